This design comes from an exercise in tuning for small area on the open sky130 flow, not from production work. At most, simulation tests tie the RTL to the original design; equivalence was not proved. The runs stand in the order in which they began. Some may have run side by side, so a run need not build on the results above it, and the first need not be the original design. Not every run is shown, and edits may drop behaviour that the tests do not exercise. Function not checked in runs 4, 5 and 9: the RTL went through the layout flow alone. Power figures rest on the tool's default switching activity, not on a simulated workload.

==> flow/config.mk <==
export PLATFORM = sky130hd
export DESIGN_NAME = Screen
export DESIGN_NICKNAME = Screen
export VERILOG_FILES = /design/flow/design.v
export SDC_FILE = /design/flow/constraint.sdc
export NUM_CORES = 4
export LEC_CHECK = 0
export CAP_MARGIN = 20
export CORE_MARGIN = 2
export CORE_UTILIZATION = 40
export SLEW_MARGIN = 20
==> flow/constraint.sdc <==
create_clock -name core_clock -period 16.0 [get_ports {clk}]
set_input_delay 3.2000 -clock core_clock [delete_from_list [all_inputs] [get_ports {clk}]]
set_output_delay 3.2000 -clock core_clock [all_outputs]
set_load 0.01 [all_outputs]
==> flow/design.v <==
`timescale 1ns / 1ps
module vga(clk,reset,hsync,vsync,hcnt,vcnt);
    input clk,reset;
    output reg hsync,vsync;
    output reg[10:0]hcnt,vcnt;
    always@(posedge clk)begin
        if(reset)begin
            hcnt<=0;vcnt<=0;
        end
        else begin
            if(hcnt>=11'd1679&&vcnt>=11'd827)begin
                hcnt<=0;vcnt<=0;
            end
            else if(hcnt>=11'd1679)begin
                hcnt<=0;vcnt<=vcnt+1'b1;
            end
            else
                hcnt<=hcnt+1'b1;
        end
    end
    always@*begin
        if(hcnt>=11'd1344&&hcnt<=11'd1479)hsync=0;
        else hsync=1'b1;
        if(vcnt>=11'd801&&vcnt<=11'd802)vsync=0;
        else vsync=1'b1;
    end
endmodule
`timescale 1ns / 1ps
module Screen(clk,reset,hsync,vsync,xball,yball,xpat,ypat,colors);
    input clk,reset;
    input [10:0]xball,yball,xpat,ypat;
    output hsync,vsync;
    output reg [11:0]colors;
    reg [2:0]color;
    wire [10:0]hcnt,vcnt;
    parameter rball = 20;
    parameter r = 60;
   vga VGA(clk,reset,hsync,vsync,hcnt,vcnt);
    always@(posedge clk)begin
        colors[8]=color[2]; 
        colors[4]=color[1]; 
        colors[0]=color[0]; 
        if((hcnt-xball)*(hcnt-xball)+(vcnt-yball)*(vcnt-yball)<=rball*rball)
            colors=12'b1111_1000_0000;
        else if((hcnt-xball)*(hcnt-xball)+(vcnt-yball)*(vcnt-yball)<=(rball+2)*(rball+2))
            colors=12'b1111_1111_1111;
        else if((hcnt-xpat)*(hcnt-xpat)+(vcnt-ypat)*(vcnt-ypat)<=r*r)
            colors=12'b1111_0000_0000;
        else if((hcnt-xpat<=11'd110&&hcnt-xpat>=11'd50)&&((vcnt-ypat)*(vcnt-ypat)<=20*20))
            colors=12'b0000_1111_0000;
        else if(
        ((hcnt-xpat)*(hcnt-xpat)+(vcnt-ypat)*(vcnt-ypat)>r*r&&(hcnt-xpat)*(hcnt-xpat)+(vcnt-ypat)*(vcnt-ypat)<=(r+5)*(r+5))||
        ((hcnt-xpat<=11'd115&&hcnt-xpat>=11'd50)&&((vcnt-ypat)*(vcnt-ypat)<=25*25))
        )
        colors=12'b1111_1111_1111;
        else if(vcnt>=11'd740||vcnt<=11'd50||(hcnt>=11'd0&&hcnt<=11'd50)||(hcnt>=11'd1230&&hcnt<=11'd1280))
            colors=12'b0000_0000_0000;
        else if(
        ((hcnt>=11'd58&&hcnt<=11'd118))&&((vcnt>=11'd345&&vcnt<=11'd445))
        )
            colors = 12'b1111_1111_0000;
        else if(
        ((hcnt>=11'd58&&hcnt<=11'd524)||(hcnt>=11'd644&&hcnt<=11'd1222))&&((vcnt>=11'd58&&vcnt<=11'd400)||(vcnt>=11'd401&&vcnt<=11'd732))
        )
            colors = 12'b0000_0000_1111;
        else if(
        (
        (hcnt>=11'd51&&hcnt<=11'd57)||
        (hcnt>=11'd525&&hcnt<=11'd531)||
        (hcnt>=11'd637&&hcnt<=11'd643)||
        (hcnt>=11'd562&&hcnt<=11'd569)||
        (hcnt>=11'd599&&hcnt<=11'd606)||
        (hcnt>=11'd1223&&hcnt<=11'd1229)
        )
        )
            colors = 12'b1111_1111_0000;
        else if(
        (
            (vcnt>=11'd51&&vcnt<=11'd57)||
            (vcnt>=11'd137&&vcnt<=11'd143)||
            (vcnt>=11'd223&&vcnt<=11'd229)||
            (vcnt>=11'd309&&vcnt<=11'd315)||
            (vcnt>=11'd395&&vcnt<=11'd401)||
            (vcnt>=11'd481&&vcnt<=11'd487)||
            (vcnt>=11'd567&&vcnt<=11'd573)||
            (vcnt>=11'd653&&vcnt<=11'd659)||
            (vcnt>=11'd733&&vcnt<=11'd739)
                )
        )
        colors = 12'b1111_1111_0000;
        else
            colors = 12'b0000_0000_1111;
    end
endmodule
==> flow/run.sh <==
#!/bin/bash
# synth_recipe.tcl (not shown) runs the flow's synth.tcl, then flattens the netlist and writes it again
# the make line also repeats each setting of config.mk as NAME=value (left out here)
make -C /OpenROAD-flow-scripts/flow DESIGN_CONFIG=/design/flow/config.mk WORK_HOME=/design/flow/orfs CLKGATE_MAP_FILE= SYNTH_SCRIPT=/design/flow/synth_recipe.tcl finish
==> impl_metrics.yaml, run 1 <==
outcome:
  status: "finished clean"
global_routing:
  overflow: 0
  antenna_found_initial: 3
  grt_pass1_vias: 20170
  grt.total_usage_pct: 20.05
  grt_pass1_wl_um: 102900
  grt_max_degree: 21
sta:
  finalSetupViolCount: 0
  rsz0062_at_grt: "no"
  setup_tns_ps: 0
  clock_skew_ps: 9.338
  hold_ws_ps: 591.9
  final_hold_viol_count: 0
  fmax_mhz: 70.90
  worst_pin_slew_ps: 1077
  slew_headroom_pct: 27.69
  post-route-min-period_ps: 14100
  slew_violations: 0
  post-route-period-util_pct: 88.15
clocking:
  cts_setup_buffers: 0
  clk_pin_slew_worst_paths_ps: 80
  cts_root_buf: "clkbuf_16"
  cts_inserted_buffers: 3
  htreeDepth: 1
  cts_resized: 0
  cts_max_path_buffers: 2
  tritoncts: "yes"
  numClockSinks: 26
  clk-insertion-delay-late_ps: 280
  ctsHoldBuffers: 0
min_path:
  hp-class: "flip-flop to flip-flop"
  hold-path-endpoint: "VGA.hcnt[0]"
  hold_start: "VGA.hcnt[0]"
  holdPathStages: 1
place:
  gp_congestion: 0.9305
  io_buffers: 59
  hpwl_um: 54030
route:
  drcViolationCount: 0
  wl_per_cell_um: 16.29
  num_vias: 19270
  routed_wl_um: 61800
  viasPerCell: 5.077
  drtIter0Drc: 1098
  ant_nets: 0
  firstDrtPassIters: 5
worst_setup_path:
  reg2reg_to: "colors[5]"
  r2r_cells: 43
  cp_data_arrival_time_ps: 14320
  cp_slowest_cell: "a2111oi_0"
  slowest_delay_ps: 640
  r2r_start: "VGA.vcnt[0]"
  end_kind: "flip-flop"
  cp-start-kind: "input pin"
  crit_path_start: "ypat[1]"
  worstPathRequired_ps: 16220
  path_max_fanout: 17
  r2r_slack_ps: 4500
  cp_common_cell: "inv_1"
  critPathKind: "input pin to flip-flop"
cells_and_area:
  antennaDiodeCount: 0
  nets: 3810
  drive_above_1_share_pct: 2.502
  area_growth_pct: 6.692
synthesis:
  synthTopCellsByArea: "fa_1 43%, ha_1 13%, inv_1 11%, nor2_1 4.1%, nand2_1 3.3%"
  avgSynthCellArea_um2: 8.534
  seq_area_frac_synth_pct: 2.076
  synth_most_common_cell: "inv_1"
  synthFlopType: "dfxtp_1"
  yosysTopAreaCell: "fa_1"
  synth_top_area_share_pct: 43.35
  ys_types: 79
  synthArstFlopShare_pct: 0
  yosys_warnings: 2
  synth_edf_count: 0
  ys_seq_elements: 26
  synth_nets: 3789
  ys_top_cells_by_count: "727 x inv_1, 543 x fa_1, 273 x nor2_1, 262 x ha_1, 219 x nand2_1"
  syn-cell-area_mm2: 0.02507
  postSynthCellCount: 2938
floorplan:
  die_h_um: 254.4
  pin_count: 60
  die-area_mm2: 0.06470
  row_count: 91
  start_util_pct: 40.56
  fp.coreArea_mm2: 0.06183
  chipWidth_um: 254.4
job:
  cap_violations: 0
-- metal layers --
layer	track usage, %	wire (um)	vias to the layer above
li1	-	-	9132
met5	0	41	-
met2	36.23	31160	432
met3	1.796	2664	97
met4	5.765	1891	6
met1	25.46	26040	9601
-- critical path, delay by kind of cell --
family | cells | cell delay (ps)
xor gates and xnor gates | 1 | 350
AOI/OAI and AO/OA | 19 | 4510
and+or+nand+nor | 10 | 1280
adders and majority gates | 8 | 3510
buffers and inverters | 8 | 1460
-- logic make-up (layout without fill, tap and decap cells) --
kind of cell	Yosys count	in the layout	synth area share [%]
compound gates	391	391	10.30
fa+ha+maj	805	805	56.43
mux	12	12	0.4890
buf+inv	826	846	12.50
xor+xnor	125	125	4.441
simple gates	753	753	13.76
flops	26	26	2.076
-- state kept, by name, indices dropped and copies added, names as in the netlist --
signal / flops
VGA.vcnt: 11
VGA.hcnt: 11
colors: 4
-- layout by cell type, fill, tap and decap left out, types with 21 or more instances in the layout --
cell	instances
a211oi_1	22
a21o_1	39
a21oi_1	90
buf_4	32
clkdlybuf4s50_1	59
dfxtp_1	26
fa_1	543
ha_1	262
inv_1	727
nand2_1	219
nand2b_1	41
nand3_1	31
nand4_1	21
nor2_1	273
nor2b_1	26
nor3_1	37
o21ai_0	84
xnor2_1	84
xor2_1	39
-- area by class of cell --
cell class | instances | area, um2
clock buffer | 3 | 75.07
clock inverter | 1 | 30.03
fill | 6200 | 35070
inverter | 751 | 2821
multi-input combinational | 2086 | 21430
sequential | 26 | 520.5
tap | 837 | 1047
timing repair buffer | 91 | 830.8
-- through the flow --
step / cells / worst slack (ps) / instance area (um2) / utilization [%]
floorplan: 2938 / 3494 / 25070 / -
global placement: 3791 / 1889 / 26650 / 43.10
detailed placement: 3791 / 1677 / 26650 / 43.10
CTS: 3795 / 1916 / 26750 / 43.27
global route: 3795 / 972.3 / 26750 / 43.27
finish: 3795 / 1896 / 26750 / 43.27
-- worst max-delay path by stage --
stage | end | slack [ps] | depth (start not counted)
2_1_floorplan | colors[3] | 3490 | 42
3_3_place_gp | colors[5] | 1890 | 46
3_5_place_dp | colors[5] | 1680 | 46
4_1_cts | colors[5] | 1920 | 46
5_1_grt | colors[5] | 970 | 43
6_report | colors[5] | 1900 | 46
Power of run 1 is not shown: default switching activity piles up to over one toggle a cycle in this logic, so the estimate is an artifact.
==> run 2, diff against run 1 <==
==> flow/design.v (replaced) <==
module vga(clk, reset, hsync, vsync, hcnt, vcnt);
    input clk, reset;
    output hsync, vsync;
    output reg [10:0] hcnt;
    output reg [9:0] vcnt;
    wire hend = hcnt[10] & hcnt[9] & hcnt[7] & (&hcnt[3:0]);
    wire vend = vcnt[9] & vcnt[8] & vcnt[5] & vcnt[4] & vcnt[3] & vcnt[1] & vcnt[0];
    always @(posedge clk) begin
        if (reset | hend) hcnt <= 11'd0;
        else hcnt <= hcnt + 11'd1;
        if (reset | (hend & vend)) vcnt <= 10'd0;
        else if (hend) vcnt <= vcnt + 10'd1;
    end
    assign hsync = ~(hcnt >= 11'd1344 && hcnt <= 11'd1479);
    assign vsync = ~(vcnt >= 10'd801 && vcnt <= 10'd802);
endmodule
module Screen(clk, reset, hsync, vsync, xball, yball, xpat, ypat, colors);
    input clk, reset;
    input [10:0] xball, yball, xpat, ypat;
    output hsync, vsync;
    output [11:0] colors;
    wire [10:0] hcnt;
    wire [9:0] vcnt;
    vga VGA(clk, reset, hsync, vsync, hcnt, vcnt);
    function [4:0] t20;
        input [4:0] a;
        case (a)
            5'd0: t20 = 5'd21;
            5'd1: t20 = 5'd20;
            5'd2: t20 = 5'd20;
            5'd3: t20 = 5'd20;
            5'd4: t20 = 5'd20;
            5'd5: t20 = 5'd20;
            5'd6: t20 = 5'd20;
            5'd7: t20 = 5'd19;
            5'd8: t20 = 5'd19;
            5'd9: t20 = 5'd18;
            5'd10: t20 = 5'd18;
            5'd11: t20 = 5'd17;
            5'd12: t20 = 5'd17;
            5'd13: t20 = 5'd16;
            5'd14: t20 = 5'd15;
            5'd15: t20 = 5'd14;
            5'd16: t20 = 5'd13;
            5'd17: t20 = 5'd11;
            5'd18: t20 = 5'd9;
            5'd19: t20 = 5'd7;
            5'd20: t20 = 5'd1;
            default: t20 = 5'd0;
        endcase
    endfunction
    function [4:0] t22;
        input [4:0] a;
        case (a)
            5'd0: t22 = 5'd23;
            5'd1: t22 = 5'd22;
            5'd2: t22 = 5'd22;
            5'd3: t22 = 5'd22;
            5'd4: t22 = 5'd22;
            5'd5: t22 = 5'd22;
            5'd6: t22 = 5'd22;
            5'd7: t22 = 5'd21;
            5'd8: t22 = 5'd21;
            5'd9: t22 = 5'd21;
            5'd10: t22 = 5'd20;
            5'd11: t22 = 5'd20;
            5'd12: t22 = 5'd19;
            5'd13: t22 = 5'd18;
            5'd14: t22 = 5'd17;
            5'd15: t22 = 5'd17;
            5'd16: t22 = 5'd16;
            5'd17: t22 = 5'd14;
            5'd18: t22 = 5'd13;
            5'd19: t22 = 5'd12;
            5'd20: t22 = 5'd10;
            5'd21: t22 = 5'd7;
            5'd22: t22 = 5'd1;
            default: t22 = 5'd0;
        endcase
    endfunction
    function [6:0] t60;
        input [6:0] a;
        case (a)
            7'd0: t60 = 7'd61;
            7'd1: t60 = 7'd60;
            7'd2: t60 = 7'd60;
            7'd3: t60 = 7'd60;
            7'd4: t60 = 7'd60;
            7'd5: t60 = 7'd60;
            7'd6: t60 = 7'd60;
            7'd7: t60 = 7'd60;
            7'd8: t60 = 7'd60;
            7'd9: t60 = 7'd60;
            7'd10: t60 = 7'd60;
            7'd11: t60 = 7'd59;
            7'd12: t60 = 7'd59;
            7'd13: t60 = 7'd59;
            7'd14: t60 = 7'd59;
            7'd15: t60 = 7'd59;
            7'd16: t60 = 7'd58;
            7'd17: t60 = 7'd58;
            7'd18: t60 = 7'd58;
            7'd19: t60 = 7'd57;
            7'd20: t60 = 7'd57;
            7'd21: t60 = 7'd57;
            7'd22: t60 = 7'd56;
            7'd23: t60 = 7'd56;
            7'd24: t60 = 7'd55;
            7'd25: t60 = 7'd55;
            7'd26: t60 = 7'd55;
            7'd27: t60 = 7'd54;
            7'd28: t60 = 7'd54;
            7'd29: t60 = 7'd53;
            7'd30: t60 = 7'd52;
            7'd31: t60 = 7'd52;
            7'd32: t60 = 7'd51;
            7'd33: t60 = 7'd51;
            7'd34: t60 = 7'd50;
            7'd35: t60 = 7'd49;
            7'd36: t60 = 7'd49;
            7'd37: t60 = 7'd48;
            7'd38: t60 = 7'd47;
            7'd39: t60 = 7'd46;
            7'd40: t60 = 7'd45;
            7'd41: t60 = 7'd44;
            7'd42: t60 = 7'd43;
            7'd43: t60 = 7'd42;
            7'd44: t60 = 7'd41;
            7'd45: t60 = 7'd40;
            7'd46: t60 = 7'd39;
            7'd47: t60 = 7'd38;
            7'd48: t60 = 7'd37;
            7'd49: t60 = 7'd35;
            7'd50: t60 = 7'd34;
            7'd51: t60 = 7'd32;
            7'd52: t60 = 7'd30;
            7'd53: t60 = 7'd29;
            7'd54: t60 = 7'd27;
            7'd55: t60 = 7'd24;
            7'd56: t60 = 7'd22;
            7'd57: t60 = 7'd19;
            7'd58: t60 = 7'd16;
            7'd59: t60 = 7'd11;
            7'd60: t60 = 7'd1;
            default: t60 = 7'd0;
        endcase
    endfunction
    function [6:0] t65;
        input [6:0] a;
        case (a)
            7'd0: t65 = 7'd66;
            7'd1: t65 = 7'd65;
            7'd2: t65 = 7'd65;
            7'd3: t65 = 7'd65;
            7'd4: t65 = 7'd65;
            7'd5: t65 = 7'd65;
            7'd6: t65 = 7'd65;
            7'd7: t65 = 7'd65;
            7'd8: t65 = 7'd65;
            7'd9: t65 = 7'd65;
            7'd10: t65 = 7'd65;
            7'd11: t65 = 7'd65;
            7'd12: t65 = 7'd64;
            7'd13: t65 = 7'd64;
            7'd14: t65 = 7'd64;
            7'd15: t65 = 7'd64;
            7'd16: t65 = 7'd64;
            7'd17: t65 = 7'd63;
            7'd18: t65 = 7'd63;
            7'd19: t65 = 7'd63;
            7'd20: t65 = 7'd62;
            7'd21: t65 = 7'd62;
            7'd22: t65 = 7'd62;
            7'd23: t65 = 7'd61;
            7'd24: t65 = 7'd61;
            7'd25: t65 = 7'd61;
            7'd26: t65 = 7'd60;
            7'd27: t65 = 7'd60;
            7'd28: t65 = 7'd59;
            7'd29: t65 = 7'd59;
            7'd30: t65 = 7'd58;
            7'd31: t65 = 7'd58;
            7'd32: t65 = 7'd57;
            7'd33: t65 = 7'd57;
            7'd34: t65 = 7'd56;
            7'd35: t65 = 7'd55;
            7'd36: t65 = 7'd55;
            7'd37: t65 = 7'd54;
            7'd38: t65 = 7'd53;
            7'd39: t65 = 7'd53;
            7'd40: t65 = 7'd52;
            7'd41: t65 = 7'd51;
            7'd42: t65 = 7'd50;
            7'd43: t65 = 7'd49;
            7'd44: t65 = 7'd48;
            7'd45: t65 = 7'd47;
            7'd46: t65 = 7'd46;
            7'd47: t65 = 7'd45;
            7'd48: t65 = 7'd44;
            7'd49: t65 = 7'd43;
            7'd50: t65 = 7'd42;
            7'd51: t65 = 7'd41;
            7'd52: t65 = 7'd40;
            7'd53: t65 = 7'd38;
            7'd54: t65 = 7'd37;
            7'd55: t65 = 7'd35;
            7'd56: t65 = 7'd34;
            7'd57: t65 = 7'd32;
            7'd58: t65 = 7'd30;
            7'd59: t65 = 7'd28;
            7'd60: t65 = 7'd26;
            7'd61: t65 = 7'd23;
            7'd62: t65 = 7'd20;
            7'd63: t65 = 7'd17;
            7'd64: t65 = 7'd12;
            7'd65: t65 = 7'd1;
            default: t65 = 7'd0;
        endcase
    endfunction
    wire [11:0] dxb = {1'b0, hcnt} - {1'b0, xball};
    wire [11:0] dyb = {2'b0, vcnt} - {1'b0, yball};
    wire [11:0] dxp = {1'b0, hcnt} - {1'b0, xpat};
    wire [11:0] dyp = {2'b0, vcnt} - {1'b0, ypat};
    wire bx = (dxb[10:0] <= 11'd22 & ~dxb[11]) | (dxb[10:0] >= 11'd2026);
    wire by = (dyb[10:0] <= 11'd22 & ~dyb[11]) | (dyb[10:0] >= 11'd2026);
    wire px = (dxp[10:0] <= 11'd65 & ~dxp[11]) | (dxp[10:0] >= 11'd1983);
    wire py = (dyp[10:0] <= 11'd65 & ~dyp[11]) | (dyp[10:0] >= 11'd1983);
    wire [4:0] axb = dxb[11] ? -dxb[4:0] : dxb[4:0];
    wire [4:0] ayb = dyb[11] ? -dyb[4:0] : dyb[4:0];
    wire [6:0] axp = dxp[11] ? -dxp[6:0] : dxp[6:0];
    wire [6:0] ayp = dyp[11] ? -dyp[6:0] : dyp[6:0];
    wire b20 = bx & by & (ayb < t20(axb));
    wire b22 = bx & by & (ayb < t22(axb));
    wire p60 = px & py & (ayp < t60(axp));
    wire p65 = px & py & (ayp < t65(axp));
    wire h1 = dxp[10:0] >= 11'd50 & dxp[10:0] <= 11'd110 & py & ayp <= 7'd20;
    wire h2 = dxp[10:0] >= 11'd50 & dxp[10:0] <= 11'd115 & py & ayp <= 7'd25;
    wire border = vcnt >= 10'd740 || vcnt <= 10'd50 || hcnt <= 11'd50 || (hcnt >= 11'd1230 && hcnt <= 11'd1280);
    wire serve = hcnt >= 11'd58 && hcnt <= 11'd118 && vcnt >= 10'd345 && vcnt <= 10'd445;
    wire table_ = (hcnt >= 11'd58 && hcnt <= 11'd524 || hcnt >= 11'd644 && hcnt <= 11'd1222) && vcnt >= 10'd58 && vcnt <= 10'd732;
    wire hline = (hcnt >= 11'd51 && hcnt <= 11'd57) || (hcnt >= 11'd525 && hcnt <= 11'd531) ||
                 (hcnt >= 11'd637 && hcnt <= 11'd643) || (hcnt >= 11'd562 && hcnt <= 11'd569) ||
                 (hcnt >= 11'd599 && hcnt <= 11'd606) || (hcnt >= 11'd1223 && hcnt <= 11'd1229);
    wire vline = (vcnt >= 10'd51 && vcnt <= 10'd57) || (vcnt >= 10'd137 && vcnt <= 10'd143) ||
                 (vcnt >= 10'd223 && vcnt <= 10'd229) || (vcnt >= 10'd309 && vcnt <= 10'd315) ||
                 (vcnt >= 10'd395 && vcnt <= 10'd401) || (vcnt >= 10'd481 && vcnt <= 10'd487) ||
                 (vcnt >= 10'd567 && vcnt <= 10'd573) || (vcnt >= 10'd653 && vcnt <= 10'd659) ||
                 (vcnt >= 10'd733 && vcnt <= 10'd739);
    wire yellow = serve | (~table_ & (hline | vline));
    reg cr, cg3, cgl, cb;
    always @(posedge clk) begin
        if (b20)         {cr, cg3, cgl, cb} <= 4'b1100;
        else if (b22)    {cr, cg3, cgl, cb} <= 4'b1111;
        else if (p60)    {cr, cg3, cgl, cb} <= 4'b1000;
        else if (h1)     {cr, cg3, cgl, cb} <= 4'b0110;
        else if (p65 | h2) {cr, cg3, cgl, cb} <= 4'b1111;
        else if (border) {cr, cg3, cgl, cb} <= 4'b0000;
        else if (yellow) {cr, cg3, cgl, cb} <= 4'b1110;
        else             {cr, cg3, cgl, cb} <= 4'b0001;
    end
    assign colors = {{4{cr}}, cg3, {3{cgl}}, {4{cb}}};
endmodule
==> run 2 against run 1 <==
Sequential share of layout area increased by 4.5 points. Still clean on timing, DRC and antenna. Non-clock buffer count fell by 30. Clock-buffer cell count grew 1.
==> impl_metrics.yaml, run 2 <==
outcome:
  status: "finished clean"
synthesis:
  synthArstFlopShare_pct: 0
  syn-cell-area_mm2: 0.007030
  postSynthCellCount: 1042
  synth_edf_count: 0
  ys_seq_elements: 25
  yosysTopAreaCell: "ha_1"
  seq_area_frac_synth_pct: 7.119
  yosys_warnings: 2
  synth_top_area_share_pct: 16.20
  synth_nets: 1183
  synthFlopType: "dfxtp_1"
  avgSynthCellArea_um2: 6.747
  synthTopCellsByArea: "ha_1 16%, dfxtp_1 7.1%, nor2_1 6.2%, a21oi_1 5.3%, o21ai_0 4.5%"
  ys_top_cells_by_count: "117 x nor2_1, 91 x ha_1, 83 x nand2_1, 74 x a21oi_1, 74 x inv_1"
  ys_types: 83
  synth_most_common_cell: "nor2_1"
cells_and_area:
  multi_input_area_mm2: 0.005958
  fillers: 1792
  regMostFlops: "VGA.hcnt"
  area_growth_pct: 9.610
  nets: 1187
  layout_common_cells: "117 x nor2_1, 91 x ha_1, 83 x nand2_1"
  regArea_um2: 500.5
  antennaDiodeCount: 0
  final_util_pct: 44.71
  final_common_cell: "nor2_1"
  drive_above_1_share_pct: 3.062
  largest_register_ffs: 11
worst_setup_path:
  crit_path_start: "xpat[0]"
  end_kind: "flip-flop"
  r2r_start: "VGA.hcnt[0]"
  cp_data_arrival_time_ps: 8600
  cp-start-kind: "input pin"
  critPathKind: "input pin to flip-flop"
  worstPathRequired_ps: 16140
  path_max_fanout: 16
global_routing:
  grt.total_usage_pct: 21.27
  grt_pass1_vias: 6665
  grt_max_degree: 26
  overflow: 0
  antenna_found_initial: 0
  grt_pass1_wl_um: 32840
place:
  hpwl_um: 15600
  place_ws_ps: 7296
  gp_congestion: 0.8696
  io_buffers: 59
sta:
  setup_ws_ps: 7536
  finalSetupViolCount: 0
  post-route-period-util_pct: 52.90
  slew_headroom_pct: 43.08
  clock_skew_ps: 5.144
  slew_violations: 0
  setup_tns_ps: 0
  fmax_mhz: 118.1
  post-route-min-period_ps: 8464
  worst_pin_slew_ps: 832.3
  final_hold_viol_count: 0
  rsz0062_at_grt: "no"
pwr:
  peakVddDrop_mv: 0.03255
  powerDensity_mw_per_mm2: 53.21
  p_leak_nw: 3.189
job:
  cap_violations: 0
clocking:
  cts_root_buf: "clkbuf_16"
  cts_resized: 0
  htreeDepth: 1
  ctsHoldBuffers: 0
  cts_max_path_buffers: 2
  clk-insertion-delay-late_ps: 260
  numClockSinks: 25
  tritoncts: "yes"
  cts_inserted_buffers: 3
  clk_pin_slew_worst_paths_ps: 70
  cts_setup_buffers: 0
floorplan:
  die-area_mm2: 0.01865
  pin_count: 60
  die_h_um: 136.6
  row_count: 48
  fp.coreArea_mm2: 0.01724
  chipWidth_um: 136.6
  start_util_pct: 40.79
min_path:
  hp-class: "flip-flop to flip-flop"
  hold_start: "VGA.hcnt[0]"
route:
  drcViolationCount: 0
  num_vias: 7564
  ant_nets: 0
  wl_per_cell_um: 15.74
  viasPerCell: 5.956
  firstDrtPassIters: 5
  drtIter0Drc: 589
  routed_wl_um: 19990
run 2: metal layers:
layer / share of wire (%) / wire length, um / vias up / GRT usage [%]
met5: 0 / 0 / - / 0
met4: 1.6 / 324 / 0 / 3.993
met3: 4.7 / 933 / 24 / 1.630
met2: 44 / 8845 / 230 / 34.06
met1: 49 / 9889 / 3477 / 31.27
li1: - / - / 3833 / -
run 2: path summary, 6_finish.rpt:
check	end	slack (ps)	depth (start not counted)
worst max register to register	cg3	10060	20
worst max-delay path	cg3	7540	20
worst min register to register	VGA.hcnt[0]	600	1
worst min-delay path	VGA.hcnt[0]	600	1
run 2: kinds of logic (layout without fill, tap and decap cells):
logic type	after synthesis	in the layout	share of synthesized area, %
AO/OA/AOI/OAI	309	309	29.74
flip-flops	25	25	7.119
AND/OR/NAND/NOR	405	405	28.37
buffers and inverters	137	140	8.133
XOR/XNOR	59	59	7.457
multiplexers	11	11	1.708
adder cells (fa/ha/maj)	96	96	17.48
run 2: where the power goes:
| group | internal, mW | switching [mW] | leakage, nW | total, mW |
|---|---|---|---|---|
| Combinational | 0.113 | 0.175 | 2.95 | 0.288 |
| Clock | 0.0341 | 0.0221 | 0.0382 | 0.0562 |
| Sequential | 0.0629 | 0.00263 | 0.202 | 0.0655 |
run 2: layout make-up:
class	count	share of cell area [%]
clock buffers	4	1.023
inverters	75	3.653
multi-input cells	880	77.32
flip-flops and latches	25	6.495
well taps	225	3.653
repair buffers	61	7.858
run 2: worst max-delay path: stages:
cell	delay, ps
clkdlybuf4s50_1	400
ha_1	240
fa_1	570
ha_1	340
or3_1	410
o21ai_1	220
and2_1	530
ha_1	330
o311ai_0	330
o211ai_1	150
ha_1	310
a21o_1	180
a21o_1	160
a21oi_1	180
nand2_1	70
nand2_1	110
nor3_1	50
a2111oi_0	420
o211a_1	280
o21ai_0	110
run 2: per-stage QoR:
step / std cells / hold WS [ps] / cell area (um2) / power [mW]
2_1_floorplan: 1042 / 578.2 / 7030 / 0.2884
3_3_place_gp: 1266 / 566.5 / 7627 / 0.3531
3_5_place_dp: 1266 / 574.4 / 7627 / 0.3510
4_1_cts: 1270 / 590.2 / 7706 / 0.4086
5_1_grt: 1270 / 632.8 / 7706 / 0.4513
6_report: 1270 / 600.0 / 7706 / 0.4101
==> run 3, diff against run 2 <==
==> flow/flow/run.sh (new file) <==
#!/bin/bash
# Standard layout, unchanged.
bash standard.sh > standard.log 2>&1
==> flow/standard.sh (new file) <==
#!/bin/bash
# synth_recipe.tcl (not shown) runs the flow's synth.tcl, then flattens the netlist and writes it again
# the make line also repeats each setting of config.mk as NAME=value (left out here)
make -C /OpenROAD-flow-scripts/flow DESIGN_CONFIG=/design/flow/config.mk WORK_HOME=/design/flow/orfs CLKGATE_MAP_FILE= SYNTH_SCRIPT=/design/flow/synth_recipe.tcl "${@:-finish}"
removed: flow/run.sh
==> run 3 against run 2 <==
Final area did not move. Sequential power is essentially flat. Combinational power is essentially flat. Sequential share of layout area unchanged. Utilization did not move. Area after synthesis did not move. Worst setup slack is the same. Register-to-register slack hardly changed. Cell count unchanged. Clock power barely moved. Clock-buffer cell count unchanged. Largest cell class unchanged.
==> impl_metrics.yaml, run 3 <==
worst_setup_path:
  path_max_fanout: 16
  worstPathRequired_ps: 16140
  cp-start-kind: "input pin"
  critPathKind: "input pin to flip-flop"
  cp_data_arrival_time_ps: 8600
  end_kind: "flip-flop"
  r2r_slack_ps: 10060
global_routing:
  grt_pass1_vias: 6665
  grt.total_usage_pct: 21.27
  antenna_found_initial: 0
  overflow: 0
  grt_max_degree: 26
  grt_pass1_wl_um: 32840
route:
  ant_nets: 0
  num_vias: 7564
  wl_per_cell_um: 15.74
  routed_wl_um: 19990
  drtIter0Drc: 589
  firstDrtPassIters: 5
  drcViolationCount: 0
  viasPerCell: 5.956
place:
  gp_congestion: 0.8696
  hpwl_um: 15600
  io_buffers: 59
clocking:
  clk_pin_slew_worst_paths_ps: 70
  tritoncts: "yes"
  htreeDepth: 1
  ctsHoldBuffers: 0
  cts_resized: 0
  cts_inserted_buffers: 3
  numClockSinks: 25
  cts_max_path_buffers: 2
  cts_root_buf: "clkbuf_16"
  cts_setup_buffers: 0
  clk-insertion-delay-late_ps: 260
cells_and_area:
  drive_above_1_share_pct: 3.062
  final_common_cell: "nor2_1"
  antennaDiodeCount: 0
  largest_register_ffs: 11
  layout_common_cells: "117 x nor2_1, 91 x ha_1, 83 x nand2_1"
  nets: 1187
  regMostFlops: "VGA.hcnt"
  area_growth_pct: 9.610
pwr:
  peakVddDrop_mv: 0.03255
  powerDensity_mw_per_mm2: 53.21
  p_total_mw: 0.4101
  p_leak_nw: 3.189
synthesis:
  yosys_warnings: 2
  synth_nets: 1183
  seq_area_frac_synth_pct: 7.119
  ys_types: 83
  avgSynthCellArea_um2: 6.747
  synth_top_area_share_pct: 16.20
  yosysTopAreaCell: "ha_1"
  synthTopCellsByArea: "ha_1 16%, dfxtp_1 7.1%, nor2_1 6.2%, a21oi_1 5.3%, o21ai_0 4.5%"
  syn-cell-area_mm2: 0.007030
  postSynthCellCount: 1042
  ys_top_cells_by_count: "117 x nor2_1, 91 x ha_1, 83 x nand2_1, 74 x a21oi_1, 74 x inv_1"
  synth_most_common_cell: "nor2_1"
  synthArstFlopShare_pct: 0
  ys_seq_elements: 25
  synth_edf_count: 0
  synthFlopType: "dfxtp_1"
floorplan:
  die-area_mm2: 0.01865
  start_util_pct: 40.79
  die_h_um: 136.6
  pin_count: 60
  fp.coreArea_mm2: 0.01724
  chipWidth_um: 136.6
  row_count: 48
sta:
  post-route-period-util_pct: 52.90
  setup_tns_ps: 0
  post-route-min-period_ps: 8464
  slew_headroom_pct: 43.08
  slew_violations: 0
  finalSetupViolCount: 0
  fmax_mhz: 118.1
  rsz0062_at_grt: "no"
  clock_skew_ps: 5.144
  worst_pin_slew_ps: 832.3
  final_hold_viol_count: 0
outcome:
  status: "finished clean"
job:
  cap_violations: 0
min_path:
  hp-class: "flip-flop to flip-flop"
## run 3: cells by family (layout without fill, tap and decap cells)
group,after synthesis,after routing,synth area share [%]
buf+inv,137,140,8.133
flops,25,25,7.119
mux,11,11,1.708
fa+ha+maj,96,96,17.48
compound gates,309,309,29.74
simple gates,405,405,28.37
xor+xnor,59,59,7.457
## run 3: layout make-up
class / instances / area, um2
multi-input cells: 880 / 5958
inverters: 75 / 281.5
well taps: 225 / 281.5
fillers: 1792 / 9530
repair buffers: 61 / 605.6
flip-flops and latches: 25 / 500.5
clock buffers: 4 / 78.83
## run 3: power breakdown
part	internal, mW	switching [mW]	total [mW]	leakage [nW]
combinational	0.113	0.175	0.288	2.95
clock	0.0341	0.0221	0.0562	0.0382
sequential	0.0629	0.00263	0.0655	0.202
## run 3: per-layer routing
| metal | vias up | wire [um] | share of wire (%) | track usage [%] |
|---|---|---|---|---|
| li1 | 3833 | - | - | - |
| met1 | 3477 | 9889 | 49 | 31.27 |
| met2 | 230 | 8845 | 44 | 34.06 |
| met3 | 24 | 933 | 4.7 | 1.630 |
| met4 | 0 | 324 | 1.6 | 3.993 |
| met5 | - | 0 | 0 | 0 |
## run 3: worst paths after layout
kind | from | endpoint | depth (start not counted)
worst max-delay path | xpat[0] | cg3 | 20
worst min-delay path | VGA.hcnt[0] | VGA.hcnt[0] | 1
worst max register to register | VGA.hcnt[0] | cg3 | 20
worst min register to register | VGA.hcnt[0] | VGA.hcnt[0] | 1
## run 3: worst max-delay path, cell delays in order
cell and delay [ps]:
clkdlybuf4s50_1 400, ha_1 240, fa_1 570, ha_1 340, or3_1 410, o21ai_1 220
and2_1 530, ha_1 330, o311ai_0 330, o211ai_1 150, ha_1 310, a21o_1 180
a21o_1 160, a21oi_1 180, nand2_1 70, nand2_1 110, nor3_1 50, a2111oi_0 420
o211a_1 280, o21ai_0 110
## run 3: through the flow
| step | setup slack (ps) | area, um2 | util (%) | std cells | hold WS [ps] |
|---|---|---|---|---|---|
| 2_1_floorplan | 7981 | 7030 | - | 1042 | 578.2 |
| 3_3_place_gp | 7416 | 7627 | 44.25 | 1266 | 566.5 |
| 3_5_place_dp | 7296 | 7627 | 44.25 | 1266 | 574.4 |
| 4_1_cts | 7542 | 7706 | 44.71 | 1270 | 590.2 |
| 5_1_grt | 7161 | 7706 | 44.71 | 1270 | 632.8 |
| 6_report | 7536 | 7706 | 44.71 | 1270 | 600.0 |
==> run 4, diff against run 3 <==
==> flow/design.v (replaced) <==
module vga(clk, reset, hsync, vsync, hcnt, vcnt);
    input clk, reset;
    output hsync, vsync;
    output reg [10:0] hcnt;
    output reg [9:0] vcnt;
    wire hend = hcnt[10] & hcnt[9] & hcnt[7] & (&hcnt[3:0]);
    wire vend = vcnt[9] & vcnt[8] & vcnt[5] & vcnt[4] & vcnt[3] & vcnt[1] & vcnt[0];
    wire hclr = reset | hend;
    wire vclr = reset | (hend & vend);
    wire [11:0] hc;
    wire [10:0] vc;
    assign hc[0] = 1'b1;
    assign vc[0] = hend;
    genvar i;
    generate
        for (i = 0; i < 11; i = i + 1) begin : hbit
            assign hc[i+1] = hc[i] & hcnt[i];
            always @(posedge clk) hcnt[i] <= ~hclr & (hcnt[i] ^ hc[i]);
        end
        for (i = 0; i < 10; i = i + 1) begin : vbit
            assign vc[i+1] = vc[i] & vcnt[i];
            always @(posedge clk) vcnt[i] <= ~vclr & (vcnt[i] ^ vc[i]);
        end
    endgenerate
    assign hsync = ~(hcnt >= 11'd1344 && hcnt <= 11'd1479);
    assign vsync = ~(vcnt >= 10'd801 && vcnt <= 10'd802);
endmodule
module Screen(clk, reset, hsync, vsync, xball, yball, xpat, ypat, colors);
    input clk, reset;
    input [10:0] xball, yball, xpat, ypat;
    output hsync, vsync;
    output [11:0] colors;
    wire [10:0] hcnt;
    wire [9:0] vcnt;
    vga VGA(clk, reset, hsync, vsync, hcnt, vcnt);
    function [11:0] sub11;
        input [10:0] a, b;
        reg c; integer i;
        begin
            c = 1'b1;
            for (i = 0; i < 11; i = i + 1) begin
                sub11[i] = a[i] ^ ~b[i] ^ c;
                c = (a[i] & ~b[i]) | (c & (a[i] ^ ~b[i]));
            end
            sub11[11] = ~c;
        end
    endfunction
    function [1:0] ball;
        input [4:0] a, b;
        reg [5:0] t [0:1];
        begin
            case (a)
                5'd0: begin t[0] = 21; t[1] = 23; end
                5'd1: begin t[0] = 20; t[1] = 22; end
                5'd2: begin t[0] = 20; t[1] = 22; end
                5'd3: begin t[0] = 20; t[1] = 22; end
                5'd4: begin t[0] = 20; t[1] = 22; end
                5'd5: begin t[0] = 20; t[1] = 22; end
                5'd6: begin t[0] = 20; t[1] = 22; end
                5'd7: begin t[0] = 19; t[1] = 21; end
                5'd8: begin t[0] = 19; t[1] = 21; end
                5'd9: begin t[0] = 18; t[1] = 21; end
                5'd10: begin t[0] = 18; t[1] = 20; end
                5'd11: begin t[0] = 17; t[1] = 20; end
                5'd12: begin t[0] = 17; t[1] = 19; end
                5'd13: begin t[0] = 16; t[1] = 18; end
                5'd14: begin t[0] = 15; t[1] = 17; end
                5'd15: begin t[0] = 14; t[1] = 17; end
                5'd16: begin t[0] = 13; t[1] = 16; end
                5'd17: begin t[0] = 11; t[1] = 14; end
                5'd18: begin t[0] = 9; t[1] = 13; end
                5'd19: begin t[0] = 7; t[1] = 12; end
                5'd20: begin t[0] = 1; t[1] = 10; end
                5'd21: begin t[0] = 0; t[1] = 7; end
                5'd22: begin t[0] = 0; t[1] = 1; end
                default: begin t[0] = 0; t[1] = 0; end
            endcase
            ball[0] = {1'b0, b} < t[0];
            ball[1] = {1'b0, b} < t[1];
        end
    endfunction
    function [1:0] pad;
        input [6:0] a, b;
        reg [7:0] t [0:1];
        begin
            case (a)
                7'd0: begin t[0] = 61; t[1] = 66; end
                7'd1: begin t[0] = 60; t[1] = 65; end
                7'd2: begin t[0] = 60; t[1] = 65; end
                7'd3: begin t[0] = 60; t[1] = 65; end
                7'd4: begin t[0] = 60; t[1] = 65; end
                7'd5: begin t[0] = 60; t[1] = 65; end
                7'd6: begin t[0] = 60; t[1] = 65; end
                7'd7: begin t[0] = 60; t[1] = 65; end
                7'd8: begin t[0] = 60; t[1] = 65; end
                7'd9: begin t[0] = 60; t[1] = 65; end
                7'd10: begin t[0] = 60; t[1] = 65; end
                7'd11: begin t[0] = 59; t[1] = 65; end
                7'd12: begin t[0] = 59; t[1] = 64; end
                7'd13: begin t[0] = 59; t[1] = 64; end
                7'd14: begin t[0] = 59; t[1] = 64; end
                7'd15: begin t[0] = 59; t[1] = 64; end
                7'd16: begin t[0] = 58; t[1] = 64; end
                7'd17: begin t[0] = 58; t[1] = 63; end
                7'd18: begin t[0] = 58; t[1] = 63; end
                7'd19: begin t[0] = 57; t[1] = 63; end
                7'd20: begin t[0] = 57; t[1] = 62; end
                7'd21: begin t[0] = 57; t[1] = 62; end
                7'd22: begin t[0] = 56; t[1] = 62; end
                7'd23: begin t[0] = 56; t[1] = 61; end
                7'd24: begin t[0] = 55; t[1] = 61; end
                7'd25: begin t[0] = 55; t[1] = 61; end
                7'd26: begin t[0] = 55; t[1] = 60; end
                7'd27: begin t[0] = 54; t[1] = 60; end
                7'd28: begin t[0] = 54; t[1] = 59; end
                7'd29: begin t[0] = 53; t[1] = 59; end
                7'd30: begin t[0] = 52; t[1] = 58; end
                7'd31: begin t[0] = 52; t[1] = 58; end
                7'd32: begin t[0] = 51; t[1] = 57; end
                7'd33: begin t[0] = 51; t[1] = 57; end
                7'd34: begin t[0] = 50; t[1] = 56; end
                7'd35: begin t[0] = 49; t[1] = 55; end
                7'd36: begin t[0] = 49; t[1] = 55; end
                7'd37: begin t[0] = 48; t[1] = 54; end
                7'd38: begin t[0] = 47; t[1] = 53; end
                7'd39: begin t[0] = 46; t[1] = 53; end
                7'd40: begin t[0] = 45; t[1] = 52; end
                7'd41: begin t[0] = 44; t[1] = 51; end
                7'd42: begin t[0] = 43; t[1] = 50; end
                7'd43: begin t[0] = 42; t[1] = 49; end
                7'd44: begin t[0] = 41; t[1] = 48; end
                7'd45: begin t[0] = 40; t[1] = 47; end
                7'd46: begin t[0] = 39; t[1] = 46; end
                7'd47: begin t[0] = 38; t[1] = 45; end
                7'd48: begin t[0] = 37; t[1] = 44; end
                7'd49: begin t[0] = 35; t[1] = 43; end
                7'd50: begin t[0] = 34; t[1] = 42; end
                7'd51: begin t[0] = 32; t[1] = 41; end
                7'd52: begin t[0] = 30; t[1] = 40; end
                7'd53: begin t[0] = 29; t[1] = 38; end
                7'd54: begin t[0] = 27; t[1] = 37; end
                7'd55: begin t[0] = 24; t[1] = 35; end
                7'd56: begin t[0] = 22; t[1] = 34; end
                7'd57: begin t[0] = 19; t[1] = 32; end
                7'd58: begin t[0] = 16; t[1] = 30; end
                7'd59: begin t[0] = 11; t[1] = 28; end
                7'd60: begin t[0] = 1; t[1] = 26; end
                7'd61: begin t[0] = 0; t[1] = 23; end
                7'd62: begin t[0] = 0; t[1] = 20; end
                7'd63: begin t[0] = 0; t[1] = 17; end
                7'd64: begin t[0] = 0; t[1] = 12; end
                7'd65: begin t[0] = 0; t[1] = 1; end
                default: begin t[0] = 0; t[1] = 0; end
            endcase
            pad[0] = {1'b0, b} < t[0];
            pad[1] = {1'b0, b} < t[1];
        end
    endfunction
    wire [11:0] dxb = sub11(hcnt, xball);
    wire [11:0] dyb = sub11({1'b0, vcnt}, yball);
    wire [11:0] dxp = sub11(hcnt, xpat);
    wire [11:0] dyp = sub11({1'b0, vcnt}, ypat);
    wire bx = (dxb[10:0] <= 11'd22 & ~dxb[11]) | (dxb[10:0] >= 11'd2026);
    wire by = (dyb[10:0] <= 11'd22 & ~dyb[11]) | (dyb[10:0] >= 11'd2026);
    wire px = (dxp[10:0] <= 11'd65 & ~dxp[11]) | (dxp[10:0] >= 11'd1983);
    wire py = (dyp[10:0] <= 11'd65 & ~dyp[11]) | (dyp[10:0] >= 11'd1983);
    wire [4:0] axb = dxb[11] ? -dxb[4:0] : dxb[4:0];
    wire [4:0] ayb = dyb[11] ? -dyb[4:0] : dyb[4:0];
    wire [6:0] axp = dxp[11] ? -dxp[6:0] : dxp[6:0];
    wire [6:0] ayp = dyp[11] ? -dyp[6:0] : dyp[6:0];
    wire [1:0] bc = ball(axb, ayb);
    wire [1:0] pc = pad(axp, ayp);
    wire b20 = bx & by & bc[0];
    wire b22 = bx & by & bc[1];
    wire p60 = px & py & pc[0];
    wire p65 = px & py & pc[1];
    wire h1 = dxp[10:0] >= 11'd50 & dxp[10:0] <= 11'd110 & py & ayp <= 7'd20;
    wire h2 = dxp[10:0] >= 11'd50 & dxp[10:0] <= 11'd115 & py & ayp <= 7'd25;
    wire border = vcnt >= 10'd740 || vcnt <= 10'd50 || hcnt <= 11'd50 || (hcnt >= 11'd1230 && hcnt <= 11'd1280);
    wire serve = hcnt >= 11'd58 && hcnt <= 11'd118 && vcnt >= 10'd345 && vcnt <= 10'd445;
    wire table_ = (hcnt >= 11'd58 && hcnt <= 11'd524 || hcnt >= 11'd644 && hcnt <= 11'd1222) && vcnt >= 10'd58 && vcnt <= 10'd732;
    wire hline = (hcnt >= 11'd51 && hcnt <= 11'd57) || (hcnt >= 11'd525 && hcnt <= 11'd531) ||
                 (hcnt >= 11'd637 && hcnt <= 11'd643) || (hcnt >= 11'd562 && hcnt <= 11'd569) ||
                 (hcnt >= 11'd599 && hcnt <= 11'd606) || (hcnt >= 11'd1223 && hcnt <= 11'd1229);
    wire vline = (vcnt >= 10'd51 && vcnt <= 10'd57) || (vcnt >= 10'd137 && vcnt <= 10'd143) ||
                 (vcnt >= 10'd223 && vcnt <= 10'd229) || (vcnt >= 10'd309 && vcnt <= 10'd315) ||
                 (vcnt >= 10'd395 && vcnt <= 10'd401) || (vcnt >= 10'd481 && vcnt <= 10'd487) ||
                 (vcnt >= 10'd567 && vcnt <= 10'd573) || (vcnt >= 10'd653 && vcnt <= 10'd659) ||
                 (vcnt >= 10'd733 && vcnt <= 10'd739);
    wire yellow = serve | (~table_ & (hline | vline));
    reg cr, cg3, cgl, cb;
    always @(posedge clk) begin
        if (b20)           {cr, cg3, cgl, cb} <= 4'b1100;
        else if (b22)      {cr, cg3, cgl, cb} <= 4'b1111;
        else if (p60)      {cr, cg3, cgl, cb} <= 4'b1000;
        else if (h1)       {cr, cg3, cgl, cb} <= 4'b0110;
        else if (p65 | h2) {cr, cg3, cgl, cb} <= 4'b1111;
        else if (border)   {cr, cg3, cgl, cb} <= 4'b0000;
        else if (yellow)   {cr, cg3, cgl, cb} <= 4'b1110;
        else               {cr, cg3, cgl, cb} <= 4'b0001;
    end
    assign colors = {{4{cr}}, cg3, {3{cgl}}, {4{cb}}};
endmodule
==> flow/flow/run.sh (replaced) <==
#!/bin/bash
# The standard layout (standard.sh), with two changes:
#  - synthesis runs flow/synth.tcl: the standard script with an
#    area-oriented ABC mapping (flow/area.abc) and no adder cells;
#  - port buffers are buf_1 cells instead of the default delay cells.
set -euo pipefail
F=$(cd "$(dirname "${BASH_SOURCE[0]}")" && pwd)
bash standard.sh SYNTH_SCRIPT=$F/synth.tcl \
  "BUFFER_PORTS_ARGS=-buffer_cell sky130_fd_sc_hd__buf_1" finish > standard.log 2>&1
==> flow/flow/area.abc (new file) <==
strash
dc2
balance
rewrite
refactor
balance
rewrite
rewrite -z
balance
refactor -z
rewrite -z
balance
&get -n
&deepsyn -T 60
&put
dch
amap
strash
dch
amap
topo
==> flow/flow/synth.tcl (new file) <==
# The standard synthesis (synth_recipe.tcl), with these changes: the
# combinational mapping runs an area-oriented ABC script (area.abc here)
# instead of ORFS's delay-oriented one. Registers are mapped as before.
set ::area_abc [file join [file dirname [file normalize [info script]]] area.abc]
proc synth {args} {
  set i [lsearch -exact $args -extra-map]
  if { $i >= 0 } { set args [lreplace $args $i [expr {$i + 1}]] }
  yosys synth -nofsm -noshare {*}$args
}
# no full/half adder cells: ABC maps the adders' gates with the rest
proc extract_fa {args} {}
proc abc {args} {
  set out {}
  set skip 0
  foreach a $args {
    if { $skip } { set skip 0; continue }
    if { $a eq "-script" || $a eq "-D" || $a eq "-constr" } { set skip 1; continue }
    lappend out $a
  }
  yosys abc -script $::area_abc {*}$out
}
source $::env(SCRIPTS_DIR)/synth.tcl
# left out here: clear keep_hierarchy, flatten, clean up, hide names made inside functions, write 1_2_yosys.v
==> run 4 against run 3 <==
Flip-flop and latch count unchanged. Via count is 28% lower. Power decreased by 38%. Clock power down 27%. Global-route usage grew 3.1 points. Largest power group unchanged. Clock-buffer cell count is the same. Sequential share of layout area up 4.9 points. Die area fell by 41%. Sequential power down 3.1%. Largest cell class unchanged. Utilization rose by 0.25 points. Highest routed layer unchanged. Register-to-register slack worse by 1400 ps.
==> impl_metrics.yaml, run 4 <==
synthesis:
  ys_seq_elements: 25
  ys_top_cells_by_count: "162 x nor2_1, 128 x o21ai_0, 111 x clkinv_1, 102 x nand2_1"
  synth_nets: 795
  yosysTopAreaCell: "o21ai_0"
  synthFlopType: "dfxtp_1"
  yosys_warnings: 4
  synthArstFlopShare_pct: 0
  synth_top_area_share_pct: 15.84
  seq_area_frac_synth_pct: 12.38
  synth_edf_count: 0
  avgSynthCellArea_um2: 5.399
  synth_most_common_cell: "nor2_1"
  syn-cell-area_mm2: 0.004044
  ys_types: 43
  postSynthCellCount: 749
  synthTopCellsByArea: "o21ai_0 16%, nor2_1 15%, dfxtp_1 12%, clkinv_1 10%, nand2_1 9.5%"
cells_and_area:
  final_common_cell: "nor2_1"
  fillers: 1083
  layout_common_cells: "162 x nor2_1, 128 x o21ai_0, 111 x clkinv_1"
  antennaDiodeCount: 0
  drive_above_1_share_pct: 0.4994
  largest_register_ffs: 11
  area_growth_pct: 8.663
  nets: 848
  regMostFlops: "VGA.hcnt"
global_routing:
  grt_pass1_vias: 4731
  grt_pass1_wl_um: 22140
  overflow: 0
  antenna_found_initial: 0
  grt_max_degree: 14
  grt.total_usage_pct: 24.36
worst_setup_path:
  crit_path_start: "xpat[2]"
  r2r_start: "VGA.hcnt[2]"
  worstPathRequired_ps: 16170
  end_kind: "flip-flop"
  cp_data_arrival_time_ps: 9910
  endpoint: "cgl"
  cp_slowest_cell: "o21ai_0"
  cp_common_cell: "o21ai_0"
  r2r_cells: 45
  reg2reg_to: "cgl"
  cp-start-kind: "input pin"
  slowest_delay_ps: 860
  critPathKind: "input pin to flip-flop"
  r2r_slack_ps: 8670
  path_max_fanout: 10
clocking:
  cts_resized: 0
  cts_root_buf: "clkbuf_8"
  ctsHoldBuffers: 0
  tritoncts: "yes"
  cts_setup_buffers: 0
  clk-insertion-delay-late_ps: 280
  numClockSinks: 25
  htreeDepth: 1
  clk_pin_slew_worst_paths_ps: 100
  cts_inserted_buffers: 3
  cts_max_path_buffers: 2
route:
  drcViolationCount: 0
  ant_nets: 0
  num_vias: 5458
  routed_wl_um: 13700
  drtIter0Drc: 332
  firstDrtPassIters: 5
  viasPerCell: 5.844
  wl_per_cell_um: 14.67
outcome:
  status: "finished clean"
pwr:
  peakVddDrop_mv: 0.03729
  powerDensity_mw_per_mm2: 58.03
  p_total_mw: 0.2550
  p_leak_nw: 1.408
min_path:
  holdPathStages: 1
  hp-class: "flip-flop to flip-flop"
floorplan:
  chipWidth_um: 104.5
  pin_count: 60
  die-area_mm2: 0.01093
  die_h_um: 104.5
  row_count: 36
  start_util_pct: 41.37
  fp.coreArea_mm2: 0.009774
job:
  cap_violations: 0
sta:
  post-route-min-period_ps: 9748
  post-route-period-util_pct: 60.92
  final_hold_viol_count: 0
  setup_tns_ps: 0
  clock_skew_ps: 3.364
  slew_violations: 0
  worst_pin_slew_ps: 1105
  rsz0062_at_grt: "no"
  slew_headroom_pct: 25.56
  fmax_mhz: 102.6
  finalSetupViolCount: 0
place:
  hpwl_um: 11250
  io_buffers: 59
  gp_congestion: 0.9820
[run 4: changes by cell type after synthesis, sizes merged, moves of 45 or more]
cell    delta
clkinv   +111
ha        -91
inv       -75
o21ai     +63
a21oi     -45
clkbuf    -45
nor2      +45
[run 4: cell type report]
| cell class | count | area [um2] | area share, % |
|---|---|---|---|
| Multi-Input combinational cell | 601 | 3037 | 69.11 |
| Sequential cell | 25 | 500.5 | 11.39 |
| Inverter | 111 | 416.7 | 9.482 |
| Timing Repair Buffer | 60 | 229.0 | 5.211 |
| Tap cell | 133 | 166.4 | 3.787 |
| Clock buffer | 4 | 45.04 | 1.025 |
[run 4: logic make-up after synthesis]
kind of cell	after synthesis	synth area share [%]
AOI/OAI and AO/OA	281	42.70
and+or+nand+nor	320	32.40
buffers and inverters	123	12.53
DFF	25	12.38
[run 4: through the flow]
| stage | std cells | hold slack [ps] | instance area (um2) | utilization, % | setup WS, ps |
|---|---|---|---|---|---|
| 2_1_floorplan | 749 | 426.9 | 4044 | - | 7303 |
| 3_3_place_gp | 930 | 447.0 | 4349 | 44.50 | 6489 |
| 3_5_place_dp | 930 | 451.4 | 4349 | 44.50 | 6152 |
| 4_1_cts | 934 | 475.9 | 4394 | 44.96 | 6455 |
| 5_1_grt | 934 | 542.0 | 4394 | 44.96 | 5375 |
| 6_report | 934 | 472.6 | 4394 | 44.96 | 6252 |
[run 4: critical path: cells and delay by family]
family          cells  cell delay (ps)
simple gates       22             2340
compound gates     18             3390
buf+inv             6              970
[run 4: worst min path at each step]
stage | start | to
final | VGA.hcnt[0] | VGA.hcnt[0]
after floorplan | VGA.hcnt[0] | VGA.hcnt[0]
after global placement | VGA.hcnt[0] | VGA.hcnt[0]
after CTS | VGA.hcnt[0] | VGA.hcnt[0]
after detailed placement | VGA.hcnt[0] | VGA.hcnt[0]
after global routing | VGA.hcnt[0] | VGA.hcnt[0]
[run 4: where the power goes]
group          internal, mW  leakage (nW)  switching, mW
registers            0.0628         0.202       0.000721
clock network        0.0179        0.0228         0.0233
logic                0.0495          1.18          0.101
total                 0.130          1.41          0.125
[run 4: metal layers]
metal	vias up	part of all wire (%)	track usage, %
li1	2778	-	-
met1	2419	45	32.99
met5	-	0	0
met4	0	2.2	6.081
met2	229	45	40.57
met3	32	7.8	3.431
==> run 5, diff against run 4 <==
--- a/flow/config.mk
+++ b/flow/config.mk
@@ -7,5 +7,5 @@
 export LEC_CHECK = 0
 export CAP_MARGIN = 20
 export CORE_MARGIN = 2
-export CORE_UTILIZATION = 40
+export CORE_UTILIZATION = 65
 export SLEW_MARGIN = 20
==> run 5 against run 4 <==
Worst setup slack improved by 280 ps. Flip-flop and latch count did not move. Non-clock buffer count rose by 1. Critical path type unchanged.
==> impl_metrics.yaml, run 5 <==
worst_setup_path:
  cp_data_arrival_time_ps: 9660
  end_kind: "flip-flop"
  slowest_delay_ps: 500
  path_max_fanout: 10
  cp_slowest_cell: "o41ai_1"
  worstPathRequired_ps: 16200
  critPathKind: "input pin to flip-flop"
  cp_num_buf_inv: 6
  r2r_cells: 46
  r2r_start: "VGA.hcnt[2]"
  cp-start-kind: "input pin"
  r2r_slack_ps: 9030
  reg2reg_to: "cg3"
  crit_family: "compound AO/OA/AOI/OAI gates"
synthesis:
  seq_area_frac_synth_pct: 12.38
  ys_types: 43
  synth_most_common_cell: "nor2_1"
  synthFlopType: "dfxtp_1"
  postSynthCellCount: 749
  synth_top_area_share_pct: 15.84
  synth_edf_count: 0
  yosysTopAreaCell: "o21ai_0"
  synth_nets: 795
  avgSynthCellArea_um2: 5.399
  syn-cell-area_mm2: 0.004044
  yosys_warnings: 4
  ys_seq_elements: 25
  synthTopCellsByArea: "o21ai_0 16%, nor2_1 15%, dfxtp_1 12%, clkinv_1 10%, nand2_1 9.5%"
  synthArstFlopShare_pct: 0
  ys_top_cells_by_count: "162 x nor2_1, 128 x o21ai_0, 111 x clkinv_1, 102 x nand2_1"
sta:
  hold_ws_ps: 499.4
  worst_pin_slew_ps: 894.7
  slew_violations: 0
  setup_ws_ps: 6536
  slew_headroom_pct: 39.72
  post-route-min-period_ps: 9464
  final_hold_viol_count: 0
  setup_tns_ps: 0
  post-route-period-util_pct: 59.15
  finalSetupViolCount: 0
  clock_skew_ps: 17.87
  rsz0062_at_grt: "no"
  fmax_mhz: 105.7
clocking:
  cts_root_buf: "clkbuf_8"
  htreeDepth: 1
  numClockSinks: 25
  cts_resized: 0
  ctsHoldBuffers: 0
  cts_max_path_buffers: 2
  cts_setup_buffers: 0
  clk-insertion-delay-late_ps: 290
  clk_pin_slew_worst_paths_ps: 110
  cts_inserted_buffers: 3
  tritoncts: "yes"
route:
  drtIter0Drc: 770
  drcViolationCount: 0
  viasPerCell: 6.689
  num_vias: 5866
  firstDrtPassIters: 9
  routed_wl_um: 13810
  ant_nets: 0
  wl_per_cell_um: 15.75
cells_and_area:
  nets: 849
  largest_register_ffs: 11
  layout_common_cells: "162 x nor2_1, 128 x o21ai_0, 111 x clkinv_1"
  drive_above_1_share_pct: 0.7481
  stdcell_area_mm2: 0.004334
  final_util_pct: 72.77
  stdcell_count: 877
  area_growth_pct: 7.178
  final_common_cell: "nor2_1"
  antennaDiodeCount: 0
  regMostFlops: "VGA.hcnt"
floorplan:
  die-area_mm2: 0.006868
  chipWidth_um: 82.88
  fp.coreArea_mm2: 0.005956
  start_util_pct: 67.90
  pin_count: 60
  row_count: 28
  die_h_um: 82.88
pwr:
  p_leak_nw: 1.417
  p_total_mw: 0.2612
  peakVddDrop_mv: 0.04491
  powerDensity_mw_per_mm2: 60.26
global_routing:
  grt_pass1_wl_um: 22560
  antenna_found_initial: 0
  overflow: 0
  grt_max_degree: 17
  grt.total_usage_pct: 38.10
  grt_pass1_vias: 5243
job:
  cap_violations: 0
min_path:
  holdPathStages: 1
  hp-class: "flip-flop to flip-flop"
  hold_start: "VGA.hcnt[0]"
  hold-path-endpoint: "VGA.hcnt[0]"
place:
  place_ws_ps: 6697
  dpl-instance-area_mm2: 0.004284
  gp_congestion: 1.010
  hpwl_um: 10910
  io_buffers: 59
  place_inst: 873
outcome:
  status: "finished clean"
-- run 5: cell counts after synthesis --
No cell type changed its count.
-- run 5: cell families (layout without fill, tap and decap cells) --
family / count (synthesis) / after routing / share of synthesized area [%]
AND/OR/NAND/NOR: 320 / 320 / 32.40
AO/OA/AOI/OAI: 281 / 281 / 42.70
buffers and inverters: 123 / 176 / 12.53
flip-flops: 25 / 25 / 12.38
-- run 5: final cells by class --
cell class,instances,area (um2)
clock buffers,3,41.29
clock inverters,1,8.758
fillers,540,1622
inverters,111,416.7
multi-input cells,601,3037
flip-flops and latches,25,500.5
well taps,75,93.84
repair buffers,61,236.5
-- run 5: power breakdown --
group	internal (mW)	switching, mW
clock	0.0184	0.0244
combinational	0.0501	0.105
sequential	0.0628	0.000763
total	0.131	0.130
-- run 5: worst max-delay path by stage --
| stage | start | slack [ps] | endpoint | cells after the start |
|---|---|---|---|---|
| floorplan | xpat[2] | 7300 | cg3 | 45 |
| global placement | xpat[0] | 6900 | cgl | 45 |
| detailed placement | xpat[0] | 6700 | cg3 | 47 |
| CTS | xpat[0] | 6870 | cg3 | 47 |
| global route | xpat[0] | 5820 | cg3 | 47 |
| finish | xpat[0] | 6540 | cg3 | 47 |
-- run 5: metal layers --
metal / track usage [%] / vias to the layer above / part of all wire (%)
met5: 0 / - / 0
met4: 19.82 / 0 / 5.7
met3: 9.543 / 135 / 12
met2: 61.88 / 453 / 44
met1: 46.32 / 2508 / 38
li1: - / 2770 / -
==> run 6, diff against run 5 <==
--- a/flow/design.v
+++ b/flow/design.v
@@ -1,10 +1,12 @@
-module vga(clk, reset, hsync, vsync, hcnt, vcnt);
+module vga(clk, reset, hsync, vsync, hn, vn);
     input clk, reset;
     output hsync, vsync;
-    output reg [10:0] hcnt;
-    output reg [9:0] vcnt;
-    wire hend = hcnt[10] & hcnt[9] & hcnt[7] & (&hcnt[3:0]);
-    wire vend = vcnt[9] & vcnt[8] & vcnt[5] & vcnt[4] & vcnt[3] & vcnt[1] & vcnt[0];
+    output reg [10:0] hn;
+    output reg [9:0] vn;
+    wire [10:0] h = ~hn;
+    wire [9:0] v = ~vn;
+    wire hend = h[10] & h[9] & h[7] & (&h[3:0]);
+    wire vend = v[9] & v[8] & v[5] & v[4] & v[3] & v[1] & v[0];
     wire hclr = reset | hend;
     wire vclr = reset | (hend & vend);
     wire [11:0] hc;
@@ -14,37 +16,27 @@
     genvar i;
     generate
         for (i = 0; i < 11; i = i + 1) begin : hbit
-            assign hc[i+1] = hc[i] & hcnt[i];
-            always @(posedge clk) hcnt[i] <= ~hclr & (hcnt[i] ^ hc[i]);
+            assign hc[i+1] = hc[i] & h[i];
+            always @(posedge clk) hn[i] <= hclr | ~(h[i] ^ hc[i]);
         end
         for (i = 0; i < 10; i = i + 1) begin : vbit
-            assign vc[i+1] = vc[i] & vcnt[i];
-            always @(posedge clk) vcnt[i] <= ~vclr & (vcnt[i] ^ vc[i]);
+            assign vc[i+1] = vc[i] & v[i];
+            always @(posedge clk) vn[i] <= vclr | ~(v[i] ^ vc[i]);
         end
     endgenerate
-    assign hsync = ~(hcnt >= 11'd1344 && hcnt <= 11'd1479);
-    assign vsync = ~(vcnt >= 10'd801 && vcnt <= 10'd802);
+    assign hsync = ~(h >= 11'd1344 && h <= 11'd1479);
+    assign vsync = ~(v >= 10'd801 && v <= 10'd802);
 endmodule
 module Screen(clk, reset, hsync, vsync, xball, yball, xpat, ypat, colors);
     input clk, reset;
     input [10:0] xball, yball, xpat, ypat;
     output hsync, vsync;
     output [11:0] colors;
-    wire [10:0] hcnt;
-    wire [9:0] vcnt;
-    vga VGA(clk, reset, hsync, vsync, hcnt, vcnt);
-    function [11:0] sub11;
-        input [10:0] a, b;
-        reg c; integer i;
-        begin
-            c = 1'b1;
-            for (i = 0; i < 11; i = i + 1) begin
-                sub11[i] = a[i] ^ ~b[i] ^ c;
-                c = (a[i] & ~b[i]) | (c & (a[i] ^ ~b[i]));
-            end
-            sub11[11] = ~c;
-        end
-    endfunction
+    wire [10:0] hn;
+    wire [9:0] vn;
+    wire [10:0] hcnt = ~hn;
+    wire [9:0] vcnt = ~vn;
+    vga VGA(clk, reset, hsync, vsync, hn, vn);
     function [1:0] ball;
         input [4:0] a, b;
         reg [5:0] t [0:1];
@@ -156,10 +148,18 @@
             pad[1] = {1'b0, b} < t[1];
         end
     endfunction
-    wire [11:0] dxb = sub11(hcnt, xball);
-    wire [11:0] dyb = sub11({1'b0, vcnt}, yball);
-    wire [11:0] dxp = sub11(hcnt, xpat);
-    wire [11:0] dyp = sub11({1'b0, vcnt}, ypat);
+    wire [11:0] exb, exp_;
+    wire [10:0] eybl, eypl;
+    nsub11 SXB(hn, xball, exb);
+    nsub11 SXP(hn, xpat, exp_);
+    nsub10 SYB(vn, yball[9:0], eybl);
+    nsub10 SYP(vn, ypat[9:0], eypl);
+    wire [11:0] eyb = {yball[10] | eybl[10], ~(yball[10] ^ eybl[10]), eybl[9:0]};
+    wire [11:0] eyp = {ypat[10] | eypl[10], ~(ypat[10] ^ eypl[10]), eypl[9:0]};
+    wire [11:0] dxb = {exb[11], ~exb[10:0]};
+    wire [11:0] dyb = {eyb[11], ~eyb[10:0]};
+    wire [11:0] dxp = {exp_[11], ~exp_[10:0]};
+    wire [11:0] dyp = {eyp[11], ~eyp[10:0]};
     wire bx = (dxb[10:0] <= 11'd22 & ~dxb[11]) | (dxb[10:0] >= 11'd2026);
     wire by = (dyb[10:0] <= 11'd22 & ~dyb[11]) | (dyb[10:0] >= 11'd2026);
     wire px = (dxp[10:0] <= 11'd65 & ~dxp[11]) | (dxp[10:0] >= 11'd1983);
@@ -201,3 +201,31 @@
     end
     assign colors = {{4{cr}}, cg3, {3{cgl}}, {4{cb}}};
 endmodule
+module nsub11(an, b, s);
+    input [10:0] an, b;
+    output [11:0] s;
+    wire [11:0] c;
+    assign c[0] = 1'b0;
+    genvar i;
+    generate
+        for (i = 0; i < 11; i = i + 1) begin : bit_
+            assign s[i] = an[i] ^ b[i] ^ c[i];
+            assign c[i+1] = (an[i] & b[i]) | (c[i] & (an[i] ^ b[i]));
+        end
+    endgenerate
+    assign s[11] = c[11];
+endmodule
+module nsub10(an, b, s);
+    input [9:0] an, b;
+    output [10:0] s;
+    wire [10:0] c;
+    assign c[0] = 1'b0;
+    genvar i;
+    generate
+        for (i = 0; i < 10; i = i + 1) begin : bit_
+            assign s[i] = an[i] ^ b[i] ^ c[i];
+            assign c[i+1] = (an[i] & b[i]) | (c[i] & (an[i] ^ b[i]));
+        end
+    endgenerate
+    assign s[10] = c[10];
+endmodule
==> flow/flow/run.sh (replaced) <==
#!/bin/bash
# The standard layout (standard.sh), with two changes:
#  - synthesis runs flow/synth.tcl (see there): the standard script with
#    an area-oriented ABC mapping and the ripple adders as full-adder cells;
#  - port buffers are buf_1 cells instead of the default delay cells.
# All tool output goes to the ORFS logs and to standard.log here.
set -euo pipefail
F=$(cd "$(dirname "${BASH_SOURCE[0]}")" && pwd)
bash standard.sh SYNTH_SCRIPT=$F/synth.tcl \
  "BUFFER_PORTS_ARGS=-buffer_cell sky130_fd_sc_hd__buf_1" finish > standard.log 2>&1
==> flow/flow/adders.v (new file) <==
// The ripple adders of Screen.v (nsub11, nsub10) as full-adder cells.
module nsub11(an, b, s);
    input [10:0] an, b;
    output [11:0] s;
    wire [11:0] c;
    sky130_fd_sc_hd__ha_1 B0(.A(an[0]), .B(b[0]), .SUM(s[0]), .COUT(c[1]));
    sky130_fd_sc_hd__fa_1 B1(.A(an[1]), .B(b[1]), .CIN(c[1]), .SUM(s[1]), .COUT(c[2]));
    sky130_fd_sc_hd__fa_1 B2(.A(an[2]), .B(b[2]), .CIN(c[2]), .SUM(s[2]), .COUT(c[3]));
    sky130_fd_sc_hd__fa_1 B3(.A(an[3]), .B(b[3]), .CIN(c[3]), .SUM(s[3]), .COUT(c[4]));
    sky130_fd_sc_hd__fa_1 B4(.A(an[4]), .B(b[4]), .CIN(c[4]), .SUM(s[4]), .COUT(c[5]));
    sky130_fd_sc_hd__fa_1 B5(.A(an[5]), .B(b[5]), .CIN(c[5]), .SUM(s[5]), .COUT(c[6]));
    sky130_fd_sc_hd__fa_1 B6(.A(an[6]), .B(b[6]), .CIN(c[6]), .SUM(s[6]), .COUT(c[7]));
    sky130_fd_sc_hd__fa_1 B7(.A(an[7]), .B(b[7]), .CIN(c[7]), .SUM(s[7]), .COUT(c[8]));
    sky130_fd_sc_hd__fa_1 B8(.A(an[8]), .B(b[8]), .CIN(c[8]), .SUM(s[8]), .COUT(c[9]));
    sky130_fd_sc_hd__fa_1 B9(.A(an[9]), .B(b[9]), .CIN(c[9]), .SUM(s[9]), .COUT(c[10]));
    sky130_fd_sc_hd__fa_1 B10(.A(an[10]), .B(b[10]), .CIN(c[10]), .SUM(s[10]), .COUT(c[11]));
    assign s[11] = c[11];
endmodule
module nsub10(an, b, s);
    input [9:0] an, b;
    output [10:0] s;
    wire [10:0] c;
    sky130_fd_sc_hd__ha_1 B0(.A(an[0]), .B(b[0]), .SUM(s[0]), .COUT(c[1]));
    sky130_fd_sc_hd__fa_1 B1(.A(an[1]), .B(b[1]), .CIN(c[1]), .SUM(s[1]), .COUT(c[2]));
    sky130_fd_sc_hd__fa_1 B2(.A(an[2]), .B(b[2]), .CIN(c[2]), .SUM(s[2]), .COUT(c[3]));
    sky130_fd_sc_hd__fa_1 B3(.A(an[3]), .B(b[3]), .CIN(c[3]), .SUM(s[3]), .COUT(c[4]));
    sky130_fd_sc_hd__fa_1 B4(.A(an[4]), .B(b[4]), .CIN(c[4]), .SUM(s[4]), .COUT(c[5]));
    sky130_fd_sc_hd__fa_1 B5(.A(an[5]), .B(b[5]), .CIN(c[5]), .SUM(s[5]), .COUT(c[6]));
    sky130_fd_sc_hd__fa_1 B6(.A(an[6]), .B(b[6]), .CIN(c[6]), .SUM(s[6]), .COUT(c[7]));
    sky130_fd_sc_hd__fa_1 B7(.A(an[7]), .B(b[7]), .CIN(c[7]), .SUM(s[7]), .COUT(c[8]));
    sky130_fd_sc_hd__fa_1 B8(.A(an[8]), .B(b[8]), .CIN(c[8]), .SUM(s[8]), .COUT(c[9]));
    sky130_fd_sc_hd__fa_1 B9(.A(an[9]), .B(b[9]), .CIN(c[9]), .SUM(s[9]), .COUT(c[10]));
    assign s[10] = c[10];
endmodule
--- a/flow/flow/area.abc
+++ b/flow/flow/area.abc
@@ -11,7 +11,7 @@
 rewrite -z
 balance
 &get -n
-&deepsyn -T 60
+&deepsyn -T 30
 &put
 dch
 amap
--- a/flow/flow/synth.tcl
+++ b/flow/flow/synth.tcl
@@ -1,8 +1,20 @@
-# The standard synthesis (synth_recipe.tcl), with these changes: the
-# combinational mapping runs an area-oriented ABC script (area.abc here)
-# instead of ORFS's delay-oriented one. Registers are mapped as before.
+# The standard synthesis (synth_recipe.tcl), with these changes:
+#  - the combinational mapping runs an area-oriented ABC script (area.abc)
+#    instead of ORFS's delay-oriented one, without the Kogge-Stone adder
+#    map and without extract_fa;
+#  - the ripple adder modules nsub11/nsub10 are mapped to full-adder
+#    cells (adders.v).
+# Registers are mapped as before.
 set ::area_abc [file join [file dirname [file normalize [info script]]] area.abc]
+set ::adders [file join [file dirname [file normalize [info script]]] adders.v]
+set ::adders_done 0
 proc synth {args} {
+  # the first call, before flattening: the ripple adders become
+  # full-adder cells
+  if { !$::adders_done } {
+    set ::adders_done 1
+    yosys read_verilog -overwrite $::adders
+  }
   set i [lsearch -exact $args -extra-map]
   if { $i >= 0 } { set args [lreplace $args $i [expr {$i + 1}]] }
   yosys synth -nofsm -noshare {*}$args
--- a/flow/config.mk
+++ b/flow/config.mk
@@ -7,5 +7,5 @@
 export LEC_CHECK = 0
 export CAP_MARGIN = 20
 export CORE_MARGIN = 2
-export CORE_UTILIZATION = 65
+export CORE_UTILIZATION = 40
 export SLEW_MARGIN = 20
==> run 6 against run 5 <==
Largest cell class unchanged. Sequential power hardly changed. Wire length is 18% lower. Clock skew is 14 ps lower. Highest routed layer unchanged. Flip-flop and latch count stayed put.
==> impl_metrics.yaml, run 6 <==
outcome:
  status: "finished clean"
floorplan:
  pin_count: 60
  fp.coreArea_mm2: 0.009284
  start_util_pct: 41.47
  die_h_um: 102.1
  die-area_mm2: 0.01043
  chipWidth_um: 102.1
  row_count: 35
cells_and_area:
  drive_above_1_share_pct: 0.9464
  regMostFlops: "VGA.hn"
  largest_register_ffs: 11
  final_common_cell: "nor2_1"
  stdcell_count: 763
  antennaDiodeCount: 0
  layout_common_cells: "143 x nor2_1, 80 x clkinv_1, 59 x o21ai_0, 59 x buf_1, 45 x nand2_1"
  nets: 723
  area_growth_pct: 9.197
clocking:
  clk-insertion-delay-late_ps: 280
  cts_resized: 0
  clk_pin_slew_worst_paths_ps: 100
  cts_root_buf: "clkbuf_8"
  ctsHoldBuffers: 0
  tritoncts: "yes"
  cts_max_path_buffers: 2
  cts_inserted_buffers: 3
  cts_setup_buffers: 0
  htreeDepth: 1
  numClockSinks: 25
global_routing:
  gr-usage-met2_pct: 38.77
  use_met1_pct: 29.95
  grt.total_usage_pct: 22.37
  antenna_found_initial: 0
  overflow: 0
  grt_pass1_wl_um: 18510
  grt_pass1_vias: 3906
  grt_max_degree: 15
  grt.busiest_layer: "met2"
  use_met3_pct: 1.847
route:
  ant_nets: 0
  viasPerCell: 5.502
  wl_per_cell_um: 14.81
  num_vias: 4198
  firstDrtPassIters: 5
  drtIter0Drc: 278
  drcViolationCount: 0
  routed_wl_um: 11300
pwr:
  powerDensity_mw_per_mm2: 62.19
  peakVddDrop_mv: 0.02933
  p_total_mw: 0.2615
  p_leak_nw: 1.305
place:
  place_inst: 759
  gp_congestion: 0.9443
  hpwl_um: 9503
  io_buffers: 59
sta:
  finalSetupViolCount: 0
  post-route-period-util_pct: 74.23
  slew_headroom_pct: 30.02
  slew_violations: 0
  hold_ws_ps: 581.6
  post-route-min-period_ps: 11880
  clock_skew_ps: 3.626
  fmax_mhz: 84.20
  setup_tns_ps: 0
  worst_pin_slew_ps: 1039
  final_hold_viol_count: 0
  rsz0062_at_grt: "no"
worst_setup_path:
  cp-start-kind: "input pin"
  r2r_start: "VGA.hn[0]"
  slowest_delay_ps: 830
  cp_slowest_cell: "o21ai_0"
  worstPathRequired_ps: 16170
  critPathKind: "input pin to flip-flop"
  crit_path_start: "xpat[0]"
  end_kind: "flip-flop"
  path_max_fanout: 10
  cp_common_cell: "fa_1"
  cp_data_arrival_time_ps: 12040
synthesis:
  synthFlopType: "dfxtp_1"
  syn-cell-area_mm2: 0.003850
  synthArstFlopShare_pct: 0
  synth_nets: 669
  synthTopCellsByArea: "fa_1 20%, nor2_1 14%, dfxtp_1 13%, clkinv_1 7.8%, o21ai_0 7.8%"
  postSynthCellCount: 581
  synth_top_area_share_pct: 19.76
  yosysTopAreaCell: "fa_1"
  ys_types: 43
  synth_most_common_cell: "nor2_1"
  seq_area_frac_synth_pct: 13.00
  yosys_warnings: 4
  avgSynthCellArea_um2: 6.626
  synth_edf_count: 0
  ys_top_cells_by_count: "143 x nor2_1, 80 x clkinv_1, 60 x o21ai_0, 45 x nand2_1, 38 x fa_1"
  ys_seq_elements: 25
min_path:
  hp-class: "flip-flop to flip-flop"
  hold_start: "VGA.hn[0]"
job:
  cap_violations: 0
[run 6: cell types whose count changed in the layout (fill, tap and decap cells not counted), sizes merged, moves of 4 or more]
cell,delta
nor2b,+4
o21ai,-68
nand2,-57
a22oi,-27
a211oi,-12
o22ai,-9
fa,+38
ha,+4
o221ai,+5
nor2,-19
o211ai,+5
o32ai,+5
clkinv,-30
nor3,-5
[run 6: cell families (layout without fill, tap and decap cells)]
group | count (synthesis) | count (layout) | share of synthesized area [%]
buffers and inverters | 92 | 145 | 10.14
DFF | 25 | 25 | 13.00
adders and majority gates | 42 | 42 | 21.06
and+or+nand+nor | 250 | 250 | 27.53
AOI/OAI and AO/OA | 172 | 172 | 28.27
[run 6: layout make-up]
| type | count | area (um2) |
|---|---|---|
| well taps | 129 | 161.4 |
| flip-flops and latches | 25 | 500.5 |
| multi-input cells | 464 | 2959 |
| fillers | 1017 | 5080 |
| repair buffers | 61 | 236.5 |
| clock buffers | 3 | 41.29 |
| clock inverters | 1 | 5.005 |
| inverters | 80 | 300.3 |
[run 6: worst max-delay path: cells and delay by family]
family	cells	cell delay, ps
buffers and inverters	3	710
adder cells (fa/ha/maj)	11	4060
AND/OR/NAND/NOR	8	1270
AO/OA/AOI/OAI	14	2770
[run 6: power by group]
group	leakage (nW)	internal [mW]	switching, mW
clock	0.0255	0.0175	0.0226
combinational	1.08	0.0546	0.103
sequential	0.203	0.0627	0.00121
[run 6: worst paths after layout]
kind	endpoint	slack, ps	cells past startpoint
max reg2reg	cr	6700	35
max	cr	4120	36
min reg2reg	VGA.hn[0]	580	2
min	VGA.hn[0]	580	2
[run 6: metrics by stage]
step / cell area, um2 / utilization [%] / setup WS (ps)
6_report: 4204 / 45.28 / 4123
5_1_grt: 4204 / 45.28 / 3527
4_1_cts: 4204 / 45.28 / 4280
3_5_place_dp: 4158 / 44.78 / 4009
3_3_place_gp: 4158 / 44.78 / 3878
2_1_floorplan: 3850 / - / 4888
[run 6: per-layer routing]
metal / share of wire, % / up-vias
met1: 45 / 1904
met5: 0 / -
li1: - / 2122
met3: 5.2 / 22
met2: 47 / 150
met4: 2.3 / 0
==> run 7, diff against run 6 <==
==> flow/design.v (replaced) <==
module vga(clk, reset, hn, vn);
    input clk, reset;
    output reg [10:0] hn;
    output reg [9:0] vn;
    wire [10:0] h = ~hn;
    wire [9:0] v = ~vn;
    wire hend = h[10] & h[9] & h[7] & (&h[3:0]);
    wire vend = v[9] & v[8] & v[5] & v[4] & v[3] & v[1] & v[0];
    wire hclr = reset | hend;
    wire vclr = reset | (hend & vend);
    wire [11:0] hc;
    wire [10:0] vc;
    assign hc[0] = 1'b1;
    assign vc[0] = hend;
    genvar i;
    generate
        for (i = 0; i < 11; i = i + 1) begin : hbit
            assign hc[i+1] = hc[i] & h[i];
            always @(posedge clk) hn[i] <= hclr | ~(h[i] ^ hc[i]);
        end
        for (i = 0; i < 10; i = i + 1) begin : vbit
            assign vc[i+1] = vc[i] & v[i];
            always @(posedge clk) vn[i] <= vclr | ~(v[i] ^ vc[i]);
        end
    endgenerate
endmodule
module bgh(input [10:0] hcnt, output bh, sh, th, hl, hs);
    wire n_new_n100;
    wire n_new_n17;
    wire n_new_n18;
    wire n_new_n19;
    wire n_new_n20;
    wire n_new_n21;
    wire n_new_n22;
    wire n_new_n23;
    wire n_new_n24;
    wire n_new_n25;
    wire n_new_n26;
    wire n_new_n27;
    wire n_new_n28;
    wire n_new_n29;
    wire n_new_n30;
    wire n_new_n31;
    wire n_new_n32;
    wire n_new_n33;
    wire n_new_n34;
    wire n_new_n35;
    wire n_new_n36;
    wire n_new_n37;
    wire n_new_n38;
    wire n_new_n39;
    wire n_new_n40;
    wire n_new_n41;
    wire n_new_n42;
    wire n_new_n43;
    wire n_new_n44;
    wire n_new_n45;
    wire n_new_n46;
    wire n_new_n47;
    wire n_new_n48;
    wire n_new_n49;
    wire n_new_n50;
    wire n_new_n51;
    wire n_new_n52;
    wire n_new_n53;
    wire n_new_n54;
    wire n_new_n55;
    wire n_new_n56;
    wire n_new_n57;
    wire n_new_n58;
    wire n_new_n59;
    wire n_new_n60;
    wire n_new_n61;
    wire n_new_n62;
    wire n_new_n63;
    wire n_new_n64;
    wire n_new_n65;
    wire n_new_n66;
    wire n_new_n67;
    wire n_new_n68;
    wire n_new_n69;
    wire n_new_n70;
    wire n_new_n71;
    wire n_new_n72;
    wire n_new_n73;
    wire n_new_n74;
    wire n_new_n75;
    wire n_new_n76;
    wire n_new_n77;
    wire n_new_n78;
    wire n_new_n79;
    wire n_new_n80;
    wire n_new_n81;
    wire n_new_n82;
    wire n_new_n83;
    wire n_new_n84;
    wire n_new_n85;
    wire n_new_n86;
    wire n_new_n88;
    wire n_new_n89;
    wire n_new_n91;
    wire n_new_n92;
    wire n_new_n93;
    wire n_new_n94;
    wire n_new_n95;
    wire n_new_n98;
    wire n_new_n99;
    assign n_new_n17 = (hcnt[2] & hcnt[3]);
    assign n_new_n18 = (~hcnt[0] & ~hcnt[1]);
    assign n_new_n19 = (n_new_n17 & ~n_new_n18);
    assign n_new_n20 = (hcnt[9] & n_new_n19);
    assign n_new_n21 = (hcnt[6] & ~n_new_n20);
    assign n_new_n22 = (~hcnt[7] & ~hcnt[10]);
    assign n_new_n23 = (hcnt[4] & n_new_n22);
    assign n_new_n24 = (hcnt[5] & n_new_n23);
    assign n_new_n25 = (~hcnt[1] & ~hcnt[2]);
    assign n_new_n26 = (hcnt[3] & ~n_new_n25);
    assign n_new_n27 = (~hcnt[6] & n_new_n26);
    assign n_new_n28 = (~hcnt[2] & ~hcnt[3]);
    assign n_new_n29 = (~hcnt[0] & ~hcnt[9]);
    assign n_new_n30 = (hcnt[1] & ~n_new_n29);
    assign n_new_n31 = (n_new_n28 & ~n_new_n30);
    assign n_new_n32 = (~n_new_n27 & ~n_new_n31);
    assign n_new_n33 = (n_new_n24 & n_new_n32);
    assign n_new_n34 = (~n_new_n21 & n_new_n33);
    assign n_new_n35 = (~hcnt[6] & ~hcnt[7]);
    assign n_new_n36 = (~hcnt[4] & ~hcnt[6]);
    assign n_new_n37 = (hcnt[9] & ~hcnt[10]);
    assign n_new_n38 = (n_new_n36 & n_new_n37);
    assign n_new_n39 = (n_new_n28 & n_new_n38);
    assign n_new_n40 = (~n_new_n35 & ~n_new_n39);
    assign n_new_n41 = (~n_new_n28 & ~n_new_n38);
    assign n_new_n42 = (~n_new_n40 & ~n_new_n41);
    assign n_new_n43 = (~hcnt[7] & ~n_new_n19);
    assign n_new_n44 = (n_new_n42 & ~n_new_n43);
    assign n_new_n45 = (hcnt[1] & n_new_n17);
    assign n_new_n46 = (~hcnt[9] & hcnt[10]);
    assign n_new_n47 = (~hcnt[4] & hcnt[7]);
    assign n_new_n48 = (n_new_n46 & n_new_n47);
    assign n_new_n49 = (~n_new_n45 & n_new_n48);
    assign n_new_n50 = (hcnt[0] & hcnt[1]);
    assign n_new_n51 = (hcnt[2] & n_new_n50);
    assign n_new_n52 = (hcnt[3] & n_new_n51);
    assign n_new_n53 = (hcnt[9] & n_new_n23);
    assign n_new_n54 = (~n_new_n52 & n_new_n53);
    assign n_new_n55 = (~n_new_n49 & ~n_new_n54);
    assign n_new_n56 = (~n_new_n44 & n_new_n55);
    assign n_new_n57 = (~hcnt[3] & ~n_new_n51);
    assign n_new_n58 = (hcnt[6] & ~n_new_n57);
    assign n_new_n59 = (~n_new_n42 & ~n_new_n58);
    assign n_new_n60 = (~hcnt[5] & ~n_new_n59);
    assign n_new_n61 = (~n_new_n56 & n_new_n60);
    assign n_new_n62 = (~n_new_n34 & ~n_new_n61);
    assign n_new_n63 = (~hcnt[8] & ~hcnt[9]);
    assign n_new_n64 = (hcnt[6] & hcnt[7]);
    assign n_new_n65 = (hcnt[10] & n_new_n64);
    assign n_new_n66 = (~hcnt[5] & ~n_new_n19);
    assign n_new_n67 = (n_new_n22 & n_new_n36);
    assign n_new_n68 = (~hcnt[8] & n_new_n67);
    assign n_new_n69 = (~n_new_n66 & n_new_n68);
    assign n_new_n70 = (~n_new_n65 & ~n_new_n69);
    assign n_new_n71 = (~hcnt[4] & ~hcnt[5]);
    assign n_new_n72 = (n_new_n57 & n_new_n71);
    assign n_new_n73 = (~n_new_n70 & ~n_new_n72);
    assign n_new_n74 = (hcnt[5] & n_new_n26);
    assign n_new_n75 = (n_new_n22 & n_new_n63);
    assign n_new_n76 = (~hcnt[6] & n_new_n75);
    assign n_new_n77 = (~n_new_n74 & n_new_n76);
    assign n_new_n78 = (~n_new_n73 & ~n_new_n77);
    assign n_new_n79 = (n_new_n63 & ~n_new_n78);
    assign n_new_n80 = (n_new_n62 & n_new_n79);
    assign n_new_n81 = (~hcnt[6] & n_new_n71);
    assign n_new_n82 = (n_new_n28 & n_new_n81);
    assign n_new_n83 = (hcnt[8] & n_new_n46);
    assign n_new_n84 = (~hcnt[7] & n_new_n18);
    assign n_new_n85 = (n_new_n83 & n_new_n84);
    assign n_new_n86 = (n_new_n82 & n_new_n85);
    assign bh = ~((~n_new_n80 & ~n_new_n86));
    assign n_new_n88 = (n_new_n24 & n_new_n58);
    assign n_new_n89 = (n_new_n75 & ~n_new_n88);
    assign sh = (n_new_n78 & n_new_n89);
    assign n_new_n91 = (hcnt[7] & ~n_new_n82);
    assign n_new_n92 = (~hcnt[8] & ~n_new_n91);
    assign n_new_n93 = (~hcnt[10] & ~n_new_n92);
    assign n_new_n94 = (~n_new_n63 & ~n_new_n67);
    assign n_new_n95 = (~n_new_n93 & n_new_n94);
    assign th = (n_new_n78 & ~n_new_n95);
    assign hl = (~hcnt[8] & ~n_new_n62);
    assign n_new_n98 = (~hcnt[3] & n_new_n71);
    assign n_new_n99 = (n_new_n64 & ~n_new_n98);
    assign n_new_n100 = (~n_new_n35 & n_new_n83);
    assign hs = ~((~n_new_n99 & n_new_n100));
endmodule
module bgv(input [9:0] vcnt, output bv, sv, tv, vl, vs);
    wire n_new_n16;
    wire n_new_n17;
    wire n_new_n18;
    wire n_new_n19;
    wire n_new_n20;
    wire n_new_n21;
    wire n_new_n22;
    wire n_new_n23;
    wire n_new_n24;
    wire n_new_n25;
    wire n_new_n26;
    wire n_new_n27;
    wire n_new_n28;
    wire n_new_n29;
    wire n_new_n30;
    wire n_new_n31;
    wire n_new_n32;
    wire n_new_n33;
    wire n_new_n34;
    wire n_new_n35;
    wire n_new_n36;
    wire n_new_n37;
    wire n_new_n38;
    wire n_new_n39;
    wire n_new_n40;
    wire n_new_n41;
    wire n_new_n42;
    wire n_new_n43;
    wire n_new_n44;
    wire n_new_n45;
    wire n_new_n46;
    wire n_new_n47;
    wire n_new_n48;
    wire n_new_n49;
    wire n_new_n50;
    wire n_new_n51;
    wire n_new_n52;
    wire n_new_n53;
    wire n_new_n55;
    wire n_new_n56;
    wire n_new_n57;
    wire n_new_n58;
    wire n_new_n59;
    wire n_new_n60;
    wire n_new_n61;
    wire n_new_n62;
    wire n_new_n63;
    wire n_new_n64;
    wire n_new_n66;
    wire n_new_n67;
    wire n_new_n68;
    wire n_new_n69;
    wire n_new_n70;
    wire n_new_n71;
    wire n_new_n72;
    wire n_new_n73;
    wire n_new_n74;
    wire n_new_n75;
    wire n_new_n76;
    wire n_new_n77;
    wire n_new_n78;
    wire n_new_n79;
    wire n_new_n80;
    wire n_new_n81;
    wire n_new_n82;
    wire n_new_n83;
    wire n_new_n85;
    wire n_new_n86;
    wire n_new_n87;
    wire n_new_n88;
    wire n_new_n89;
    wire n_new_n90;
    wire n_new_n91;
    wire n_new_n92;
    wire n_new_n93;
    wire n_new_n95;
    wire n_new_n96;
    wire n_new_n97;
    assign n_new_n16 = (~vcnt[0] & ~vcnt[1]);
    assign n_new_n17 = (vcnt[8] & n_new_n16);
    assign n_new_n18 = (vcnt[5] & ~vcnt[7]);
    assign n_new_n19 = (~n_new_n17 & n_new_n18);
    assign n_new_n20 = (vcnt[2] & ~vcnt[9]);
    assign n_new_n21 = (~vcnt[1] & ~n_new_n20);
    assign n_new_n22 = (vcnt[3] & ~n_new_n21);
    assign n_new_n23 = (n_new_n19 & ~n_new_n22);
    assign n_new_n24 = (~vcnt[8] & ~vcnt[9]);
    assign n_new_n25 = (~vcnt[2] & ~n_new_n24);
    assign n_new_n26 = (vcnt[3] & ~n_new_n18);
    assign n_new_n27 = (n_new_n25 & ~n_new_n26);
    assign n_new_n28 = (~n_new_n23 & ~n_new_n27);
    assign n_new_n29 = (vcnt[0] & vcnt[1]);
    assign n_new_n30 = (~n_new_n25 & n_new_n29);
    assign n_new_n31 = (~vcnt[5] & vcnt[7]);
    assign n_new_n32 = (vcnt[1] & ~vcnt[9]);
    assign n_new_n33 = (n_new_n31 & ~n_new_n32);
    assign n_new_n34 = (~vcnt[3] & ~n_new_n20);
    assign n_new_n35 = (~n_new_n33 & n_new_n34);
    assign n_new_n36 = (~n_new_n30 & n_new_n35);
    assign n_new_n37 = (vcnt[8] & vcnt[9]);
    assign n_new_n38 = (vcnt[4] & ~n_new_n37);
    assign n_new_n39 = (~n_new_n36 & n_new_n38);
    assign n_new_n40 = (~n_new_n28 & n_new_n39);
    assign n_new_n41 = (~vcnt[3] & ~vcnt[4]);
    assign n_new_n42 = (~vcnt[2] & n_new_n41);
    assign n_new_n43 = (vcnt[5] & ~n_new_n42);
    assign n_new_n44 = (vcnt[6] & vcnt[7]);
    assign n_new_n45 = (vcnt[9] & n_new_n44);
    assign n_new_n46 = (n_new_n43 & n_new_n45);
    assign n_new_n47 = (~vcnt[6] & ~vcnt[7]);
    assign n_new_n48 = (n_new_n24 & n_new_n47);
    assign n_new_n49 = (vcnt[3] & vcnt[4]);
    assign n_new_n50 = (vcnt[5] & n_new_n49);
    assign n_new_n51 = (n_new_n48 & ~n_new_n50);
    assign n_new_n52 = (~n_new_n37 & ~n_new_n51);
    assign n_new_n53 = (~n_new_n46 & n_new_n52);
    assign bv = (~n_new_n40 & ~n_new_n53);
    assign n_new_n55 = (vcnt[1] & vcnt[2]);
    assign n_new_n56 = (n_new_n50 & n_new_n55);
    assign n_new_n57 = (~vcnt[6] & ~n_new_n56);
    assign n_new_n58 = (~vcnt[2] & n_new_n16);
    assign n_new_n59 = (~vcnt[7] & n_new_n49);
    assign n_new_n60 = (~n_new_n58 & n_new_n59);
    assign n_new_n61 = (~n_new_n18 & ~n_new_n60);
    assign n_new_n62 = (~n_new_n57 & n_new_n61);
    assign n_new_n63 = (vcnt[8] & ~vcnt[9]);
    assign n_new_n64 = (~n_new_n47 & n_new_n63);
    assign sv = (~n_new_n62 & n_new_n64);
    assign n_new_n66 = (~vcnt[9] & ~n_new_n29);
    assign n_new_n67 = (~vcnt[8] & ~n_new_n16);
    assign n_new_n68 = (vcnt[2] & n_new_n49);
    assign n_new_n69 = (n_new_n67 & n_new_n68);
    assign n_new_n70 = (~n_new_n66 & n_new_n69);
    assign n_new_n71 = (~vcnt[5] & ~n_new_n70);
    assign n_new_n72 = (vcnt[1] & ~vcnt[8]);
    assign n_new_n73 = (~vcnt[9] & n_new_n41);
    assign n_new_n74 = (~n_new_n72 & n_new_n73);
    assign n_new_n75 = (n_new_n43 & ~n_new_n74);
    assign n_new_n76 = (vcnt[8] & n_new_n58);
    assign n_new_n77 = (~n_new_n37 & n_new_n44);
    assign n_new_n78 = (~n_new_n76 & n_new_n77);
    assign n_new_n79 = (~n_new_n75 & n_new_n78);
    assign n_new_n80 = (~n_new_n71 & n_new_n79);
    assign n_new_n81 = (vcnt[9] & n_new_n80);
    assign n_new_n82 = (n_new_n23 & n_new_n48);
    assign n_new_n83 = (n_new_n53 & ~n_new_n82);
    assign tv = (~n_new_n81 & n_new_n83);
    assign n_new_n85 = (~n_new_n25 & n_new_n67);
    assign n_new_n86 = (~vcnt[2] & ~n_new_n29);
    assign n_new_n87 = (~vcnt[9] & ~n_new_n86);
    assign n_new_n88 = (~n_new_n85 & ~n_new_n87);
    assign n_new_n89 = (vcnt[3] & ~vcnt[4]);
    assign n_new_n90 = (n_new_n31 & n_new_n89);
    assign n_new_n91 = (~n_new_n88 & n_new_n90);
    assign n_new_n92 = (~n_new_n40 & ~n_new_n91);
    assign n_new_n93 = (~vcnt[6] & ~n_new_n92);
    assign vl = ~((~n_new_n80 & ~n_new_n93));
    assign n_new_n95 = (~n_new_n29 & n_new_n37);
    assign n_new_n96 = (n_new_n47 & n_new_n95);
    assign n_new_n97 = (n_new_n42 & n_new_n96);
    assign vs = ~((n_new_n19 & n_new_n97));
endmodule
module Screen(clk, reset, hsync, vsync, xball, yball, xpat, ypat, colors);
    input clk, reset;
    input [10:0] xball, yball, xpat, ypat;
    output hsync, vsync;
    output [11:0] colors;
    wire [10:0] hn;
    wire [9:0] vn;
    wire [10:0] hcnt = ~hn;
    wire [9:0] vcnt = ~vn;
    vga VGA(clk, reset, hn, vn);
    wire [11:0] exb, exp_;
    wire [10:0] eybl, eypl;
    nsub11 SXB(hn, xball, exb);
    nsub11 SXP(hn, xpat, exp_);
    nsub10 SYB(vn, yball[9:0], eybl);
    nsub10 SYP(vn, ypat[9:0], eypl);
    wire [11:0] eyb = {yball[10] | eybl[10], ~(yball[10] ^ eybl[10]), eybl[9:0]};
    wire [11:0] eyp = {ypat[10] | eypl[10], ~(ypat[10] ^ eypl[10]), eypl[9:0]};
    wire bx, by, px, py, hx1, hx2, hy1, hy2;
    wire [4:0] axb, ayb;
    wire [6:0] axp, ayp;
    axb WXB(exb[10:0], exb[11], bx, axb);
    axb WYB(eyb[10:0], eyb[11], by, ayb);
    axp WXP(exp_[10:0], exp_[11], px, axp, hx1, hx2);
    ayp WYP(eyp[10:0], eyp[11], py, ayp, hy1, hy2);
    wire [1:0] bc, pc;
    ballc CB(axb, ayb, bc[0], bc[1]);    
    padc CP(axp, ayp, pc[0], pc[1]);     
    wire b20 = bx & by & bc[0];
    wire b22 = bx & by & bc[1];
    wire p60 = px & py & pc[0];
    wire p65 = px & py & pc[1];
    wire h1 = hx1 & hy1;
    wire h2 = hx2 & hy2;
    wire bh, sh, th, hl, bv, sv, tv, vl;
    bgh BH(hcnt, bh, sh, th, hl, hsync);
    bgv BV(vcnt, bv, sv, tv, vl, vsync);
    wire border = bh | bv;
    wire serve = sh & sv;
    wire table_ = th & tv;
    wire hline = hl;
    wire vline = vl;
    wire yellow = serve | (~table_ & (hline | vline));
    reg cr, cg3, cgl, cb;
    always @(posedge clk) begin
        if (b20)           {cr, cg3, cgl, cb} <= 4'b1100;
        else if (b22)      {cr, cg3, cgl, cb} <= 4'b1111;
        else if (p60)      {cr, cg3, cgl, cb} <= 4'b1000;
        else if (h1)       {cr, cg3, cgl, cb} <= 4'b0110;
        else if (p65 | h2) {cr, cg3, cgl, cb} <= 4'b1111;
        else if (border)   {cr, cg3, cgl, cb} <= 4'b0000;
        else if (yellow)   {cr, cg3, cgl, cb} <= 4'b1110;
        else               {cr, cg3, cgl, cb} <= 4'b0001;
    end
    assign colors = {{4{cr}}, cg3, {3{cgl}}, {4{cb}}};
endmodule
module nsub11(an, b, s);
    input [10:0] an, b;
    output [11:0] s;
    wire [11:0] c;
    assign c[0] = 1'b0;
    genvar i;
    generate
        for (i = 0; i < 11; i = i + 1) begin : bit_
            assign s[i] = an[i] ^ b[i] ^ c[i];
            assign c[i+1] = (an[i] & b[i]) | (c[i] & (an[i] ^ b[i]));
        end
    endgenerate
    assign s[11] = c[11];
endmodule
module nsub10(an, b, s);
    input [9:0] an, b;
    output [10:0] s;
    wire [10:0] c;
    assign c[0] = 1'b0;
    genvar i;
    generate
        for (i = 0; i < 10; i = i + 1) begin : bit_
            assign s[i] = an[i] ^ b[i] ^ c[i];
            assign c[i+1] = (an[i] & b[i]) | (c[i] & (an[i] ^ b[i]));
        end
    endgenerate
    assign s[10] = c[10];
endmodule
module axb(input [10:0] e, input s, output w, output [4:0] m);
    wire n_new_n19;
    wire n_new_n20;
    wire n_new_n21;
    wire n_new_n22;
    wire n_new_n23;
    wire n_new_n24;
    wire n_new_n25;
    wire n_new_n26;
    wire n_new_n27;
    wire n_new_n28;
    wire n_new_n29;
    wire n_new_n30;
    wire n_new_n31;
    wire n_new_n32;
    wire n_new_n33;
    wire n_new_n34;
    wire n_new_n35;
    wire n_new_n37;
    wire n_new_n38;
    wire n_new_n39;
    wire n_new_n41;
    wire n_new_n42;
    wire n_new_n43;
    wire n_new_n45;
    wire n_new_n46;
    wire n_new_n47;
    wire n_new_n49;
    wire n_new_n50;
    wire n_new_n51;
    assign n_new_n19 = (e[0] & e[1]);
    assign n_new_n20 = (e[2] & n_new_n19);
    assign n_new_n21 = (e[3] & n_new_n20);
    assign n_new_n22 = (e[4] & n_new_n21);
    assign n_new_n23 = (~e[9] & ~e[10]);
    assign n_new_n24 = (s & n_new_n23);
    assign n_new_n25 = (~e[5] & ~e[6]);
    assign n_new_n26 = (~e[7] & ~e[8]);
    assign n_new_n27 = (n_new_n25 & n_new_n26);
    assign n_new_n28 = (n_new_n24 & n_new_n27);
    assign n_new_n29 = (~n_new_n22 & n_new_n28);
    assign n_new_n30 = (e[9] & e[10]);
    assign n_new_n31 = (~s & n_new_n30);
    assign n_new_n32 = (e[5] & e[6]);
    assign n_new_n33 = (e[7] & e[8]);
    assign n_new_n34 = (n_new_n32 & n_new_n33);
    assign n_new_n35 = (n_new_n31 & n_new_n34);
    assign w = ~((~n_new_n29 & ~n_new_n35));
    assign n_new_n37 = (~e[0] & s);
    assign n_new_n38 = (~e[1] & ~n_new_n37);
    assign n_new_n39 = (e[1] & n_new_n37);
    assign m[1] = ~((~n_new_n38 & ~n_new_n39));
    assign n_new_n41 = (s & ~n_new_n19);
    assign n_new_n42 = (e[2] & n_new_n41);
    assign n_new_n43 = (~e[2] & ~n_new_n41);
    assign m[2] = ~((~n_new_n42 & ~n_new_n43));
    assign n_new_n45 = (s & ~n_new_n20);
    assign n_new_n46 = (e[3] & n_new_n45);
    assign n_new_n47 = (~e[3] & ~n_new_n45);
    assign m[3] = ~((~n_new_n46 & ~n_new_n47));
    assign n_new_n49 = (s & ~n_new_n21);
    assign n_new_n50 = (e[4] & n_new_n49);
    assign n_new_n51 = (~e[4] & ~n_new_n49);
    assign m[4] = ~((~n_new_n50 & ~n_new_n51));
    assign m[0] = (~e[0]);
endmodule
module axp(input [10:0] e, input s, output w, output [6:0] m, output hx1, output hx2);
    wire n_new_n23;
    wire n_new_n24;
    wire n_new_n25;
    wire n_new_n26;
    wire n_new_n27;
    wire n_new_n28;
    wire n_new_n29;
    wire n_new_n30;
    wire n_new_n31;
    wire n_new_n32;
    wire n_new_n33;
    wire n_new_n34;
    wire n_new_n35;
    wire n_new_n36;
    wire n_new_n37;
    wire n_new_n39;
    wire n_new_n40;
    wire n_new_n41;
    wire n_new_n43;
    wire n_new_n44;
    wire n_new_n45;
    wire n_new_n47;
    wire n_new_n48;
    wire n_new_n49;
    wire n_new_n51;
    wire n_new_n52;
    wire n_new_n53;
    wire n_new_n55;
    wire n_new_n56;
    wire n_new_n57;
    wire n_new_n59;
    wire n_new_n60;
    wire n_new_n61;
    wire n_new_n63;
    wire n_new_n64;
    wire n_new_n65;
    wire n_new_n66;
    wire n_new_n67;
    wire n_new_n68;
    wire n_new_n70;
    wire n_new_n71;
    wire n_new_n72;
    wire n_new_n73;
    wire n_new_n74;
    wire n_new_n75;
    assign n_new_n23 = (e[7] & e[8]);
    assign n_new_n24 = (e[9] & e[10]);
    assign n_new_n25 = (n_new_n23 & n_new_n24);
    assign n_new_n26 = (~s & n_new_n25);
    assign n_new_n27 = (e[2] & e[3]);
    assign n_new_n28 = (e[1] & n_new_n27);
    assign n_new_n29 = (e[0] & n_new_n28);
    assign n_new_n30 = (e[4] & n_new_n29);
    assign n_new_n31 = (e[5] & n_new_n30);
    assign n_new_n32 = (e[6] & n_new_n31);
    assign n_new_n33 = (~e[7] & ~e[8]);
    assign n_new_n34 = (~e[9] & ~e[10]);
    assign n_new_n35 = (s & n_new_n34);
    assign n_new_n36 = (n_new_n33 & n_new_n35);
    assign n_new_n37 = (~n_new_n32 & n_new_n36);
    assign w = ~((~n_new_n26 & ~n_new_n37));
    assign n_new_n39 = (~e[0] & s);
    assign n_new_n40 = (e[1] & ~n_new_n39);
    assign n_new_n41 = (~e[1] & n_new_n39);
    assign m[1] = (~n_new_n40 & ~n_new_n41);
    assign n_new_n43 = (s & ~n_new_n40);
    assign n_new_n44 = (e[2] & ~n_new_n43);
    assign n_new_n45 = (~e[2] & n_new_n43);
    assign m[2] = (~n_new_n44 & ~n_new_n45);
    assign n_new_n47 = (s & ~n_new_n44);
    assign n_new_n48 = (e[3] & ~n_new_n47);
    assign n_new_n49 = (~e[3] & n_new_n47);
    assign m[3] = (~n_new_n48 & ~n_new_n49);
    assign n_new_n51 = (s & ~n_new_n29);
    assign n_new_n52 = (e[4] & ~n_new_n51);
    assign n_new_n53 = (~e[4] & n_new_n51);
    assign m[4] = (~n_new_n52 & ~n_new_n53);
    assign n_new_n55 = (s & ~n_new_n30);
    assign n_new_n56 = (e[5] & ~n_new_n55);
    assign n_new_n57 = (~e[5] & n_new_n55);
    assign m[5] = (~n_new_n56 & ~n_new_n57);
    assign n_new_n59 = (s & ~n_new_n31);
    assign n_new_n60 = (e[6] & ~n_new_n59);
    assign n_new_n61 = (~e[6] & n_new_n59);
    assign m[6] = (~n_new_n60 & ~n_new_n61);
    assign n_new_n63 = (~e[4] & ~e[5]);
    assign n_new_n64 = (~n_new_n28 & n_new_n63);
    assign n_new_n65 = (e[6] & ~n_new_n64);
    assign n_new_n66 = (~e[6] & ~n_new_n27);
    assign n_new_n67 = (n_new_n63 & n_new_n66);
    assign n_new_n68 = (n_new_n25 & ~n_new_n67);
    assign hx2 = (~n_new_n65 & n_new_n68);
    assign n_new_n70 = (~e[0] & ~e[1]);
    assign n_new_n71 = (~e[2] & ~e[3]);
    assign n_new_n72 = (n_new_n70 & n_new_n71);
    assign n_new_n73 = (e[4] & ~n_new_n72);
    assign n_new_n74 = (~e[5] & ~e[6]);
    assign n_new_n75 = (~n_new_n73 & n_new_n74);
    assign hx1 = (hx2 & ~n_new_n75);
    assign m[0] = (~e[0]);
endmodule
module ayp(input [10:0] e, input s, output w, output [6:0] m, output hy1, output hy2);
    wire n_new_n23;
    wire n_new_n24;
    wire n_new_n25;
    wire n_new_n26;
    wire n_new_n27;
    wire n_new_n28;
    wire n_new_n29;
    wire n_new_n30;
    wire n_new_n31;
    wire n_new_n32;
    wire n_new_n33;
    wire n_new_n34;
    wire n_new_n35;
    wire n_new_n36;
    wire n_new_n37;
    wire n_new_n38;
    wire n_new_n39;
    wire n_new_n40;
    wire n_new_n41;
    wire n_new_n42;
    wire n_new_n44;
    wire n_new_n45;
    wire n_new_n46;
    wire n_new_n48;
    wire n_new_n50;
    wire n_new_n52;
    wire n_new_n54;
    wire n_new_n56;
    wire n_new_n58;
    wire n_new_n59;
    wire n_new_n60;
    wire n_new_n61;
    wire n_new_n62;
    wire n_new_n63;
    wire n_new_n64;
    wire n_new_n65;
    wire n_new_n66;
    wire n_new_n67;
    wire n_new_n68;
    wire n_new_n69;
    wire n_new_n71;
    wire n_new_n72;
    wire n_new_n73;
    wire n_new_n74;
    wire n_new_n75;
    wire n_new_n76;
    wire n_new_n77;
    assign n_new_n23 = (e[7] & e[8]);
    assign n_new_n24 = (e[9] & e[10]);
    assign n_new_n25 = (~s & n_new_n24);
    assign n_new_n26 = (n_new_n23 & n_new_n25);
    assign n_new_n27 = (~e[7] & ~e[8]);
    assign n_new_n28 = (~e[9] & ~e[10]);
    assign n_new_n29 = (s & n_new_n28);
    assign n_new_n30 = (n_new_n27 & n_new_n29);
    assign n_new_n31 = (e[0] & e[1]);
    assign n_new_n32 = (s & ~n_new_n31);
    assign n_new_n33 = (e[2] & ~n_new_n32);
    assign n_new_n34 = (s & ~n_new_n33);
    assign n_new_n35 = (e[3] & ~n_new_n34);
    assign n_new_n36 = (s & ~n_new_n35);
    assign n_new_n37 = (e[4] & ~n_new_n36);
    assign n_new_n38 = (s & ~n_new_n37);
    assign n_new_n39 = (e[5] & ~n_new_n38);
    assign n_new_n40 = (s & ~n_new_n39);
    assign n_new_n41 = (e[6] & ~n_new_n40);
    assign n_new_n42 = (n_new_n30 & ~n_new_n41);
    assign w = ~((~n_new_n26 & ~n_new_n42));
    assign n_new_n44 = (~e[0] & ~e[1]);
    assign n_new_n45 = (n_new_n32 & ~n_new_n44);
    assign n_new_n46 = (~e[1] & ~s);
    assign m[1] = ~((~n_new_n45 & ~n_new_n46));
    assign n_new_n48 = (~e[2] & n_new_n32);
    assign m[2] = (~n_new_n33 & ~n_new_n48);
    assign n_new_n50 = (~e[3] & n_new_n34);
    assign m[3] = (~n_new_n35 & ~n_new_n50);
    assign n_new_n52 = (~e[4] & n_new_n36);
    assign m[4] = (~n_new_n37 & ~n_new_n52);
    assign n_new_n54 = (~e[5] & n_new_n38);
    assign m[5] = (~n_new_n39 & ~n_new_n54);
    assign n_new_n56 = (~e[6] & n_new_n40);
    assign m[6] = (~n_new_n41 & ~n_new_n56);
    assign n_new_n58 = (~e[5] & ~e[6]);
    assign n_new_n59 = (n_new_n30 & n_new_n58);
    assign n_new_n60 = (~e[2] & ~e[3]);
    assign n_new_n61 = (e[4] & ~n_new_n60);
    assign n_new_n62 = (n_new_n59 & ~n_new_n61);
    assign n_new_n63 = (e[5] & e[6]);
    assign n_new_n64 = (n_new_n26 & n_new_n63);
    assign n_new_n65 = (~e[3] & ~e[4]);
    assign n_new_n66 = (~e[2] & ~e[4]);
    assign n_new_n67 = (~n_new_n31 & n_new_n66);
    assign n_new_n68 = (~n_new_n65 & ~n_new_n67);
    assign n_new_n69 = (n_new_n64 & n_new_n68);
    assign hy1 = ~((~n_new_n62 & ~n_new_n69));
    assign n_new_n71 = (e[1] & e[2]);
    assign n_new_n72 = (n_new_n65 & ~n_new_n71);
    assign n_new_n73 = (n_new_n64 & ~n_new_n72);
    assign n_new_n74 = (~e[2] & n_new_n44);
    assign n_new_n75 = (e[3] & e[4]);
    assign n_new_n76 = (~n_new_n74 & n_new_n75);
    assign n_new_n77 = (n_new_n59 & ~n_new_n76);
    assign hy2 = ~((~n_new_n73 & ~n_new_n77));
    assign m[0] = (~e[0]);
endmodule
module ballc(input [4:0] a, input [4:0] b, output z0, output z1);
    wire n_new_n13;
    wire n_new_n14;
    wire n_new_n15;
    wire n_new_n16;
    wire n_new_n17;
    wire n_new_n18;
    wire n_new_n19;
    wire n_new_n20;
    wire n_new_n21;
    wire n_new_n22;
    wire n_new_n23;
    wire n_new_n24;
    wire n_new_n25;
    wire n_new_n26;
    wire n_new_n27;
    wire n_new_n28;
    wire n_new_n29;
    wire n_new_n30;
    wire n_new_n31;
    wire n_new_n32;
    wire n_new_n33;
    wire n_new_n34;
    wire n_new_n35;
    wire n_new_n36;
    wire n_new_n37;
    wire n_new_n38;
    wire n_new_n39;
    wire n_new_n40;
    wire n_new_n41;
    wire n_new_n42;
    wire n_new_n43;
    wire n_new_n44;
    wire n_new_n45;
    wire n_new_n46;
    wire n_new_n47;
    wire n_new_n48;
    wire n_new_n49;
    wire n_new_n50;
    wire n_new_n51;
    wire n_new_n52;
    wire n_new_n53;
    wire n_new_n55;
    wire n_new_n56;
    wire n_new_n57;
    wire n_new_n58;
    wire n_new_n59;
    wire n_new_n60;
    wire n_new_n61;
    wire n_new_n62;
    wire n_new_n63;
    wire n_new_n64;
    wire n_new_n65;
    wire n_new_n66;
    wire n_new_n67;
    wire n_new_n68;
    wire n_new_n69;
    wire n_new_n70;
    wire n_new_n71;
    wire n_new_n72;
    wire n_new_n73;
    wire n_new_n74;
    wire n_new_n75;
    wire n_new_n76;
    wire n_new_n77;
    wire n_new_n78;
    assign n_new_n13 = (~a[0] & ~b[0]);
    assign n_new_n14 = (~b[1] & n_new_n13);
    assign n_new_n15 = (b[3] & b[2]);
    assign n_new_n16 = (~n_new_n14 & n_new_n15);
    assign n_new_n17 = (~a[2] & ~n_new_n16);
    assign n_new_n18 = (~a[0] & ~b[2]);
    assign n_new_n19 = (~b[1] & n_new_n18);
    assign n_new_n20 = (~b[3] & ~b[0]);
    assign n_new_n21 = (n_new_n19 & n_new_n20);
    assign n_new_n22 = (~n_new_n17 & ~n_new_n21);
    assign n_new_n23 = (a[2] & b[3]);
    assign n_new_n24 = (~n_new_n19 & n_new_n23);
    assign n_new_n25 = (a[0] & b[1]);
    assign n_new_n26 = (b[2] & n_new_n25);
    assign n_new_n27 = (~n_new_n20 & n_new_n26);
    assign n_new_n28 = (~a[1] & ~n_new_n27);
    assign n_new_n29 = (~n_new_n24 & n_new_n28);
    assign n_new_n30 = (n_new_n22 & ~n_new_n29);
    assign n_new_n31 = (~a[3] & ~n_new_n30);
    assign n_new_n32 = (a[4] & ~n_new_n31);
    assign n_new_n33 = (~a[2] & ~a[1]);
    assign n_new_n34 = (~b[0] & n_new_n33);
    assign n_new_n35 = (a[1] & b[0]);
    assign n_new_n36 = (~b[2] & ~n_new_n35);
    assign n_new_n37 = (a[3] & ~n_new_n36);
    assign n_new_n38 = (~n_new_n34 & n_new_n37);
    assign n_new_n39 = (a[0] & n_new_n35);
    assign n_new_n40 = (a[2] & n_new_n39);
    assign n_new_n41 = (~b[1] & ~n_new_n40);
    assign n_new_n42 = (~n_new_n38 & n_new_n41);
    assign n_new_n43 = (~a[1] & n_new_n13);
    assign n_new_n44 = (~a[3] & n_new_n43);
    assign n_new_n45 = (b[2] & ~n_new_n44);
    assign n_new_n46 = (~a[2] & ~n_new_n45);
    assign n_new_n47 = (a[3] & ~n_new_n43);
    assign n_new_n48 = (~b[2] & ~n_new_n47);
    assign n_new_n49 = (~n_new_n46 & ~n_new_n48);
    assign n_new_n50 = (~n_new_n42 & n_new_n49);
    assign n_new_n51 = (~a[4] & ~b[3]);
    assign n_new_n52 = (~n_new_n50 & n_new_n51);
    assign n_new_n53 = (b[4] & ~n_new_n52);
    assign z1 = (~n_new_n32 & ~n_new_n53);
    assign n_new_n55 = (n_new_n26 & n_new_n35);
    assign n_new_n56 = (~b[2] & n_new_n14);
    assign n_new_n57 = (b[3] & ~n_new_n56);
    assign n_new_n58 = (~a[2] & ~n_new_n57);
    assign n_new_n59 = (b[0] & n_new_n25);
    assign n_new_n60 = (~a[1] & ~n_new_n59);
    assign n_new_n61 = (~n_new_n22 & n_new_n60);
    assign n_new_n62 = (~n_new_n58 & ~n_new_n61);
    assign n_new_n63 = (~n_new_n55 & ~n_new_n62);
    assign n_new_n64 = (a[3] & a[1]);
    assign n_new_n65 = (~n_new_n13 & n_new_n64);
    assign n_new_n66 = (a[2] & b[1]);
    assign n_new_n67 = (n_new_n15 & n_new_n66);
    assign n_new_n68 = (n_new_n65 & n_new_n67);
    assign n_new_n69 = (~a[4] & ~n_new_n68);
    assign n_new_n70 = (~n_new_n63 & ~n_new_n69);
    assign n_new_n71 = (~a[3] & n_new_n66);
    assign n_new_n72 = (~b[1] & n_new_n46);
    assign n_new_n73 = (~n_new_n71 & ~n_new_n72);
    assign n_new_n74 = (~n_new_n39 & ~n_new_n73);
    assign n_new_n75 = (n_new_n48 & ~n_new_n66);
    assign n_new_n76 = (b[4] & ~n_new_n75);
    assign n_new_n77 = (~n_new_n74 & n_new_n76);
    assign n_new_n78 = (~n_new_n70 & ~n_new_n77);
    assign z0 = (z1 & n_new_n78);
endmodule
module padc(input [6:0] a, input [6:0] b, output z0, output z1);
    wire n_new_n100;
    wire n_new_n101;
    wire n_new_n102;
    wire n_new_n103;
    wire n_new_n104;
    wire n_new_n105;
    wire n_new_n106;
    wire n_new_n107;
    wire n_new_n108;
    wire n_new_n109;
    wire n_new_n110;
    wire n_new_n111;
    wire n_new_n112;
    wire n_new_n113;
    wire n_new_n115;
    wire n_new_n116;
    wire n_new_n117;
    wire n_new_n118;
    wire n_new_n119;
    wire n_new_n120;
    wire n_new_n121;
    wire n_new_n122;
    wire n_new_n123;
    wire n_new_n124;
    wire n_new_n125;
    wire n_new_n126;
    wire n_new_n127;
    wire n_new_n128;
    wire n_new_n129;
    wire n_new_n130;
    wire n_new_n131;
    wire n_new_n132;
    wire n_new_n133;
    wire n_new_n134;
    wire n_new_n135;
    wire n_new_n136;
    wire n_new_n137;
    wire n_new_n138;
    wire n_new_n139;
    wire n_new_n140;
    wire n_new_n141;
    wire n_new_n142;
    wire n_new_n143;
    wire n_new_n144;
    wire n_new_n145;
    wire n_new_n146;
    wire n_new_n147;
    wire n_new_n148;
    wire n_new_n149;
    wire n_new_n150;
    wire n_new_n151;
    wire n_new_n152;
    wire n_new_n153;
    wire n_new_n154;
    wire n_new_n155;
    wire n_new_n156;
    wire n_new_n157;
    wire n_new_n158;
    wire n_new_n159;
    wire n_new_n160;
    wire n_new_n161;
    wire n_new_n162;
    wire n_new_n163;
    wire n_new_n164;
    wire n_new_n165;
    wire n_new_n166;
    wire n_new_n167;
    wire n_new_n168;
    wire n_new_n169;
    wire n_new_n17;
    wire n_new_n170;
    wire n_new_n171;
    wire n_new_n172;
    wire n_new_n173;
    wire n_new_n174;
    wire n_new_n175;
    wire n_new_n176;
    wire n_new_n177;
    wire n_new_n178;
    wire n_new_n179;
    wire n_new_n18;
    wire n_new_n180;
    wire n_new_n181;
    wire n_new_n182;
    wire n_new_n183;
    wire n_new_n184;
    wire n_new_n185;
    wire n_new_n186;
    wire n_new_n187;
    wire n_new_n188;
    wire n_new_n189;
    wire n_new_n19;
    wire n_new_n190;
    wire n_new_n191;
    wire n_new_n192;
    wire n_new_n193;
    wire n_new_n20;
    wire n_new_n21;
    wire n_new_n22;
    wire n_new_n23;
    wire n_new_n24;
    wire n_new_n25;
    wire n_new_n26;
    wire n_new_n27;
    wire n_new_n28;
    wire n_new_n29;
    wire n_new_n30;
    wire n_new_n31;
    wire n_new_n32;
    wire n_new_n33;
    wire n_new_n34;
    wire n_new_n35;
    wire n_new_n36;
    wire n_new_n37;
    wire n_new_n38;
    wire n_new_n39;
    wire n_new_n40;
    wire n_new_n41;
    wire n_new_n42;
    wire n_new_n43;
    wire n_new_n44;
    wire n_new_n45;
    wire n_new_n46;
    wire n_new_n47;
    wire n_new_n48;
    wire n_new_n49;
    wire n_new_n50;
    wire n_new_n51;
    wire n_new_n52;
    wire n_new_n53;
    wire n_new_n54;
    wire n_new_n55;
    wire n_new_n56;
    wire n_new_n57;
    wire n_new_n58;
    wire n_new_n59;
    wire n_new_n60;
    wire n_new_n61;
    wire n_new_n62;
    wire n_new_n63;
    wire n_new_n64;
    wire n_new_n65;
    wire n_new_n66;
    wire n_new_n67;
    wire n_new_n68;
    wire n_new_n69;
    wire n_new_n70;
    wire n_new_n71;
    wire n_new_n72;
    wire n_new_n73;
    wire n_new_n74;
    wire n_new_n75;
    wire n_new_n76;
    wire n_new_n77;
    wire n_new_n78;
    wire n_new_n79;
    wire n_new_n80;
    wire n_new_n81;
    wire n_new_n82;
    wire n_new_n83;
    wire n_new_n84;
    wire n_new_n85;
    wire n_new_n86;
    wire n_new_n87;
    wire n_new_n88;
    wire n_new_n89;
    wire n_new_n90;
    wire n_new_n91;
    wire n_new_n92;
    wire n_new_n93;
    wire n_new_n94;
    wire n_new_n95;
    wire n_new_n96;
    wire n_new_n97;
    wire n_new_n98;
    wire n_new_n99;
    assign n_new_n17 = (~a[6] & ~b[6]);
    assign n_new_n18 = (a[1] & a[0]);
    assign n_new_n19 = (~a[2] & ~n_new_n18);
    assign n_new_n20 = (b[0] & ~n_new_n19);
    assign n_new_n21 = (~a[0] & ~b[4]);
    assign n_new_n22 = (a[4] & ~n_new_n21);
    assign n_new_n23 = (~a[1] & ~a[0]);
    assign n_new_n24 = (~a[1] & ~b[0]);
    assign n_new_n25 = (~n_new_n23 & ~n_new_n24);
    assign n_new_n26 = (~b[1] & ~n_new_n25);
    assign n_new_n27 = (a[2] & ~n_new_n26);
    assign n_new_n28 = (a[1] & b[1]);
    assign n_new_n29 = (~a[0] & ~b[0]);
    assign n_new_n30 = (n_new_n28 & ~n_new_n29);
    assign n_new_n31 = (b[1] & b[0]);
    assign n_new_n32 = (~n_new_n30 & ~n_new_n31);
    assign n_new_n33 = (~n_new_n27 & n_new_n32);
    assign n_new_n34 = (~b[5] & ~b[3]);
    assign n_new_n35 = (~a[4] & ~b[4]);
    assign n_new_n36 = (~n_new_n34 & ~n_new_n35);
    assign n_new_n37 = (~a[0] & ~n_new_n36);
    assign n_new_n38 = (n_new_n33 & n_new_n37);
    assign n_new_n39 = (~a[3] & ~b[3]);
    assign n_new_n40 = (~a[2] & ~b[1]);
    assign n_new_n41 = (n_new_n39 & n_new_n40);
    assign n_new_n42 = (a[5] & ~n_new_n41);
    assign n_new_n43 = (~n_new_n38 & n_new_n42);
    assign n_new_n44 = (~n_new_n22 & ~n_new_n43);
    assign n_new_n45 = (~a[4] & ~a[0]);
    assign n_new_n46 = (~b[3] & n_new_n45);
    assign n_new_n47 = (a[5] & ~n_new_n46);
    assign n_new_n48 = (a[2] & a[1]);
    assign n_new_n49 = (~a[3] & ~b[1]);
    assign n_new_n50 = (~n_new_n48 & n_new_n49);
    assign n_new_n51 = (~n_new_n47 & n_new_n50);
    assign n_new_n52 = (~n_new_n44 & ~n_new_n51);
    assign n_new_n53 = (~n_new_n20 & ~n_new_n52);
    assign n_new_n54 = (a[3] & a[2]);
    assign n_new_n55 = (b[3] & n_new_n54);
    assign n_new_n56 = (n_new_n35 & ~n_new_n55);
    assign n_new_n57 = (a[5] & ~n_new_n56);
    assign n_new_n58 = (~a[2] & ~a[1]);
    assign n_new_n59 = (a[3] & b[3]);
    assign n_new_n60 = (b[1] & n_new_n59);
    assign n_new_n61 = (~n_new_n58 & n_new_n60);
    assign n_new_n62 = (a[4] & b[3]);
    assign n_new_n63 = (~n_new_n61 & ~n_new_n62);
    assign n_new_n64 = (~n_new_n57 & n_new_n63);
    assign n_new_n65 = (~a[3] & ~b[5]);
    assign n_new_n66 = (~n_new_n18 & n_new_n65);
    assign n_new_n67 = (~n_new_n30 & n_new_n66);
    assign n_new_n68 = (~n_new_n64 & ~n_new_n67);
    assign n_new_n69 = (~n_new_n53 & n_new_n68);
    assign n_new_n70 = (~b[2] & ~n_new_n69);
    assign n_new_n71 = (~a[4] & n_new_n24);
    assign n_new_n72 = (~a[3] & b[4]);
    assign n_new_n73 = (~n_new_n71 & n_new_n72);
    assign n_new_n74 = (~b[2] & ~n_new_n73);
    assign n_new_n75 = (~b[5] & ~b[4]);
    assign n_new_n76 = (~n_new_n34 & ~n_new_n39);
    assign n_new_n77 = (~a[1] & ~n_new_n76);
    assign n_new_n78 = (~n_new_n75 & ~n_new_n77);
    assign n_new_n79 = (a[0] & n_new_n31);
    assign n_new_n80 = (~n_new_n78 & ~n_new_n79);
    assign n_new_n81 = (n_new_n74 & n_new_n80);
    assign n_new_n82 = (a[5] & ~a[4]);
    assign n_new_n83 = (a[3] & ~n_new_n82);
    assign n_new_n84 = (a[5] & b[4]);
    assign n_new_n85 = (~b[0] & ~n_new_n84);
    assign n_new_n86 = (~n_new_n83 & n_new_n85);
    assign n_new_n87 = (b[5] & ~n_new_n86);
    assign n_new_n88 = (~b[1] & n_new_n23);
    assign n_new_n89 = (~n_new_n62 & n_new_n88);
    assign n_new_n90 = (~n_new_n87 & n_new_n89);
    assign n_new_n91 = (b[3] & n_new_n18);
    assign n_new_n92 = (n_new_n75 & ~n_new_n91);
    assign n_new_n93 = (~n_new_n65 & ~n_new_n92);
    assign n_new_n94 = (~n_new_n90 & n_new_n93);
    assign n_new_n95 = (~n_new_n81 & n_new_n94);
    assign n_new_n96 = (~a[2] & ~n_new_n95);
    assign n_new_n97 = (n_new_n35 & ~n_new_n59);
    assign n_new_n98 = (a[2] & ~n_new_n39);
    assign n_new_n99 = (n_new_n30 & n_new_n98);
    assign n_new_n100 = (n_new_n97 & ~n_new_n99);
    assign n_new_n101 = (~b[5] & ~n_new_n83);
    assign n_new_n102 = (a[5] & ~n_new_n101);
    assign n_new_n103 = (b[5] & b[4]);
    assign n_new_n104 = (b[3] & n_new_n103);
    assign n_new_n105 = (~n_new_n102 & ~n_new_n104);
    assign n_new_n106 = (~n_new_n84 & ~n_new_n103);
    assign n_new_n107 = (a[4] & ~n_new_n39);
    assign n_new_n108 = (~n_new_n106 & n_new_n107);
    assign n_new_n109 = (~n_new_n33 & n_new_n108);
    assign n_new_n110 = (n_new_n105 & ~n_new_n109);
    assign n_new_n111 = (~n_new_n100 & ~n_new_n110);
    assign n_new_n112 = (~n_new_n96 & n_new_n111);
    assign n_new_n113 = (~n_new_n70 & n_new_n112);
    assign z0 = (n_new_n17 & ~n_new_n113);
    assign n_new_n115 = (a[5] & b[5]);
    assign n_new_n116 = (b[2] & b[1]);
    assign n_new_n117 = (~n_new_n23 & n_new_n116);
    assign n_new_n118 = (a[4] & n_new_n18);
    assign n_new_n119 = (~n_new_n117 & ~n_new_n118);
    assign n_new_n120 = (a[2] & ~n_new_n119);
    assign n_new_n121 = (~a[4] & n_new_n116);
    assign n_new_n122 = (b[2] & n_new_n48);
    assign n_new_n123 = (~n_new_n121 & ~n_new_n122);
    assign n_new_n124 = (n_new_n20 & ~n_new_n123);
    assign n_new_n125 = (n_new_n39 & ~n_new_n124);
    assign n_new_n126 = (~n_new_n120 & n_new_n125);
    assign n_new_n127 = (n_new_n115 & ~n_new_n126);
    assign n_new_n128 = (~a[2] & ~n_new_n25);
    assign n_new_n129 = (~b[3] & ~b[2]);
    assign n_new_n130 = (n_new_n128 & n_new_n129);
    assign n_new_n131 = (n_new_n127 & ~n_new_n130);
    assign n_new_n132 = (~b[2] & ~n_new_n54);
    assign n_new_n133 = (~a[0] & ~b[5]);
    assign n_new_n134 = (~b[1] & n_new_n133);
    assign n_new_n135 = (~n_new_n132 & ~n_new_n134);
    assign n_new_n136 = (~a[1] & ~b[2]);
    assign n_new_n137 = (a[2] & ~b[5]);
    assign n_new_n138 = (~n_new_n136 & n_new_n137);
    assign n_new_n139 = (~n_new_n135 & ~n_new_n138);
    assign n_new_n140 = (~a[3] & n_new_n128);
    assign n_new_n141 = (~b[1] & ~b[0]);
    assign n_new_n142 = (b[5] & ~n_new_n141);
    assign n_new_n143 = (n_new_n58 & ~n_new_n142);
    assign n_new_n144 = (~n_new_n140 & ~n_new_n143);
    assign n_new_n145 = (~n_new_n139 & n_new_n144);
    assign n_new_n146 = (~n_new_n115 & ~n_new_n145);
    assign n_new_n147 = (~a[3] & ~a[2]);
    assign n_new_n148 = (~b[2] & ~n_new_n28);
    assign n_new_n149 = (~n_new_n147 & ~n_new_n148);
    assign n_new_n150 = (~a[5] & ~n_new_n31);
    assign n_new_n151 = (~n_new_n149 & n_new_n150);
    assign n_new_n152 = (a[4] & ~n_new_n151);
    assign n_new_n153 = (~n_new_n105 & n_new_n152);
    assign n_new_n154 = (~n_new_n146 & n_new_n153);
    assign n_new_n155 = (~n_new_n131 & ~n_new_n154);
    assign n_new_n156 = (~a[2] & ~n_new_n88);
    assign n_new_n157 = (~b[3] & ~n_new_n31);
    assign n_new_n158 = (~n_new_n156 & n_new_n157);
    assign n_new_n159 = (~n_new_n140 & ~n_new_n158);
    assign n_new_n160 = (~n_new_n135 & ~n_new_n159);
    assign n_new_n161 = (n_new_n127 & ~n_new_n160);
    assign n_new_n162 = (~b[4] & ~n_new_n161);
    assign n_new_n163 = (b[0] & n_new_n18);
    assign n_new_n164 = (~b[1] & ~n_new_n163);
    assign n_new_n165 = (n_new_n74 & n_new_n147);
    assign n_new_n166 = (~a[5] & ~a[3]);
    assign n_new_n167 = (~n_new_n35 & ~n_new_n166);
    assign n_new_n168 = (~n_new_n165 & n_new_n167);
    assign n_new_n169 = (n_new_n164 & ~n_new_n168);
    assign n_new_n170 = (~b[0] & ~n_new_n28);
    assign n_new_n171 = (n_new_n120 & ~n_new_n170);
    assign n_new_n172 = (~n_new_n36 & ~n_new_n122);
    assign n_new_n173 = (~n_new_n171 & n_new_n172);
    assign n_new_n174 = (n_new_n129 & n_new_n164);
    assign n_new_n175 = (b[3] & b[2]);
    assign n_new_n176 = (a[6] & ~a[0]);
    assign n_new_n177 = (~n_new_n175 & n_new_n176);
    assign n_new_n178 = (~n_new_n174 & ~n_new_n177);
    assign n_new_n179 = (a[6] & b[6]);
    assign n_new_n180 = (~a[4] & ~n_new_n54);
    assign n_new_n181 = (~n_new_n179 & n_new_n180);
    assign n_new_n182 = (~n_new_n178 & n_new_n181);
    assign n_new_n183 = (~n_new_n97 & ~n_new_n182);
    assign n_new_n184 = (~n_new_n173 & n_new_n183);
    assign n_new_n185 = (~n_new_n169 & n_new_n184);
    assign n_new_n186 = (~n_new_n162 & n_new_n185);
    assign n_new_n187 = (~n_new_n155 & n_new_n186);
    assign n_new_n188 = (n_new_n17 & ~n_new_n187);
    assign n_new_n189 = (~a[6] & ~b[0]);
    assign n_new_n190 = (~n_new_n140 & ~n_new_n189);
    assign n_new_n191 = (~a[5] & n_new_n75);
    assign n_new_n192 = (~n_new_n190 & n_new_n191);
    assign n_new_n193 = (n_new_n182 & n_new_n192);
    assign z1 = ~((~n_new_n188 & ~n_new_n193));
endmodule
==> run 7 against run 6 <==
Via count decreased by 0.38%. Highest routed layer unchanged. Largest power group unchanged. Non-clock buffer count decreased by 2. Clock skew about the same. Critical endpoint is now cb. Synthesized cell count decreased by 6.7%.
==> impl_metrics.yaml, run 7 <==
global_routing:
  antenna_found_initial: 0
  grt.total_usage_pct: 23.85
  grt_pass1_wl_um: 19310
  overflow: 0
  grt_max_degree: 16
  grt_pass1_vias: 3959
worst_setup_path:
  cp_data_arrival_time_ps: 10860
  cp_common_cell: "fa_1"
  worstPathRequired_ps: 16180
  crit_family: "adder cells"
  path_depth: 30
  cp-start-kind: "input pin"
  end_kind: "flip-flop"
  r2r_cells: 29
  cp_num_buf_inv: 4
  path_max_fanout: 8
  critPathKind: "input pin to flip-flop"
  cp_slowest_cell: "a21oi_1"
  slowest_delay_ps: 570
synthesis:
  synth_most_common_cell: "nor2_1"
  synth_edf_count: 0
  yosysTopAreaCell: "fa_1"
  ys_top_cells_by_count: "119 x nor2_1, 75 x clkinv_1, 50 x nand2_1, 43 x o21ai_0"
  postSynthCellCount: 542
  synthFlopType: "dfxtp_1"
  synthTopCellsByArea: "fa_1 21%, dfxtp_1 14%, nor2_1 12%, clkinv_1 7.7%, o21ai_0 5.9%"
  avgSynthCellArea_um2: 6.768
  synth_top_area_share_pct: 20.74
  ys_seq_elements: 25
  syn-cell-area_mm2: 0.003669
  synthArstFlopShare_pct: 0
  yosys_warnings: 2
  synth_nets: 630
  ys_types: 44
  seq_area_frac_synth_pct: 13.64
sta:
  post-route-period-util_pct: 66.77
  post-route-min-period_ps: 10680
  slew_violations: 0
  slew_headroom_pct: 45.60
  fmax_mhz: 93.60
  rsz0062_at_grt: "no"
  final_hold_viol_count: 0
  finalSetupViolCount: 0
  worst_pin_slew_ps: 813.5
  setup_tns_ps: 0
  setup_ws_ps: 5316
  clock_skew_ps: 3.734
route:
  routed_wl_um: 11540
  drtIter0Drc: 303
  viasPerCell: 5.966
  num_vias: 4182
  drcViolationCount: 0
  wl_per_cell_um: 16.46
  firstDrtPassIters: 5
  ant_nets: 0
place:
  hpwl_um: 9506
  place_inst: 697
  place_ws_ps: 5270
  gp_congestion: 0.9776
  io_buffers: 59
  dpl-instance-area_mm2: 0.003935
cells_and_area:
  drive_above_1_share_pct: 0.6745
  stdcell_count: 701
  nets: 682
  fillers: 926
  layout_common_cells: "119 x nor2_1, 75 x clkinv_1, 59 x buf_1"
  regMostFlops: "VGA.hn"
  largest_register_ffs: 11
  stdcell_area_mm2: 0.003984
  area_growth_pct: 8.595
  antennaDiodeCount: 0
  final_common_cell: "nor2_1"
min_path:
  holdPathStages: 1
  hp-class: "flip-flop to flip-flop"
floorplan:
  chipWidth_um: 99.77
  row_count: 34
  die-area_mm2: 0.009953
  start_util_pct: 41.66
  die_h_um: 99.77
  fp.coreArea_mm2: 0.008806
  pin_count: 60
clocking:
  cts_inserted_buffers: 3
  ctsHoldBuffers: 0
  cts_root_buf: "clkbuf_8"
  cts_resized: 0
  cts_setup_buffers: 0
  clk-insertion-delay-late_ps: 270
  tritoncts: "yes"
  numClockSinks: 25
  clk_pin_slew_worst_paths_ps: 90
  htreeDepth: 1
  cts_max_path_buffers: 2
pwr:
  peakVddDrop_mv: 0.02962
  powerDensity_mw_per_mm2: 55.32
  p_leak_nw: 1.214
outcome:
  status: "finished clean"
job:
  cap_violations: 0
## run 7: path summary, 6_finish.rpt
kind | start | endpoint | slack, ps
setup / recovery | xpat[0] | cb | 5320
hold / removal | VGA.hn[0] | VGA.hn[0] | 470
hold reg to reg | VGA.hn[0] | VGA.hn[0] | 470
setup reg to reg | VGA.hn[0] | cb | 7930
## run 7: layout make-up
cell class | count | area (um2) | share of cell area [%]
clock buffers | 3 | 41.29 | 1.036
repair buffers | 59 | 221.5 | 5.559
flip-flops and latches | 25 | 500.5 | 12.56
clock inverters | 1 | 7.507 | 0.1884
well taps | 108 | 135.1 | 3.392
multi-input cells | 430 | 2796 | 70.19
inverters | 75 | 281.5 | 7.067
## run 7: worst register-to-register path, delay by kind of cell (launching register included)
kind                     cells  cell delay [ps]
AND/OR/NAND/NOR              5              710
AO/OA/AOI/OAI               10             2010
flip-flops                   1              370
buffers and inverters        3              610
adder cells (fa/ha/maj)     11             4280
## run 7: cells by family (layout without fill, tap and decap cells)
group,after synthesis,in the layout,share of synthesized area (%)
buffers and inverters,87,138,10.13
AND/OR/NAND/NOR,228,228,26.23
AO/OA/AOI/OAI,160,160,27.90
adder cells (fa/ha/maj),42,42,22.10
flip-flops,25,25,13.64
## run 7: per-stage QoR
step	power (mW)	hold slack (ps)	utilization, %
2_1_floorplan	0.1469	399.9	-
3_3_place_gp	0.1818	450.6	44.69
3_5_place_dp	0.1786	458.5	44.69
4_1_cts	0.2182	481.0	45.24
5_1_grt	0.2392	512.1	45.24
6_report	0.2204	473.7	45.24
## run 7: layer usage
metal	wire length [um]	track usage, %
met1	5019	33.20
met2	5174	38.25
met3	1031	3.373
met4	312	7.692
met5	0	0
## run 7: where the power goes
part	total, mW	internal (mW)	switching [mW]
Combinational	0.118	0.0382	0.0796
Clock	0.0387	0.0176	0.0210
Sequential	0.0639	0.0627	0.00113
Total	0.220	0.119	0.102
==> run 8, diff against run 7 <==
--- a/flow/config.mk
+++ b/flow/config.mk
@@ -8,4 +8,7 @@
 export CAP_MARGIN = 20
 export CORE_MARGIN = 2
 export CORE_UTILIZATION = 40
+export CTS_BUF_LIST = sky130_fd_sc_hd__clkbuf_8
+export CTS_CLUSTER_DIAMETER = 100
+export CTS_CLUSTER_SIZE = 30
 export SLEW_MARGIN = 20
==> run 8 against run 7 <==
Largest power group unchanged. Largest cell class unchanged. First-iteration DRC count unchanged. Clock skew unchanged. Die area unchanged. Register-to-register slack about the same. Still clean. Utilization unchanged. Sequential share of layout area unchanged.
==> impl_metrics.yaml, run 8 <==
clocking:
  cts_inserted_buffers: 3
  clk_pin_slew_worst_paths_ps: 90
  cts_root_buf: "clkbuf_8"
  ctsHoldBuffers: 0
  tritoncts: "yes"
  clk-insertion-delay-late_ps: 270
  numClockSinks: 25
  htreeDepth: 1
  cts_max_path_buffers: 2
  cts_resized: 0
  cts_setup_buffers: 0
pwr:
  clockPowerShare_pct: 17.6
  powerDensity_mw_per_mm2: 55.32
  power_frac_comb_pct: 53.5
  sw_frac_of_total_pct: 46.19
  seqPwrFrac_pct: 29.0
  p_sw_mw: 0.1018
  p_int_mw: 0.1186
  peakVddDrop_mv: 0.02962
  p_leak_nw: 1.214
floorplan:
  die_h_um: 99.77
  pin_count: 60
  row_count: 34
  start_util_pct: 41.66
  die-area_mm2: 0.009953
  fp.coreArea_mm2: 0.008806
  chipWidth_um: 99.77
synthesis:
  synth_top_area_share_pct: 20.74
  synth_edf_count: 0
  synthArstFlopShare_pct: 0
  syn-cell-area_mm2: 0.003669
  synth_most_common_cell: "nor2_1"
  ys_types: 44
  seq_area_frac_synth_pct: 13.64
  synth_nets: 630
  ys_top_cells_by_count: "119 x nor2_1, 75 x clkinv_1, 50 x nand2_1, 43 x o21ai_0"
  synthFlopType: "dfxtp_1"
  synthTopCellsByArea: "fa_1 21%, dfxtp_1 14%, nor2_1 12%, clkinv_1 7.7%, o21ai_0 5.9%"
  yosys_warnings: 2
  avgSynthCellArea_um2: 6.768
  ys_seq_elements: 25
  yosysTopAreaCell: "fa_1"
  postSynthCellCount: 542
sta:
  finalSetupViolCount: 0
  clock_skew_ps: 3.734
  post-route-min-period_ps: 10680
  fmax_mhz: 93.60
  post-route-period-util_pct: 66.77
  setup_ws_ps: 5316
  final_hold_viol_count: 0
  slew_violations: 0
  setup_tns_ps: 0
  rsz0062_at_grt: "no"
  slew_headroom_pct: 45.60
  worst_pin_slew_ps: 813.5
route:
  drcViolationCount: 0
  drtIter0Drc: 303
  viasPerCell: 5.966
  wl_per_cell_um: 16.46
  ant_nets: 0
  routed_wl_um: 11540
  num_vias: 4182
  firstDrtPassIters: 5
place:
  gp_congestion: 0.9776
  place_ws_ps: 5270
  hpwl_um: 9506
  io_buffers: 59
  dpl-instance-area_mm2: 0.003935
worst_setup_path:
  end_kind: "flip-flop"
  cp_data_arrival_time_ps: 10860
  worstPathRequired_ps: 16180
  critPathKind: "input pin to flip-flop"
  cp_slowest_cell: "a21oi_1"
  path_max_fanout: 8
  slowest_delay_ps: 570
  cp_common_cell: "fa_1"
  cp-start-kind: "input pin"
cells_and_area:
  nets: 682
  final_common_cell: "nor2_1"
  area_growth_pct: 8.595
  layout_common_cells: "119 x nor2_1, 75 x clkinv_1, 59 x buf_1"
  stdcell_area_mm2: 0.003984
  antennaDiodeCount: 0
  regMostFlops: "VGA.hn"
  drive_above_1_share_pct: 0.6745
  largest_register_ffs: 11
global_routing:
  overflow: 0
  grt_pass1_vias: 3959
  antenna_found_initial: 0
  grt_max_degree: 16
  grt_pass1_wl_um: 19310
  grt.total_usage_pct: 23.85
job:
  cap_violations: 0
outcome:
  status: "finished clean"
min_path:
  hp-class: "flip-flop to flip-flop"
-- run 8: cells by family after synthesis --
logic type,Yosys count,synth area share (%)
DFF,25,13.64
and+or+nand+nor,228,26.23
AOI/OAI and AO/OA,160,27.90
buffers and inverters,87,10.13
adders and majority gates,42,22.10
-- run 8: final timing paths --
kind | depth (start not counted) | end | slack, ps | from
max | 30 | cb | 5320 | xpat[0]
min | 1 | VGA.hn[0] | 470 | VGA.hn[0]
max reg2reg | 29 | cb | 7930 | VGA.hn[0]
min reg2reg | 1 | VGA.hn[0] | 470 | VGA.hn[0]
-- run 8: metrics by stage --
step	util (%)	power [mW]	hold WS, ps	std cells
2_1_floorplan	-	0.1469	399.9	542
3_3_place_gp	44.69	0.1818	450.6	697
3_5_place_dp	44.69	0.1786	458.5	697
4_1_cts	45.24	0.2182	481.0	701
5_1_grt	45.24	0.2392	512.1	701
6_report	45.24	0.2204	473.7	701
-- run 8: cell type report --
type                    count  area (um2)
fillers                   926        4822
multi-input cells         430        2796
flip-flops and latches     25       500.5
inverters                  75       281.5
repair buffers             59       221.5
well taps                 108       135.1
clock buffers               3       41.29
clock inverters             1       7.507
-- run 8: metal layers --
layer | wire (um) | part of all wire [%] | vias up | GRT usage (%)
met1 | 5019 | 44 | 1897 | 33.20
met3 | 1031 | 8.9 | 30 | 3.373
li1 | - | - | 2016 | -
met5 | 0 | 0 | - | 0
met4 | 312 | 2.7 | 0 | 7.692
met2 | 5174 | 45 | 239 | 38.25
-- run 8: worst max-delay path: cells and delay by family --
kind / cells / cell delay [ps]
buf+inv: 4 / 700
fa+ha+maj: 11 / 4250
compound gates: 10 / 2010
simple gates: 5 / 700
-- run 8: power groups by stage --
stage / Clock [mW] / Sequential [mW] / Combinational [mW]
global route: 0.0431 / 0.0641 / 0.132
detailed placement: 0 / 0.0654 / 0.113
finish: 0.0387 / 0.0639 / 0.118
CTS: 0.0405 / 0.0639 / 0.114
floorplan: 0 / 0.0650 / 0.0819
global placement: 0 / 0.0654 / 0.116
==> run 9, diff against run 8 <==
--- a/flow/design.v
+++ b/flow/design.v
@@ -361,53 +361,33 @@
     output [11:0] colors;
     wire [10:0] hn;
     wire [9:0] vn;
+    vga VGA(clk, reset, hn, vn);
     wire [10:0] hcnt = ~hn;
     wire [9:0] vcnt = ~vn;
-    vga VGA(clk, reset, hn, vn);
     wire [11:0] exb, exp_;
-    wire [10:0] eybl, eypl;
     nsub11 SXB(hn, xball, exb);
     nsub11 SXP(hn, xpat, exp_);
-    nsub10 SYB(vn, yball[9:0], eybl);
-    nsub10 SYP(vn, ypat[9:0], eypl);
-    wire [11:0] eyb = {yball[10] | eybl[10], ~(yball[10] ^ eybl[10]), eybl[9:0]};
-    wire [11:0] eyp = {ypat[10] | eypl[10], ~(ypat[10] ^ eypl[10]), eypl[9:0]};
+    wire [10:0] eyb, eyp;
+    nsub10 SYB(vn, yball[9:0], eyb);
+    nsub10 SYP(vn, ypat[9:0], eyp);
     wire bx, by, px, py, hx1, hx2, hy1, hy2;
-    wire [4:0] axb, ayb;
-    wire [6:0] axp, ayp;
-    axb WXB(exb[10:0], exb[11], bx, axb);
-    axb WYB(eyb[10:0], eyb[11], by, ayb);
-    axp WXP(exp_[10:0], exp_[11], px, axp, hx1, hx2);
-    ayp WYP(eyp[10:0], eyp[11], py, ayp, hy1, hy2);
-    wire [1:0] bc, pc;
-    ballc CB(axb, ayb, bc[0], bc[1]);    
-    padc CP(axp, ayp, pc[0], pc[1]);     
-    wire b20 = bx & by & bc[0];
-    wire b22 = bx & by & bc[1];
-    wire p60 = px & py & pc[0];
-    wire p65 = px & py & pc[1];
-    wire h1 = hx1 & hy1;
-    wire h2 = hx2 & hy2;
+    wire [4:0] axb_, ayb_;
+    wire [6:0] axp_, ayp_;
+    axb WXB(exb[10:0], exb[11], bx, axb_);
+    ayb WYB(eyb[9:0], eyb[10], yball[10], by, ayb_);
+    axp WXP(exp_[10:0], exp_[11], px, axp_, hx1, hx2);
+    aypp WYP(eyp[9:0], eyp[10], ypat[10], py, ayp_, hy1, hy2);
+    wire b20, b22, p60, p65;
+    ballc CB(axb_, ayb_, b20, b22);    
+    padc CP(axp_, ayp_, p60, p65);     
     wire bh, sh, th, hl, bv, sv, tv, vl;
     bgh BH(hcnt, bh, sh, th, hl, hsync);
     bgv BV(vcnt, bv, sv, tv, vl, vsync);
-    wire border = bh | bv;
-    wire serve = sh & sv;
-    wire table_ = th & tv;
-    wire hline = hl;
-    wire vline = vl;
-    wire yellow = serve | (~table_ & (hline | vline));
+    wire nr, ng3, ngl, nb;
+    col C(bx, by, px, py, b20, b22, p60, p65, hx1, hx2, hy1, hy2,
+          bh, bv, sh, sv, th, tv, hl, vl, nr, ng3, ngl, nb);
     reg cr, cg3, cgl, cb;
-    always @(posedge clk) begin
-        if (b20)           {cr, cg3, cgl, cb} <= 4'b1100;
-        else if (b22)      {cr, cg3, cgl, cb} <= 4'b1111;
-        else if (p60)      {cr, cg3, cgl, cb} <= 4'b1000;
-        else if (h1)       {cr, cg3, cgl, cb} <= 4'b0110;
-        else if (p65 | h2) {cr, cg3, cgl, cb} <= 4'b1111;
-        else if (border)   {cr, cg3, cgl, cb} <= 4'b0000;
-        else if (yellow)   {cr, cg3, cgl, cb} <= 4'b1110;
-        else               {cr, cg3, cgl, cb} <= 4'b0001;
-    end
+    always @(posedge clk) {cr, cg3, cgl, cb} <= {nr, ng3, ngl, nb};
     assign colors = {{4{cr}}, cg3, {3{cgl}}, {4{cb}}};
 endmodule
 module nsub11(an, b, s);
@@ -504,6 +484,74 @@
     assign m[4] = ~((~n_new_n50 & ~n_new_n51));
     assign m[0] = (~e[0]);
 endmodule
+module ayb(input [9:0] el, input c, input y10, output w, output [4:0] m);
+    wire n_new_n19;
+    wire n_new_n20;
+    wire n_new_n21;
+    wire n_new_n22;
+    wire n_new_n23;
+    wire n_new_n24;
+    wire n_new_n25;
+    wire n_new_n26;
+    wire n_new_n27;
+    wire n_new_n28;
+    wire n_new_n29;
+    wire n_new_n30;
+    wire n_new_n31;
+    wire n_new_n32;
+    wire n_new_n33;
+    wire n_new_n34;
+    wire n_new_n35;
+    wire n_new_n36;
+    wire n_new_n38;
+    wire n_new_n39;
+    wire n_new_n40;
+    wire n_new_n42;
+    wire n_new_n43;
+    wire n_new_n44;
+    wire n_new_n46;
+    wire n_new_n47;
+    wire n_new_n48;
+    wire n_new_n50;
+    wire n_new_n51;
+    wire n_new_n52;
+    assign n_new_n19 = (el[0] & el[1]);
+    assign n_new_n20 = (el[2] & n_new_n19);
+    assign n_new_n21 = (el[3] & n_new_n20);
+    assign n_new_n22 = (el[4] & n_new_n21);
+    assign n_new_n23 = (~el[7] & ~el[8]);
+    assign n_new_n24 = (~el[9] & n_new_n23);
+    assign n_new_n25 = (c & y10);
+    assign n_new_n26 = (~c & ~y10);
+    assign n_new_n27 = (~el[5] & ~el[6]);
+    assign n_new_n28 = (~n_new_n26 & n_new_n27);
+    assign n_new_n29 = (~n_new_n25 & n_new_n28);
+    assign n_new_n30 = (n_new_n24 & n_new_n29);
+    assign n_new_n31 = (~n_new_n22 & n_new_n30);
+    assign n_new_n32 = (el[7] & el[8]);
+    assign n_new_n33 = (el[9] & n_new_n32);
+    assign n_new_n34 = (el[5] & el[6]);
+    assign n_new_n35 = (n_new_n26 & n_new_n34);
+    assign n_new_n36 = (n_new_n33 & n_new_n35);
+    assign w = ~((~n_new_n31 & ~n_new_n36));
+    assign n_new_n38 = (~el[0] & ~n_new_n26);
+    assign n_new_n39 = (el[1] & n_new_n38);
+    assign n_new_n40 = (~el[1] & ~n_new_n38);
+    assign m[1] = ~((~n_new_n39 & ~n_new_n40));
+    assign n_new_n42 = (~n_new_n19 & ~n_new_n26);
+    assign n_new_n43 = (el[2] & n_new_n42);
+    assign n_new_n44 = (~el[2] & ~n_new_n42);
+    assign m[2] = ~((~n_new_n43 & ~n_new_n44));
+    assign n_new_n46 = (~n_new_n20 & ~n_new_n26);
+    assign n_new_n47 = (el[3] & n_new_n46);
+    assign n_new_n48 = (~el[3] & ~n_new_n46);
+    assign m[3] = ~((~n_new_n47 & ~n_new_n48));
+    assign n_new_n50 = (~n_new_n21 & ~n_new_n26);
+    assign n_new_n51 = (el[4] & n_new_n50);
+    assign n_new_n52 = (~el[4] & ~n_new_n50);
+    assign m[4] = ~((~n_new_n51 & ~n_new_n52));
+    assign m[0] = (~el[0]);
+endmodule
 module axp(input [10:0] e, input s, output w, output [6:0] m, output hx1, output hx2);
     wire n_new_n23;
     wire n_new_n24;
@@ -606,7 +654,7 @@
     assign hx1 = (hx2 & ~n_new_n75);
     assign m[0] = (~e[0]);
 endmodule
-module ayp(input [10:0] e, input s, output w, output [6:0] m, output hy1, output hy2);
+module aypp(input [9:0] el, input c, input y10, output w, output [6:0] m, output hy1, output hy2);
     wire n_new_n23;
     wire n_new_n24;
     wire n_new_n25;
@@ -627,15 +675,15 @@
     wire n_new_n40;
     wire n_new_n41;
     wire n_new_n42;
-    wire n_new_n44;
+    wire n_new_n43;
     wire n_new_n45;
     wire n_new_n46;
-    wire n_new_n48;
-    wire n_new_n50;
-    wire n_new_n52;
-    wire n_new_n54;
-    wire n_new_n56;
-    wire n_new_n58;
+    wire n_new_n47;
+    wire n_new_n49;
+    wire n_new_n51;
+    wire n_new_n53;
+    wire n_new_n55;
+    wire n_new_n57;
     wire n_new_n59;
     wire n_new_n60;
     wire n_new_n61;
@@ -654,63 +702,65 @@
     wire n_new_n75;
     wire n_new_n76;
     wire n_new_n77;
-    assign n_new_n23 = (e[7] & e[8]);
-    assign n_new_n24 = (e[9] & e[10]);
-    assign n_new_n25 = (~s & n_new_n24);
-    assign n_new_n26 = (n_new_n23 & n_new_n25);
-    assign n_new_n27 = (~e[7] & ~e[8]);
-    assign n_new_n28 = (~e[9] & ~e[10]);
-    assign n_new_n29 = (s & n_new_n28);
-    assign n_new_n30 = (n_new_n27 & n_new_n29);
-    assign n_new_n31 = (e[0] & e[1]);
-    assign n_new_n32 = (s & ~n_new_n31);
-    assign n_new_n33 = (e[2] & ~n_new_n32);
-    assign n_new_n34 = (s & ~n_new_n33);
-    assign n_new_n35 = (e[3] & ~n_new_n34);
-    assign n_new_n36 = (s & ~n_new_n35);
-    assign n_new_n37 = (e[4] & ~n_new_n36);
-    assign n_new_n38 = (s & ~n_new_n37);
-    assign n_new_n39 = (e[5] & ~n_new_n38);
-    assign n_new_n40 = (s & ~n_new_n39);
-    assign n_new_n41 = (e[6] & ~n_new_n40);
-    assign n_new_n42 = (n_new_n30 & ~n_new_n41);
-    assign w = ~((~n_new_n26 & ~n_new_n42));
-    assign n_new_n44 = (~e[0] & ~e[1]);
-    assign n_new_n45 = (n_new_n32 & ~n_new_n44);
-    assign n_new_n46 = (~e[1] & ~s);
-    assign m[1] = ~((~n_new_n45 & ~n_new_n46));
-    assign n_new_n48 = (~e[2] & n_new_n32);
-    assign m[2] = (~n_new_n33 & ~n_new_n48);
-    assign n_new_n50 = (~e[3] & n_new_n34);
-    assign m[3] = (~n_new_n35 & ~n_new_n50);
-    assign n_new_n52 = (~e[4] & n_new_n36);
-    assign m[4] = (~n_new_n37 & ~n_new_n52);
-    assign n_new_n54 = (~e[5] & n_new_n38);
-    assign m[5] = (~n_new_n39 & ~n_new_n54);
-    assign n_new_n56 = (~e[6] & n_new_n40);
-    assign m[6] = (~n_new_n41 & ~n_new_n56);
-    assign n_new_n58 = (~e[5] & ~e[6]);
-    assign n_new_n59 = (n_new_n30 & n_new_n58);
-    assign n_new_n60 = (~e[2] & ~e[3]);
-    assign n_new_n61 = (e[4] & ~n_new_n60);
-    assign n_new_n62 = (n_new_n59 & ~n_new_n61);
-    assign n_new_n63 = (e[5] & e[6]);
-    assign n_new_n64 = (n_new_n26 & n_new_n63);
-    assign n_new_n65 = (~e[3] & ~e[4]);
-    assign n_new_n66 = (~e[2] & ~e[4]);
-    assign n_new_n67 = (~n_new_n31 & n_new_n66);
-    assign n_new_n68 = (~n_new_n65 & ~n_new_n67);
-    assign n_new_n69 = (n_new_n64 & n_new_n68);
-    assign hy1 = ~((~n_new_n62 & ~n_new_n69));
-    assign n_new_n71 = (e[1] & e[2]);
-    assign n_new_n72 = (n_new_n65 & ~n_new_n71);
-    assign n_new_n73 = (n_new_n64 & ~n_new_n72);
-    assign n_new_n74 = (~e[2] & n_new_n44);
-    assign n_new_n75 = (e[3] & e[4]);
-    assign n_new_n76 = (~n_new_n74 & n_new_n75);
-    assign n_new_n77 = (n_new_n59 & ~n_new_n76);
-    assign hy2 = ~((~n_new_n73 & ~n_new_n77));
-    assign m[0] = (~e[0]);
+    wire n_new_n78;
+    assign n_new_n23 = (~c & ~y10);
+    assign n_new_n24 = (el[0] & el[1]);
+    assign n_new_n25 = (~n_new_n23 & ~n_new_n24);
+    assign n_new_n26 = (el[2] & ~n_new_n25);
+    assign n_new_n27 = (~n_new_n23 & ~n_new_n26);
+    assign n_new_n28 = (el[3] & ~n_new_n27);
+    assign n_new_n29 = (~n_new_n23 & ~n_new_n28);
+    assign n_new_n30 = (el[4] & ~n_new_n29);
+    assign n_new_n31 = (~n_new_n23 & ~n_new_n30);
+    assign n_new_n32 = (el[5] & ~n_new_n31);
+    assign n_new_n33 = (~n_new_n23 & ~n_new_n32);
+    assign n_new_n34 = (el[6] & ~n_new_n33);
+    assign n_new_n35 = (~el[7] & ~el[8]);
+    assign n_new_n36 = (~el[9] & n_new_n35);
+    assign n_new_n37 = (c & y10);
+    assign n_new_n38 = (~n_new_n23 & ~n_new_n37);
+    assign n_new_n39 = (n_new_n36 & n_new_n38);
+    assign n_new_n40 = (~n_new_n34 & n_new_n39);
+    assign n_new_n41 = (el[7] & el[8]);
+    assign n_new_n42 = (el[9] & n_new_n41);
+    assign n_new_n43 = (n_new_n23 & n_new_n42);
+    assign w = ~((~n_new_n40 & ~n_new_n43));
+    assign n_new_n45 = (~el[0] & ~el[1]);
+    assign n_new_n46 = (~n_new_n23 & n_new_n45);
+    assign n_new_n47 = (el[1] & ~n_new_n25);
+    assign m[1] = (~n_new_n46 & ~n_new_n47);
+    assign n_new_n49 = (~el[2] & n_new_n25);
+    assign m[2] = (~n_new_n26 & ~n_new_n49);
+    assign n_new_n51 = (~el[3] & n_new_n27);
+    assign m[3] = (~n_new_n28 & ~n_new_n51);
+    assign n_new_n53 = (~el[4] & n_new_n29);
+    assign m[4] = (~n_new_n30 & ~n_new_n53);
+    assign n_new_n55 = (~el[5] & n_new_n31);
+    assign m[5] = (~n_new_n32 & ~n_new_n55);
+    assign n_new_n57 = (~el[6] & n_new_n33);
+    assign m[6] = (~n_new_n34 & ~n_new_n57);
+    assign n_new_n59 = (~el[2] & ~n_new_n24);
+    assign n_new_n60 = (el[3] & ~n_new_n59);
+    assign n_new_n61 = (~el[4] & ~n_new_n60);
+    assign n_new_n62 = (el[5] & el[6]);
+    assign n_new_n63 = (n_new_n43 & n_new_n62);
+    assign n_new_n64 = (~n_new_n61 & n_new_n63);
+    assign n_new_n65 = (~el[2] & ~el[3]);
+    assign n_new_n66 = (el[4] & ~n_new_n65);
+    assign n_new_n67 = (~el[5] & ~el[6]);
+    assign n_new_n68 = (n_new_n39 & n_new_n67);
+    assign n_new_n69 = (~n_new_n66 & n_new_n68);
+    assign hy1 = ~((~n_new_n64 & ~n_new_n69));
+    assign n_new_n71 = (el[1] & el[2]);
+    assign n_new_n72 = (~el[3] & ~el[4]);
+    assign n_new_n73 = (~n_new_n71 & n_new_n72);
+    assign n_new_n74 = (n_new_n63 & ~n_new_n73);
+    assign n_new_n75 = (~el[2] & n_new_n45);
+    assign n_new_n76 = (el[3] & el[4]);
+    assign n_new_n77 = (~n_new_n75 & n_new_n76);
+    assign n_new_n78 = (n_new_n68 & ~n_new_n77);
+    assign hy2 = ~((~n_new_n74 & ~n_new_n78));
+    assign m[0] = (~el[0]);
 endmodule
 module ballc(input [4:0] a, input [4:0] b, output z0, output z1);
     wire n_new_n13;
@@ -1202,3 +1252,65 @@
     assign n_new_n193 = (n_new_n182 & n_new_n192);
     assign z1 = ~((~n_new_n188 & ~n_new_n193));
 endmodule
+module col(input bx, by, px, py, b20, b22, p60, p65, hx1, hx2, hy1, hy2, bh, bv, sh, sv, th, tv, hl, vl, output cr, cg3, cgl, cb);
+    wire n_new_n25;
+    wire n_new_n26;
+    wire n_new_n27;
+    wire n_new_n28;
+    wire n_new_n29;
+    wire n_new_n30;
+    wire n_new_n31;
+    wire n_new_n32;
+    wire n_new_n33;
+    wire n_new_n34;
+    wire n_new_n35;
+    wire n_new_n36;
+    wire n_new_n37;
+    wire n_new_n38;
+    wire n_new_n39;
+    wire n_new_n40;
+    wire n_new_n41;
+    wire n_new_n42;
+    wire n_new_n43;
+    wire n_new_n44;
+    wire n_new_n46;
+    wire n_new_n47;
+    wire n_new_n48;
+    wire n_new_n51;
+    wire n_new_n52;
+    wire n_new_n53;
+    wire n_new_n54;
+    wire n_new_n55;
+    assign n_new_n25 = (hx1 & hy1);
+    assign n_new_n26 = (~hl & ~vl);
+    assign n_new_n27 = (th & tv);
+    assign n_new_n28 = (~n_new_n26 & ~n_new_n27);
+    assign n_new_n29 = (sh & sv);
+    assign n_new_n30 = (~n_new_n28 & ~n_new_n29);
+    assign n_new_n31 = (~bh & ~bv);
+    assign n_new_n32 = (~n_new_n30 & n_new_n31);
+    assign n_new_n33 = (px & py);
+    assign n_new_n34 = (p65 & n_new_n33);
+    assign n_new_n35 = (hx2 & hy2);
+    assign n_new_n36 = (~n_new_n34 & ~n_new_n35);
+    assign n_new_n37 = (~n_new_n32 & n_new_n36);
+    assign n_new_n38 = (~n_new_n25 & ~n_new_n37);
+    assign n_new_n39 = (p60 & n_new_n33);
+    assign n_new_n40 = (bx & by);
+    assign n_new_n41 = (b20 & n_new_n40);
+    assign n_new_n42 = (~n_new_n39 & ~n_new_n41);
+    assign n_new_n43 = (b22 & n_new_n40);
+    assign n_new_n44 = (n_new_n42 & ~n_new_n43);
+    assign cr = ~((~n_new_n38 & n_new_n44));
+    assign n_new_n46 = (~n_new_n25 & n_new_n37);
+    assign n_new_n47 = (~n_new_n39 & ~n_new_n46);
+    assign n_new_n48 = (~n_new_n43 & ~n_new_n47);
+    assign cg3 = ~((~n_new_n41 & n_new_n48));
+    assign cgl = (~n_new_n41 & ~n_new_n48);
+    assign n_new_n51 = (~b20 & n_new_n43);
+    assign n_new_n52 = (n_new_n30 & n_new_n31);
+    assign n_new_n53 = (n_new_n36 & ~n_new_n52);
+    assign n_new_n54 = (~n_new_n25 & n_new_n42);
+    assign n_new_n55 = (~n_new_n53 & n_new_n54);
+    assign cb = ~((~n_new_n51 & ~n_new_n55));
+endmodule
--- a/flow/config.mk
+++ b/flow/config.mk
@@ -8,7 +8,4 @@
 export CAP_MARGIN = 20
 export CORE_MARGIN = 2
 export CORE_UTILIZATION = 40
-export CTS_BUF_LIST = sky130_fd_sc_hd__clkbuf_8
-export CTS_CLUSTER_DIAMETER = 100
-export CTS_CLUSTER_SIZE = 30
 export SLEW_MARGIN = 20
==> run 9 against run 8 <==
Still clean on timing, DRC and antenna. Sequential share of layout area is 0.11 points lower. First-iteration DRC count is 26% higher. Synthesized cell count is 1.8% lower. Critical path depth stayed put. Flip-flop and latch count stayed put. Clock skew is 8.4 ps higher. Sequential power hardly changed.
==> impl_metrics.yaml, run 9 <==
outcome:
  status: "finished clean"
floorplan:
  row_count: 35
  chipWidth_um: 100.2
  fp.coreArea_mm2: 0.009109
  start_util_pct: 40.66
  pin_count: 60
  die_h_um: 100.2
  die-area_mm2: 0.01005
sta:
  setup_tns_ps: 0
  rsz0062_at_grt: "no"
  final_hold_viol_count: 0
  slew_violations: 0
  post-route-period-util_pct: 69.46
  setup_ws_ps: 4886
  fmax_mhz: 89.98
  clock_skew_ps: 12.15
  worst_pin_slew_ps: 867.8
  post-route-min-period_ps: 11110
  finalSetupViolCount: 0
  slew_headroom_pct: 41.54
cells_and_area:
  drive_above_1_share_pct: 0.6861
  stdcell_count: 694
  area_growth_pct: 8.547
  final_common_cell: "nor2_1"
  nets: 672
  regMostFlops: "VGA.hn"
  antennaDiodeCount: 0
  regArea_um2: 500.5
  stdcell_area_mm2: 0.004020
  layout_common_cells: "106 x nor2_1, 78 x clkinv_1, 59 x buf_1"
  multi_input_area_mm2: 0.002820
  fillers: 938
  largest_register_ffs: 11
global_routing:
  grt.total_usage_pct: 23.26
  grt_pass1_wl_um: 18860
  antenna_found_initial: 0
  grt_pass1_vias: 4069
  grt_max_degree: 15
  overflow: 0
min_path:
  hp-class: "flip-flop to flip-flop"
clocking:
  clk_pin_slew_worst_paths_ps: 110
  clk-insertion-delay-late_ps: 280
  ctsHoldBuffers: 0
  cts_root_buf: "clkbuf_8"
  numClockSinks: 25
  htreeDepth: 1
  tritoncts: "yes"
  cts_inserted_buffers: 3
  cts_max_path_buffers: 2
  cts_setup_buffers: 0
  cts_resized: 0
synthesis:
  synthFlopType: "dfxtp_1"
  yosys_warnings: 2
  synth_most_common_cell: "nor2_1"
  synth_nets: 620
  synthTopCellsByArea: "fa_1 21%, dfxtp_1 14%, nor2_1 11%, clkinv_1 7.9%, o21ai_0 5.3%"
  synthArstFlopShare_pct: 0
  ys_top_cells_by_count: "106 x nor2_1, 78 x clkinv_1, 39 x o21ai_0, 38 x fa_1, 36 x a21oi_1"
  synth_top_area_share_pct: 20.54
  ys_types: 47
  seq_area_frac_synth_pct: 13.51
  syn-cell-area_mm2: 0.003704
  ys_seq_elements: 25
  yosysTopAreaCell: "fa_1"
  avgSynthCellArea_um2: 6.962
  postSynthCellCount: 532
  synth_edf_count: 0
route:
  firstDrtPassIters: 5
  drcViolationCount: 0
  drtIter0Drc: 381
  routed_wl_um: 11710
  viasPerCell: 6.141
  ant_nets: 0
  num_vias: 4262
  wl_per_cell_um: 16.87
pwr:
  p_sw_mw: 0.1051
  seqPwrFrac_pct: 28.0
  sw_frac_of_total_pct: 46.18
  peakVddDrop_mv: 0.02918
  p_total_mw: 0.2275
  powerDensity_mw_per_mm2: 56.60
  p_int_mw: 0.1225
  clockPowerShare_pct: 17.7
  power_frac_comb_pct: 54.2
  p_leak_nw: 1.218
worst_setup_path:
  cp_common_cell: "fa_1"
  slowest_delay_ps: 610
  r2r_slack_ps: 7480
  cp-start-kind: "input pin"
  cp_data_arrival_time_ps: 11290
  path_max_fanout: 9
  critPathKind: "input pin to flip-flop"
  worstPathRequired_ps: 16170
  end_kind: "flip-flop"
  cp_slowest_cell: "o22ai_1"
place:
  place_ws_ps: 4819
  place_inst: 690
  hpwl_um: 9678
  dpl-instance-area_mm2: 0.003974
  io_buffers: 59
  gp_congestion: 0.9803
job:
  cap_violations: 0
-- run 9: changes by cell type after synthesis, sizes merged, moves of 5 or more --
cell,before,now
o211ai,10,5
nor3,24,30
nor2,119,106
nand2,50,28
-- run 9: path summary, 6_finish.rpt --
| path | depth (start not counted) | from | to |
|---|---|---|---|
| worst max-delay path | 30 | xpat[0] | cr |
| worst min-delay path | 2 | VGA.hn[0] | VGA.hn[0] |
| worst max register to register | 29 | VGA.hn[0] | cr |
| worst min register to register | 2 | VGA.hn[0] | VGA.hn[0] |
-- run 9: kinds of logic after synthesis --
| group | Yosys count | synth area share [%] |
|---|---|---|
| buffers and inverters | 90 | 10.34 |
| and+or+nand+nor | 212 | 25.54 |
| AOI/OAI and AO/OA | 163 | 28.72 |
| adders and majority gates | 42 | 21.89 |
| DFF | 25 | 13.51 |
-- run 9: routing by layer --
metal | GRT usage (%) | part of all wire, %
met5 | 0 | 0
met4 | 8.219 | 2.5
met3 | 1.811 | 5.5
met2 | 40.89 | 49
met1 | 29.98 | 43
-- run 9: power groups by stage --
stage / Sequential, mW / Combinational [mW] / Clock (mW)
after floorplan: 0.0650 / 0.0871 / 0
after global placement: 0.0652 / 0.121 / 0
after detailed placement: 0.0653 / 0.119 / 0
after CTS: 0.0638 / 0.119 / 0.0414
after global routing: 0.0639 / 0.135 / 0.0426
final: 0.0638 / 0.123 / 0.0403
-- run 9: critical path: cells and delay by family --
kind	cells	cell delay, ps
AOI/OAI and AO/OA	10	2550
and+or+nand+nor	5	900
adders and majority gates	11	4210
buffers and inverters	4	410
-- run 9: through the flow --
stage	hold WS, ps	utilization (%)
2_1_floorplan	481.8	-
3_3_place_gp	513.2	43.63
3_5_place_dp	526.3	43.63
4_1_cts	549.0	44.13
5_1_grt	578.2	44.13
6_report	549.0	44.13
-- run 9: final cells by class --
cell class / instances / area share [%]
tap: 111 / 3.455
multi-input combinational: 417 / 70.15
clock buffer: 3 / 1.027
timing repair buffer: 59 / 5.509
clock inverter: 1 / 0.1245
sequential: 25 / 12.45
inverter: 78 / 7.283
==> run 10, diff against run 9 <==
--- a/flow/design.v
+++ b/flow/design.v
@@ -24,17 +24,86 @@
         end
     endgenerate
 endmodule
-module bgh(input [10:0] hcnt, output bh, sh, th, hl, hs);
+module bgall(input [10:0] hcnt, input [9:0] vcnt, output border, output yellow, output hs, output vs);
     wire n_new_n100;
-    wire n_new_n17;
-    wire n_new_n18;
-    wire n_new_n19;
-    wire n_new_n20;
-    wire n_new_n21;
-    wire n_new_n22;
-    wire n_new_n23;
-    wire n_new_n24;
-    wire n_new_n25;
+    wire n_new_n101;
+    wire n_new_n103;
+    wire n_new_n104;
+    wire n_new_n105;
+    wire n_new_n106;
+    wire n_new_n107;
+    wire n_new_n108;
+    wire n_new_n109;
+    wire n_new_n110;
+    wire n_new_n111;
+    wire n_new_n112;
+    wire n_new_n113;
+    wire n_new_n114;
+    wire n_new_n115;
+    wire n_new_n116;
+    wire n_new_n117;
+    wire n_new_n118;
+    wire n_new_n119;
+    wire n_new_n120;
+    wire n_new_n121;
+    wire n_new_n122;
+    wire n_new_n123;
+    wire n_new_n124;
+    wire n_new_n125;
+    wire n_new_n126;
+    wire n_new_n127;
+    wire n_new_n128;
+    wire n_new_n129;
+    wire n_new_n130;
+    wire n_new_n131;
+    wire n_new_n132;
+    wire n_new_n133;
+    wire n_new_n134;
+    wire n_new_n135;
+    wire n_new_n136;
+    wire n_new_n137;
+    wire n_new_n138;
+    wire n_new_n139;
+    wire n_new_n140;
+    wire n_new_n141;
+    wire n_new_n142;
+    wire n_new_n143;
+    wire n_new_n144;
+    wire n_new_n145;
+    wire n_new_n146;
+    wire n_new_n147;
+    wire n_new_n148;
+    wire n_new_n149;
+    wire n_new_n150;
+    wire n_new_n151;
+    wire n_new_n152;
+    wire n_new_n153;
+    wire n_new_n154;
+    wire n_new_n155;
+    wire n_new_n156;
+    wire n_new_n157;
+    wire n_new_n158;
+    wire n_new_n159;
+    wire n_new_n160;
+    wire n_new_n161;
+    wire n_new_n162;
+    wire n_new_n163;
+    wire n_new_n164;
+    wire n_new_n165;
+    wire n_new_n166;
+    wire n_new_n167;
+    wire n_new_n168;
+    wire n_new_n169;
+    wire n_new_n170;
+    wire n_new_n171;
+    wire n_new_n172;
+    wire n_new_n173;
+    wire n_new_n174;
+    wire n_new_n176;
+    wire n_new_n177;
+    wire n_new_n179;
+    wire n_new_n180;
+    wire n_new_n181;
     wire n_new_n26;
     wire n_new_n27;
     wire n_new_n28;
@@ -96,170 +165,6 @@
     wire n_new_n84;
     wire n_new_n85;
     wire n_new_n86;
-    wire n_new_n88;
-    wire n_new_n89;
-    wire n_new_n91;
-    wire n_new_n92;
-    wire n_new_n93;
-    wire n_new_n94;
-    wire n_new_n95;
-    wire n_new_n98;
-    wire n_new_n99;
-    assign n_new_n17 = (hcnt[2] & hcnt[3]);
-    assign n_new_n18 = (~hcnt[0] & ~hcnt[1]);
-    assign n_new_n19 = (n_new_n17 & ~n_new_n18);
-    assign n_new_n20 = (hcnt[9] & n_new_n19);
-    assign n_new_n21 = (hcnt[6] & ~n_new_n20);
-    assign n_new_n22 = (~hcnt[7] & ~hcnt[10]);
-    assign n_new_n23 = (hcnt[4] & n_new_n22);
-    assign n_new_n24 = (hcnt[5] & n_new_n23);
-    assign n_new_n25 = (~hcnt[1] & ~hcnt[2]);
-    assign n_new_n26 = (hcnt[3] & ~n_new_n25);
-    assign n_new_n27 = (~hcnt[6] & n_new_n26);
-    assign n_new_n28 = (~hcnt[2] & ~hcnt[3]);
-    assign n_new_n29 = (~hcnt[0] & ~hcnt[9]);
-    assign n_new_n30 = (hcnt[1] & ~n_new_n29);
-    assign n_new_n31 = (n_new_n28 & ~n_new_n30);
-    assign n_new_n32 = (~n_new_n27 & ~n_new_n31);
-    assign n_new_n33 = (n_new_n24 & n_new_n32);
-    assign n_new_n34 = (~n_new_n21 & n_new_n33);
-    assign n_new_n35 = (~hcnt[6] & ~hcnt[7]);
-    assign n_new_n36 = (~hcnt[4] & ~hcnt[6]);
-    assign n_new_n37 = (hcnt[9] & ~hcnt[10]);
-    assign n_new_n38 = (n_new_n36 & n_new_n37);
-    assign n_new_n39 = (n_new_n28 & n_new_n38);
-    assign n_new_n40 = (~n_new_n35 & ~n_new_n39);
-    assign n_new_n41 = (~n_new_n28 & ~n_new_n38);
-    assign n_new_n42 = (~n_new_n40 & ~n_new_n41);
-    assign n_new_n43 = (~hcnt[7] & ~n_new_n19);
-    assign n_new_n44 = (n_new_n42 & ~n_new_n43);
-    assign n_new_n45 = (hcnt[1] & n_new_n17);
-    assign n_new_n46 = (~hcnt[9] & hcnt[10]);
-    assign n_new_n47 = (~hcnt[4] & hcnt[7]);
-    assign n_new_n48 = (n_new_n46 & n_new_n47);
-    assign n_new_n49 = (~n_new_n45 & n_new_n48);
-    assign n_new_n50 = (hcnt[0] & hcnt[1]);
-    assign n_new_n51 = (hcnt[2] & n_new_n50);
-    assign n_new_n52 = (hcnt[3] & n_new_n51);
-    assign n_new_n53 = (hcnt[9] & n_new_n23);
-    assign n_new_n54 = (~n_new_n52 & n_new_n53);
-    assign n_new_n55 = (~n_new_n49 & ~n_new_n54);
-    assign n_new_n56 = (~n_new_n44 & n_new_n55);
-    assign n_new_n57 = (~hcnt[3] & ~n_new_n51);
-    assign n_new_n58 = (hcnt[6] & ~n_new_n57);
-    assign n_new_n59 = (~n_new_n42 & ~n_new_n58);
-    assign n_new_n60 = (~hcnt[5] & ~n_new_n59);
-    assign n_new_n61 = (~n_new_n56 & n_new_n60);
-    assign n_new_n62 = (~n_new_n34 & ~n_new_n61);
-    assign n_new_n63 = (~hcnt[8] & ~hcnt[9]);
-    assign n_new_n64 = (hcnt[6] & hcnt[7]);
-    assign n_new_n65 = (hcnt[10] & n_new_n64);
-    assign n_new_n66 = (~hcnt[5] & ~n_new_n19);
-    assign n_new_n67 = (n_new_n22 & n_new_n36);
-    assign n_new_n68 = (~hcnt[8] & n_new_n67);
-    assign n_new_n69 = (~n_new_n66 & n_new_n68);
-    assign n_new_n70 = (~n_new_n65 & ~n_new_n69);
-    assign n_new_n71 = (~hcnt[4] & ~hcnt[5]);
-    assign n_new_n72 = (n_new_n57 & n_new_n71);
-    assign n_new_n73 = (~n_new_n70 & ~n_new_n72);
-    assign n_new_n74 = (hcnt[5] & n_new_n26);
-    assign n_new_n75 = (n_new_n22 & n_new_n63);
-    assign n_new_n76 = (~hcnt[6] & n_new_n75);
-    assign n_new_n77 = (~n_new_n74 & n_new_n76);
-    assign n_new_n78 = (~n_new_n73 & ~n_new_n77);
-    assign n_new_n79 = (n_new_n63 & ~n_new_n78);
-    assign n_new_n80 = (n_new_n62 & n_new_n79);
-    assign n_new_n81 = (~hcnt[6] & n_new_n71);
-    assign n_new_n82 = (n_new_n28 & n_new_n81);
-    assign n_new_n83 = (hcnt[8] & n_new_n46);
-    assign n_new_n84 = (~hcnt[7] & n_new_n18);
-    assign n_new_n85 = (n_new_n83 & n_new_n84);
-    assign n_new_n86 = (n_new_n82 & n_new_n85);
-    assign bh = ~((~n_new_n80 & ~n_new_n86));
-    assign n_new_n88 = (n_new_n24 & n_new_n58);
-    assign n_new_n89 = (n_new_n75 & ~n_new_n88);
-    assign sh = (n_new_n78 & n_new_n89);
-    assign n_new_n91 = (hcnt[7] & ~n_new_n82);
-    assign n_new_n92 = (~hcnt[8] & ~n_new_n91);
-    assign n_new_n93 = (~hcnt[10] & ~n_new_n92);
-    assign n_new_n94 = (~n_new_n63 & ~n_new_n67);
-    assign n_new_n95 = (~n_new_n93 & n_new_n94);
-    assign th = (n_new_n78 & ~n_new_n95);
-    assign hl = (~hcnt[8] & ~n_new_n62);
-    assign n_new_n98 = (~hcnt[3] & n_new_n71);
-    assign n_new_n99 = (n_new_n64 & ~n_new_n98);
-    assign n_new_n100 = (~n_new_n35 & n_new_n83);
-    assign hs = ~((~n_new_n99 & n_new_n100));
-endmodule
-module bgv(input [9:0] vcnt, output bv, sv, tv, vl, vs);
-    wire n_new_n16;
-    wire n_new_n17;
-    wire n_new_n18;
-    wire n_new_n19;
-    wire n_new_n20;
-    wire n_new_n21;
-    wire n_new_n22;
-    wire n_new_n23;
-    wire n_new_n24;
-    wire n_new_n25;
-    wire n_new_n26;
-    wire n_new_n27;
-    wire n_new_n28;
-    wire n_new_n29;
-    wire n_new_n30;
-    wire n_new_n31;
-    wire n_new_n32;
-    wire n_new_n33;
-    wire n_new_n34;
-    wire n_new_n35;
-    wire n_new_n36;
-    wire n_new_n37;
-    wire n_new_n38;
-    wire n_new_n39;
-    wire n_new_n40;
-    wire n_new_n41;
-    wire n_new_n42;
-    wire n_new_n43;
-    wire n_new_n44;
-    wire n_new_n45;
-    wire n_new_n46;
-    wire n_new_n47;
-    wire n_new_n48;
-    wire n_new_n49;
-    wire n_new_n50;
-    wire n_new_n51;
-    wire n_new_n52;
-    wire n_new_n53;
-    wire n_new_n55;
-    wire n_new_n56;
-    wire n_new_n57;
-    wire n_new_n58;
-    wire n_new_n59;
-    wire n_new_n60;
-    wire n_new_n61;
-    wire n_new_n62;
-    wire n_new_n63;
-    wire n_new_n64;
-    wire n_new_n66;
-    wire n_new_n67;
-    wire n_new_n68;
-    wire n_new_n69;
-    wire n_new_n70;
-    wire n_new_n71;
-    wire n_new_n72;
-    wire n_new_n73;
-    wire n_new_n74;
-    wire n_new_n75;
-    wire n_new_n76;
-    wire n_new_n77;
-    wire n_new_n78;
-    wire n_new_n79;
-    wire n_new_n80;
-    wire n_new_n81;
-    wire n_new_n82;
-    wire n_new_n83;
-    wire n_new_n85;
-    wire n_new_n86;
     wire n_new_n87;
     wire n_new_n88;
     wire n_new_n89;
@@ -267,92 +172,169 @@
     wire n_new_n91;
     wire n_new_n92;
     wire n_new_n93;
+    wire n_new_n94;
     wire n_new_n95;
     wire n_new_n96;
     wire n_new_n97;
-    assign n_new_n16 = (~vcnt[0] & ~vcnt[1]);
-    assign n_new_n17 = (vcnt[8] & n_new_n16);
-    assign n_new_n18 = (vcnt[5] & ~vcnt[7]);
-    assign n_new_n19 = (~n_new_n17 & n_new_n18);
-    assign n_new_n20 = (vcnt[2] & ~vcnt[9]);
-    assign n_new_n21 = (~vcnt[1] & ~n_new_n20);
-    assign n_new_n22 = (vcnt[3] & ~n_new_n21);
-    assign n_new_n23 = (n_new_n19 & ~n_new_n22);
-    assign n_new_n24 = (~vcnt[8] & ~vcnt[9]);
-    assign n_new_n25 = (~vcnt[2] & ~n_new_n24);
-    assign n_new_n26 = (vcnt[3] & ~n_new_n18);
-    assign n_new_n27 = (n_new_n25 & ~n_new_n26);
-    assign n_new_n28 = (~n_new_n23 & ~n_new_n27);
-    assign n_new_n29 = (vcnt[0] & vcnt[1]);
-    assign n_new_n30 = (~n_new_n25 & n_new_n29);
-    assign n_new_n31 = (~vcnt[5] & vcnt[7]);
-    assign n_new_n32 = (vcnt[1] & ~vcnt[9]);
-    assign n_new_n33 = (n_new_n31 & ~n_new_n32);
-    assign n_new_n34 = (~vcnt[3] & ~n_new_n20);
-    assign n_new_n35 = (~n_new_n33 & n_new_n34);
-    assign n_new_n36 = (~n_new_n30 & n_new_n35);
-    assign n_new_n37 = (vcnt[8] & vcnt[9]);
-    assign n_new_n38 = (vcnt[4] & ~n_new_n37);
-    assign n_new_n39 = (~n_new_n36 & n_new_n38);
-    assign n_new_n40 = (~n_new_n28 & n_new_n39);
-    assign n_new_n41 = (~vcnt[3] & ~vcnt[4]);
-    assign n_new_n42 = (~vcnt[2] & n_new_n41);
-    assign n_new_n43 = (vcnt[5] & ~n_new_n42);
-    assign n_new_n44 = (vcnt[6] & vcnt[7]);
-    assign n_new_n45 = (vcnt[9] & n_new_n44);
-    assign n_new_n46 = (n_new_n43 & n_new_n45);
-    assign n_new_n47 = (~vcnt[6] & ~vcnt[7]);
-    assign n_new_n48 = (n_new_n24 & n_new_n47);
-    assign n_new_n49 = (vcnt[3] & vcnt[4]);
-    assign n_new_n50 = (vcnt[5] & n_new_n49);
-    assign n_new_n51 = (n_new_n48 & ~n_new_n50);
-    assign n_new_n52 = (~n_new_n37 & ~n_new_n51);
-    assign n_new_n53 = (~n_new_n46 & n_new_n52);
-    assign bv = (~n_new_n40 & ~n_new_n53);
-    assign n_new_n55 = (vcnt[1] & vcnt[2]);
-    assign n_new_n56 = (n_new_n50 & n_new_n55);
-    assign n_new_n57 = (~vcnt[6] & ~n_new_n56);
-    assign n_new_n58 = (~vcnt[2] & n_new_n16);
-    assign n_new_n59 = (~vcnt[7] & n_new_n49);
+    wire n_new_n98;
+    wire n_new_n99;
+    assign n_new_n26 = (hcnt[1] & hcnt[2]);
+    assign n_new_n27 = (hcnt[0] & n_new_n26);
+    assign n_new_n28 = (~hcnt[3] & ~n_new_n27);
+    assign n_new_n29 = (hcnt[6] & ~n_new_n28);
+    assign n_new_n30 = (hcnt[3] & ~hcnt[5]);
+    assign n_new_n31 = (n_new_n27 & n_new_n30);
+    assign n_new_n32 = (~hcnt[0] & ~hcnt[1]);
+    assign n_new_n33 = (hcnt[2] & hcnt[3]);
+    assign n_new_n34 = (~n_new_n32 & n_new_n33);
+    assign n_new_n35 = (hcnt[5] & ~n_new_n34);
+    assign n_new_n36 = (~n_new_n31 & ~n_new_n35);
+    assign n_new_n37 = (n_new_n29 & n_new_n36);
+    assign n_new_n38 = (hcnt[9] & ~hcnt[10]);
+    assign n_new_n39 = (n_new_n37 & n_new_n38);
+    assign n_new_n40 = (~hcnt[6] & ~hcnt[10]);
+    assign n_new_n41 = (~hcnt[5] & hcnt[9]);
+    assign n_new_n42 = (n_new_n40 & n_new_n41);
+    assign n_new_n43 = (~hcnt[2] & ~hcnt[3]);
+    assign n_new_n44 = (n_new_n42 & n_new_n43);
+    assign n_new_n45 = (~hcnt[0] & ~hcnt[9]);
+    assign n_new_n46 = (hcnt[1] & ~n_new_n45);
+    assign n_new_n47 = (n_new_n43 & ~n_new_n46);
+    assign n_new_n48 = (~hcnt[1] & ~hcnt[2]);
+    assign n_new_n49 = (hcnt[3] & ~n_new_n48);
+    assign n_new_n50 = (hcnt[5] & n_new_n40);
+    assign n_new_n51 = (~n_new_n49 & n_new_n50);
+    assign n_new_n52 = (~n_new_n47 & n_new_n51);
+    assign n_new_n53 = (~n_new_n44 & ~n_new_n52);
+    assign n_new_n54 = (~n_new_n39 & n_new_n53);
+    assign n_new_n55 = (hcnt[4] & ~n_new_n54);
+    assign n_new_n56 = (~hcnt[4] & ~hcnt[5]);
+    assign n_new_n57 = (~n_new_n26 & n_new_n56);
+    assign n_new_n58 = (~hcnt[3] & n_new_n56);
+    assign n_new_n59 = (hcnt[6] & hcnt[7]);
     assign n_new_n60 = (~n_new_n58 & n_new_n59);
-    assign n_new_n61 = (~n_new_n18 & ~n_new_n60);
-    assign n_new_n62 = (~n_new_n57 & n_new_n61);
-    assign n_new_n63 = (vcnt[8] & ~vcnt[9]);
-    assign n_new_n64 = (~n_new_n47 & n_new_n63);
-    assign sv = (~n_new_n62 & n_new_n64);
-    assign n_new_n66 = (~vcnt[9] & ~n_new_n29);
-    assign n_new_n67 = (~vcnt[8] & ~n_new_n16);
-    assign n_new_n68 = (vcnt[2] & n_new_n49);
-    assign n_new_n69 = (n_new_n67 & n_new_n68);
-    assign n_new_n70 = (~n_new_n66 & n_new_n69);
-    assign n_new_n71 = (~vcnt[5] & ~n_new_n70);
-    assign n_new_n72 = (vcnt[1] & ~vcnt[8]);
-    assign n_new_n73 = (~vcnt[9] & n_new_n41);
-    assign n_new_n74 = (~n_new_n72 & n_new_n73);
-    assign n_new_n75 = (n_new_n43 & ~n_new_n74);
-    assign n_new_n76 = (vcnt[8] & n_new_n58);
-    assign n_new_n77 = (~n_new_n37 & n_new_n44);
-    assign n_new_n78 = (~n_new_n76 & n_new_n77);
-    assign n_new_n79 = (~n_new_n75 & n_new_n78);
-    assign n_new_n80 = (~n_new_n71 & n_new_n79);
-    assign n_new_n81 = (vcnt[9] & n_new_n80);
-    assign n_new_n82 = (n_new_n23 & n_new_n48);
-    assign n_new_n83 = (n_new_n53 & ~n_new_n82);
-    assign tv = (~n_new_n81 & n_new_n83);
-    assign n_new_n85 = (~n_new_n25 & n_new_n67);
-    assign n_new_n86 = (~vcnt[2] & ~n_new_n29);
-    assign n_new_n87 = (~vcnt[9] & ~n_new_n86);
-    assign n_new_n88 = (~n_new_n85 & ~n_new_n87);
-    assign n_new_n89 = (vcnt[3] & ~vcnt[4]);
-    assign n_new_n90 = (n_new_n31 & n_new_n89);
-    assign n_new_n91 = (~n_new_n88 & n_new_n90);
-    assign n_new_n92 = (~n_new_n40 & ~n_new_n91);
-    assign n_new_n93 = (~vcnt[6] & ~n_new_n92);
-    assign vl = ~((~n_new_n80 & ~n_new_n93));
-    assign n_new_n95 = (~n_new_n29 & n_new_n37);
-    assign n_new_n96 = (n_new_n47 & n_new_n95);
-    assign n_new_n97 = (n_new_n42 & n_new_n96);
-    assign vs = ~((n_new_n19 & n_new_n97));
+    assign n_new_n61 = (~n_new_n57 & n_new_n60);
+    assign n_new_n62 = (~hcnt[8] & ~n_new_n61);
+    assign n_new_n63 = (hcnt[4] & hcnt[5]);
+    assign n_new_n64 = (hcnt[3] & n_new_n63);
+    assign n_new_n65 = (n_new_n40 & ~n_new_n64);
+    assign n_new_n66 = (~hcnt[9] & ~n_new_n65);
+    assign n_new_n67 = (~hcnt[4] & n_new_n42);
+    assign n_new_n68 = (~n_new_n66 & ~n_new_n67);
+    assign n_new_n69 = (n_new_n62 & ~n_new_n68);
+    assign n_new_n70 = (~hcnt[4] & n_new_n44);
+    assign n_new_n71 = (hcnt[7] & ~n_new_n70);
+    assign n_new_n72 = (~hcnt[8] & ~n_new_n71);
+    assign n_new_n73 = (~hcnt[10] & ~n_new_n72);
+    assign n_new_n74 = (~n_new_n69 & ~n_new_n73);
+    assign n_new_n75 = (~hcnt[8] & ~hcnt[9]);
+    assign n_new_n76 = (~hcnt[6] & ~hcnt[7]);
+    assign n_new_n77 = (n_new_n45 & n_new_n48);
+    assign n_new_n78 = (n_new_n76 & n_new_n77);
+    assign n_new_n79 = (n_new_n58 & n_new_n78);
+    assign n_new_n80 = (~n_new_n75 & ~n_new_n79);
+    assign n_new_n81 = (n_new_n74 & ~n_new_n80);
+    assign n_new_n82 = (~n_new_n55 & n_new_n81);
+    assign n_new_n83 = (vcnt[4] & vcnt[5]);
+    assign n_new_n84 = (vcnt[0] & vcnt[1]);
+    assign n_new_n85 = (~vcnt[2] & ~vcnt[3]);
+    assign n_new_n86 = (~n_new_n84 & n_new_n85);
+    assign n_new_n87 = (n_new_n83 & ~n_new_n86);
+    assign n_new_n88 = (~vcnt[6] & ~vcnt[7]);
+    assign n_new_n89 = (~vcnt[8] & ~vcnt[9]);
+    assign n_new_n90 = (n_new_n88 & n_new_n89);
+    assign n_new_n91 = (~n_new_n87 & n_new_n90);
+    assign n_new_n92 = (~vcnt[3] & ~vcnt[4]);
+    assign n_new_n93 = (vcnt[5] & n_new_n92);
+    assign n_new_n94 = (~vcnt[2] & n_new_n93);
+    assign n_new_n95 = (vcnt[6] & vcnt[7]);
+    assign n_new_n96 = (vcnt[9] & n_new_n95);
+    assign n_new_n97 = (vcnt[5] & n_new_n96);
+    assign n_new_n98 = (~n_new_n94 & n_new_n97);
+    assign n_new_n99 = (vcnt[8] & vcnt[9]);
+    assign n_new_n100 = (~n_new_n98 & ~n_new_n99);
+    assign n_new_n101 = (~n_new_n91 & n_new_n100);
+    assign border = ~((~n_new_n82 & n_new_n101));
+    assign n_new_n103 = (vcnt[1] & ~vcnt[8]);
+    assign n_new_n104 = (vcnt[2] & ~vcnt[9]);
+    assign n_new_n105 = (~n_new_n103 & ~n_new_n104);
+    assign n_new_n106 = (~vcnt[1] & vcnt[8]);
+    assign n_new_n107 = (~vcnt[9] & ~n_new_n106);
+    assign n_new_n108 = (~vcnt[2] & ~n_new_n107);
+    assign n_new_n109 = (vcnt[3] & ~n_new_n108);
+    assign n_new_n110 = (~n_new_n105 & n_new_n109);
+    assign n_new_n111 = (~vcnt[0] & ~vcnt[1]);
+    assign n_new_n112 = (vcnt[2] & ~n_new_n111);
+    assign n_new_n113 = (vcnt[9] & ~n_new_n84);
+    assign n_new_n114 = (n_new_n112 & ~n_new_n113);
+    assign n_new_n115 = (~vcnt[3] & ~n_new_n114);
+    assign n_new_n116 = (n_new_n83 & n_new_n88);
+    assign n_new_n117 = (~n_new_n115 & n_new_n116);
+    assign n_new_n118 = (~n_new_n110 & n_new_n117);
+    assign n_new_n119 = (vcnt[4] & n_new_n85);
+    assign n_new_n120 = (~n_new_n107 & n_new_n119);
+    assign n_new_n121 = (~vcnt[0] & n_new_n105);
+    assign n_new_n122 = (~vcnt[4] & ~n_new_n121);
+    assign n_new_n123 = (n_new_n109 & n_new_n122);
+    assign n_new_n124 = (~n_new_n120 & ~n_new_n123);
+    assign n_new_n125 = (~vcnt[5] & ~vcnt[6]);
+    assign n_new_n126 = (vcnt[7] & n_new_n125);
+    assign n_new_n127 = (~n_new_n124 & n_new_n126);
+    assign n_new_n128 = (~n_new_n118 & ~n_new_n127);
+    assign n_new_n129 = (~n_new_n99 & ~n_new_n128);
+    assign n_new_n130 = (vcnt[3] & vcnt[4]);
+    assign n_new_n131 = (~vcnt[5] & n_new_n130);
+    assign n_new_n132 = (n_new_n112 & n_new_n131);
+    assign n_new_n133 = (~n_new_n94 & ~n_new_n132);
+    assign n_new_n134 = (~vcnt[8] & ~n_new_n133);
+    assign n_new_n135 = (~vcnt[2] & n_new_n111);
+    assign n_new_n136 = (~n_new_n103 & ~n_new_n135);
+    assign n_new_n137 = (~n_new_n134 & ~n_new_n136);
+    assign n_new_n138 = (vcnt[0] & n_new_n103);
+    assign n_new_n139 = (~n_new_n93 & ~n_new_n138);
+    assign n_new_n140 = (~vcnt[9] & n_new_n95);
+    assign n_new_n141 = (~n_new_n139 & n_new_n140);
+    assign n_new_n142 = (~n_new_n137 & n_new_n141);
+    assign n_new_n143 = (~n_new_n129 & ~n_new_n142);
+    assign n_new_n144 = (n_new_n74 & ~n_new_n143);
+    assign n_new_n145 = (~hcnt[9] & hcnt[10]);
+    assign n_new_n146 = (n_new_n62 & n_new_n145);
+    assign n_new_n147 = (n_new_n37 & n_new_n146);
+    assign n_new_n148 = (~n_new_n72 & ~n_new_n147);
+    assign n_new_n149 = (n_new_n29 & n_new_n63);
+    assign n_new_n150 = (n_new_n130 & ~n_new_n135);
+    assign n_new_n151 = (~vcnt[5] & vcnt[6]);
+    assign n_new_n152 = (~n_new_n150 & n_new_n151);
+    assign n_new_n153 = (vcnt[1] & vcnt[2]);
+    assign n_new_n154 = (vcnt[3] & ~vcnt[6]);
+    assign n_new_n155 = (n_new_n153 & n_new_n154);
+    assign n_new_n156 = (n_new_n83 & n_new_n155);
+    assign n_new_n157 = (~hcnt[10] & vcnt[8]);
+    assign n_new_n158 = (~vcnt[9] & n_new_n157);
+    assign n_new_n159 = (~n_new_n88 & ~n_new_n95);
+    assign n_new_n160 = (n_new_n158 & n_new_n159);
+    assign n_new_n161 = (~n_new_n156 & n_new_n160);
+    assign n_new_n162 = (n_new_n66 & n_new_n161);
+    assign n_new_n163 = (~n_new_n152 & n_new_n162);
+    assign n_new_n164 = (~n_new_n149 & n_new_n163);
+    assign n_new_n165 = (n_new_n34 & n_new_n67);
+    assign n_new_n166 = (~hcnt[7] & ~n_new_n165);
+    assign n_new_n167 = (~n_new_n164 & n_new_n166);
+    assign n_new_n168 = (~n_new_n55 & n_new_n167);
+    assign n_new_n169 = (~n_new_n148 & ~n_new_n168);
+    assign n_new_n170 = (n_new_n87 & n_new_n90);
+    assign n_new_n171 = (~n_new_n110 & n_new_n170);
+    assign n_new_n172 = (n_new_n96 & n_new_n134);
+    assign n_new_n173 = (~n_new_n171 & ~n_new_n172);
+    assign n_new_n174 = (~n_new_n169 & n_new_n173);
+    assign yellow = ~((~n_new_n144 & n_new_n174));
+    assign n_new_n176 = (hcnt[8] & ~n_new_n76);
+    assign n_new_n177 = (n_new_n145 & n_new_n176);
+    assign hs = ~((~n_new_n60 & n_new_n177));
+    assign n_new_n179 = (vcnt[8] & n_new_n88);
+    assign n_new_n180 = (~n_new_n111 & n_new_n179);
+    assign n_new_n181 = (n_new_n113 & n_new_n180);
+    assign vs = ~((n_new_n94 & n_new_n181));
 endmodule
 module Screen(clk, reset, hsync, vsync, xball, yball, xpat, ypat, colors);
     input clk, reset;
@@ -380,12 +362,11 @@
     wire b20, b22, p60, p65;
     ballc CB(axb_, ayb_, b20, b22);    
     padc CP(axp_, ayp_, p60, p65);     
-    wire bh, sh, th, hl, bv, sv, tv, vl;
-    bgh BH(hcnt, bh, sh, th, hl, hsync);
-    bgv BV(vcnt, bv, sv, tv, vl, vsync);
+    wire border, yellow;
+    bgall BG(hcnt, vcnt, border, yellow, hsync, vsync);
     wire nr, ng3, ngl, nb;
-    col C(bx, by, px, py, b20, b22, p60, p65, hx1, hx2, hy1, hy2,
-          bh, bv, sh, sv, th, tv, hl, vl, nr, ng3, ngl, nb);
+    col2 C(bx, by, px, py, b20, b22, p60, p65, hx1, hx2, hy1, hy2,
+           border, yellow, nr, ng3, ngl, nb);
     reg cr, cg3, cgl, cb;
     always @(posedge clk) {cr, cg3, cgl, cb} <= {nr, ng3, ngl, nb};
     assign colors = {{4{cr}}, cg3, {3{cgl}}, {4{cb}}};
@@ -1252,7 +1233,13 @@
     assign n_new_n193 = (n_new_n182 & n_new_n192);
     assign z1 = ~((~n_new_n188 & ~n_new_n193));
 endmodule
-module col(input bx, by, px, py, b20, b22, p60, p65, hx1, hx2, hy1, hy2, bh, bv, sh, sv, th, tv, hl, vl, output cr, cg3, cgl, cb);
+module col2(input bx, by, px, py, b20, b22, p60, p65, hx1, hx2, hy1, hy2, border, yellow, output cr, cg3, cgl, cb);
+    wire n_new_n19;
+    wire n_new_n20;
+    wire n_new_n21;
+    wire n_new_n22;
+    wire n_new_n23;
+    wire n_new_n24;
     wire n_new_n25;
     wire n_new_n26;
     wire n_new_n27;
@@ -1261,56 +1248,38 @@
     wire n_new_n30;
     wire n_new_n31;
     wire n_new_n32;
-    wire n_new_n33;
     wire n_new_n34;
     wire n_new_n35;
     wire n_new_n36;
-    wire n_new_n37;
-    wire n_new_n38;
     wire n_new_n39;
     wire n_new_n40;
     wire n_new_n41;
     wire n_new_n42;
     wire n_new_n43;
-    wire n_new_n44;
-    wire n_new_n46;
-    wire n_new_n47;
-    wire n_new_n48;
-    wire n_new_n51;
-    wire n_new_n52;
-    wire n_new_n53;
-    wire n_new_n54;
-    wire n_new_n55;
-    assign n_new_n25 = (hx1 & hy1);
-    assign n_new_n26 = (~hl & ~vl);
-    assign n_new_n27 = (th & tv);
-    assign n_new_n28 = (~n_new_n26 & ~n_new_n27);
-    assign n_new_n29 = (sh & sv);
-    assign n_new_n30 = (~n_new_n28 & ~n_new_n29);
-    assign n_new_n31 = (~bh & ~bv);
-    assign n_new_n32 = (~n_new_n30 & n_new_n31);
-    assign n_new_n33 = (px & py);
-    assign n_new_n34 = (p65 & n_new_n33);
-    assign n_new_n35 = (hx2 & hy2);
-    assign n_new_n36 = (~n_new_n34 & ~n_new_n35);
-    assign n_new_n37 = (~n_new_n32 & n_new_n36);
-    assign n_new_n38 = (~n_new_n25 & ~n_new_n37);
-    assign n_new_n39 = (p60 & n_new_n33);
-    assign n_new_n40 = (bx & by);
-    assign n_new_n41 = (b20 & n_new_n40);
-    assign n_new_n42 = (~n_new_n39 & ~n_new_n41);
-    assign n_new_n43 = (b22 & n_new_n40);
-    assign n_new_n44 = (n_new_n42 & ~n_new_n43);
-    assign cr = ~((~n_new_n38 & n_new_n44));
-    assign n_new_n46 = (~n_new_n25 & n_new_n37);
-    assign n_new_n47 = (~n_new_n39 & ~n_new_n46);
-    assign n_new_n48 = (~n_new_n43 & ~n_new_n47);
-    assign cg3 = ~((~n_new_n41 & n_new_n48));
-    assign cgl = (~n_new_n41 & ~n_new_n48);
-    assign n_new_n51 = (~b20 & n_new_n43);
-    assign n_new_n52 = (n_new_n30 & n_new_n31);
-    assign n_new_n53 = (n_new_n36 & ~n_new_n52);
-    assign n_new_n54 = (~n_new_n25 & n_new_n42);
-    assign n_new_n55 = (~n_new_n53 & n_new_n54);
-    assign cb = ~((~n_new_n51 & ~n_new_n55));
+    assign n_new_n19 = (hx1 & hy1);
+    assign n_new_n20 = (~border & yellow);
+    assign n_new_n21 = (px & py);
+    assign n_new_n22 = (p65 & n_new_n21);
+    assign n_new_n23 = (hx2 & hy2);
+    assign n_new_n24 = (~n_new_n22 & ~n_new_n23);
+    assign n_new_n25 = (~n_new_n20 & n_new_n24);
+    assign n_new_n26 = (~n_new_n19 & ~n_new_n25);
+    assign n_new_n27 = (bx & by);
+    assign n_new_n28 = (b22 & n_new_n27);
+    assign n_new_n29 = (p60 & n_new_n21);
+    assign n_new_n30 = (b20 & n_new_n27);
+    assign n_new_n31 = (~n_new_n29 & ~n_new_n30);
+    assign n_new_n32 = (~n_new_n28 & n_new_n31);
+    assign cr = ~((~n_new_n26 & n_new_n32));
+    assign n_new_n34 = (~n_new_n19 & n_new_n25);
+    assign n_new_n35 = (~n_new_n29 & ~n_new_n34);
+    assign n_new_n36 = (~n_new_n28 & ~n_new_n35);
+    assign cg3 = ~((~n_new_n30 & n_new_n36));
+    assign cgl = (~n_new_n30 & ~n_new_n36);
+    assign n_new_n39 = (~b20 & n_new_n28);
+    assign n_new_n40 = (~border & ~yellow);
+    assign n_new_n41 = (n_new_n24 & ~n_new_n40);
+    assign n_new_n42 = (~n_new_n19 & n_new_n31);
+    assign n_new_n43 = (~n_new_n41 & n_new_n42);
+    assign cb = ~((~n_new_n39 & ~n_new_n43));
 endmodule
==> flow/flow/area.abc (replaced) <==
strash
dch -f
amap
strash
dch -f
amap
strash
dch -f
amap
topo
==> run 10 against run 9 <==
Hold slack got worse by 82 ps. Largest power group unchanged. Via count fell by 3.1%. Clock-buffer cell count did not move. Still clean on timing, DRC and antenna. Cell count rose by 0.14%.
==> impl_metrics.yaml, run 10 <==
cells_and_area:
  final_common_cell: "nor2_1"
  fillers: 946
  layout_common_cells: "114 x nor2_1, 75 x clkinv_1, 59 x buf_1"
  area_growth_pct: 8.976
  regMostFlops: "VGA.hn"
  nets: 676
  drive_above_1_share_pct: 1.022
  antennaDiodeCount: 0
  largest_register_ffs: 11
synthesis:
  avgSynthCellArea_um2: 6.839
  seq_area_frac_synth_pct: 13.70
  postSynthCellCount: 534
  synth_top_area_share_pct: 20.83
  ys_top_cells_by_count: "114 x nor2_1, 75 x clkinv_1, 46 x nand2_1, 39 x a21oi_1"
  synthArstFlopShare_pct: 0
  ys_types: 44
  synthTopCellsByArea: "fa_1 21%, dfxtp_1 14%, nor2_1 12%, clkinv_1 7.7%, a21oi_1 5.3%"
  synth_edf_count: 0
  synth_nets: 622
  ys_seq_elements: 25
  syn-cell-area_mm2: 0.003652
  yosys_warnings: 2
  synthFlopType: "dfxtp_1"
  yosysTopAreaCell: "fa_1"
  synth_most_common_cell: "nor2_1"
clocking:
  clk_pin_slew_worst_paths_ps: 110
  cts_inserted_buffers: 3
  cts_root_buf: "clkbuf_8"
  ctsHoldBuffers: 0
  clk-insertion-delay-late_ps: 280
  cts_resized: 0
  cts_setup_buffers: 0
  htreeDepth: 1
  tritoncts: "yes"
  numClockSinks: 25
  cts_max_path_buffers: 2
sta:
  post-route-period-util_pct: 67.58
  fmax_mhz: 92.49
  clock_skew_ps: 13.65
  rsz0062_at_grt: "no"
  finalSetupViolCount: 0
  slew_violations: 0
  setup_tns_ps: 0
  final_hold_viol_count: 0
  slew_headroom_pct: 38.85
  worst_pin_slew_ps: 917.3
  post-route-min-period_ps: 10810
floorplan:
  pin_count: 60
  row_count: 34
  chipWidth_um: 99.56
  start_util_pct: 41.47
  die-area_mm2: 0.009911
  die_h_um: 99.56
  fp.coreArea_mm2: 0.008806
worst_setup_path:
  critPathKind: "input pin to flip-flop"
  cp_common_cell: "fa_1"
  r2r_start: "VGA.hn[0]"
  r2r_slack_ps: 7770
  cp_slowest_cell: "a21oi_1"
  crit_family: "adder cells"
  cp_data_arrival_time_ps: 10970
  slowest_delay_ps: 590
  path_max_fanout: 8
  r2r_cells: 30
  end_kind: "flip-flop"
  cp_num_buf_inv: 3
  worstPathRequired_ps: 16160
  reg2reg_to: "cgl"
  cp-start-kind: "input pin"
route:
  drtIter0Drc: 315
  firstDrtPassIters: 5
  viasPerCell: 5.945
  drcViolationCount: 0
  ant_nets: 0
  num_vias: 4132
  routed_wl_um: 11240
  wl_per_cell_um: 16.18
global_routing:
  grt.total_usage_pct: 22.26
  overflow: 0
  grt_pass1_wl_um: 17880
  grt_pass1_vias: 3806
  antenna_found_initial: 0
  grt_max_degree: 15
min_path:
  hold_start: "VGA.hn[0]"
  hold-path-endpoint: "VGA.hn[0]"
  hp-class: "flip-flop to flip-flop"
  holdPathStages: 1
pwr:
  p_leak_nw: 1.198
  powerDensity_mw_per_mm2: 54.99
  peakVddDrop_mv: 0.03447
  p_total_mw: 0.2189
place:
  io_buffers: 59
  hpwl_um: 9493
  gp_congestion: 1.042
job:
  cap_violations: 0
outcome:
  status: "finished clean"
[run 10: cell count changes after synthesis, moves of 4 or more]
cell / change
o22ai_1: -6
nor4_1: +4
or3_1: -4
nor2_1: +8
o311ai_0: +4
o211ai_1: +8
or2_0: -5
nand2_1: +18
nor3_1: -9
o31a_1: -4
o32a_1: -4
nand3_1: -5
[run 10: how the worst max path moves through the flow]
stage               end     from  slack [ps]  cells after the start
floorplan            cr  xpat[0]        6090                     30
global placement     cr  xpat[0]        4980                     31
detailed placement   cr  xpat[0]        5030                     31
CTS                  cr  xpat[0]        5350                     31
global route         cb  ypat[0]        4830                     29
finish              cgl  xpat[0]        5190                     31
[run 10: per-layer routing]
layer / vias up / global-route usage (%) / wire length (um)
li1: 2007 / - / -
met1: 1913 / 27.83 / 4757
met2: 178 / 40.07 / 5500
met3: 34 / 2.108 / 609
met4: 0 / 7.587 / 376
met5: - / 0 / 0
[run 10: worst register-to-register path, delay by kind of cell (launching register included)]
| kind | cells | cell delay [ps] |
|---|---|---|
| AO/OA/AOI/OAI | 13 | 2520 |
| AND/OR/NAND/NOR | 4 | 570 |
| flip-flops | 1 | 370 |
| buffers and inverters | 2 | 420 |
| adder cells (fa/ha/maj) | 11 | 4230 |
[run 10: metrics by stage]
step | setup WS, ps | cells | hold WS, ps | utilization [%] | instance area [um2]
2_1_floorplan | 6088 | 534 | 406.9 | - | 3652
6_report | 5188 | 695 | 467.1 | 45.20 | 3980
5_1_grt | 4835 | 695 | 520.0 | 45.20 | 3980
3_5_place_dp | 5028 | 691 | 456.9 | 44.67 | 3934
3_3_place_gp | 4976 | 691 | 457.4 | 44.67 | 3934
4_1_cts | 5351 | 695 | 479.7 | 45.20 | 3980
[run 10: cell families after synthesis]
group	count (synthesis)	share of synthesized area [%]
and+or+nand+nor	221	26.10
adders and majority gates	42	22.20
buffers and inverters	87	10.17
AOI/OAI and AO/OA	159	27.82
DFF	25	13.70
[run 10: power breakdown]
part	internal (mW)	switching [mW]	leakage [nW]	total, mW
Combinational	0.0383	0.0763	0.970	0.115
Clock	0.0175	0.0228	0.0255	0.0403
Sequential	0.0628	0.00113	0.203	0.0639
[run 10: area by class of cell]
| cell class | count | area, um2 | area share [%] |
|---|---|---|---|
| clock buffers | 3 | 41.29 | 1.037 |
| clock inverters | 1 | 5.005 | 0.1257 |
| inverters | 75 | 281.5 | 7.073 |
| multi-input cells | 422 | 2780 | 69.85 |
| flip-flops and latches | 25 | 500.5 | 12.57 |
| well taps | 108 | 135.1 | 3.395 |
| repair buffers | 61 | 236.5 | 5.942 |
==> run 11, diff against run 10 <==
--- a/flow/config.mk
+++ b/flow/config.mk
@@ -8,4 +8,7 @@
 export CAP_MARGIN = 20
 export CORE_MARGIN = 2
 export CORE_UTILIZATION = 40
+export CTS_BUF_LIST = sky130_fd_sc_hd__clkbuf_16
+export CTS_CLUSTER_DIAMETER = 200
+export CTS_CLUSTER_SIZE = 50
 export SLEW_MARGIN = 20
==> run 11 against run 10 <==
Flip-flop and latch count did not move. Global-route usage rose by 0.15 points. Still clean. Die area did not move. Clock power rose by 45%.
==> impl_metrics.yaml, run 11 <==
cells_and_area:
  drive_above_1_share_pct: 1.022
  fillers: 938
  antennaDiodeCount: 0
  final_common_cell: "nor2_1"
  layout_common_cells: "114 x nor2_1, 75 x clkinv_1, 59 x buf_1"
  final_util_pct: 45.58
  largest_register_ffs: 11
  regMostFlops: "VGA.hn"
  nets: 676
  area_growth_pct: 9.901
clocking:
  cts_inserted_buffers: 3
  cts_max_path_buffers: 2
  tritoncts: "yes"
  numClockSinks: 25
  cts_resized: 0
  ctsHoldBuffers: 0
  htreeDepth: 1
  cts_setup_buffers: 0
  clk-insertion-delay-late_ps: 270
  cts_root_buf: "clkbuf_16"
  clk_pin_slew_worst_paths_ps: 70
sta:
  final_hold_viol_count: 0
  post-route-min-period_ps: 10780
  slew_headroom_pct: 35.72
  setup_tns_ps: 0
  worst_pin_slew_ps: 954.1
  finalSetupViolCount: 0
  fmax_mhz: 92.74
  clock_skew_ps: 5.771
  rsz0062_at_grt: "no"
  post-route-period-util_pct: 67.39
  slew_violations: 0
route:
  drtIter0Drc: 306
  ant_nets: 0
  wl_per_cell_um: 16.14
  num_vias: 4133
  viasPerCell: 5.947
  firstDrtPassIters: 5
  drcViolationCount: 0
  routed_wl_um: 11220
place:
  hpwl_um: 9493
  io_buffers: 59
  gp_congestion: 1.042
synthesis:
  synth_top_area_share_pct: 20.83
  synthTopCellsByArea: "fa_1 21%, dfxtp_1 14%, nor2_1 12%, clkinv_1 7.7%, a21oi_1 5.3%"
  yosysTopAreaCell: "fa_1"
  synth_most_common_cell: "nor2_1"
  ys_types: 44
  synthSimpleGateAreaFrac_pct: 26.10
  postSynthCellCount: 534
  synth_compound_area_share_pct: 27.82
  synth_edf_count: 0
  ys_top_cells_by_count: "114 x nor2_1, 75 x clkinv_1, 46 x nand2_1, 39 x a21oi_1"
  synth_nets: 622
  synthArstFlopShare_pct: 0
  synth.area.mux_share_pct: 0
  yosys_warnings: 2
  ys_seq_elements: 25
  synth_top_family_by_area: "compound AO/OA/AOI/OAI gates"
  syn-cell-area_mm2: 0.003652
  synthFlopType: "dfxtp_1"
  seq_area_frac_synth_pct: 13.70
  synth_xor_area_share_pct: 0
  avgSynthCellArea_um2: 6.839
  synthAdderAreaFrac_pct: 22.20
floorplan:
  die_h_um: 99.56
  die-area_mm2: 0.009911
  chipWidth_um: 99.56
  row_count: 34
  start_util_pct: 41.47
  fp.coreArea_mm2: 0.008806
  pin_count: 60
worst_setup_path:
  worstPathRequired_ps: 16130
  path_max_fanout: 8
  cp_slowest_cell: "a21oi_1"
  cp-start-kind: "input pin"
  critPathKind: "input pin to flip-flop"
  slowest_delay_ps: 590
  cp_common_cell: "fa_1"
  end_kind: "flip-flop"
  cp_data_arrival_time_ps: 10920
pwr:
  p_sw_mw: 0.1018
  clockPowerShare_pct: 24.7
  sw_frac_of_total_pct: 43.01
  powerDensity_mw_per_mm2: 58.97
  p_total_mw: 0.2367
  power_frac_comb_pct: 48.3
  p_int_mw: 0.1349
  peakVddDrop_mv: 0.03584
  seqPwrFrac_pct: 27.0
  p_leak_nw: 1.213
job:
  cap_violations: 0
global_routing:
  grt.total_usage_pct: 22.41
  grt_pass1_wl_um: 17940
  overflow: 0
  antenna_found_initial: 0
  grt_max_degree: 15
  grt_pass1_vias: 3811
min_path:
  hp-class: "flip-flop to flip-flop"
outcome:
  status: "finished clean"
run 11: worst max-delay path, delay by kind of cell:
kind / cells / cell delay (ps)
buf+inv: 3 / 480
fa+ha+maj: 11 / 4180
simple gates: 4 / 570
compound gates: 13 / 2470
run 11: path summary, 6_finish.rpt:
path | start | end | slack [ps] | cells after the start
setup / recovery | xpat[0] | cgl | 5220 | 31
hold reg to reg | VGA.hn[0] | VGA.hn[0] | 460 | 1
setup reg to reg | VGA.hn[0] | cgl | 7810 | 30
hold / removal | VGA.hn[0] | VGA.hn[0] | 460 | 1
run 11: area by class of cell:
type	instances	area [um2]	area share, %
clock buffers	3	75.07	1.870
clock inverters	1	5.005	0.1247
inverters	75	281.5	7.014
multi-input cells	422	2780	69.26
flip-flops and latches	25	500.5	12.47
well taps	108	135.1	3.367
repair buffers	61	236.5	5.892
run 11: layer usage:
metal  track usage, %  vias to the layer above  part of all wire (%)
met5                0                        -                     0
met4            8.008                        0                   3.5
met3            2.319                       37                   5.1
met2            40.28                      177                    49
met1            27.78                     1914                    42
li1                 -                     2005                     -
run 11: cell families (layout without fill, tap and decap cells):
group	count (synthesis)	in the layout
simple gates	221	221
flops	25	25
buf+inv	87	140
compound gates	159	159
fa+ha+maj	42	42
run 11: stage by stage:
step / hold WS [ps] / cells / cell area, um2 / worst slack (ps)
global route: 513.2 / 695 / 4014 / 4811
floorplan: 406.9 / 534 / 3652 / 6088
finish: 461.7 / 695 / 4014 / 5217
global placement: 457.4 / 691 / 3934 / 4976
detailed placement: 456.9 / 691 / 3934 / 5028
CTS: 472.9 / 695 / 4014 / 5328
run 11: power groups by stage:
stage / logic [mW] / registers [mW] / clock network [mW]
floorplan: 0.0803 / 0.0651 / 0
global placement: 0.114 / 0.0654 / 0
detailed placement: 0.111 / 0.0654 / 0
CTS: 0.112 / 0.0639 / 0.0610
global route: 0.127 / 0.0641 / 0.0636
finish: 0.114 / 0.0639 / 0.0586
==> run 12, diff against run 11 <==
--- a/flow/config.mk
+++ b/flow/config.mk
@@ -8,7 +8,5 @@
 export CAP_MARGIN = 20
 export CORE_MARGIN = 2
 export CORE_UTILIZATION = 40
-export CTS_BUF_LIST = sky130_fd_sc_hd__clkbuf_16
-export CTS_CLUSTER_DIAMETER = 200
-export CTS_CLUSTER_SIZE = 50
+export CTS_BUF_LIST = sky130_fd_sc_hd__clkbuf_8 sky130_fd_sc_hd__clkbuf_4
 export SLEW_MARGIN = 20
==> run 12 against run 11 <==
Global-route usage is 0.15 points lower. Area after synthesis did not move. Flip-flop and latch count did not move. Register-to-register slack lost 40 ps. Clock-buffer cell count stayed put. Clock skew increased by 7.9 ps. Wire length is 0.22% higher. Final area down 0.84%. Power shrank 7.5%. Critical endpoint unchanged.
==> impl_metrics.yaml, run 12 <==
clocking:
  cts_inserted_buffers: 3
  clk_pin_slew_worst_paths_ps: 110
  cts_setup_buffers: 0
  cts_max_path_buffers: 2
  numClockSinks: 25
  tritoncts: "yes"
  ctsHoldBuffers: 0
  clk-insertion-delay-late_ps: 280
  cts_resized: 0
  cts_root_buf: "clkbuf_8"
  htreeDepth: 1
worst_setup_path:
  r2r_cells: 30
  critPathKind: "input pin to flip-flop"
  cp_num_buf_inv: 3
  cp_data_arrival_time_ps: 10970
  cp_common_cell: "fa_1"
  path_depth: 31
  slowest_delay_ps: 590
  worstPathRequired_ps: 16160
  path_max_fanout: 8
  cp-start-kind: "input pin"
  cp_slowest_cell: "a21oi_1"
  crit_family: "adder cells"
  end_kind: "flip-flop"
place:
  gp_congestion: 1.042
  place_inst: 691
  io_buffers: 59
  hpwl_um: 9493
  dpl-instance-area_mm2: 0.003934
job:
  cap_violations: 0
floorplan:
  pin_count: 60
  row_count: 34
  start_util_pct: 41.47
  die-area_mm2: 0.009911
  chipWidth_um: 99.56
  die_h_um: 99.56
  fp.coreArea_mm2: 0.008806
cells_and_area:
  stdcell_area_mm2: 0.003980
  regMostFlops: "VGA.hn"
  regArea_um2: 500.5
  area_growth_pct: 8.976
  antennaDiodeCount: 0
  layout_common_cells: "114 x nor2_1, 75 x clkinv_1, 59 x buf_1"
  multi_input_area_mm2: 0.002780
  nets: 676
  fillers: 946
  drive_above_1_share_pct: 1.022
  largest_register_ffs: 11
  stdcell_count: 695
  final_common_cell: "nor2_1"
synthesis:
  postSynthCellCount: 534
  yosys_warnings: 2
  synth_edf_count: 0
  ys_types: 44
  yosysTopAreaCell: "fa_1"
  syn-cell-area_mm2: 0.003652
  synth_nets: 622
  synthArstFlopShare_pct: 0
  synthTopCellsByArea: "fa_1 21%, dfxtp_1 14%, nor2_1 12%, clkinv_1 7.7%, a21oi_1 5.3%"
  avgSynthCellArea_um2: 6.839
  synthFlopType: "dfxtp_1"
  ys_seq_elements: 25
  ys_top_cells_by_count: "114 x nor2_1, 75 x clkinv_1, 46 x nand2_1, 39 x a21oi_1"
  synth_top_area_share_pct: 20.83
  seq_area_frac_synth_pct: 13.70
  synth_most_common_cell: "nor2_1"
sta:
  finalSetupViolCount: 0
  slew_headroom_pct: 38.85
  fmax_mhz: 92.49
  hold_ws_ps: 467.1
  worst_pin_slew_ps: 917.3
  setup_tns_ps: 0
  final_hold_viol_count: 0
  post-route-min-period_ps: 10810
  post-route-period-util_pct: 67.58
  slew_violations: 0
  rsz0062_at_grt: "no"
  clock_skew_ps: 13.65
pwr:
  p_leak_nw: 1.198
  p_sw_mw: 0.1003
  power_frac_comb_pct: 52.4
  clockPowerShare_pct: 18.4
  powerDensity_mw_per_mm2: 54.99
  peakVddDrop_mv: 0.03447
  seqPwrFrac_pct: 29.2
  p_int_mw: 0.1186
  sw_frac_of_total_pct: 45.82
route:
  drtIter0Drc: 315
  ant_nets: 0
  routed_wl_um: 11240
  viasPerCell: 5.945
  met3_length_um: 609
  num_vias: 4132
  firstDrtPassIters: 5
  m1WireLength_um: 4757
  met2_length_um: 5500
  wl_per_cell_um: 16.18
  maxUsedRoutingLayer: "met4"
  drcViolationCount: 0
outcome:
  status: "finished clean"
global_routing:
  grt_pass1_wl_um: 17880
  grt.total_usage_pct: 22.26
  antenna_found_initial: 0
  overflow: 0
  grt_max_degree: 15
  grt_pass1_vias: 3806
min_path:
  hp-class: "flip-flop to flip-flop"
  holdPathStages: 1
[run 12: cell counts after synthesis]
No cell type changed its count.
[run 12: power by group through the flow]
stage	logic (mW)	registers [mW]	clock network (mW)
6_report	0.115	0.0639	0.0403
5_1_grt	0.127	0.0641	0.0445
4_1_cts	0.111	0.0639	0.0424
3_5_place_dp	0.111	0.0654	0
3_3_place_gp	0.114	0.0654	0
2_1_floorplan	0.0803	0.0651	0
[run 12: layer usage]
metal / track usage [%] / up-vias
li1: - / 2007
met1: 27.83 / 1913
met2: 40.07 / 178
met3: 2.108 / 34
met4: 7.587 / 0
met5: 0 / -
[run 12: worst paths after layout]
| path | slack (ps) | from | end |
|---|---|---|---|
| worst min-delay path | 470 | VGA.hn[0] | VGA.hn[0] |
| worst max register to register | 7770 | VGA.hn[0] | cgl |
| worst min register to register | 470 | VGA.hn[0] | VGA.hn[0] |
| worst max-delay path | 5190 | xpat[0] | cgl |
[run 12: stage by stage]
step           util [%]  setup WS (ps)  total power, mW
4_1_cts           45.20           5351           0.2178
3_3_place_gp      44.67           4976           0.1798
2_1_floorplan         -           6088           0.1454
3_5_place_dp      44.67           5028           0.1763
5_1_grt           45.20           4835           0.2354
6_report          45.20           5188           0.2189
[run 12: area by class of cell]
| class | instances | area share, % |
|---|---|---|
| Inverter | 75 | 7.073 |
| Tap cell | 108 | 3.395 |
| Clock buffer | 3 | 1.037 |
| Timing Repair Buffer | 61 | 5.942 |
| Sequential cell | 25 | 12.57 |
| Clock inverter | 1 | 0.1257 |
| Multi-Input combinational cell | 422 | 69.85 |
[run 12: cells by family after synthesis]
| group | Yosys count | share of synthesized area [%] |
|---|---|---|
| AO/OA/AOI/OAI | 159 | 27.82 |
| AND/OR/NAND/NOR | 221 | 26.10 |
| buffers and inverters | 87 | 10.17 |
| flip-flops | 25 | 13.70 |
| adder cells (fa/ha/maj) | 42 | 22.20 |

## port drivers added, routing unchanged
In the flow no input, the clock included, has a driving cell. The finished layouts below were timed again as built, in two steps.
Step 1 (the two cells are an assumption about what drives the block):
set clk [get_ports {clk}]
set_driving_cell -lib_cell sky130_fd_sc_hd__clkbuf_16 $clk
set_driving_cell -lib_cell sky130_fd_sc_hd__buf_2 [delete_from_list [all_inputs] $clk]
Step 2, shift: input delay + t, output delay - t, t = (earliest + latest rising clock arrival at the registers) / 2. This alone moves slack from input paths to output paths.
Slacks: ideal / step 1 / step 2; pairs: ideal / step 1.
| run | shift t [ns] | setup WS [ns] | worst setup path after step 2 | worst register clock-pin slew, ns | worst slew at a driven data input, ns |
|---|---|---|---|---|---|
| run 1 | 0.321 | 1.896 / 1.906 / 1.585 | input to register | 0.08 / 0.08 | 0.12 |
| run 2 | 0.295 | 7.536 / 7.550 / 7.255 | input to register | 0.07 / 0.07 | 0.05 |
| run 3 | 0.295 | 7.536 / 7.550 / 7.255 | input to register | 0.07 / 0.07 | 0.05 |
| run 4 | 0.307 | 6.252 / 6.262 / 5.955 | input to register | 0.10 / 0.10 | 0.04 |
| run 5 | 0.317 | 6.536 / 6.541 / 6.224 | input to register | 0.11 / 0.11 | 0.05 |
| run 6 | 0.304 | 4.123 / 4.127 / 3.823 | input to register | 0.10 / 0.10 | 0.05 |
| run 7 | 0.296 | 5.316 / 5.323 / 5.027 | input to register | 0.09 / 0.09 | 0.04 |
| run 8 | 0.296 | 5.316 / 5.323 / 5.027 | input to register | 0.09 / 0.09 | 0.04 |
| run 9 | 0.305 | 4.886 / 4.898 / 4.593 | input to register | 0.11 / 0.11 | 0.05 |
| run 10 | 0.303 | 5.188 / 5.197 / 4.894 | input to register | 0.11 / 0.11 | 0.04 |
| run 11 | 0.299 | 5.217 / 5.231 / 4.932 | input to register | 0.07 / 0.07 | 0.04 |
| run 12 | 0.303 | 5.188 / 5.197 / 4.894 | input to register | 0.11 / 0.11 | 0.04 |
After both steps every run listed still meets setup and hold. For run 5, which loses most, drivers alone change the setup slack by +0.005 ns; drivers and shift together by -0.312 ns.
